This design comes from an exercise in tuning for small area and a short achievable clock period on the open sky130 flow, not from production work. At most, simulation tests tie the RTL to the original design; equivalence was not proved. The runs stand in the order in which they began. Some may have run side by side, so a run need not build on the results above it, and the first need not be the original design. Not every run is shown, and edits may drop behaviour that the tests do not exercise. Only the layout flow was run in run 2; the RTL was not checked for function there.

## flow/design.v

```verilog
module mux8to1_8bit( input [7:0] in0,in1,in2,in3,in4,in5,in6,in7, input [2:0] Sel, output reg [7:0] outBus );
	always@(in0 or in1 or in2 or in3 or in4 or in5 or in6 or in7 or Sel)
	case (Sel)
			3'b000: outBus=in0;
			3'b001: outBus=in1;
			3'b010: outBus=in2;
			3'b011: outBus=in3;
			3'b100: outBus=in4;
			3'b101: outBus=in5;
			3'b110: outBus=in6;
			3'b111: outBus=in7;
	endcase
endmodule
module mux4to1_8bit( input [7:0] in0,in1,in2,in3, input [1:0] Sel, output reg [7:0] outBus );
	always@(in0 or in1 or in2 or in3 or Sel)
	case (Sel)
			2'b00: outBus=in0;
			2'b01: outBus=in1;
			2'b10: outBus=in2;
			2'b11: outBus=in3;
	endcase
endmodule
module mux2to1_8bit( input [7:0] in0,in1, input Sel, output reg [7:0] outBus );
	always@(in0 or in1 or Sel)
	case (Sel)
			1'b0: outBus=in0;
			1'b1: outBus=in1;
	endcase
endmodule
module mux8to1_32bit( input [31:0] in0,in1,in2,in3,in4,in5,in6,in7, input [2:0] Sel, output reg [31:0] outBus );
	always@(in0 or in1 or in2 or in3 or in4 or in5 or in6 or in7 or Sel)
	case (Sel)
			3'b000: outBus=in0;
			3'b001: outBus=in1;
			3'b010: outBus=in2;
			3'b011: outBus=in3;
			3'b100: outBus=in4;
			3'b101: outBus=in5;
			3'b110: outBus=in6;
			3'b111: outBus=in7;
	endcase
endmodule
module mux4to1_32bit( input [31:0] in0,in1,in2,in3, input [1:0] Sel, output reg [31:0] outBus );
	always@(in0 or in1 or in2 or in3 or Sel)
	case (Sel)
			2'b00: outBus=in0;
			2'b01: outBus=in1;
			2'b10: outBus=in2;
			2'b11: outBus=in3;
	endcase
endmodule
module mux2to1_32bit( input [31:0] in0,in1, input Sel, output reg [31:0] outBus );
	always@(in0 or in1 or Sel)
	case (Sel)
			1'b0: outBus=in0;
			1'b1: outBus=in1;
	endcase
endmodule
module mux2to1_1bit( input in0, in1, input Sel, output reg outBus );
	always@(in0 or in1 or Sel)
	case (Sel)
			1'b0: outBus=in0;
			1'b1: outBus=in1;
	endcase
endmodule
module signExt3to32( input [2:0] offset, output reg [31:0] signExtOffset);
  always@(offset)
  begin
    case(offset[2])
      1'b0: signExtOffset = { 29'b00000000000000000000000000000, offset};
      1'b1: signExtOffset = { 29'b11111111111111111111111111111, offset};
    endcase
  end
endmodule
module signExt5to32( input [4:0] offset, output reg [31:0] signExtOffset);
  always@(offset)
  begin
    case(offset[4])
      1'b0: signExtOffset = { 27'b000000000000000000000000000, offset};
      1'b1: signExtOffset = { 27'b111111111111111111111111111, offset};
    endcase
  end
endmodule
module signExt8to32( input [7:0] offset, output reg [31:0] signExtOffset);
  always@(offset)
  begin
    case(offset[7])
      1'b0: signExtOffset = { 24'b00000000000000000000000, offset};
      1'b1: signExtOffset = { 24'b111111111111111111111111, offset};
    endcase
  end
endmodule
module signExt11to32( input [10:0] offset, output reg [31:0] signExtOffset);
  always@(offset)
  begin
    case(offset[10])
      1'b0: signExtOffset = { 21'b000000000000000000000, offset};
      1'b1: signExtOffset = { 21'b111111111111111111111, offset};
    endcase
  end
endmodule
module zeroExt8to32( input [7:0] offset, output reg [31:0] zeroExtOffset);
  always@(offset)
  begin
    zeroExtOffset = { 24'b000000000000000000000000, offset};
  end
endmodule
module decoder3to8( input [2:0] encoded, output reg [7:0] decOut);
	always@(encoded)
	begin
		case(encoded)
			3'b000: decOut=8'b00000001; 
			3'b001: decOut=8'b00000010;
			3'b010: decOut=8'b00000100;
			3'b011: decOut=8'b00001000;
			3'b100: decOut=8'b00010000;
			3'b101: decOut=8'b00100000;
			3'b110: decOut=8'b01000000;
			3'b111: decOut=8'b10000000;
		endcase
	end
endmodule
module alu(
		input [31:0] aluIn1, input [31:0] aluIn2, input aluOp, output reg [31:0] aluOut, 
		output reg flag_z, output reg flag_n, output reg flag_c, output reg flag_v
);
 	reg [31:0] signedAluIn2;
	always@(aluIn1 or aluIn2 or aluOp)
	begin
		case(aluOp)
			1'b0: signedAluIn2 = aluIn2;
			1'b1: signedAluIn2 = -aluIn2;
		endcase
		{flag_c,aluOut} = aluIn1 + signedAluIn2;
		flag_z = (aluOut == 0)?1'b1:1'b0;
		flag_n = aluOut[31];
		flag_v = ( (aluIn1[31]==0 && signedAluIn2[31]==0 && aluOut[31]==1 ) || (aluIn1[31]==1 && signedAluIn2[31]==1 && aluOut[31]==0 ) )?1:0;
	end
endmodule
module adder32bit(input [31:0] op1, input [31:0] op2, output reg [31:0] res);
	always@(op1 or op2)
		res = op1 + op2;
endmodule
module D_ff (input clk, input reset, input regWrite, input decOut1b, input d, output reg q);
	always @ (posedge clk)
	begin
	if(reset==1'b1)
		q<=0;
	else
		if(regWrite == 1'b1 && decOut1b==1'b1) begin q<=d; end
	end
endmodule
module register3bit( input clk, input reset, input regWrite, input decOut1b, input [2:0] writeData, output  [2:0] outR );
	D_ff d0(clk, reset, regWrite, decOut1b, writeData[0], outR[0]);
	D_ff d1(clk, reset, regWrite, decOut1b, writeData[1], outR[1]);
	D_ff d2(clk, reset, regWrite, decOut1b, writeData[2], outR[2]);
endmodule
module flagRegister4bit( 
	input clk, input reset, input regWrite, 
	input p4_flag_z, p4_flag_n, p4_flag_c, p4_flag_v,
	output flag_z, flag_n, flag_c, flag_v
);
	register1bit reg_flag_z( clk, reset, regWrite, 1'b1, p4_flag_z, flag_z);
	register1bit reg_flag_n( clk, reset, regWrite, 1'b1, p4_flag_n, flag_n);
	register1bit reg_flag_c( clk, reset, regWrite, 1'b1, p4_flag_c, flag_c);
	register1bit reg_flag_v( clk, reset, regWrite, 1'b1, p4_flag_v, flag_v);
endmodule
module register1bit( input clk, input reset, input regWrite, input decOut1b, input writeData, output  outR );
	D_ff d0(clk, reset, regWrite, decOut1b, writeData, outR);
endmodule
module register8bit( input clk, input reset, input regWrite, input decOut1b, input [7:0] writeData, output  [7:0] outR );
	D_ff d0(clk, reset, regWrite, decOut1b, writeData[0], outR[0]);
	D_ff d1(clk, reset, regWrite, decOut1b, writeData[1], outR[1]);
	D_ff d2(clk, reset, regWrite, decOut1b, writeData[2], outR[2]);
	D_ff d3(clk, reset, regWrite, decOut1b, writeData[3], outR[3]);
	D_ff d4(clk, reset, regWrite, decOut1b, writeData[4], outR[4]);
	D_ff d5(clk, reset, regWrite, decOut1b, writeData[5], outR[5]);
	D_ff d6(clk, reset, regWrite, decOut1b, writeData[6], outR[6]);
	D_ff d7(clk, reset, regWrite, decOut1b, writeData[7], outR[7]);
endmodule
module register16bit( input clk, input reset, input regWrite, input decOut1b, input [15:0] writeData, output  [15:0] outR );
	D_ff d0(clk, reset, regWrite, decOut1b, writeData[0], outR[0]);
	D_ff d1(clk, reset, regWrite, decOut1b, writeData[1], outR[1]);
	D_ff d2(clk, reset, regWrite, decOut1b, writeData[2], outR[2]);
	D_ff d3(clk, reset, regWrite, decOut1b, writeData[3], outR[3]);
	D_ff d4(clk, reset, regWrite, decOut1b, writeData[4], outR[4]);
	D_ff d5(clk, reset, regWrite, decOut1b, writeData[5], outR[5]);
	D_ff d6(clk, reset, regWrite, decOut1b, writeData[6], outR[6]);
	D_ff d7(clk, reset, regWrite, decOut1b, writeData[7], outR[7]);
	D_ff d8(clk, reset, regWrite, decOut1b, writeData[8], outR[8]);
	D_ff d9(clk, reset, regWrite, decOut1b, writeData[9], outR[9]);
	D_ff d10(clk, reset, regWrite, decOut1b, writeData[10], outR[10]);
	D_ff d11(clk, reset, regWrite, decOut1b, writeData[11], outR[11]);
	D_ff d12(clk, reset, regWrite, decOut1b, writeData[12], outR[12]);
	D_ff d13(clk, reset, regWrite, decOut1b, writeData[13], outR[13]);
	D_ff d14(clk, reset, regWrite, decOut1b, writeData[14], outR[14]);
	D_ff d15(clk, reset, regWrite, decOut1b, writeData[15], outR[15]);
endmodule
module register32bit( input clk, input reset, input regWrite, input decOut1b, input [31:0] writeData, output  [31:0] outR );
	D_ff d0(clk, reset, regWrite, decOut1b, writeData[0], outR[0]);
	D_ff d1(clk, reset, regWrite, decOut1b, writeData[1], outR[1]);
	D_ff d2(clk, reset, regWrite, decOut1b, writeData[2], outR[2]);
	D_ff d3(clk, reset, regWrite, decOut1b, writeData[3], outR[3]);
	D_ff d4(clk, reset, regWrite, decOut1b, writeData[4], outR[4]);
	D_ff d5(clk, reset, regWrite, decOut1b, writeData[5], outR[5]);
	D_ff d6(clk, reset, regWrite, decOut1b, writeData[6], outR[6]);
	D_ff d7(clk, reset, regWrite, decOut1b, writeData[7], outR[7]);
	D_ff d8(clk, reset, regWrite, decOut1b, writeData[8], outR[8]);
	D_ff d9(clk, reset, regWrite, decOut1b, writeData[9], outR[9]);
	D_ff d10(clk, reset, regWrite, decOut1b, writeData[10], outR[10]);
	D_ff d11(clk, reset, regWrite, decOut1b, writeData[11], outR[11]);
	D_ff d12(clk, reset, regWrite, decOut1b, writeData[12], outR[12]);
	D_ff d13(clk, reset, regWrite, decOut1b, writeData[13], outR[13]);
	D_ff d14(clk, reset, regWrite, decOut1b, writeData[14], outR[14]);
	D_ff d15(clk, reset, regWrite, decOut1b, writeData[15], outR[15]);
	D_ff d16(clk, reset, regWrite, decOut1b, writeData[16], outR[16]);
	D_ff d17(clk, reset, regWrite, decOut1b, writeData[17], outR[17]);
	D_ff d18(clk, reset, regWrite, decOut1b, writeData[18], outR[18]);
	D_ff d19(clk, reset, regWrite, decOut1b, writeData[19], outR[19]);
	D_ff d20(clk, reset, regWrite, decOut1b, writeData[20], outR[20]);
	D_ff d21(clk, reset, regWrite, decOut1b, writeData[21], outR[21]);
	D_ff d22(clk, reset, regWrite, decOut1b, writeData[22], outR[22]);
	D_ff d23(clk, reset, regWrite, decOut1b, writeData[23], outR[23]);
	D_ff d24(clk, reset, regWrite, decOut1b, writeData[24], outR[24]);
	D_ff d25(clk, reset, regWrite, decOut1b, writeData[25], outR[25]);
	D_ff d26(clk, reset, regWrite, decOut1b, writeData[26], outR[26]);
	D_ff d27(clk, reset, regWrite, decOut1b, writeData[27], outR[27]);
	D_ff d28(clk, reset, regWrite, decOut1b, writeData[28], outR[28]);
	D_ff d29(clk, reset, regWrite, decOut1b, writeData[29], outR[29]);
	D_ff d30(clk, reset, regWrite, decOut1b, writeData[30], outR[30]);
	D_ff d31(clk, reset, regWrite, decOut1b, writeData[31], outR[31]);
endmodule
module register32bit_2WriteData( input clk, input reset, input regWrite1, input regWrite2, input decOut1b, input writeData_sel, input [31:0] writeData_1, input [31:0] writeData_2, output  [31:0] outR );
	wire [31:0] writeData;
	wire regWrite;
	mux2to1_32bit mux_writeData(writeData_1, writeData_2, writeData_sel, writeData);	 
	mux2to1_1bit mux_regWrite(regWrite1, regWrite2,writeData_sel, regWrite);
	D_ff d0(clk, reset, regWrite, decOut1b, writeData[0], outR[0]);
	D_ff d1(clk, reset, regWrite, decOut1b, writeData[1], outR[1]);
	D_ff d2(clk, reset, regWrite, decOut1b, writeData[2], outR[2]);
	D_ff d3(clk, reset, regWrite, decOut1b, writeData[3], outR[3]);
	D_ff d4(clk, reset, regWrite, decOut1b, writeData[4], outR[4]);
	D_ff d5(clk, reset, regWrite, decOut1b, writeData[5], outR[5]);
	D_ff d6(clk, reset, regWrite, decOut1b, writeData[6], outR[6]);
	D_ff d7(clk, reset, regWrite, decOut1b, writeData[7], outR[7]);
	D_ff d8(clk, reset, regWrite, decOut1b, writeData[8], outR[8]);
	D_ff d9(clk, reset, regWrite, decOut1b, writeData[9], outR[9]);
	D_ff d10(clk, reset, regWrite, decOut1b, writeData[10], outR[10]);
	D_ff d11(clk, reset, regWrite, decOut1b, writeData[11], outR[11]);
	D_ff d12(clk, reset, regWrite, decOut1b, writeData[12], outR[12]);
	D_ff d13(clk, reset, regWrite, decOut1b, writeData[13], outR[13]);
	D_ff d14(clk, reset, regWrite, decOut1b, writeData[14], outR[14]);
	D_ff d15(clk, reset, regWrite, decOut1b, writeData[15], outR[15]);
	D_ff d16(clk, reset, regWrite, decOut1b, writeData[16], outR[16]);
	D_ff d17(clk, reset, regWrite, decOut1b, writeData[17], outR[17]);
	D_ff d18(clk, reset, regWrite, decOut1b, writeData[18], outR[18]);
	D_ff d19(clk, reset, regWrite, decOut1b, writeData[19], outR[19]);
	D_ff d20(clk, reset, regWrite, decOut1b, writeData[20], outR[20]);
	D_ff d21(clk, reset, regWrite, decOut1b, writeData[21], outR[21]);
	D_ff d22(clk, reset, regWrite, decOut1b, writeData[22], outR[22]);
	D_ff d23(clk, reset, regWrite, decOut1b, writeData[23], outR[23]);
	D_ff d24(clk, reset, regWrite, decOut1b, writeData[24], outR[24]);
	D_ff d25(clk, reset, regWrite, decOut1b, writeData[25], outR[25]);
	D_ff d26(clk, reset, regWrite, decOut1b, writeData[26], outR[26]);
	D_ff d27(clk, reset, regWrite, decOut1b, writeData[27], outR[27]);
	D_ff d28(clk, reset, regWrite, decOut1b, writeData[28], outR[28]);
	D_ff d29(clk, reset, regWrite, decOut1b, writeData[29], outR[29]);
	D_ff d30(clk, reset, regWrite, decOut1b, writeData[30], outR[30]);
	D_ff d31(clk, reset, regWrite, decOut1b, writeData[31], outR[31]);
endmodule
module pipleline_IF_ID( 
		input clk, input reset, input regWrite, input IF_flush,
		input [15:0] aluInstr, memInstr, input [31:0] pc_plus4, 
		output [15:0] p1_aluInstr, output [15:0] p1_memInstr, output [31:0] p1_pc_plus4
	);
	register16bit reg_aluInstr(clk, reset | IF_flush, regWrite, 1'b1, aluInstr, p1_aluInstr);
	register16bit reg_memInstr(clk, reset | IF_flush, regWrite, 1'b1, memInstr, p1_memInstr);
	register32bit reg_pc_plus4(clk, reset | IF_flush, regWrite, 1'b1, pc_plus4 , p1_pc_plus4);
endmodule
module pipeline_ID_EX( 
		input clk, input reset, input regWrite, input ID_flush, input p2_pipeline_stall,
		input [2:0] alu_rn, alu_rm, alu_rd, mem_rn, mem_rd,
		output [2:0] p2_alu_rn, p2_alu_rm, p2_alu_rd, p2_mem_rn, p2_mem_rd,
		input [31:0] alu_reg_rm, alu_reg_rn, mem_reg_rn, mem_reg_rd, 
		output [31:0] p2_alu_reg_rm, p2_alu_reg_rn, p2_mem_reg_rn, p2_mem_reg_rd, 
		input [31:0] ex_alu_reg_rm, ex_alu_reg_rn, ex_mem_reg_rn, input [7:0] ex_mem_reg_rd,
		input [31:0] alu_sextImm3, mem_sextImm5,
		output [31:0] p2_alu_sextImm3, p2_mem_sextImm5,
		input [31:0] mem_shiftedSext8_branchOffset,	
		output [31:0] p2_mem_shiftedSext8_branchOffset,
		input memRead, memWrite, alu_regWrite, mem_regWrite, flag_regWrite,
		input aluOp, aluSrcB,
		input isBranch, isJump,
		output p2_memRead, p2_memWrite, p2_alu_regWrite, p2_mem_regWrite, p2_flag_regWrite,
		output p2_aluOp, p2_aluSrcB,
		output p2_isBranch, p2_isJump
	);
	wire signal_reset = reset | ID_flush;
	wire valWrite = regWrite | p2_pipeline_stall;
	wire [31:0] v_alu_reg_rn = p2_pipeline_stall ? ex_alu_reg_rn : alu_reg_rn;
	wire [31:0] v_alu_reg_rm = p2_pipeline_stall ? ex_alu_reg_rm : alu_reg_rm;
	wire [31:0] v_mem_reg_rn = p2_pipeline_stall ? ex_mem_reg_rn : mem_reg_rn;
	wire [31:0] v_mem_reg_rd = p2_pipeline_stall ? {24'b0, ex_mem_reg_rd} : mem_reg_rd;
	register3bit reg_alu_rn( clk, reset, regWrite, 1'b1, alu_rn, p2_alu_rn );
	register3bit reg_alu_rm( clk, reset, regWrite, 1'b1, alu_rm, p2_alu_rm );
	register3bit reg_alu_rd( clk, reset, regWrite, 1'b1, alu_rd, p2_alu_rd );
	register3bit reg_mem_rn( clk, reset, regWrite, 1'b1, mem_rn, p2_mem_rn );
	register3bit reg_mem_rd( clk, reset, regWrite, 1'b1, mem_rd, p2_mem_rd );
	register32bit reg_alu_reg_rn( clk, reset, valWrite, 1'b1, v_alu_reg_rn, p2_alu_reg_rn );
	register32bit reg_alu_reg_rm( clk, reset, valWrite, 1'b1, v_alu_reg_rm, p2_alu_reg_rm );
	register32bit reg_mem_reg_rn( clk, reset, valWrite, 1'b1, v_mem_reg_rn, p2_mem_reg_rn );
	register32bit reg_mem_reg_rd( clk, reset, valWrite, 1'b1, v_mem_reg_rd, p2_mem_reg_rd );
	register32bit reg_alu_sextImm3( clk, reset, regWrite, 1'b1, alu_sextImm3, p2_alu_sextImm3 );
	register32bit reg_mem_sextImm5( clk, reset, regWrite, 1'b1, mem_sextImm5, p2_mem_sextImm5 );
	register32bit reg_mem_sextImm8( clk, reset, regWrite, 1'b1, mem_shiftedSext8_branchOffset, p2_mem_shiftedSext8_branchOffset ); 
	register1bit  reg_memRead( clk, signal_reset, regWrite, 1'b1, memRead, p2_memRead);
	register1bit  reg_memWrite( clk, signal_reset, regWrite, 1'b1, memWrite, p2_memWrite);
	register1bit  reg_alu_regWrite( clk, signal_reset, regWrite, 1'b1, alu_regWrite, p2_alu_regWrite);
	register1bit  reg_mem_regWrite( clk, signal_reset, regWrite, 1'b1, mem_regWrite, p2_mem_regWrite);
	register1bit  reg_mem_flag_regWrite( clk, signal_reset, regWrite, 1'b1, flag_regWrite, p2_flag_regWrite);
	register1bit  reg_aluOp( clk, signal_reset, regWrite, 1'b1, aluOp, p2_aluOp);
	register1bit  reg_aluSrcB( clk, signal_reset, regWrite, 1'b1, aluSrcB, p2_aluSrcB);
	register1bit  reg_isBranch( clk, signal_reset, regWrite, 1'b1, isBranch, p2_isBranch);
	register1bit  reg_isJump( clk, signal_reset, regWrite, 1'b1, isJump, p2_isJump);
endmodule
module pipeline_EX_MEM( 
	input clk, reset, regWrite, EX_flush, bubble,
	input p2_memRead, p2_memWrite, p2_alu_regWrite, p2_mem_regWrite, p2_flag_regWrite,
	input [2:0] alu_rd, mem_rd,
	input [7:0] mem_reg_rd,
	input [31:0] alu_aluOut,  mem_address,
	input alu_flag_z, alu_flag_n, alu_flag_c, alu_flag_v,
	output p3_memRead, p3_memWrite, p3_alu_regWrite, p3_mem_regWrite,
	output [2:0] p3_alu_rd, p3_mem_rd,
	output [7:0] p3_mem_reg_rd, 
	output [31:0] p3_alu_aluOut, p3_mem_address,
	output p3_flag_z, p3_flag_n, p3_flag_c, p3_flag_v
);
	wire signal_reset = reset | EX_flush | bubble;
	register1bit  reg_memRead( clk, signal_reset, regWrite, 1'b1, p2_memRead, p3_memRead );
	register1bit  reg_memWrite( clk, signal_reset, regWrite, 1'b1, p2_memWrite, p3_memWrite);
	register1bit  reg_alu_regWrite( clk, signal_reset, regWrite, 1'b1, p2_alu_regWrite, p3_alu_regWrite);
	register1bit  reg_mem_regWrite( clk, signal_reset, regWrite, 1'b1, p2_mem_regWrite, p3_mem_regWrite);
	register3bit reg_alu_rd( clk, reset | EX_flush, regWrite, 1'b1, alu_rd, p3_alu_rd );
	register3bit reg_mem_rd( clk, reset | EX_flush, regWrite, 1'b1, mem_rd, p3_mem_rd );
	register32bit reg_alu_aluOut( clk, reset | EX_flush, regWrite, 1'b1, alu_aluOut, p3_alu_aluOut );
	register8bit reg_mem_reg_rd( clk, reset | EX_flush, regWrite, 1'b1, mem_reg_rd, p3_mem_reg_rd );
	register32bit reg_mem_address( clk, reset | EX_flush, regWrite, 1'b1, mem_address, p3_mem_address );
	register1bit reg_flag_z( clk, reset | EX_flush, regWrite & p2_flag_regWrite & ~bubble , 1'b1, alu_flag_z, p3_flag_z);  
	register1bit reg_flag_n( clk, reset | EX_flush, regWrite & p2_flag_regWrite & ~bubble , 1'b1, alu_flag_n, p3_flag_n);  
	register1bit reg_flag_c( clk, reset | EX_flush, regWrite & p2_flag_regWrite & ~bubble , 1'b1, alu_flag_c, p3_flag_c);  
	register1bit reg_flag_v( clk, reset | EX_flush, regWrite & p2_flag_regWrite & ~bubble , 1'b1, alu_flag_v, p3_flag_v);  
endmodule
module pipeline_MEM_WB(
		input clk, reset, regWrite,
		input p3_alu_regWrite, p3_mem_regWrite,
		input [2:0]  alu_rd, mem_rd,
		input [31:0] alu_aluOut, mem_memOut,
		input p3_flag_z, p3_flag_n, p3_flag_c, p3_flag_v,
		output p4_alu_regWrite, p4_mem_regWrite,
		output [2:0] p4_alu_rd, p4_mem_rd,
		output [31:0] p4_alu_aluOut, p4_mem_memOut,
		output p4_flag_z, p4_flag_n, p4_flag_c, p4_flag_v
);
	register1bit  reg_alu_regWrite( clk, reset, regWrite, 1'b1, p3_alu_regWrite, p4_alu_regWrite);
	register1bit  reg_mem_regWrite( clk, reset, regWrite, 1'b1, p3_mem_regWrite, p4_mem_regWrite);
	register3bit reg_alu_rd( clk, reset, regWrite, 1'b1, alu_rd, p4_alu_rd );
	register3bit reg_mem_rd( clk, reset, regWrite, 1'b1, mem_rd, p4_mem_rd );
	register32bit reg_alu_aluOut( clk, reset, regWrite, 1'b1, alu_aluOut, p4_alu_aluOut );
	register32bit reg_mem_memOut( clk, reset, regWrite, 1'b1, mem_memOut, p4_mem_memOut );
	register1bit reg_flag_z( clk, reset, regWrite , 1'b1, p3_flag_z, p4_flag_z);  
	register1bit reg_flag_n( clk, reset, regWrite , 1'b1, p3_flag_n, p4_flag_n);  
	register1bit reg_flag_c( clk, reset, regWrite , 1'b1, p3_flag_c, p4_flag_c);  
	register1bit reg_flag_v( clk, reset, regWrite , 1'b1, p3_flag_v, p4_flag_v);  
endmodule
module dataMem(input clk, input reset, input regWrite, input [31:0] memAddress, input [7:0] writeData, output hit, output [7:0] memOut);
	assign hit = 1'b1;
	wire [7:0] decOut;
	wire [7:0] outR0, outR1, outR2, outR3, outR4, outR5, outR6, outR7;
	decoder3to8 dm_decoder( memAddress[2:0], decOut);
	register8bit dm0( clk, reset, regWrite, decOut[0], writeData, outR0 );
	register8bit dm1( clk, reset, regWrite, decOut[1], writeData, outR1 );
	register8bit dm2( clk, reset, regWrite, decOut[2], writeData, outR2 );
	register8bit dm3( clk, reset, regWrite, decOut[3], writeData, outR3 );
	register8bit dm4( clk, reset, regWrite, decOut[4], writeData, outR4 );
	register8bit dm5( clk, reset, regWrite, decOut[5], writeData, outR5 );
	register8bit dm6( clk, reset, regWrite, decOut[6], writeData, outR6 );
	register8bit dm7( clk, reset, regWrite, decOut[7], writeData, outR7 );
	mux8to1_8bit dm_mux( outR0, outR1, outR2, outR3, outR4, outR5, outR6, outR7, memAddress[2:0], memOut);
endmodule
module controlCircuit(
		input [6:0] p1_aluOpcode, input [4:0] p1_memOpcode, 
		input p3_flag_v, input p3_flag_n, input p2_isBranch,
		output reg memRead, output reg memWrite, output reg alu_regWrite,output reg mem_regWrite, output reg flag_regWrite,
		output reg aluOp, output reg aluSrcB, 
		output reg isBranch, output reg isJump,output reg [1:0] pcSrc,
		output reg IF_flush, output reg ID_flush, output reg EX_flush
	);
	reg undefined_instruction;
	always @ (*)
	begin
		undefined_instruction = 0;
		aluOp = p1_aluOpcode[5];
		aluSrcB = p1_aluOpcode[6];
		IF_flush=0; ID_flush=0; EX_flush=0; isBranch = 0; isJump = 0;
		case(p1_aluOpcode[4:0])
			5'b00011: 
				begin
					alu_regWrite = 1;	 
					flag_regWrite = 1;
				end
			5'b01000: 
				begin
					alu_regWrite = 0;	 
					flag_regWrite = 1;
				end
			5'b00000:  
				begin
					alu_regWrite = 0;	 
					flag_regWrite = 0;
				end
			default: 
				begin
					alu_regWrite = 0;
					flag_regWrite = 0;
					undefined_instruction = 1;
				end
		endcase
		case(p1_memOpcode[4:0])
			5'b01100:   
				begin
					memRead = 0;
					memWrite = 1;
					mem_regWrite = 0;
				end
			5'b01101:  
				begin
					memRead = 1;
					memWrite = 0;
					mem_regWrite = 1;
				end
			5'b11010:  
				begin
					memRead = 0;
					memWrite = 0;
					mem_regWrite = 0;
					isBranch = 1;
				end
			5'b11110:  
				begin
					memRead = 0;
					memWrite = 0;
					mem_regWrite = 0;
					isJump = 1;
				end
			5'b00000:  
				begin
					memRead = 0;
					memWrite = 0;
					mem_regWrite = 0;
				end
			default:
				begin
					memRead = 0;
					memWrite = 0;
					mem_regWrite = 0; 
					undefined_instruction = 1;
				end
		endcase
		if(p3_flag_v )  
			begin
				pcSrc = 3;
				IF_flush=1; ID_flush=1; EX_flush=1;
			end
		else if(p2_isBranch & p3_flag_n )  
			begin	
				pcSrc = 1;
				IF_flush=1; ID_flush=1;
			end
		else if (isJump)  
			begin
				pcSrc = 2;
				IF_flush=1;
			end
		else if(undefined_instruction)
			begin
				pcSrc = 3;
				IF_flush=1;
			end
		else
			pcSrc = 0;
	end
endmodule
module registerSet( 
		input clk, input reset,
		input alu_regWrite, input mem_regWrite, input [7:0] decOut1, input [7:0] decOut2, 
		input [31:0] writeData_1, input [31:0] writeData_2,  
		output [31:0] outR0,outR1,outR2,outR3,outR4,outR5,outR6,outR7 
	);
	wire [7:0] decOut;
	assign decOut[0] = decOut1[0] | decOut2[0];
	assign decOut[1] = decOut1[1] | decOut2[1];
	assign decOut[2] = decOut1[2] | decOut2[2];
	assign decOut[3] = decOut1[3] | decOut2[3];
	assign decOut[4] = decOut1[4] | decOut2[4];
	assign decOut[5] = decOut1[5] | decOut2[5];
	assign decOut[6] = decOut1[6] | decOut2[6];
	assign decOut[7] = decOut1[7] | decOut2[7];
	register32bit_2WriteData r0 (clk, reset, alu_regWrite, mem_regWrite, decOut[0] , decOut2[0], writeData_1, writeData_2 , outR0 );
	register32bit_2WriteData r1 (clk, reset, alu_regWrite, mem_regWrite, decOut[1] , decOut2[1], writeData_1, writeData_2 , outR1 );
	register32bit_2WriteData r2 (clk, reset, alu_regWrite, mem_regWrite, decOut[2] , decOut2[2], writeData_1, writeData_2 , outR2 );
	register32bit_2WriteData r3 (clk, reset, alu_regWrite, mem_regWrite, decOut[3] , decOut2[3], writeData_1, writeData_2 , outR3 );
	register32bit_2WriteData r4 (clk, reset, alu_regWrite, mem_regWrite, decOut[4] , decOut2[4], writeData_1, writeData_2 , outR4 );
	register32bit_2WriteData r5 (clk, reset, alu_regWrite, mem_regWrite, decOut[5] , decOut2[5], writeData_1, writeData_2 , outR5 );
	register32bit_2WriteData r6 (clk, reset, alu_regWrite, mem_regWrite, decOut[6] , decOut2[6], writeData_1, writeData_2 , outR6 );
	register32bit_2WriteData r7 (clk, reset, alu_regWrite, mem_regWrite, decOut[7] , decOut2[7], writeData_1, writeData_2 , outR7 );
endmodule
module registerFile(
	input clk, input reset, 
	input p4_mem_regWrite, input [2:0] mem_rn, mem_rd, p4_mem_rd, input [31:0] mem_writeData,
	input p4_alu_regWrite, input [2:0] alu_rm, alu_rn, alu_rd, p4_alu_rd, input [31:0] alu_writeData,
	output [31:0] mem_reg_rn, mem_reg_rd, 
	output [31:0] alu_reg_rm, alu_reg_rn
	);
	wire [31:0] outR0,outR1,outR2,outR3,outR4,outR5,outR6,outR7;
	wire [7:0] alu_decOut, mem_decOut;
	decoder3to8 alu_decoder(p4_alu_rd, alu_decOut);
	decoder3to8 mem_decoder(p4_mem_rd, mem_decOut);
	wire [7:0] mem_decOut_we = mem_decOut & {8{p4_mem_regWrite}};
	registerSet rSet0( clk, reset, p4_alu_regWrite, p4_mem_regWrite, alu_decOut, mem_decOut_we, alu_writeData, mem_writeData, outR0,outR1,outR2,outR3,outR4,outR5,outR6,outR7 ); 
	wire [31:0] file_mem_reg_rn, file_mem_reg_rd, file_alu_reg_rn, file_alu_reg_rm;
	mux8to1_32bit mux_mrn( outR0,outR1,outR2,outR3,outR4,outR5,outR6,outR7, mem_rn, file_mem_reg_rn );
	mux8to1_32bit mux_mrd( outR0,outR1,outR2,outR3,outR4,outR5,outR6,outR7, mem_rd, file_mem_reg_rd );
	mux8to1_32bit mux_arn( outR0,outR1,outR2,outR3,outR4,outR5,outR6,outR7,alu_rn, file_alu_reg_rn );
	mux8to1_32bit mux_arm( outR0,outR1,outR2,outR3,outR4,outR5,outR6,outR7,alu_rm, file_alu_reg_rm );
	assign mem_reg_rn = (p4_mem_regWrite && p4_mem_rd == mem_rn) ? mem_writeData : (p4_alu_regWrite && p4_alu_rd == mem_rn) ? alu_writeData : file_mem_reg_rn;
	assign mem_reg_rd = (p4_mem_regWrite && p4_mem_rd == mem_rd) ? mem_writeData : (p4_alu_regWrite && p4_alu_rd == mem_rd) ? alu_writeData : file_mem_reg_rd;
	assign alu_reg_rn = (p4_mem_regWrite && p4_mem_rd == alu_rn) ? mem_writeData : (p4_alu_regWrite && p4_alu_rd == alu_rn) ? alu_writeData : file_alu_reg_rn;
	assign alu_reg_rm = (p4_mem_regWrite && p4_mem_rd == alu_rm) ? mem_writeData : (p4_alu_regWrite && p4_alu_rd == alu_rm) ? alu_writeData : file_alu_reg_rm;
endmodule
module forwarding_unit(
		input p3_alu_regWrite, input p4_alu_regWrite, input p4_mem_regWrite,input p2_alu_regWrite,
		input [2:0] p4_mem_rd, input [2:0] p4_alu_rd, 
		input [2:0] p3_alu_rd, input [2:0] p3_mem_rd,
		input [2:0] p2_mem_rd,input [2:0] p2_alu_rm ,
		input [2:0] p2_alu_rn,input [2:0] p2_mem_rn,
		output reg [1:0] f_alu_reg_rn_sel , output reg [1:0] f_alu_reg_rm_sel, output reg [1:0] f_mem_reg_rn_sel, output reg [1:0] f_mem_reg_rd_sel, output reg f_memStage_mem_rd_sel  
	); 
		always @ (*)
		begin
		f_alu_reg_rn_sel = 0 ; f_alu_reg_rm_sel = 0 ; f_mem_reg_rn_sel = 0 ; f_mem_reg_rd_sel = 0; f_memStage_mem_rd_sel = 0; 
		if( p3_alu_regWrite == 1 && p3_alu_rd != 0 && p3_alu_rd == p2_alu_rn )	 
			f_alu_reg_rn_sel = 1;
		else if( p4_mem_regWrite == 1 && p4_mem_rd != 0 && p4_mem_rd == p2_alu_rn )	 
			f_alu_reg_rn_sel = 3;
		else if( p4_alu_regWrite == 1 && p4_alu_rd != 0 && p4_alu_rd == p2_alu_rn )	 
			f_alu_reg_rn_sel = 2;
		if( p3_alu_regWrite == 1 &&  p3_alu_rd != 0 && p3_alu_rd == p2_alu_rm )	 
			f_alu_reg_rm_sel = 1;
		else if( p4_mem_regWrite == 1 && p4_mem_rd != 0 && p4_mem_rd == p2_alu_rm )	 
			f_alu_reg_rm_sel = 3;
		else if( p4_alu_regWrite == 1 && p4_alu_rd != 0 && p4_alu_rd == p2_alu_rm )	 
			f_alu_reg_rm_sel = 2;
		if( p3_alu_regWrite == 1 &&  p3_alu_rd != 0 && p3_alu_rd == p2_mem_rn )		 
			f_mem_reg_rn_sel = 1;
		else if( p4_mem_regWrite == 1 && p4_mem_rd != 0 && p4_mem_rd == p2_mem_rn )	 
			f_mem_reg_rn_sel = 3;
		else if( p4_alu_regWrite == 1 && p4_alu_rd != 0 && p4_alu_rd == p2_mem_rn )	 
			f_mem_reg_rn_sel = 2;
		if( p3_alu_regWrite == 1 &&  p3_alu_rd != 0 && p3_alu_rd == p2_mem_rd )		 
			f_mem_reg_rd_sel = 1;
		else if( p4_mem_regWrite == 1 && p4_mem_rd != 0 && p4_mem_rd == p2_mem_rd )	 
			f_mem_reg_rd_sel = 3;
		else if( p4_alu_regWrite == 1 && p4_alu_rd != 0 && p4_alu_rd == p2_mem_rd )	 
			f_mem_reg_rd_sel = 2;
		if( p4_mem_regWrite == 1 && p4_mem_rd != 0 && p4_mem_rd == p3_mem_rd )  
			f_memStage_mem_rd_sel = 1;
	end
endmodule
module hazard_detection(
		input p3_mem_regWrite, input [2:0] p3_mem_rd,
		input [2:0] p2_alu_rm, input [2:0] p2_alu_rn, input [2:0] p2_mem_rn,
		output reg PCWrite_HU, output reg p1_regWrite_HU, output reg p2_stall
	);
		always @ (*)	  
		begin
			PCWrite_HU = 1;  p1_regWrite_HU = 1;  p2_stall = 0; 
			if ( p3_mem_regWrite == 1 && p3_mem_rd !=0 && (p2_alu_rm == p3_mem_rd || p2_alu_rn == p3_mem_rd || p2_mem_rn == p3_mem_rd ) )
				begin 
					PCWrite_HU = 0;  
					p1_regWrite_HU = 0;  
					p2_stall = 1; 
				end	
		end
endmodule
module IFStage(
		input clk, input reset, input p1_pipeline_regWrite, input IF_flush,
		input pcWrite, 	input [31:0] pc_branchTarget, pc_jumpTarget, 
		input [1:0] pcSrc,  
		output [15:0] p1_aluInstr, p1_memInstr, 
		output [31:0] p1_pc_plus4,
		output [31:0] imem_addr, input [31:0] imem_data
	);
	wire [31:0] pc_out;
	wire [31:0] pc_writeData;
	register32bit PC( clk, reset, pcWrite, 1'b1, pc_writeData, pc_out );
	wire [31:0] pc_plus4;
	adder32bit adder_pc( pc_out, 32'd4 , pc_plus4 );
	mux4to1_32bit mux_pc_writeData( pc_plus4, pc_branchTarget,  pc_jumpTarget, 32'b00000000_11111111_00000000_11111111, pcSrc, pc_writeData );
	wire [31:0] instr2Word;
	assign imem_addr = pc_out;
	assign instr2Word = imem_data;
	pipleline_IF_ID p1(
		clk, reset, p1_pipeline_regWrite, IF_flush,
		instr2Word[31:16], instr2Word[15:0], pc_plus4, 
		p1_memInstr, p1_aluInstr, p1_pc_plus4 
	);
endmodule
module IDStage(
		input clk, input reset, input p2_pipeline_regWrite, input p2_pipeline_stall,  
		input [15:0] p1_aluInstr, p1_memInstr,
		input p3_flag_v, p3_flag_n,  
		input p4_mem_regWrite, p4_alu_regWrite, 
		input [2:0] p4_alu_rd, p4_mem_rd, 
		input [31:0] p4_alu_writeData, p4_mem_writeData,
		input p4_flag_z, p4_flag_n, p4_flag_c, p4_flag_v,
		input [31:0] ex_alu_reg_rm, ex_alu_reg_rn, ex_mem_reg_rn, input [7:0] ex_mem_reg_rd,
		output [2:0] p2_alu_rm, p2_alu_rn, p2_alu_rd, p2_mem_rn, p2_mem_rd, 
		output [31:0] p2_alu_reg_rm, p2_alu_reg_rn, p2_mem_reg_rn, p2_mem_reg_rd, 
		output [31:0] p2_alu_sext3_imm, p2_mem_sext5_memOffset, p2_mem_shiftedSext8_branchOffset, 		
		output [31:0] mem_shiftedSext11_jumpOffset,
		output flag_z, flag_n, flag_c, flag_v, 	 
		output p2_memRead, p2_memWrite, p2_alu_regWrite, p2_mem_regWrite, p2_flag_regWrite,
		output p2_aluOp, p2_aluSrcB,
		output p2_isBranch, p2_isJump, output [1:0] pcSrc,														 
		output IF_flush, output ID_flush, output EX_flush
	);
	wire [31:0] mem_sext11_jumpOffset, mem_sext8_branchOffset;
	wire [31:0] mem_shiftedSext8_branchOffset;  
	signExt11to32 mem_signExt11( p1_memInstr[15:5], mem_sext11_jumpOffset );
	signExt8to32 mem_signExt8( p1_memInstr[15:8], mem_sext8_branchOffset );
	assign mem_shiftedSext11_jumpOffset = {mem_sext11_jumpOffset[30:0],1'b0};
	assign mem_shiftedSext8_branchOffset = {mem_sext8_branchOffset[30:0],1'b0};	
	wire memRead, memWrite, alu_regWrite, mem_regWrite, flag_regWrite;
	wire aluOp, aluSrcB; 
	wire isBranch, isJump;
	wire alu_undefinedInstruction, mem_undefinedInstruction;
	wire IF_flush_raw, ID_flush_raw;
	controlCircuit ctrlCkt(
		p1_aluInstr[6:0] , p1_memInstr[4:0],
		p3_flag_v, p3_flag_n, p2_isBranch,
		memRead, memWrite, alu_regWrite, mem_regWrite, flag_regWrite,
		aluOp, aluSrcB, 
		isBranch, isJump, pcSrc,
		IF_flush_raw, ID_flush_raw, EX_flush
	);
	wire redirect_ok = p3_flag_v | ~p2_pipeline_stall;
	assign IF_flush = IF_flush_raw & redirect_ok;
	assign ID_flush = ID_flush_raw & redirect_ok;
	wire ID_flush_eff = ID_flush;
	flagRegister4bit flag_register( clk, reset, 1'b1,
		p4_flag_z, p4_flag_n, p4_flag_c, p4_flag_v,
		flag_z, flag_n, flag_c, flag_v
	);
	wire [31:0] alu_reg_rm, alu_reg_rn, mem_reg_rn, mem_reg_rd;
	registerFile rFile( clk, reset, 
		p4_mem_regWrite, p1_memInstr[10:8], p1_memInstr[7:5], p4_mem_rd, p4_mem_writeData,
		p4_alu_regWrite, p1_aluInstr[15:13], p1_aluInstr[12:10], p1_aluInstr[9:7], p4_alu_rd, p4_alu_writeData,
		mem_reg_rn, mem_reg_rd, 
		alu_reg_rm, alu_reg_rn
	);
	wire [31:0] alu_sext3_imm, mem_sext5_memOffset;
	signExt3to32 alu_signExt3( p1_aluInstr[15:13], alu_sext3_imm );
	signExt5to32 mem_signExt5( p1_memInstr[15:11], mem_sext5_memOffset );
	pipeline_ID_EX p2( 
		clk, reset, p2_pipeline_regWrite, ID_flush_eff, p2_pipeline_stall,
		p1_aluInstr[15:13], p1_aluInstr[12:10], p1_aluInstr[9:7], p1_memInstr[10:8], p1_memInstr[7:5],	 
		p2_alu_rm, p2_alu_rn, p2_alu_rd, p2_mem_rn, p2_mem_rd,											 
		alu_reg_rm, alu_reg_rn, mem_reg_rn, mem_reg_rd, 							 
		p2_alu_reg_rm, p2_alu_reg_rn, p2_mem_reg_rn, p2_mem_reg_rd, 				 
		ex_alu_reg_rm, ex_alu_reg_rn, ex_mem_reg_rn, ex_mem_reg_rd,				 
		alu_sext3_imm, mem_sext5_memOffset, 			 
		p2_alu_sext3_imm, p2_mem_sext5_memOffset, 		 
		mem_shiftedSext8_branchOffset,		 
		p2_mem_shiftedSext8_branchOffset,	 
		memRead, memWrite, alu_regWrite, mem_regWrite, flag_regWrite,
		aluOp, aluSrcB, 
		isBranch, isJump, 
		p2_memRead, p2_memWrite, p2_alu_regWrite, p2_mem_regWrite, p2_flag_regWrite,
		p2_aluOp, p2_aluSrcB,
		p2_isBranch, p2_isJump
	);
endmodule
module EXStage(input clk, input reset, input p3_pipeline_regWrite, input EX_flush,
		input p2_memRead, p2_memWrite, p2_alu_regWrite, p2_mem_regWrite, p2_flag_regWrite,
		input p2_aluOp, p2_aluSrcB, 
		input [2:0] p2_alu_rn, p2_alu_rm, p2_alu_rd, p2_mem_rn, p2_mem_rd,
		input [31:0] p2_alu_reg_rm, p2_alu_reg_rn, p2_mem_reg_rn,
		input [7:0] p2_mem_reg_rd, 
		input [31:0] p2_alu_sextImm3, p2_mem_sextImm5,
		input [1:0]	 f_mem_reg_rd_sel, 										 
		input [1:0]  f_mem_reg_rn_sel, f_alu_reg_rm_sel, f_alu_reg_rn_sel,	 
		input [31:0] f_mem_reg_rn_1, f_mem_reg_rn_2, f_mem_reg_rn_3,	 
		input [7:0] f_mem_reg_rd_1, f_mem_reg_rd_2, f_mem_reg_rd_3,		 
		input [31:0] f_alu_reg_rm_1, f_alu_reg_rm_2, f_alu_reg_rm_3,	 
		input [31:0] f_alu_reg_rn_1, f_alu_reg_rn_2, f_alu_reg_rn_3, 	 
		output p3_memRead, p3_memWrite, p3_alu_regWrite, p3_mem_regWrite,
		output [2:0] p3_alu_rd, p3_mem_rd,
		output [7:0] p3_mem_reg_rd,
		output [31:0] p3_alu_aluOut, p3_mem_address,
		output p3_flag_z, p3_flag_n, p3_flag_c, p3_flag_v,
		input stall,
		output [31:0] ex_alu_reg_rm, ex_alu_reg_rn, ex_mem_reg_rn, output [7:0] ex_mem_reg_rd
);
	wire [31:0] selected_mem_reg_rn;
	mux4to1_32bit mux_mem_reg_rn( p2_mem_reg_rn, f_mem_reg_rn_1, f_mem_reg_rn_2, f_mem_reg_rn_3, f_mem_reg_rn_sel, selected_mem_reg_rn );
	wire [7:0] selected_mem_reg_rd;
	mux4to1_8bit mux_mem_reg_rd( p2_mem_reg_rd, f_mem_reg_rd_1, f_mem_reg_rd_2, f_mem_reg_rd_3, f_mem_reg_rd_sel, selected_mem_reg_rd );
	wire [31:0] mem_address;
	adder32bit memAddressAdder(p2_mem_sextImm5, selected_mem_reg_rn, mem_address);
	wire [31:0] aluIn1;
	mux4to1_32bit mux_alu_reg_rn( p2_alu_reg_rn, f_alu_reg_rn_1, f_alu_reg_rn_2, f_alu_reg_rn_3, f_alu_reg_rn_sel, aluIn1 );
	wire [31:0] selected_alu_reg_rm;
	wire [31:0] aluIn2;
	mux4to1_32bit mux_alu_reg_rm( p2_alu_reg_rm, f_alu_reg_rm_1, f_alu_reg_rm_2, f_alu_reg_rm_3, f_alu_reg_rm_sel, selected_alu_reg_rm );
	assign ex_alu_reg_rm = selected_alu_reg_rm;
	assign ex_alu_reg_rn = aluIn1;
	assign ex_mem_reg_rn = selected_mem_reg_rn;
	assign ex_mem_reg_rd = selected_mem_reg_rd;
	mux2to1_32bit mux_alu_rm_imm( selected_alu_reg_rm, p2_alu_sextImm3, p2_aluSrcB, aluIn2 );
	wire [31:0] aluOut;
	wire alu_flag_z, alu_flag_n, alu_flag_c, alu_flag_v;
	alu theALU(
		aluIn1, aluIn2, p2_aluOp, aluOut, 
		alu_flag_z, alu_flag_n, alu_flag_c, alu_flag_v
	);
	pipeline_EX_MEM p3( 
		clk, reset, p3_pipeline_regWrite, EX_flush, stall,
		p2_memRead, p2_memWrite, p2_alu_regWrite, p2_mem_regWrite, p2_flag_regWrite,
		p2_alu_rd, p2_mem_rd,
		p2_mem_reg_rd, 
		aluOut, mem_address,
		alu_flag_z, alu_flag_n, alu_flag_c, alu_flag_v,
		p3_memRead, p3_memWrite, p3_alu_regWrite, p3_mem_regWrite,
		p3_alu_rd, p3_mem_rd,
		p3_mem_reg_rd, 
		p3_alu_aluOut, p3_mem_address,
		p3_flag_z, p3_flag_n, p3_flag_c, p3_flag_v
	);	
endmodule
module MEMStage( 
		input clk, reset, p4_pipeline_regWrite, 
		input p3_memWrite, p3_alu_regWrite, p3_mem_regWrite,
		input [2:0] p3_alu_rd, p3_mem_rd,
		input [7:0] p3_mem_reg_rd, 
		input [31:0] p3_alu_aluOut, p3_mem_address,
		input f_memStage_mem_rd_sel,
		input [7:0] f_memStage_mem_reg_rd,
		input p3_flag_z, p3_flag_n, p3_flag_c, p3_flag_v,
		output p4_alu_regWrite, p4_mem_regWrite,
		output [2:0] p4_alu_rd, p4_mem_rd,
		output [31:0] p4_alu_aluOut, 
		output [31:0] p4_mem_memOut,
		output p4_flag_z, p4_flag_n, p4_flag_c, p4_flag_v
);
	wire [7:0] selected_mem_rd;
	mux2to1_8bit mux_f_memStage_mem_rd( p3_mem_reg_rd, f_memStage_mem_reg_rd, f_memStage_mem_rd_sel, selected_mem_rd );
	wire [7:0] mem_memOut_8bit;
	wire [31:0] mem_memOut;
	wire hit;
	dataMem dataMemory( clk, reset, p3_memWrite, p3_mem_address, selected_mem_rd, hit, mem_memOut_8bit );
	zeroExt8to32 zExt_memOut( mem_memOut_8bit, mem_memOut );
	pipeline_MEM_WB p4( 
		clk, reset, p4_pipeline_regWrite, 
		p3_alu_regWrite, p3_mem_regWrite,
		p3_alu_rd, p3_mem_rd,
		p3_alu_aluOut, mem_memOut,
		p3_flag_z, p3_flag_n, p3_flag_c, p3_flag_v,
		p4_alu_regWrite, p4_mem_regWrite,
		p4_alu_rd, p4_mem_rd,
		p4_alu_aluOut, p4_mem_memOut,
		p4_flag_z, p4_flag_n, p4_flag_c, p4_flag_v
	);
endmodule
module mainModule(
		input clk, input reset,
		output [31:0] imem_addr, input [31:0] imem_data,
		output wb_alu_we, output [2:0] wb_alu_rd, output [31:0] wb_alu_data,
		output wb_mem_we, output [2:0] wb_mem_rd, output [7:0] wb_mem_data,
		output [3:0] flags
	);
	wire IF_flush, ID_flush, EX_flush; 
	wire pcWrite, p1_pipeline_regWrite;
	wire p2_pipeline_regWrite, p2_pipeline_stall;
	wire hu_pcWrite, hu_p1_regWrite, hu_stall;
	wire p3_pipeline_regWrite = 1'b1;
	wire [1:0]  f_mem_reg_rn_sel, f_alu_reg_rm_sel, f_alu_reg_rn_sel;	 
	wire [1:0] f_mem_reg_rd_sel;
	wire f_memStage_mem_rd_sel;
	wire [31:0] p2_pc_branchTarget, pc_jumpTarget; 
	wire [1:0] pcSrc;
	wire [15:0] p1_aluInstr, p1_memInstr;  
	wire [31:0] p1_pc_plus4;
	IFStage the_IFStage(
		clk, reset, p1_pipeline_regWrite, IF_flush, 
		pcWrite, 	p2_pc_branchTarget, pc_jumpTarget, 
		pcSrc,  
		p1_aluInstr, p1_memInstr, p1_pc_plus4,
		imem_addr, imem_data
	);
	wire p2_memRead, p2_memWrite, p2_alu_regWrite, p2_mem_regWrite, p2_flag_regWrite;
	wire p2_aluOp, p2_aluSrcB;
	wire p2_isBranch, p2_isJump; 
	wire p3_memRead, p3_memWrite, p3_alu_regWrite, p3_mem_regWrite;
	wire p4_alu_regWrite, p4_mem_regWrite;
	wire [2:0] p2_alu_rm, p2_alu_rn, p2_alu_rd, p2_mem_rn, p2_mem_rd;
	wire [2:0] p3_alu_rd, p3_mem_rd;
	wire [2:0] p4_alu_rd, p4_mem_rd;
	wire [31:0] p2_alu_reg_rm, p2_alu_reg_rn, p2_mem_reg_rn, p2_mem_reg_rd;  
	wire [31:0] p2_alu_imm, p2_memOffset;
	wire [7:0] p3_mem_reg_rd;
	wire [31:0] p3_alu_aluOut, p3_mem_address;
	wire [31:0] p4_alu_aluOut, p4_mem_memOut;
	wire [31:0] f_mem_reg_rn_1, f_mem_reg_rn_2, f_mem_reg_rn_3;	 
	wire [7:0] f_mem_reg_rd_1, f_mem_reg_rd_2, f_mem_reg_rd_3;		 
	wire [31:0] f_alu_reg_rm_1, f_alu_reg_rm_2, f_alu_reg_rm_3;	 
	wire [31:0] f_alu_reg_rn_1, f_alu_reg_rn_2, f_alu_reg_rn_3; 	 
	wire [7:0] f_memStage_mem_reg_rd;	
	assign f_mem_reg_rn_1 = p3_alu_aluOut; assign f_mem_reg_rn_2 = p4_alu_aluOut; assign f_mem_reg_rn_3 = p4_mem_memOut;
	assign f_alu_reg_rm_1 = p3_alu_aluOut; assign f_alu_reg_rm_2 = p4_alu_aluOut; assign f_alu_reg_rm_3 = p4_mem_memOut;
	assign f_alu_reg_rn_1 = p3_alu_aluOut; assign f_alu_reg_rn_2 = p4_alu_aluOut; assign f_alu_reg_rn_3 = p4_mem_memOut;
	assign f_mem_reg_rd_1 = p3_alu_aluOut[7:0]; assign f_mem_reg_rd_2 = p4_alu_aluOut[7:0]; assign f_mem_reg_rd_3 = p4_mem_memOut[7:0];
	assign f_memStage_mem_reg_rd = p4_mem_memOut[7:0];
	wire [31:0] ex_alu_reg_rm, ex_alu_reg_rn, ex_mem_reg_rn;
	wire [7:0] ex_mem_reg_rd;
	wire flag_z, flag_n, flag_c, flag_v;
	wire p3_flag_z, p3_flag_n, p3_flag_c, p3_flag_v;
	wire p4_flag_z, p4_flag_n, p4_flag_c, p4_flag_v;
	IDStage theIDStage(
		clk, reset, p2_pipeline_regWrite, p2_pipeline_stall,  
		p1_aluInstr, p1_memInstr,
		p3_flag_v, p3_flag_n,  
		p4_mem_regWrite, p4_alu_regWrite,
		p4_alu_rd, p4_mem_rd,  
		p4_alu_aluOut, p4_mem_memOut,
		p4_flag_z, p4_flag_n, p4_flag_c, p4_flag_v,
		ex_alu_reg_rm, ex_alu_reg_rn, ex_mem_reg_rn, ex_mem_reg_rd,
		p2_alu_rm, p2_alu_rn, p2_alu_rd, p2_mem_rn, p2_mem_rd, 
		p2_alu_reg_rm, p2_alu_reg_rn, p2_mem_reg_rn, p2_mem_reg_rd, 
		p2_alu_imm, p2_memOffset, 
		p2_pc_branchTarget, pc_jumpTarget,
		flag_z, flag_n, flag_c, flag_v, 	 
		p2_memRead, p2_memWrite, p2_alu_regWrite, p2_mem_regWrite, p2_flag_regWrite,
		p2_aluOp, p2_aluSrcB,
		p2_isBranch, p2_isJump, pcSrc,															 
		IF_flush, ID_flush, EX_flush
	);
	EXStage theEXStage(clk, reset, p3_pipeline_regWrite, EX_flush,
		p2_memRead, p2_memWrite, p2_alu_regWrite, p2_mem_regWrite, p2_flag_regWrite,
		p2_aluOp, p2_aluSrcB, 
		p2_alu_rn, p2_alu_rm, p2_alu_rd, p2_mem_rn, p2_mem_rd,
		p2_alu_reg_rm, p2_alu_reg_rn, p2_mem_reg_rn, 
		p2_mem_reg_rd[7:0],  									 
		p2_alu_imm, p2_memOffset, 
		f_mem_reg_rd_sel, 										 
		f_mem_reg_rn_sel, f_alu_reg_rm_sel, f_alu_reg_rn_sel,	 
		f_mem_reg_rn_1, f_mem_reg_rn_2, f_mem_reg_rn_3,	 
		f_mem_reg_rd_1, f_mem_reg_rd_2, f_mem_reg_rd_3,	 
		f_alu_reg_rm_1, f_alu_reg_rm_2, f_alu_reg_rm_3,	 
		f_alu_reg_rn_1, f_alu_reg_rn_2, f_alu_reg_rn_3, 	 
		p3_memRead, p3_memWrite, p3_alu_regWrite, p3_mem_regWrite,
		p3_alu_rd, p3_mem_rd,
		p3_mem_reg_rd,
		p3_alu_aluOut, p3_mem_address,
		p3_flag_z, p3_flag_n, p3_flag_c, p3_flag_v,
		p2_pipeline_stall,
		ex_alu_reg_rm, ex_alu_reg_rn, ex_mem_reg_rn, ex_mem_reg_rd
	);
	MEMStage theMEMStage( 
		clk, reset, 1'b1,
		p3_memWrite, p3_alu_regWrite, p3_mem_regWrite,
		p3_alu_rd, p3_mem_rd,
		p3_mem_reg_rd, 
		p3_alu_aluOut, p3_mem_address,
		f_memStage_mem_rd_sel,
		f_memStage_mem_reg_rd[7:0],
		p3_flag_z, p3_flag_n, p3_flag_c, p3_flag_v,
		p4_alu_regWrite, p4_mem_regWrite,
		p4_alu_rd, p4_mem_rd,
		p4_alu_aluOut,
		p4_mem_memOut,
		p4_flag_z, p4_flag_n, p4_flag_c, p4_flag_v
	);
	forwarding_unit the_forwarding_unit(
		p3_alu_regWrite, p4_alu_regWrite, p4_mem_regWrite, p2_alu_regWrite,
		p4_mem_rd, p4_alu_rd, 
		p3_alu_rd, p3_mem_rd,
		p2_mem_rd, p2_alu_rm ,
		p2_alu_rn, p2_mem_rn,
		f_alu_reg_rn_sel , f_alu_reg_rm_sel, f_mem_reg_rn_sel, f_mem_reg_rd_sel, f_memStage_mem_rd_sel  
	); 	
	 hazard_detection the_hazard_detection(
		p3_mem_regWrite, p3_mem_rd,
		p2_alu_rm, p2_alu_rn, p2_mem_rn,
		hu_pcWrite, hu_p1_regWrite, hu_stall
	);	
	assign p2_pipeline_stall = hu_stall & ~p3_flag_v;
	assign pcWrite = ~p2_pipeline_stall;
	assign p1_pipeline_regWrite = ~p2_pipeline_stall;
	assign p2_pipeline_regWrite = ~p2_pipeline_stall;
	assign wb_alu_we = p4_alu_regWrite;
	assign wb_alu_rd = p4_alu_rd;
	assign wb_alu_data = p4_alu_aluOut;
	assign wb_mem_we = p4_mem_regWrite;
	assign wb_mem_rd = p4_mem_rd;
	assign wb_mem_data = p4_mem_memOut[7:0];
	assign flags = {flag_z, flag_n, flag_c, flag_v};
endmodule
```

## flow/run.sh

```bash
#!/bin/bash
# synth_recipe.tcl (not shown) runs the flow's synth.tcl, then flattens the netlist and writes it again
# the make line also repeats each setting of config.mk as NAME=value (left out here)
make -C /OpenROAD-flow-scripts/flow DESIGN_CONFIG=/design/flow/config.mk WORK_HOME=/design/flow/orfs CLKGATE_MAP_FILE= SYNTH_SCRIPT=/design/flow/synth_recipe.tcl finish
```

## flow/config.mk

```make
export PLATFORM = sky130hd
export DESIGN_NAME = mainModule
export DESIGN_NICKNAME = mainModule
export VERILOG_FILES = /design/flow/design.v
export SDC_FILE = /design/flow/constraint.sdc
export NUM_CORES = 4
export LEC_CHECK = 0
export CAP_MARGIN = 20
export CORE_MARGIN = 2
export CORE_UTILIZATION = 40
export PLACE_DENSITY = 0.6
export SLEW_MARGIN = 20
```

## flow/constraint.sdc

```tcl
create_clock -name core_clock -period 10.0 [get_ports {clk}]
set_input_delay 2.0000 -clock core_clock [delete_from_list [all_inputs] [get_ports {clk}]]
set_output_delay 2.0000 -clock core_clock [all_outputs]
set_load 0.01 [all_outputs]
```

==> flow_summary.toml, run 1 <==
[status]
status = "no timing/DRC/antenna violations"

[floorplan]
die_h_microns = 295
fp.dieW_microns = 295
ios = 118
start_util = 0.404
std_cell_rows = 106
core_area_sq_mm = 0.0836
fp.dieArea_sq_mm = 0.0867

[synthesis]
async_flop_share = 0
yosys.area.top_type = "dfxtp_1"
syn_avg_cell_area_sq_um = 7.62
yosys_most_used_dff = "dfxtp_1"
yosysWarnings = 19
synth-edff-count = 0
syn_inst = 4433
synth_top_area_share = 0.369
synthTopCellsByArea = "dfxtp_1 37%, nand2_1 9.8%, a21oi_1 6.5%"
synth.distinct_cells = 84
ys_seq_area_frac = 0.369
synth_seq_cells = 622
syn_nets = 4505
syn-cell-area_sq_mm = 0.0338

[global_route]
grt_overflow = 0
grt_pass1_vias = 30600
grt_pass1_wl_microns = 199000
antenna_found_initial = 1
grt_use_total = 0.299
grt_max_degree = 87

[clock_network]
cts_setup_buffers = 0
ctsHoldBuffers = 0
path_clk_slew_ns = 0.06
ctsResizeCount = 0
cts.htree.levels = 3
clk_latency_ns = 0.66
cts_root_buf = "clkbuf_16"
cts_tree = "done"
clkSinkCount = 622
clk_path_buf_depth = 3
cts_made_buffers = 70

[sta]
tightest_slew_ns = 1.14
hold_viol = 0
rsz0062_at_grt = "no"
slew_viol_final = 0
fin_skew_ns = 0.0467
period_needed_ns = 8.06
fin_setup_tns_ns = 0
finalSetupViolCount = 0
fin_crit_sh = 0.806
maxClockFrequency_mhz = 124
slew_headroom = 0.240

[cells_and_area]
antenna_cells = 0
fillCellCount = 8407
layout_common_cells = "884 x nand2_1, 620 x dfxtp_1, 441 x a21oi_1"
final_nets = 4281
area_growth_pct = 10.1
drive_gt1_frac = 0.0626
final_common_cell = "nand2_1"

[run]
cap_violations = 0

[placed_design]
dp_hpwl_microns = 84000
gp_congestion = 0.935
io_buffer_count = 117

[setup_path]
r2r_start = "theMEMStage.p4.reg_alu_regWrite.d0.q"
required_ns = 10.55
worstSetupPathType = "flip-flop to flip-flop"
arrival_ns = 8.61
setup.worst_path.start = "theMEMStage.p4.reg_alu_regWrite.d0.q"
worstPathMaxFanout = 34
r2r_setup_slack_ns = 1.94
worstSetupStartpointType = "flip-flop"
endpoint_kind = "flip-flop"

[route]
drc = 0
totalWireLength_microns = 134000
drt-initial-drc-count = 3768
routedWlPerCell_microns = 25.0
firstDrtPassIters = 8
antenna_left = 0
vias = 33300
vias_per_cell = 6.24

[min_path]
hp-start = "theMEMStage.p4.reg_flag_n.d0.q"
hold_class = "flip-flop to flip-flop"
==> metrics by stage <==
step                worst slack [ns]   util  std cells  instance area [sq um]  hold slack, ns
floorplan                       3.55      -       4433                  33800           0.414
global placement                2.20  0.417       5216                  34800           0.420
detailed placement              2.09  0.417       5216                  34800           0.422
CTS                             2.01  0.445       5341                  37100           0.435
global route                    1.29  0.445       5342                  37200           0.446
finish                          1.94  0.445       5342                  37200           0.433
==> synth_stat cells (30+ instances only) <==
cell,n
a211oi_1,108
a21oi_1,441
a221oi_1,71
a22o_1,56
a22oi_1,105
a311oi_1,80
and2_1,53
buf_1,30
buf_4,86
clkbuf_1,371
dfxtp_1,622
ha_1,36
inv_1,51
mux2i_1,92
nand2_1,885
nand2b_1,31
nand3_1,55
nand4_1,63
nor2_1,338
nor2b_1,56
nor3_1,54
o2111ai_1,36
o211ai_1,47
o21ai_0,194
o22ai_1,36
xnor2_1,71
xor2_1,59
==> worst max-delay path: stages (launching register included) <==
cell	delay, ns
dfxtp_1	0.79
o31ai_2	0.28
or4_2	0.73
buf_4	0.31
nand3_1	0.32
o221ai_1	0.27
mux2i_1	0.26
ha_1	0.24
inv_1	0.11
nor3_2	0.34
a31o_1	0.23
o211ai_1	0.24
or3_1	0.45
a211oi_1	0.22
o21bai_1	0.14
ha_1	0.35
and4_1	0.29
nand3_1	0.13
nor3_1	0.07
a211oi_1	0.32
nand2_1	0.12
xor2_1	0.16
or4_1	0.51
or4_1	0.53
or4_1	0.40
o21ai_1	0.14
==> routing by layer <==
layer	share of wire	global-route usage	up-vias
met5	0	0	-
met2	0.45	0.467	1855
met3	0.095	0.0563	401
met4	0.058	0.163	0
li1	-	-	15300
met1	0.40	0.389	15800
==> area by class of cell <==
class	count	area, sq um	share of cell area
multi-input combinational	3260	19000	0.511
sequential	622	12500	0.335
clock buffer	103	2010	0.0540
timing repair buffer	201	1810	0.0488
tap	1080	1350	0.0364
clock inverter	22	327	0.00879
inverter	54	203	0.00545
==> final timing paths <==
path                                                                  to  cells after the start
worst max-delay path                       theEXStage.p3.reg_flag_z.d0.q                     25
worst min-delay path            theIDStage.flag_register.reg_flag_n.d0.q                      1
worst max register to register             theEXStage.p3.reg_flag_z.d0.q                     25
worst min register to register  theIDStage.flag_register.reg_flag_n.d0.q                      1
==> cells by family (layout without fill, tap and decap cells) <==
group / after synthesis / in the layout / share of synthesized area
compound gates: 1340 / 1340 / 0.260
xor+xnor: 130 / 130 / 0.0337
fa+ha+maj: 38 / 38 / 0.0145
buf+inv: 551 / 380 / 0.0712
flops: 622 / 622 / 0.369
mux: 121 / 121 / 0.0410
simple gates: 1631 / 1631 / 0.211
Power of run 1 is not shown: the default activity estimate is doubtful for this run.
==> inputs of run 2 (changes only) <==
==> flow/design.v (replaced) <==
module mainModule(
		input clk, input reset,
		output [31:0] imem_addr, input [31:0] imem_data,
		output wb_alu_we, output [2:0] wb_alu_rd, output [31:0] wb_alu_data,
		output wb_mem_we, output [2:0] wb_mem_rd, output [7:0] wb_mem_data,
		output [3:0] flags
	);
	reg [31:0] pc;
	reg [31:0] ir;                                   
	reg [2:0] e_rm, e_rn, e_rd, e_mrn, e_mrd;
	reg [4:0] e_off;                                 
	reg e_aop, e_asrc;
	reg e_awe, e_fwe, e_ld, e_st, e_br;
	reg rm_p3, rm_wm, rm_wa, rn_p3, rn_wm, rn_wa;
	reg pstall;                                      
	reg m_awe, m_ld, m_st;
	reg [2:0] m_ard, m_mrd;
	reg [31:0] m_alu;
	reg [7:0] m_sd;
	reg [2:0] m_addr;
	reg m_z, m_n, m_c, m_v;
	reg w_awe, w_mwe;
	reg [2:0] w_ard, w_mrd;
	reg [31:0] w_alu;
	reg [7:0] w_mem;
	reg w_z, w_n, w_c, w_v;
	reg [3:0] fl;                                    
	reg [63:0]  rlo;                                 
	reg [191:0] rhi;                                 
	reg [7:0]  hz;
	reg [31:0] r0old;
	reg hz0old;
	reg [63:0] dm;                                   
	wire [15:0] ia = ir[15:0];
	wire [15:0] im = ir[31:16];
	wire a_wr  = ia[4:0] == 5'b00011;
	wire a_cmp = ia[4:0] == 5'b01000;
	wire a_nop = ia[4:0] == 5'b00000;
	wire o_st  = im[4:0] == 5'b01100;
	wire o_ld  = im[4:0] == 5'b01101;
	wire o_br  = im[4:0] == 5'b11010;
	wire o_jp  = im[4:0] == 5'b11110;
	wire o_nop = im[4:0] == 5'b00000;
	wire undef = ~(a_wr | a_cmp | a_nop) | ~(o_st | o_ld | o_br | o_jp | o_nop);
	wire v   = m_v;
	wire brt = e_br & m_n;
	wire hz_stall = m_ld & (m_mrd != 3'd0) &
		((e_rm == m_mrd) | (e_rn == m_mrd) | (e_mrn == m_mrd));
	wire stall = hz_stall & ~v;
	wire if_flush = (v | brt | o_jp | undef) & ~stall;
	wire id_flush = (v | brt) & ~stall;
	wire [31:0] btarget = {{23{e_off[4]}}, e_off, e_mrn, 1'b0};
	wire [31:0] jtarget = {{20{im[15]}}, im[15:5], 1'b0};
	wire [31:0] pc_next = v ? 32'h00FF00FF : brt ? btarget : o_jp ? jtarget :
		undef ? 32'h00FF00FF : pc + 32'd4;
	always @(posedge clk) begin
		if (reset) pc <= 32'd0;
		else if (~stall) pc <= pc_next;
		if (reset | if_flush) ir <= 32'd0;
		else if (~stall) ir <= imem_data;
		if (~stall) begin
			e_rm <= ia[15:13]; e_rn <= ia[12:10]; e_rd <= ia[9:7];
			e_mrn <= im[10:8]; e_mrd <= im[7:5]; e_off <= im[15:11];
			e_aop <= ia[5]; e_asrc <= ia[6];
		end
		if (reset | id_flush) {e_awe, e_fwe, e_ld, e_st, e_br} <= 5'd0;
		else if (~stall) {e_awe, e_fwe, e_ld, e_st, e_br} <= {a_wr, a_wr | a_cmp, o_ld, o_st, o_br};
		pstall <= stall & ~reset;
	end
	wire [2:0] n_rm = stall ? e_rm : ia[15:13];
	wire [2:0] n_rn = stall ? e_rn : ia[12:10];
	wire n_rm_p3 = ~stall & e_awe & (e_rd == n_rm) & (n_rm != 3'd0);
	wire n_rm_wm = m_ld & (m_mrd == n_rm) & (n_rm != 3'd0);
	wire n_rm_wa = m_awe & (m_ard == n_rm) & (n_rm != 3'd0);
	wire n_rn_p3 = ~stall & e_awe & (e_rd == n_rn) & (n_rn != 3'd0);
	wire n_rn_wm = m_ld & (m_mrd == n_rn) & (n_rn != 3'd0);
	wire n_rn_wa = m_awe & (m_ard == n_rn) & (n_rn != 3'd0);
	always @(posedge clk) begin
		rm_p3 <= n_rm_p3; rm_wm <= ~n_rm_p3 & n_rm_wm; rm_wa <= ~n_rm_p3 & ~n_rm_wm & n_rm_wa;
		rn_p3 <= n_rn_p3; rn_wm <= ~n_rn_p3 & n_rn_wm; rn_wa <= ~n_rn_p3 & ~n_rn_wm & n_rn_wa;
	end
	wire [7:0] r0lo_eff = pstall ? r0old[7:0] : rlo[0+:8];
	wire [23:0] r0hi_eff = pstall ? (hz0old ? 24'd0 : r0old[31:8]) : (hz[0] ? 24'd0 : rhi[0+:24]);
	wire [255:0] rf_eff;
	assign rf_eff[31:0] = {r0hi_eff, r0lo_eff};
	genvar ri;
	generate
		for (ri = 1; ri < 8; ri = ri + 1) begin : g_rd
			assign rf_eff[32*ri +: 32] = {hz[ri] ? 24'd0 : rhi[24*ri +: 24], rlo[8*ri +: 8]};
		end
	endgenerate
	wire [31:0] w_mem32 = {24'd0, w_mem};
	wire [31:0] rm_val = rm_p3 ? m_alu : rm_wm ? w_mem32 : rm_wa ? w_alu : rf_eff[32*e_rm +: 32];
	wire [31:0] rn_val = rn_p3 ? m_alu : rn_wm ? w_mem32 : rn_wa ? w_alu : rf_eff[32*e_rn +: 32];
	wire mrn_p3 = m_awe & (m_ard == e_mrn) & (e_mrn != 3'd0);
	wire mrn_wm = w_mwe & (w_mrd == e_mrn) & (e_mrn != 3'd0);
	wire mrn_wa = w_awe & (w_ard == e_mrn) & (e_mrn != 3'd0);
	wire [31:0] mrn_rf = rf_eff[32*e_mrn +: 32];
	wire [31:0] mrd_rf = rf_eff[32*e_mrd +: 32];
	wire [2:0] mrn_val = mrn_p3 ? m_alu[2:0] : mrn_wm ? w_mem[2:0] : mrn_wa ? w_alu[2:0] : mrn_rf[2:0];
	wire mrd_pf = pstall & w_awe & (w_ard == e_mrd) & (e_mrd != 3'd0);
	wire [7:0] mrd_val = mrd_pf ? w_alu[7:0] : mrd_rf[7:0];
	wire [31:0] A = rn_val;
	wire [31:0] B = e_asrc ? {{29{e_rm[2]}}, e_rm} : rm_val;
	wire sub = e_aop;
	wire [31:0] Bx = B ^ {32{sub}};
	wire [32:0] sum = {1'b0, A} + {1'b0, Bx} + {32'd0, sub};
	wire [31:0] out = sum[31:0];
	wire b_lo_zero = ~|B[30:0];
	wire f_c = sub ? (sum[32] & ~(b_lo_zero & ~B[31])) : sum[32];
	wire s31 = sub ? (~B[31] | b_lo_zero) : B[31];
	wire f_v = (A[31] == s31) & (out[31] != A[31]);
	wire f_n = out[31];
	wire [31:0] zk = A ^ Bx;
	wire [31:0] zo = {A[30:0] | Bx[30:0], sub};
	wire f_z = (zk == zo);
	wire [2:0] addr = e_off[2:0] + mrn_val;
	always @(posedge clk) begin
		if (reset | v | stall) {m_awe, m_ld, m_st} <= 3'd0;
		else {m_awe, m_ld, m_st} <= {e_awe, e_ld, e_st};
		m_ard <= e_rd; m_mrd <= e_mrd;
		m_alu <= out; m_sd <= mrd_val; m_addr <= addr;
		if (reset | v) {m_z, m_n, m_c, m_v} <= 4'd0;
		else if (e_fwe & ~stall) {m_z, m_n, m_c, m_v} <= {f_z, f_n, f_c, f_v};
	end
	wire st_fwd = w_mwe & (w_mrd != 3'd0) & (w_mrd == m_mrd);
	wire [7:0] st_data = reset ? 8'd0 : st_fwd ? w_mem : m_sd;
	wire [7:0] mem_out = dm[m_addr*8 +: 8];
	genvar gi;
	generate
		for (gi = 0; gi < 8; gi = gi + 1) begin : g_dm
			always @(posedge clk)
				if (reset | (m_st & (m_addr == gi))) dm[gi*8 +: 8] <= st_data;
		end
	endgenerate
	always @(posedge clk) begin
		w_awe <= m_awe & ~reset;
		w_mwe <= m_ld & ~reset;
		w_ard <= m_ard; w_mrd <= m_mrd;
		w_alu <= m_alu; w_mem <= mem_out;
		{w_z, w_n, w_c, w_v} <= reset ? 4'd0 : {m_z, m_n, m_c, m_v};
		fl <= reset ? 4'd0 : {w_z, w_n, w_c, w_v};
	end
	wire [7:0] wd_m = reset ? 8'd0 : w_mem;
	wire [7:0] wd_a = reset ? 8'd0 : w_alu[7:0];
	generate
		for (gi = 0; gi < 8; gi = gi + 1) begin : g_rf
			wire mw = w_mwe & (w_mrd == gi);
			wire aw = w_awe & (w_ard == gi);
			always @(posedge clk) begin
				if (reset | mw | aw) rlo[gi*8 +: 8] <= mw ? wd_m : wd_a;
				if (aw) rhi[gi*24 +: 24] <= w_alu[31:8];
				if (reset | mw) hz[gi] <= 1'b1;
				else if (aw) hz[gi] <= 1'b0;
			end
		end
	endgenerate
	always @(posedge clk) begin
		r0old <= {rhi[0+:24], rlo[0+:8]};
		hz0old <= hz[0];
	end
	assign imem_addr = pc;
	assign wb_alu_we = w_awe;
	assign wb_alu_rd = w_ard;
	assign wb_alu_data = w_alu;
	assign wb_mem_we = w_mwe;
	assign wb_mem_rd = w_mrd;
	assign wb_mem_data = w_mem;
	assign flags = fl;
endmodule
==> run 2 against run 1 <==
Against the previous run:
- hold slack lost 0.066 ns
- clock-buffer cell count fell by 12
- critical path type unchanged
- sequential cell count decreased by 51
- register-to-register slack better by 1.4 ns
- critical path depth down 6
- largest cell class is now flip-flops and latches
==> flow_summary.toml, run 2 <==
[status]
status = "no timing/DRC/antenna violations"

[route]
totalWireLength_microns = 102000
vias = 24800
antenna_left = 0
firstDrtPassIters = 8
vias_per_cell = 6.18
routedWlPerCell_microns = 25.5
drc = 0
drt-initial-drc-count = 2881

[clock_network]
clk_path_buf_depth = 3
cts_made_buffers = 67
clkSinkCount = 571
cts_setup_buffers = 0
path_clk_slew_ns = 0.06
cts_root_buf = "clkbuf_16"
cts.htree.levels = 3
ctsResizeCount = 0
ctsHoldBuffers = 0
clk_latency_ns = 0.63
cts_tree = "done"

[floorplan]
core_area_sq_mm = 0.0747
std_cell_rows = 100
fp.dieArea_sq_mm = 0.0778
fp.dieW_microns = 279
start_util = 0.405
die_h_microns = 279
ios = 118

[sta]
layout_setup_ws_ns = 3.35
fin_skew_ns = 0.0245
fin_crit_sh = 0.665
tightest_slew_ns = 1.11
period_needed_ns = 6.65
slew_viol_final = 0
finalSetupViolCount = 0
hold_viol = 0
maxClockFrequency_mhz = 150
rsz0062_at_grt = "no"
fin_setup_tns_ns = 0
slew_headroom = 0.253

[synthesis]
yosys.area.top_type = "edfxtp_1"
syn_avg_cell_area_sq_um = 10.2
yosys_most_used_dff = "edfxtp_1"
syn_inst = 2959
async_flop_share = 0
synth.distinct_cells = 83
synthTopCellsByArea = "edfxtp_1 33%, dfxtp_1 16%, mux4_2 6.8%"
ys_seq_area_frac = 0.489
syn-cell-area_sq_mm = 0.0302
synth_top_area_share = 0.334
synth_seq_cells = 571
yosysWarnings = 1
synth-edff-count = 336
syn_nets = 3059
synth_commonest_cells = "385 x nand2_1, 336 x edfxtp_1, 267 x a21oi_1"
synth.most_common_cell = "nand2_1"

[setup_path]
worstSetupPathType = "flip-flop to flip-flop"
r2r_setup_slack_ns = 3.35
r2r_start = "e_rn[0]"
r2r_cells = 19
crit_path_cell_trace = "clkinv_1, buf_4, mux4_2, mux2i_1, nor2_1, a211oi_1, a21oi_1, mux2_2, ha_1, nor2b_1, o21ai_0, a21boi_0, o31ai_1, o31ai_1, a31oi_1, o21ai_0, a211oi_1, o311ai_0, and4b_1"
cp_slowest_cell = "dfxtp_4"
required_ns = 10.55
endpoint_kind = "flip-flop"
r2r-end = "m_c"
slowest_delay_ns = 0.93
crit_family = "compound AO/OA/AOI/OAI gates"
cp_num_buf_inv = 2
worstPathMaxFanout = 79
worstSetupStartpointType = "flip-flop"
arrival_ns = 7.20

[min_path]
whs_endpoint = "r0old[9]"
hp-start = "rhi[1]"
hold_class = "flip-flop to flip-flop"
whs_path_depth = 0

[global_route]
grt_max_degree = 94
antenna_found_initial = 1
grt_use_total = 0.260
grt_pass1_wl_microns = 154000
grt_overflow = 0
grt_pass1_vias = 24200

[cells_and_area]
regMostFlops = "rhi"
largest_reg_flops = 192
final_common_cell = "nand2_1"
fillCellCount = 6774
drive_gt1_frac = 0.108
layout_common_cells = "385 x nand2_1, 336 x edfxtp_1, 267 x a21oi_1"
final_nets = 3085
postLayoutCoreUtil = 0.464
fin_area_sq_mm = 0.0346
area_growth_pct = 14.5

[placed_design]
place_ws_ns = 3.50
place_area_sq_mm = 0.0323
gp_congestion = 0.978
io_buffer_count = 117
dp_hpwl_microns = 68600

[run]
cap_violations = 0
## run 2: changes by cell type in the layout (fill, tap and decap cells not counted), sizes merged, moves of 84 or more
| cell | delta |
|---|---|
| a21oi | -175 |
| a22oi | -84 |
| dfxtp | -387 |
| edfxtp | +336 |
| nand2 | -500 |
| nor2 | -169 |
## run 2: cell type report
type                            count  area, sq um  share of cell area
Multi-Input combinational cell   2048        14100               0.409
Clock inverter                     32          449              0.0130
Sequential cell                   571        14800               0.428
Clock buffer                       91         1910              0.0552
Inverter                          113          424              0.0122
Antenna cell                        1         2.50           0.0000723
Timing Repair Buffer              184         1670              0.0483
Tap cell                          969         1210              0.0350
## run 2: metal layers
metal / track usage / share of wire / vias to the layer above
met5: 0 / 0 / -
met4: 0.120 / 0.048 / 0
met3: 0.0395 / 0.090 / 278
met2: 0.413 / 0.46 / 1439
met1: 0.352 / 0.41 / 12100
li1: - / - / 10900
## run 2: worst max-delay path by stage
stage | to | from | cells after the start | slack [ns]
after floorplan | m_v | e_rn[0] | 23 | 4.75
after global placement | m_c | e_rn[0] | 19 | 3.68
after detailed placement | m_c | e_rn[0] | 19 | 3.50
after CTS | m_c | e_rn[0] | 19 | 3.48
after global routing | m_c | e_rn[0] | 19 | 3.04
final | m_c | e_rn[0] | 19 | 3.35
## run 2: metrics by stage
step / hold WS (ns) / instances
finish: 0.367 / 4009
global route: 0.374 / 4008
CTS: 0.369 / 4008
detailed placement: 0.356 / 3885
global placement: 0.354 / 3885
floorplan: 0.329 / 2959
## run 2: cell families after synthesis
family | share of synthesized area
AOI/OAI and AO/OA | 0.160
xor gates and xnor gates | 0.0382
adders and majority gates | 0.0278
buffers and inverters | 0.0447
DFF | 0.489
muxes | 0.0904
and+or+nand+nor | 0.150
Power of run 2 is not shown: the default activity estimate is doubtful for this run.
==> inputs of run 3 (changes only) <==
--- a/flow/design.v
+++ b/flow/design.v
@@ -13,3 +13,5 @@
 	reg e_awe, e_fwe, e_ld, e_st, e_br;
-	reg rm_p3, rm_wm, rm_wa, rn_p3, rn_wm, rn_wa;
+	reg [7:0] rm_sr, rn_sr;
+	reg rm_old, rm_p3, rm_wm, rm_wa, rm_imm;
+	reg rn_old, rn_p3, rn_wm, rn_wa;
 	reg pstall;                                      
@@ -71,2 +73,3 @@
 	wire [2:0] n_rn = stall ? e_rn : ia[12:10];
+	wire n_asrc = stall ? e_asrc : ia[6];
 	wire n_rm_p3 = ~stall & e_awe & (e_rd == n_rm) & (n_rm != 3'd0);
@@ -77,5 +80,18 @@
 	wire n_rn_wa = m_awe & (m_ard == n_rn) & (n_rn != 3'd0);
-	always @(posedge clk) begin
-		rm_p3 <= n_rm_p3; rm_wm <= ~n_rm_p3 & n_rm_wm; rm_wa <= ~n_rm_p3 & ~n_rm_wm & n_rm_wa;
-		rn_p3 <= n_rn_p3; rn_wm <= ~n_rn_p3 & n_rn_wm; rn_wa <= ~n_rn_p3 & ~n_rn_wm & n_rn_wa;
+	wire n_rm_rf = ~n_asrc & ~n_rm_p3 & ~n_rm_wm & ~n_rm_wa;
+	wire n_rn_rf = ~n_rn_p3 & ~n_rn_wm & ~n_rn_wa;
+	wire [7:0] n_rm_dec = 8'd1 << n_rm;
+	wire [7:0] n_rn_dec = 8'd1 << n_rn;
+	always @(posedge clk) begin
+		rm_imm <= n_asrc;
+		rm_p3 <= ~n_asrc & n_rm_p3;
+		rm_wm <= ~n_asrc & ~n_rm_p3 & n_rm_wm;
+		rm_wa <= ~n_asrc & ~n_rm_p3 & ~n_rm_wm & n_rm_wa;
+		rm_sr <= n_rm_dec & {8{n_rm_rf}} & {7'h7f, ~stall};
+		rm_old <= n_rm_dec[0] & n_rm_rf & stall;
+		rn_p3 <= n_rn_p3;
+		rn_wm <= ~n_rn_p3 & n_rn_wm;
+		rn_wa <= ~n_rn_p3 & ~n_rn_wm & n_rn_wa;
+		rn_sr <= n_rn_dec & {8{n_rn_rf}} & {7'h7f, ~stall};
+		rn_old <= n_rn_dec[0] & n_rn_rf & stall;
 	end
@@ -91,5 +107,26 @@
 	endgenerate
-	wire [31:0] w_mem32 = {24'd0, w_mem};
-	wire [31:0] rm_val = rm_p3 ? m_alu : rm_wm ? w_mem32 : rm_wa ? w_alu : rf_eff[32*e_rm +: 32];
-	wire [31:0] rn_val = rn_p3 ? m_alu : rn_wm ? w_mem32 : rn_wa ? w_alu : rf_eff[32*e_rn +: 32];
+	wire [7:0] rm_sh = rm_sr & ~hz;
+	wire [7:0] rn_sh = rn_sr & ~hz;
+	wire rm_oldh = rm_old & ~hz0old;
+	wire rn_oldh = rn_old & ~hz0old;
+	reg [31:0] rm_or, rn_or;
+	integer k;
+	always @(*) begin
+		rm_or[7:0]  = ({8{rm_old}} & r0old[7:0]) | ({8{rm_p3}} & m_alu[7:0]) |
+			({8{rm_wm}} & w_mem) | ({8{rm_wa}} & w_alu[7:0]) | {{5{rm_imm & e_rm[2]}}, {3{rm_imm}} & e_rm};
+		rm_or[31:8] = ({24{rm_oldh}} & r0old[31:8]) | ({24{rm_p3}} & m_alu[31:8]) |
+			({24{rm_wa}} & w_alu[31:8]) | {24{rm_imm & e_rm[2]}};
+		rn_or[7:0]  = ({8{rn_old}} & r0old[7:0]) | ({8{rn_p3}} & m_alu[7:0]) |
+			({8{rn_wm}} & w_mem) | ({8{rn_wa}} & w_alu[7:0]);
+		rn_or[31:8] = ({24{rn_oldh}} & r0old[31:8]) | ({24{rn_p3}} & m_alu[31:8]) |
+			({24{rn_wa}} & w_alu[31:8]);
+		for (k = 0; k < 8; k = k + 1) begin
+			rm_or[7:0]  = rm_or[7:0]  | ({8{rm_sr[k]}}  & rlo[8*k +: 8]);
+			rm_or[31:8] = rm_or[31:8] | ({24{rm_sh[k]}} & rhi[24*k +: 24]);
+			rn_or[7:0]  = rn_or[7:0]  | ({8{rn_sr[k]}}  & rlo[8*k +: 8]);
+			rn_or[31:8] = rn_or[31:8] | ({24{rn_sh[k]}} & rhi[24*k +: 24]);
+		end
+	end
+	wire [31:0] rm_val = rm_or;
+	wire [31:0] rn_val = rn_or;
 	wire mrn_p3 = m_awe & (m_ard == e_mrn) & (e_mrn != 3'd0);
@@ -103,3 +140,3 @@
 	wire [31:0] A = rn_val;
-	wire [31:0] B = e_asrc ? {{29{e_rm[2]}}, e_rm} : rm_val;
+	wire [31:0] B = rm_val;
 	wire sub = e_aop;
==> flow/flow/run.sh (new file) <==
#!/bin/bash
# Standard ORFS layout (standard.sh, standard synthesis unchanged) with a
# tighter timing-repair target, smaller port buffers and a denser floorplan.
# Each tool's full output stays in orfs/logs; make's own output goes to standard.log.
set -o pipefail
bash standard.sh \
  SETUP_SLACK_MARGIN=6.5 \
  "BUFFER_PORTS_ARGS=-buffer_cell sky130_fd_sc_hd__buf_2" \
  finish > standard.log 2>&1
==> flow/standard.sh (new file) <==
#!/bin/bash
# synth_recipe.tcl (not shown) runs the flow's synth.tcl, then flattens the netlist and writes it again
# the make line also repeats each setting of config.mk as NAME=value (left out here)
make -C /OpenROAD-flow-scripts/flow DESIGN_CONFIG=/design/flow/config.mk WORK_HOME=/design/flow/orfs CLKGATE_MAP_FILE= SYNTH_SCRIPT=/design/flow/synth_recipe.tcl "${@:-finish}"
--- a/flow/config.mk
+++ b/flow/config.mk
@@ -9,4 +9,4 @@
 export CORE_MARGIN = 2
-export CORE_UTILIZATION = 40
-export PLACE_DENSITY = 0.6
+export CORE_UTILIZATION = 60
+export PLACE_DENSITY = 0.7
 export SLEW_MARGIN = 20
removed: flow/run.sh
==> run 3 against run 2 <==
Against the previous run:
- sequential share of layout area up 2.5 points
- clock skew up 0.00090 ns
- setup slack better by 2.9 ns
- synthesized area down 6.7%
- first-iteration DRC count up 25%
- critical endpoint is now m_alu[30]
- register-to-register slack better by 2.9 ns
==> flow_summary.toml, run 3 <==
[clock_network]
clk_latency_ns = 0.64
cts_tree = "done"
clk_path_buf_depth = 3
cts_root_buf = "clkbuf_16"
cts_made_buffers = 59
path_clk_slew_ns = 0.06
clkSinkCount = 589
cts.htree.levels = 2

[floorplan]
std_cell_rows = 79
core_area_sq_mm = 0.0465
ios = 118
fp.dieArea_sq_mm = 0.0488
die_h_microns = 221
start_util = 0.607
fp.dieW_microns = 221

[min_path]
hp-start = "m_alu[13]"
whs_endpoint = "w_alu[13]"
hold_class = "flip-flop to flip-flop"
whs_path_depth = 0

[route]
antenna_left = 0
routedWlPerCell_microns = 28.6
drt-initial-drc-count = 3590
vias = 23800
vias_per_cell = 6.88
totalWireLength_microns = 99100
drc = 0
firstDrtPassIters = 8

[run]
cap_violations = 0

[placed_design]
gp_congestion = 0.959
io_buffer_count = 117
dp_hpwl_microns = 60200

[synthesis]
synth-edff-count = 335
synth.distinct_cells = 78
synth_top_area_share = 0.357
yosysWarnings = 1
async_flop_share = 0
ys_seq_area_frac = 0.537
syn_nets = 2753
synth_commonest_cells = "410 x nand2_1, 335 x edfxtp_1, 254 x dfxtp_1"
synthTopCellsByArea = "edfxtp_1 36%, dfxtp_1 18%, nand2_1 5.5%"
synth.most_common_cell = "nand2_1"
yosys.area.top_type = "edfxtp_1"
synth_seq_cells = 589
syn_inst = 2653
syn_avg_cell_area_sq_um = 10.6
yosys_most_used_dff = "edfxtp_1"
syn-cell-area_sq_mm = 0.0282

[setup_path]
r2r_cells = 13
worst-path-stages = 13
worstSetupPathType = "flip-flop to flip-flop"
slowest_delay_ns = 0.46
endpoint_kind = "flip-flop"
r2r_setup_slack_ns = 6.23
worstSetupStartpointType = "flip-flop"
r2r_start = "rlo[4]"
crit_family = "compound AO/OA/AOI/OAI gates"
arrival_ns = 4.34
crit_path_cell_trace = "a222oi_1, nand3_1, a2111oi_4, xnor2_1, ha_2, and3_4, a221oi_4, a311oi_4, o2111ai_2, nand2_2, a211o_1, a21oi_2, xnor2_1"
r2r-end = "m_alu[30]"
required_ns = 10.57
cp_num_buf_inv = 0
worstPathMaxFanout = 5
cp_slowest_cell = "edfxtp_1"
critPathMostFrequentCell = "xnor2_1"

[global_route]
grt_pass1_wl_microns = 144000
grt_use_total = 0.390
antenna_found_initial = 2
grt_max_degree = 73
grt_pass1_vias = 23100
grt_overflow = 0

[sta]
slew_headroom = 0.316
finalSetupViolCount = 0
rsz0062_at_grt = "yes"
slew_viol_final = 0
tightest_slew_ns = 1.02
fin_setup_tns_ns = 0
fin_skew_ns = 0.0254
maxClockFrequency_mhz = 265
hold_viol = 0
fin_crit_sh = 0.377
period_needed_ns = 3.77

[cells_and_area]
largest_reg_flops = 192
final_common_cell = "nand2_1"
layout_common_cells = "406 x nand2_1, 335 x edfxtp_1, 203 x dfxtp_1"
area_growth_pct = 19.4
fillCellCount = 3242
regMostFlops = "rhi"
final_nets = 2906
drive_gt1_frac = 0.231

[status]
status = "no timing/DRC/antenna violations"
[run 3: cell count changes in the layout (fill, tap and decap cells not counted), moves of 56 or more]
cell | before | now
nor3b_1 | 71 | 4
a22oi_1 | 21 | 189
a21oi_1 | 267 | 147
a31oi_1 | 62 | 6
clkdlybuf4s50_1 | 116 | 0
o21ai_0 | 134 | 63
buf_2 | 0 | 117
[run 3: logic make-up (layout without fill, tap and decap cells)]
group,after synthesis,in the layout,share of synthesized area
AND/OR/NAND/NOR,818,824,0.135
AO/OA/AOI/OAI,684,684,0.172
flip-flops,589,589,0.537
buffers and inverters,284,479,0.0388
XOR/XNOR,134,134,0.0416
multiplexers,78,78,0.0459
adder cells (fa/ha/maj),66,66,0.0298
other,0,2,0
[run 3: worst max path at each step]
stage / start / end
6_report: rlo[4] / m_alu[30]
3_5_place_dp: rm_old / m_c
2_1_floorplan: rn_sr[1] / m_c
5_1_grt: rlo[4] / m_alu[20]
3_3_place_gp: rm_sr[0] / m_c
4_1_cts: rn_sr[0] / m_c
[run 3: metrics by stage]
stage          utilization  cell area (sq um)  std cells  hold WS (ns)  setup slack (ns)
6_report             0.725              33700       3463         0.370              6.23
5_1_grt              0.725              33700       3461         0.374              6.08
4_1_cts              0.709              32900       3430         0.368              6.35
3_5_place_dp         0.632              29300       3232         0.358              5.38
3_3_place_gp         0.632              29300       3232         0.358              5.50
2_1_floorplan            -              28500       2653         0.326              6.44
[run 3: final cells by class]
type	count	area, sq um	area share
Antenna cell	2	5.00	0.000149
Clock inverter	31	260	0.00773
Tap cell	607	759	0.0225
Inverter	101	379	0.0113
Sequential cell	589	15200	0.453
Clock buffer	78	1550	0.0459
Multi-Input combinational cell	1786	13300	0.394
Timing Repair Buffer	269	2200	0.0653
[run 3: repair_timing]
action                                  in CTS  in global routing
hold buffers                                 0                  0
buffers inserted                            81                 29
resized for setup                          218                 89
pin swaps                                   59                 49
gates cloned                                 8                  2
endpoints found under the setup margin      80                 86
[run 3: metal layers]
layer	GRT usage	share of wire
met3	0.0803	0.10
met1	0.489	0.36
met5	0	0
met4	0.222	0.069
met2	0.631	0.47
Power of run 3 is not shown: the default activity estimate is doubtful for this run.
==> inputs of run 4 (changes only) <==
--- a/flow/design.v
+++ b/flow/design.v
@@ -13,5 +13,6 @@
 	reg e_awe, e_fwe, e_ld, e_st, e_br;
-	reg [7:0] rm_sr, rn_sr;
-	reg rm_old, rm_p3, rm_wm, rm_wa, rm_imm;
-	reg rn_old, rn_p3, rn_wm, rn_wa;
+	reg [7:0] rm_sr, rn_sr;                          
+	reg [7:0] rm_sh, rn_sh;                          
+	reg rm_old, rm_oldh, rm_p3, rm_wm, rm_wa, rm_imm;
+	reg rn_old, rn_oldh, rn_p3, rn_wm, rn_wa;
 	reg pstall;                                      
@@ -22,3 +23,9 @@
 	reg [2:0] m_addr;
-	reg m_z, m_n, m_c, m_v;
+	reg m_fnew;                                      
+	reg [3:0] m_fold;                                
+	reg m_znew, m_vraw, m_vsp, m_a31, m_craw, m_cmask;
+	wire m_z = m_fnew ? m_znew : m_fold[3];
+	wire m_n = m_fnew ? m_alu[31] : m_fold[2];
+	wire m_c = m_fnew ? (m_craw & ~m_cmask) : m_fold[1];
+	wire m_v = m_fnew ? (m_vsp ? m_a31 : m_vraw) : m_fold[0];
 	reg w_awe, w_mwe;
@@ -32,4 +39,4 @@
 	reg [7:0]  hz;
+	wire [7:0] hz_nx;                                
 	reg [31:0] r0old;
-	reg hz0old;
 	reg [63:0] dm;                                   
@@ -90,3 +97,5 @@
 		rm_sr <= n_rm_dec & {8{n_rm_rf}} & {7'h7f, ~stall};
+		rm_sh <= n_rm_dec & {8{n_rm_rf}} & {7'h7f, ~stall} & ~hz_nx;
 		rm_old <= n_rm_dec[0] & n_rm_rf & stall;
+		rm_oldh <= n_rm_dec[0] & n_rm_rf & stall & ~hz[0];
 		rn_p3 <= n_rn_p3;
@@ -95,6 +104,8 @@
 		rn_sr <= n_rn_dec & {8{n_rn_rf}} & {7'h7f, ~stall};
+		rn_sh <= n_rn_dec & {8{n_rn_rf}} & {7'h7f, ~stall} & ~hz_nx;
 		rn_old <= n_rn_dec[0] & n_rn_rf & stall;
+		rn_oldh <= n_rn_dec[0] & n_rn_rf & stall & ~hz[0];
 	end
 	wire [7:0] r0lo_eff = pstall ? r0old[7:0] : rlo[0+:8];
-	wire [23:0] r0hi_eff = pstall ? (hz0old ? 24'd0 : r0old[31:8]) : (hz[0] ? 24'd0 : rhi[0+:24]);
+	wire [23:0] r0hi_eff = pstall ? r0old[31:8] : (hz[0] ? 24'd0 : rhi[0+:24]);    
 	wire [255:0] rf_eff;
@@ -107,6 +118,2 @@
 	endgenerate
-	wire [7:0] rm_sh = rm_sr & ~hz;
-	wire [7:0] rn_sh = rn_sr & ~hz;
-	wire rm_oldh = rm_old & ~hz0old;
-	wire rn_oldh = rn_old & ~hz0old;
 	reg [31:0] rm_or, rn_or;
@@ -143,9 +150,28 @@
 	wire [31:0] Bx = B ^ {32{sub}};
-	wire [32:0] sum = {1'b0, A} + {1'b0, Bx} + {32'd0, sub};
-	wire [31:0] out = sum[31:0];
-	wire b_lo_zero = ~|B[30:0];
-	wire f_c = sub ? (sum[32] & ~(b_lo_zero & ~B[31])) : sum[32];
-	wire s31 = sub ? (~B[31] | b_lo_zero) : B[31];
-	wire f_v = (A[31] == s31) & (out[31] != A[31]);
-	wire f_n = out[31];
+	wire [31:0] pp = A ^ Bx;
+	wire [31:0] gg = A & Bx;
+	reg [191:0] pg, pq;                                         
+	integer l, i, j;
+	always @(*) begin
+		pg[31:0] = {gg[31:1], gg[0] | (pp[0] & sub)};
+		pq[31:0] = pp;
+		for (l = 0; l < 5; l = l + 1) begin
+			for (i = 0; i < 32; i = i + 1) begin
+				if ((i >> l) & 1) begin
+					j = ((i >> l) << l) - 1;
+					pg[32*(l+1)+i] = pg[32*l+i] | (pq[32*l+i] & pg[32*l+j]);
+					pq[32*(l+1)+i] = pq[32*l+i] & pq[32*l+j];
+				end else begin
+					pg[32*(l+1)+i] = pg[32*l+i];
+					pq[32*(l+1)+i] = pq[32*l+i];
+				end
+			end
+		end
+	end
+	wire [31:0] cy = pg[160 +: 32];                                   
+	wire [31:0] out = pp ^ {cy[30:0], sub};
+	wire cout = cy[31];
+	wire bx_lo_ones = &Bx[30:0];
+	wire f_cmask = sub & bx_lo_ones & Bx[31];
+	wire f_vsp = sub & bx_lo_ones & ~Bx[31];
 	wire [31:0] zk = A ^ Bx;
@@ -159,4 +185,6 @@
 		m_alu <= out; m_sd <= mrd_val; m_addr <= addr;
-		if (reset | v) {m_z, m_n, m_c, m_v} <= 4'd0;
-		else if (e_fwe & ~stall) {m_z, m_n, m_c, m_v} <= {f_z, f_n, f_c, f_v};
+		m_fnew <= e_fwe & ~stall & ~reset & ~v;
+		m_fold <= (reset | v) ? 4'd0 : {m_z, m_n, m_c, m_v};
+		m_znew <= f_z; m_vraw <= cy[30] ^ cy[31]; m_vsp <= f_vsp; m_a31 <= A[31];
+		m_craw <= cout; m_cmask <= f_cmask;
 	end
@@ -186,2 +214,3 @@
 			wire aw = w_awe & (w_ard == gi);
+			assign hz_nx[gi] = reset | mw | (hz[gi] & ~aw);
 			always @(posedge clk) begin
@@ -189,4 +218,3 @@
 				if (aw) rhi[gi*24 +: 24] <= w_alu[31:8];
-				if (reset | mw) hz[gi] <= 1'b1;
-				else if (aw) hz[gi] <= 1'b0;
+				hz[gi] <= hz_nx[gi];
 			end
@@ -196,3 +224,2 @@
 		r0old <= {rhi[0+:24], rlo[0+:8]};
-		hz0old <= hz[0];
 	end
==> run 4 against run 3 <==
Against the previous run:
- via count is 1.8% lower
- sequential cell count is 24 higher
- clock skew down 0.0090 ns
- cell area decreased by 2.8%
- clock-buffer cell count grew 7
- fmax is 5.0% higher
- core utilization is 3.7 points lower
- final cell count fell by 2.4%
- global-route usage decreased by 2.0 points
- sequential share of layout area rose by 2.6 points
- die area up 2.1%
- synthesized area rose by 2.1%
==> flow_summary.toml, run 4 <==
[min_path]
whs_path_depth = 0
hold_class = "flip-flop to flip-flop"
whs_endpoint = "w_alu[6]"
hp-start = "m_alu[6]"

[sta]
slew_headroom = 0.241
slew_viol_final = 0
rsz0062_at_grt = "yes"
tightest_slew_ns = 1.13
fin_crit_sh = 0.359
finalSetupViolCount = 0
fin_setup_tns_ns = 0
maxClockFrequency_mhz = 278
fin_skew_ns = 0.0164
period_needed_ns = 3.59
hold_viol = 0

[placed_design]
dp_hpwl_microns = 59900
place_area_sq_mm = 0.0299
io_buffer_count = 117
gp_congestion = 0.969

[clock_network]
clk_path_buf_depth = 3
cts_tree = "done"
clkSinkCount = 613
clk_latency_ns = 0.64
cts.htree.levels = 2
ctsHoldBuffers = 0
path_clk_slew_ns = 0.07
cts_root_buf = "clkbuf_16"
cts_made_buffers = 61

[cells_and_area]
final_common_cell = "nand2_1"
regMostFlops = "rhi"
largest_reg_flops = 192
fin_area_sq_mm = 0.0327
postLayoutCoreUtil = 0.688
fillCellCount = 3488
area_growth_pct = 13.6
final_nets = 2817
antenna_cells = 0
layout_common_cells = "365 x nand2_1, 335 x edfxtp_1, 252 x dfxtp_1"
drive_gt1_frac = 0.172

[status]
status = "no timing/DRC/antenna violations"

[synthesis]
syn-cell-area_sq_mm = 0.0288
yosysWarnings = 1
synth.distinct_cells = 88
synth_commonest_cells = "366 x nand2_1, 335 x edfxtp_1, 278 x dfxtp_1"
syn_avg_cell_area_sq_um = 11.0
synth_top_area_share = 0.349
syn_inst = 2624
yosys.area.top_type = "edfxtp_1"
synth_seq_cells = 613
synthTopCellsByArea = "edfxtp_1 35%, dfxtp_1 19%, nand2_1 4.8%"
syn_nets = 2728
async_flop_share = 0
synth.most_common_cell = "nand2_1"
yosys_most_used_dff = "edfxtp_1"
ys_seq_area_frac = 0.542
synth-edff-count = 335

[setup_path]
critPathMostFrequentCell = "a21o_1"
arrival_ns = 4.12
r2r_cells = 15
endpoint_kind = "flip-flop"
slowest_delay_ns = 0.42
cp_slowest_cell = "and3_1"
required_ns = 10.53
r2r_setup_slack_ns = 6.41
r2r-end = "m_vraw"
cp_num_buf_inv = 2
r2r_start = "rm_wa"
worstPathMaxFanout = 7
crit_family = "compound AO/OA/AOI/OAI gates"
crit_path_cell_trace = "buf_12, buf_4, a22o_1, a221oi_1, and3_1, xnor2_1, ha_1, a21o_1, a21o_1, a21oi_1, o21ai_0, a21oi_2, o211ai_1, nand2_1, mux2_2"
worstSetupPathType = "flip-flop to flip-flop"
worstSetupStartpointType = "flip-flop"

[global_route]
grt_overflow = 0
grt_pass1_vias = 22700
grt_use_total = 0.370
grt_pass1_wl_microns = 139000
antenna_found_initial = 0
grt_max_degree = 73

[route]
firstDrtPassIters = 8
vias_per_cell = 6.92
drc = 0
vias = 23400
totalWireLength_microns = 94200
routedWlPerCell_microns = 27.9
antenna_left = 0
drt-initial-drc-count = 3334

[floorplan]
die_h_microns = 223
core_area_sq_mm = 0.0475
start_util = 0.606
fp.dieW_microns = 223
ios = 118
fp.dieArea_sq_mm = 0.0498
std_cell_rows = 80

[run]
cap_violations = 0
-- run 4: final cells by class --
class,count,area [sq um],share of cell area
Clock inverter,30,383,0.0117
Sequential cell,613,15700,0.479
Multi-Input combinational cell,1749,12500,0.382
Inverter,102,383,0.0117
Tap cell,615,769,0.0235
Clock buffer,85,1800,0.0549
Timing Repair Buffer,186,1220,0.0372
-- run 4: how the worst max path moves through the flow --
stage | depth (start not counted) | from | to | slack, ns
floorplan | 15 | rm_p3 | m_vraw | 6.52
global placement | 14 | rm_wa | m_vraw | 5.38
detailed placement | 14 | rm_wa | m_vraw | 5.27
CTS | 14 | rm_wa | m_vraw | 6.47
global route | 14 | rm_wa | m_vraw | 6.19
finish | 15 | rm_wa | m_vraw | 6.41
-- run 4: through the flow --
step	hold slack, ns	setup slack, ns	std cells
floorplan	0.329	6.52	2624
global placement	0.358	5.38	3237
detailed placement	0.361	5.27	3237
CTS	0.369	6.47	3368
global route	0.370	6.19	3380
finish	0.370	6.41	3380
-- run 4: cells by family (layout without fill, tap and decap cells) --
family          count (synthesis)  after routing  synth area share
simple gates                  788            790             0.127
compound gates                663            663             0.171
flops                         613            613             0.542
buf+inv                       264            403            0.0360
xor+xnor                      136            136            0.0413
mux                            89             89            0.0506
fa+ha+maj                      70             70            0.0320
other cells                     1              1          0.000130
-- run 4: timing repair --
item	in CTS	in global routing
gates cloned	2	2
pin swaps	20	25
setup endpoints to repair	72	50
setup buffers	14	10
endpoints found under the hold margin	0	0
gates resized for setup	85	21
-- run 4: layer usage --
metal | GRT usage | wire length (microns) | vias to the layer above
li1 | - | - | 10000
met1 | 0.480 | 35300 | 11400
met2 | 0.597 | 43800 | 1637
met3 | 0.0678 | 9730 | 377
met4 | 0.192 | 5380 | 0
met5 | 0 | 0 | -
Power of run 4 is not shown: the default activity estimate is doubtful for this run.
==> inputs of run 5 (changes only) <==
--- a/flow/design.v
+++ b/flow/design.v
@@ -9,2 +9,3 @@
 	reg [31:0] ir;                                   
+	reg iv;                                          
 	reg [2:0] e_rm, e_rn, e_rd, e_mrn, e_mrd;
@@ -44,11 +45,13 @@
 	wire [15:0] im = ir[31:16];
-	wire a_wr  = ia[4:0] == 5'b00011;
-	wire a_cmp = ia[4:0] == 5'b01000;
-	wire a_nop = ia[4:0] == 5'b00000;
-	wire o_st  = im[4:0] == 5'b01100;
-	wire o_ld  = im[4:0] == 5'b01101;
-	wire o_br  = im[4:0] == 5'b11010;
-	wire o_jp  = im[4:0] == 5'b11110;
-	wire o_nop = im[4:0] == 5'b00000;
-	wire undef = ~(a_wr | a_cmp | a_nop) | ~(o_st | o_ld | o_br | o_jp | o_nop);
+	wire a_wr0  = ia[4:0] == 5'b00011;
+	wire a_cmp0 = ia[4:0] == 5'b01000;
+	wire a_nop0 = ia[4:0] == 5'b00000;
+	wire o_st0  = im[4:0] == 5'b01100;
+	wire o_ld0  = im[4:0] == 5'b01101;
+	wire o_br0  = im[4:0] == 5'b11010;
+	wire o_jp0  = im[4:0] == 5'b11110;
+	wire o_nop0 = im[4:0] == 5'b00000;
+	wire a_wr = iv & a_wr0, a_cmp = iv & a_cmp0;
+	wire o_st = iv & o_st0, o_ld = iv & o_ld0, o_br = iv & o_br0, o_jp = iv & o_jp0;
+	wire undef = iv & (~(a_wr0 | a_cmp0 | a_nop0) | ~(o_st0 | o_ld0 | o_br0 | o_jp0 | o_nop0));
 	wire v   = m_v;
@@ -67,7 +70,8 @@
 		else if (~stall) pc <= pc_next;
-		if (reset | if_flush) ir <= 32'd0;
-		else if (~stall) ir <= imem_data;
+		if (~stall) ir <= imem_data;
+		if (reset | if_flush) iv <= 1'b0;
+		else if (~stall) iv <= 1'b1;
 		if (~stall) begin
-			e_rm <= ia[15:13]; e_rn <= ia[12:10]; e_rd <= ia[9:7];
-			e_mrn <= im[10:8]; e_mrd <= im[7:5]; e_off <= im[15:11];
+			e_rm <= ia[15:13] & {3{iv}}; e_rn <= ia[12:10] & {3{iv}}; e_rd <= ia[9:7];
+			e_mrn <= im[10:8] & {3{iv}}; e_mrd <= im[7:5]; e_off <= im[15:11];
 			e_aop <= ia[5]; e_asrc <= ia[6];
@@ -76,3 +80,3 @@
 		else if (~stall) {e_awe, e_fwe, e_ld, e_st, e_br} <= {a_wr, a_wr | a_cmp, o_ld, o_st, o_br};
-		pstall <= stall & ~reset;
+		pstall <= stall;
 	end
--- a/flow/config.mk
+++ b/flow/config.mk
@@ -10,2 +10,4 @@
 export CORE_UTILIZATION = 60
+export CTS_CLUSTER_DIAMETER = 80
+export CTS_CLUSTER_SIZE = 20
 export PLACE_DENSITY = 0.7
==> run 5 against run 4 <==
Against the previous run:
- clock-buffer cell count shrank 22
- cell area fell by 2.5%
- still clean
- synthesized area is 0.43% lower
- via count shrank 4.4%
- critical path depth is 1 higher
- synthesized cell count is 3.5% lower
- sequential cell count is 1 higher
- register-to-register slack got worse by 0.09 ns
- critical path type unchanged
- first-iteration DRC count shrank 2.6%
- wire length fell by 7.3%
==> flow_summary.toml, run 5 <==
[status]
status = "no timing/DRC/antenna violations"

[route]
vias_per_cell = 6.85
routedWlPerCell_microns = 26.7
totalWireLength_microns = 87300
vias = 22400
firstDrtPassIters = 7
drt-initial-drc-count = 3248
drc = 0
antenna_left = 0

[setup_path]
arrival_ns = 4.18
worstSetupStartpointType = "flip-flop"
r2r-end = "m_vraw"
r2r_start = "e_rm[2]"
r2r_setup_slack_ns = 6.32
required_ns = 10.50
worstPathMaxFanout = 10
r2r_cells = 16
worstSetupPathType = "flip-flop to flip-flop"
endpoint_kind = "flip-flop"

[clock_network]
ctsHoldBuffers = 0
cts_root_buf = "clkbuf_16"
cts_tree = "done"
clk_path_buf_depth = 3
clkSinkCount = 614
path_clk_slew_ns = 0.09
cts.htree.levels = 2
cts_made_buffers = 39
clk_latency_ns = 0.60

[sta]
tightest_slew_ns = 1.06
fin_skew_ns = 0.0279
rsz0062_at_grt = "yes"
layout_setup_ws_ns = 6.32
fin_setup_tns_ns = 0
period_needed_ns = 3.68
fin_crit_sh = 0.368
hold_viol = 0
slew_viol_final = 0
slew_headroom = 0.297
maxClockFrequency_mhz = 272
holdWs_ns = 0.362
finalSetupViolCount = 0

[synthesis]
yosys_most_used_dff = "edfxtp_1"
synthTopCellsByArea = "edfxtp_1 39%, dfxtp_1 17%, a22oi_1 4.8%"
yosysWarnings = 1
synth.most_common_cell = "edfxtp_1"
synth_top_area_share = 0.390
syn-cell-area_sq_mm = 0.0287
syn_inst = 2532
synth_commonest_cells = "373 x edfxtp_1, 309 x nand2_1, 241 x dfxtp_1"
syn_avg_cell_area_sq_um = 11.3
async_flop_share = 0
syn_nets = 2636
synth.distinct_cells = 76
synth_seq_cells = 614
synth-edff-count = 373
ys_seq_area_frac = 0.558
yosys.area.top_type = "edfxtp_1"

[global_route]
grt_use_total = 0.347
grt_pass1_wl_microns = 131000
grt_max_degree = 78
grt_pass1_vias = 21700
antenna_found_initial = 1
grt_overflow = 0

[min_path]
hp-start = "m_alu[18]"
whs_path_depth = 0
whs_endpoint = "w_alu[18]"
hold_class = "flip-flop to flip-flop"

[placed_design]
io_buffer_count = 117
dpl.cell_count = 3139
place_ws_ns = 5.09
dp_hpwl_microns = 55900
gp_congestion = 0.968

[cells_and_area]
area_growth_pct = 11.3
finalNonFillerCells = 3268
regMostFlops = "rhi"
final_common_cell = "edfxtp_1"
final_nets = 2725
layout_common_cells = "373 x edfxtp_1, 308 x nand2_1, 212 x dfxtp_1"
drive_gt1_frac = 0.169
largest_reg_flops = 192

[floorplan]
core_area_sq_mm = 0.0474
die_h_microns = 223
fp.dieArea_sq_mm = 0.0496
ios = 118
fp.dieW_microns = 223
std_cell_rows = 80
start_util = 0.605

[run]
cap_violations = 0
run 5: timing repair:
item / CTS / global route
setup buffers: 39 / 13
gates cloned: 2 / 2
endpoints found under the hold margin: 0 / 0
gates resized for setup: 93 / 43
pin swaps: 48 / 24
endpoints found under the setup margin: 168 / 90
run 5: layout make-up:
class | instances | area (sq um)
clock buffers | 63 | 1130
diodes | 2 | 5.00
repair buffers | 206 | 1340
flip-flops and latches | 614 | 16100
well taps | 615 | 769
clock inverters | 8 | 100
multi-input cells | 1675 | 12200
fillers | 3604 | 15500
inverters | 85 | 333
run 5: critical path, stage by stage, from the launching register on:
cell	delay [ns]
edfxtp_1	0.43
and2_4	0.20
buf_12	0.16
buf_4	0.15
a211oi_1	0.19
and3_1	0.27
xnor2_1	0.16
ha_1	0.28
a21o_1	0.17
a21o_1	0.18
a21oi_2	0.27
o21ai_0	0.16
a21oi_2	0.18
o21ai_2	0.10
a21o_1	0.20
a21oi_4	0.17
mux2_4	0.31
run 5: worst max-delay path by stage:
stage | from | endpoint | cells past startpoint
2_1_floorplan | e_rm[2] | m_vraw | 16
3_3_place_gp | e_rm[2] | m_vraw | 16
3_5_place_dp | e_rm[2] | m_vraw | 16
4_1_cts | e_rm[2] | m_vraw | 16
5_1_grt | rlo[5] | m_vraw | 14
6_report | e_rm[2] | m_vraw | 16
run 5: kinds of logic (layout without fill, tap and decap cells):
kind of cell	Yosys count	after routing	share of synthesized area
flip-flops	614	614	0.558
AO/OA/AOI/OAI	606	607	0.153
AND/OR/NAND/NOR	760	763	0.127
buffers and inverters	247	362	0.0347
other	1	3	0.000131
adder cells (fa/ha/maj)	70	70	0.0321
XOR/XNOR	134	134	0.0409
multiplexers	100	100	0.0538
run 5: through the flow:
stage                     area, sq um   util
after floorplan                 28800      -
after global placement          29700  0.626
after detailed placement        29700  0.626
after CTS                       31600  0.667
after global routing            31900  0.673
final                           31900  0.673
run 5: metal layers:
metal | vias up | part of all wire | track usage
met1 | 10800 | 0.38 | 0.458
met5 | - | 0 | 0
li1 | 9702 | - | -
met4 | 0 | 0.045 | 0.144
met2 | 1540 | 0.47 | 0.567
met3 | 306 | 0.10 | 0.0639
Power of run 5 is not shown: the default activity estimate is doubtful for this run.
==> inputs of run 6 (changes only) <==
--- a/flow/config.mk
+++ b/flow/config.mk
@@ -10,4 +10,4 @@
 export CORE_UTILIZATION = 60
-export CTS_CLUSTER_DIAMETER = 80
-export CTS_CLUSTER_SIZE = 20
+export CTS_CLUSTER_DIAMETER = 90
+export CTS_CLUSTER_SIZE = 25
 export PLACE_DENSITY = 0.7
==> run 6 against run 5 <==
Against the previous run:
- setup slack got worse by 0.059 ns
- non-clock buffer count decreased by 1
- synthesized cell count stayed put
- register-to-register slack worse by 0.06 ns
- cell area down 0.88%
- core utilization down 0.59 points
- via count decreased by 0.22%
- critical path depth decreased by 2
- final cell count down 0.52%
- clock skew up 0.0045 ns
- synthesized area unchanged
- global-route usage decreased by 0.47 points
==> flow_summary.toml, run 6 <==
[status]
status = "no timing/DRC/antenna violations"

[min_path]
hold_class = "flip-flop to flip-flop"
whs_path_depth = 0

[placed_design]
gp_congestion = 0.968
dp_hpwl_microns = 55900
io_buffer_count = 117
place_area_sq_mm = 0.0297

[synthesis]
synth.distinct_cells = 76
yosys_most_used_dff = "edfxtp_1"
async_flop_share = 0
synthTopCellsByArea = "edfxtp_1 39%, dfxtp_1 17%, a22oi_1 4.8%"
synth-edff-count = 373
synth_commonest_cells = "373 x edfxtp_1, 309 x nand2_1, 241 x dfxtp_1"
synth_seq_cells = 614
yosys.area.top_type = "edfxtp_1"
synth_top_area_share = 0.390
yosysWarnings = 1
synth.most_common_cell = "edfxtp_1"
syn_avg_cell_area_sq_um = 11.3
ys_seq_area_frac = 0.558
syn_nets = 2636
syn_inst = 2532
syn-cell-area_sq_mm = 0.0287

[floorplan]
ios = 118
fp.dieW_microns = 223
start_util = 0.605
std_cell_rows = 80
fp.dieArea_sq_mm = 0.0496
die_h_microns = 223
core_area_sq_mm = 0.0474

[clock_network]
cts_tree = "done"
cts_root_buf = "clkbuf_16"
path_clk_slew_ns = 0.11
clk_path_buf_depth = 3
cts_made_buffers = 30
cts.htree.levels = 1
clkSinkCount = 614
clk_latency_ns = 0.64

[setup_path]
required_ns = 10.53
r2r_cells = 14
worstSetupStartpointType = "flip-flop"
worstSetupPathType = "flip-flop to flip-flop"
endpoint_kind = "flip-flop"
arrival_ns = 4.27
worstPathMaxFanout = 4

[global_route]
grt_overflow = 0
grt_pass1_wl_microns = 130000
grt_use_total = 0.342
antenna_found_initial = 1
grt_pass1_vias = 21700
grt_max_degree = 78

[sta]
finalSetupViolCount = 0
period_needed_ns = 3.74
tightest_slew_ns = 1.09
holdWs_ns = 0.374
rsz0062_at_grt = "yes"
slew_headroom = 0.276
fin_skew_ns = 0.0324
slew_viol_final = 0
maxClockFrequency_mhz = 267
fin_setup_tns_ns = 0
fin_crit_sh = 0.374
hold_viol = 0

[route]
drc = 0
wl_met3_microns = 8740
routedWlPerCell_microns = 26.7
vias_per_cell = 6.87
wl_met2_microns = 41300
firstDrtPassIters = 9
vias = 22300
totalWireLength_microns = 86700
antenna_left = 0
top_layer = "met4"
wl_met1_microns = 32500
drt-initial-drc-count = 3227

[cells_and_area]
fin_area_sq_mm = 0.0316
final_nets = 2715
largest_reg_flops = 192
final_common_cell = "edfxtp_1"
regMostFlops = "rhi"
layout_common_cells = "373 x edfxtp_1, 307 x nand2_1, 210 x dfxtp_1"
area_growth_pct = 10.3
drive_gt1_frac = 0.168

[run]
cap_violations = 0
[run 6: cell type report]
cell class                 instances  area, sq um
tap                              615          769
clock inverter                    10         78.8
sequential                       614        16100
inverter                          85          330
timing repair buffer             205         1320
multi-input combinational       1675        12200
antenna                            1         2.50
clock buffer                      46          832
fill                            3626        15800
[run 6: metal layers]
layer,up-vias,global-route usage
met5,-,0
met4,0,0.147
met1,10800,0.449
met2,1523,0.564
li1,9686,-
met3,310,0.0585
[run 6: cell families (layout without fill, tap and decap cells)]
family,after synthesis,in the layout,synth area share
buffers and inverters,247,346,0.0347
xor gates and xnor gates,134,134,0.0409
AOI/OAI and AO/OA,606,607,0.153
and+or+nand+nor,760,763,0.127
muxes,100,100,0.0538
other,1,2,0.000131
DFF,614,614,0.558
adders and majority gates,70,70,0.0321
[run 6: worst paths after layout]
check,start,to,slack (ns)
worst max-delay path,rlo[5],m_vraw,6.26
worst min-delay path,m_alu[22],w_alu[22],0.37
worst max register to register,rlo[5],m_vraw,6.26
worst min register to register,m_alu[22],w_alu[22],0.37
[run 6: critical path: stages, from the launching register on]
cell       delay [ns]
edfxtp_1         0.44
a222oi_1         0.44
nand3_1          0.19
a2111oi_4        0.42
xnor2_2          0.19
ha_4             0.26
a21oi_4          0.12
o211ai_1         0.15
o221ai_2         0.31
o21ai_4          0.13
a21oi_2          0.20
o21ai_2          0.09
a21o_1           0.20
a21oi_4          0.17
mux2_4           0.31
[run 6: what timing repair did]
action                                  in CTS  in global routing
endpoints found under the setup margin     176                 82
cloned                                       2                  2
setup buffers                               39                 12
gates resized for setup                     95                 52
hold buffers                                 0                  0
pin swaps                                   46                 30
[run 6: through the flow]
stage,util,cells,setup slack [ns]
6_report,0.667,3251,6.26
5_1_grt,0.667,3251,6.04
4_1_cts,0.659,3236,6.32
3_5_place_dp,0.626,3139,5.09
3_3_place_gp,0.626,3139,5.26
2_1_floorplan,-,2532,6.24
Power of run 6 is not shown: the default activity estimate is doubtful for this run.
==> inputs of run 7 (changes only) <==
--- a/flow/design.v
+++ b/flow/design.v
@@ -40,3 +40,3 @@
 	reg [7:0]  hz;
-	wire [7:0] hz_nx;                                
+	wire [7:0] hz_sel;                               
 	reg [31:0] r0old;
@@ -101,3 +101,3 @@
 		rm_sr <= n_rm_dec & {8{n_rm_rf}} & {7'h7f, ~stall};
-		rm_sh <= n_rm_dec & {8{n_rm_rf}} & {7'h7f, ~stall} & ~hz_nx;
+		rm_sh <= n_rm_dec & {8{n_rm_rf}} & {7'h7f, ~stall} & ~hz_sel;
 		rm_old <= n_rm_dec[0] & n_rm_rf & stall;
@@ -108,3 +108,3 @@
 		rn_sr <= n_rn_dec & {8{n_rn_rf}} & {7'h7f, ~stall};
-		rn_sh <= n_rn_dec & {8{n_rn_rf}} & {7'h7f, ~stall} & ~hz_nx;
+		rn_sh <= n_rn_dec & {8{n_rn_rf}} & {7'h7f, ~stall} & ~hz_sel;
 		rn_old <= n_rn_dec[0] & n_rn_rf & stall;
@@ -218,3 +218,3 @@
 			wire aw = w_awe & (w_ard == gi);
-			assign hz_nx[gi] = reset | mw | (hz[gi] & ~aw);
+			assign hz_sel[gi] = mw | (hz[gi] & ~aw);
 			always @(posedge clk) begin
@@ -222,3 +222,3 @@
 				if (aw) rhi[gi*24 +: 24] <= w_alu[31:8];
-				hz[gi] <= hz_nx[gi];
+				hz[gi] <= reset | hz_sel[gi];
 			end
--- a/flow/config.mk
+++ b/flow/config.mk
@@ -7,2 +7,3 @@
 export LEC_CHECK = 0
+export ABC_AREA = 1
 export CAP_MARGIN = 20
@@ -10,4 +11,4 @@
 export CORE_UTILIZATION = 60
-export CTS_CLUSTER_DIAMETER = 90
-export CTS_CLUSTER_SIZE = 25
+export CTS_CLUSTER_DIAMETER = 80
+export CTS_CLUSTER_SIZE = 20
 export PLACE_DENSITY = 0.7
==> run 7 against run 6 <==
Against the previous run:
- setup slack gained 0.29 ns
- critical path depth shrank 13
- synthesized cell count grew 25%
- hold slack lost 0.0079 ns
- fmax grew 8.4%
- clock skew shrank 0.011 ns
- core utilization grew 0.28 points
- wire length grew 9.6%
- global-route usage grew 3.0 points
- register-to-register slack gained 0.33 ns
- die area grew 1.5%
- cell area grew 1.3%
- critical path type is now flip-flop to output pin
==> flow_summary.toml, run 7 <==
[clock_network]
ctsHoldBuffers = 0
clk_path_buf_depth = 3
cts_root_buf = "clkbuf_16"
clk_latency_ns = 0.60
clkSinkCount = 614
cts_tree = "done"
path_clk_slew_ns = 0.09
cts.htree.levels = 2
cts_made_buffers = 38

[synthesis]
ys_seq_area_frac = 0.550
synth_commonest_cells = "839 x nand2_1, 373 x edfxtp_1, 299 x inv_1"
syn_inst = 3177
synth_top_area_share = 0.384
synth_seq_cells = 614
synthTopCellsByArea = "edfxtp_1 38%, dfxtp_1 17%, nand2_1 11%"
yosys_most_used_dff = "edfxtp_1"
synth.most_common_cell = "nand2_1"
syn_nets = 3281
syn_avg_cell_area_sq_um = 9.17
synth.distinct_cells = 54
async_flop_share = 0
syn-cell-area_sq_mm = 0.0291
synth-edff-count = 373
yosys.area.top_type = "edfxtp_1"
yosysWarnings = 1

[floorplan]
start_util = 0.609
fp.dieArea_sq_mm = 0.0503
ios = 118
fp.dieW_microns = 224
core_area_sq_mm = 0.0478
die_h_microns = 224
std_cell_rows = 80

[setup_path]
worstSetupPathType = "flip-flop to output pin"
cp_num_buf_inv = 1
cp_slowest_cell = "dfxtp_1"
required_ns = 8.00
crit_path_cell_trace = "buf_2"
crit_family = "flip-flops"
endpoint_kind = "output pin"
slowest_delay_ns = 0.64
arrival_ns = 1.45
worstSetupStartpointType = "flip-flop"
worstPathMaxFanout = 6

[placed_design]
io_buffer_count = 117
gp_congestion = 0.993
dpl.cell_count = 3815
dp_hpwl_microns = 63300

[cells_and_area]
fillCellCount = 3814
final_common_cell = "nand2_1"
largest_reg_flops = 192
seq_area_sq_mm = 0.0160
regMostFlops = "rhi"
area_growth_pct = 9.96
drive_gt1_frac = 0.0984
layout_common_cells = "836 x nand2_1, 373 x edfxtp_1, 296 x inv_1"
multi_input_area_sq_mm = 0.0118
finalNonFillerCells = 3908
final_nets = 3366

[sta]
hold_viol = 0
slew_headroom = 0.203
fin_setup_tns_ns = 0
period_needed_ns = 3.45
tightest_slew_ns = 1.19
fin_skew_ns = 0.0210
slew_viol_final = 0
rsz0062_at_grt = "yes"
maxClockFrequency_mhz = 290
finalSetupViolCount = 0
fin_crit_sh = 0.345

[route]
totalWireLength_microns = 95000
routedWlPerCell_microns = 24.3
firstDrtPassIters = 6
vias = 24700
vias_per_cell = 6.33
drt-initial-drc-count = 2845
drc = 0
antenna_left = 0

[global_route]
grt_max_degree = 73
grt_use_total = 0.372
grt_pass1_vias = 23400
grt_overflow = 0
grt_pass1_wl_microns = 141000
antenna_found_initial = 2

[status]
status = "no timing/DRC/antenna violations"

[min_path]
hold_class = "flip-flop to flip-flop"

[run]
cap_violations = 0
run 7: kinds of logic after synthesis:
group | count (synthesis) | share of synthesized area
simple gates | 1352 | 0.196
flops | 614 | 0.550
compound gates | 598 | 0.133
buf+inv | 437 | 0.0576
xor+xnor | 105 | 0.0316
fa+ha+maj | 70 | 0.0316
other cells | 1 | 0.000129
run 7: timing repair:
action,CTS,global route
pin swaps,3,8
resized for setup,36,39
buffers inserted,7,13
endpoints found under the setup margin,193,101
gates cloned,1,1
run 7: area by class of cell:
class	count	share of cell area
flip-flops and latches	614	0.501
multi-input cells	2126	0.367
inverters	309	0.0363
clock buffers	65	0.0351
repair buffers	173	0.0349
well taps	615	0.0240
clock inverters	5	0.00168
diodes	1	0.0000781
run 7: through the flow:
step | setup slack [ns] | hold slack, ns | util | area [sq um]
5_1_grt | 6.41 | 0.368 | 0.670 | 32000
6_report | 6.55 | 0.366 | 0.670 | 32000
3_5_place_dp | 5.71 | 0.344 | 0.633 | 30300
2_1_floorplan | 6.57 | 0.331 | - | 29200
3_3_place_gp | 5.80 | 0.348 | 0.633 | 30300
4_1_cts | 6.51 | 0.366 | 0.664 | 31700
run 7: worst paths after layout:
check                                from              to  slack, ns  cells after the start
worst max-delay path             w_mem[2]  wb_mem_data[2]       6.55                      1
worst min-delay path            m_alu[30]       w_alu[30]       0.37                      0
worst max register to register      rn_wa       m_alu[17]       6.59                     18
worst min register to register  m_alu[30]       w_alu[30]       0.37                      0
run 7: per-layer routing:
metal	part of all wire	GRT usage
met5	0.00012	0
met4	0.058	0.190
met2	0.46	0.601
met1	0.38	0.480
met3	0.099	0.0715
Power of run 7 is not shown: the default activity estimate is doubtful for this run.
==> inputs of run 8 (changes only) <==
--- a/flow/design.v
+++ b/flow/design.v
@@ -26,4 +26,4 @@
 	reg [3:0] m_fold;                                
-	reg m_znew, m_vraw, m_vsp, m_a31, m_craw, m_cmask;
-	wire m_z = m_fnew ? m_znew : m_fold[3];
+	reg m_vraw, m_vsp, m_a31, m_craw, m_cmask;
+	wire m_z = m_fnew ? (m_alu == 32'd0) : m_fold[3];
 	wire m_n = m_fnew ? m_alu[31] : m_fold[2];
@@ -180,5 +180,2 @@
 	wire f_vsp = sub & bx_lo_ones & ~Bx[31];
-	wire [31:0] zk = A ^ Bx;
-	wire [31:0] zo = {A[30:0] | Bx[30:0], sub};
-	wire f_z = (zk == zo);
 	wire [2:0] addr = e_off[2:0] + mrn_val;
@@ -191,3 +188,3 @@
 		m_fold <= (reset | v) ? 4'd0 : {m_z, m_n, m_c, m_v};
-		m_znew <= f_z; m_vraw <= cy[30] ^ cy[31]; m_vsp <= f_vsp; m_a31 <= A[31];
+		m_vraw <= cy[30] ^ cy[31]; m_vsp <= f_vsp; m_a31 <= A[31];
 		m_craw <= cout; m_cmask <= f_cmask;
==> run 8 against run 7 <==
Against the previous run:
- hold slack gained 0.026 ns
- wire length is 4.4% lower
- final cell count shrank 2.8%
- highest routed layer is now met4
==> flow_summary.toml, run 8 <==
[route]
vias_per_cell = 6.36
firstDrtPassIters = 8
antenna_left = 0
vias = 24200
routedWlPerCell_microns = 23.9
drt-initial-drc-count = 2987
drc = 0
totalWireLength_microns = 90800

[clock_network]
cts.htree.levels = 2
clk_path_buf_depth = 3
cts_made_buffers = 38
path_clk_slew_ns = 0.08
clkSinkCount = 613
cts_tree = "done"
cts_root_buf = "clkbuf_16"
ctsHoldBuffers = 0
clk_latency_ns = 0.59

[setup_path]
cp_num_buf_inv = 19
r2r_start = "rn_p3"
critPathMostFrequentCell = "buf_6"
r2r_cells = 27
crit_family = "buffers and inverters"
crit_end = "m_alu[0]"
worstSetupStartpointType = "flip-flop"
cp_slowest_cell = "dfxtp_4"
arrival_ns = 4.00
worst-path-stages = 27
worstPathMaxFanout = 5
required_ns = 10.47
r2r-end = "m_alu[0]"
slowest_delay_ns = 0.36
r2r_setup_slack_ns = 6.46
worstSetupPathType = "flip-flop to flip-flop"
endpoint_kind = "flip-flop"
setup.worst_path.start = "rn_p3"

[synthesis]
yosys.area.top_type = "edfxtp_1"
synth_commonest_cells = "876 x nand2_1, 373 x edfxtp_1, 240 x dfxtp_1"
synth_seq_cells = 613
syn_inst = 3054
syn-cell-area_sq_mm = 0.0282
synth_fa_ha_area_frac = 0.0185
synth_top_area_share = 0.397
muxShareOfSynthArea = 0.000710
synth-simple-area-share = 0.207
yosys_most_used_dff = "edfxtp_1"
syn_nets = 3126
ys_seq_area_frac = 0.568
synth-edff-count = 373
synth.most_common_cell = "nand2_1"
synth_compound_area_frac = 0.131
synth_top_family_by_area = "simple AND/OR/NAND/NOR gates"
yosysWarnings = 1
syn_avg_cell_area_sq_um = 9.23
synth_xor_area_frac = 0.0224
synthTopCellsByArea = "edfxtp_1 40%, dfxtp_1 17%, nand2_1 12%"
async_flop_share = 0
synth.distinct_cells = 53

[floorplan]
core_area_sq_mm = 0.0465
start_util = 0.607
fp.dieW_microns = 221
ios = 118
std_cell_rows = 79
die_h_microns = 221
fp.dieArea_sq_mm = 0.0487

[sta]
hold_viol = 0
slew_headroom = 0.304
period_needed_ns = 3.54
layout_setup_ws_ns = 6.46
fin_setup_tns_ns = 0
fin_crit_sh = 0.354
rsz0062_at_grt = "yes"
fin_skew_ns = 0.0197
tightest_slew_ns = 1.03
finalSetupViolCount = 0
slew_viol_final = 0
maxClockFrequency_mhz = 283

[placed_design]
io_buffer_count = 117
gp_congestion = 0.950
dp_hpwl_microns = 60100
place_ws_ns = 5.61

[cells_and_area]
regMostFlops = "rhi"
antenna_cells = 0
final_nets = 3233
fillCellCount = 3748
area_growth_pct = 10.5
final_common_cell = "nand2_1"
postLayoutCoreUtil = 0.671
largest_reg_flops = 192
layout_common_cells = "872 x nand2_1, 373 x edfxtp_1, 236 x dfxtp_1"
drive_gt1_frac = 0.111

[status]
status = "no timing/DRC/antenna violations"

[min_path]
hold_class = "flip-flop to flip-flop"
hp-start = "m_ard[2]"

[run]
cap_violations = 0

[global_route]
grt_max_degree = 75
grt_pass1_vias = 23000
antenna_found_initial = 0
grt_use_total = 0.367
grt_overflow = 0
grt_pass1_wl_microns = 134000
[run 8: area by class of cell]
type / count / area [sq um] / share of cell area
clock buffer: 61 / 1060 / 0.0340
clock inverter: 8 / 71.3 / 0.00229
inverter: 245 / 942 / 0.0302
multi-input combinational: 2059 / 10900 / 0.351
sequential: 613 / 16000 / 0.514
tap: 607 / 759 / 0.0244
timing repair buffer: 203 / 1360 / 0.0437
timing repair inverter: 1 / 5.00 / 0.000161
[run 8: per-stage QoR]
step / hold WS, ns / std cells / area [sq um]
global route: 0.401 / 3797 / 31200
floorplan: 0.332 / 3054 / 28200
detailed placement: 0.366 / 3682 / 29300
CTS: 0.390 / 3781 / 30900
global placement: 0.363 / 3681 / 29300
finish: 0.393 / 3797 / 31200
[run 8: worst min path at each step]
stage	endpoint	slack, ns	cells after the start
CTS	w_alu[2]	0.39	0
floorplan	w_mrd[0]	0.33	0
global placement	w_alu[2]	0.36	0
global route	w_alu[7]	0.40	0
detailed placement	w_alu[2]	0.37	0
finish	w_ard[2]	0.39	0
[run 8: cell families (layout without fill, tap and decap cells)]
| kind of cell | count (synthesis) | in the layout |
|---|---|---|
| simple gates | 1375 | 1375 |
| flops | 613 | 613 |
| compound gates | 571 | 571 |
| buf+inv | 382 | 518 |
| xor+xnor | 72 | 72 |
| fa+ha+maj | 38 | 38 |
| mux | 2 | 2 |
| other cells | 1 | 1 |
[run 8: repair_timing]
action / CTS / global route
setup buffers: 28 / 15
gates cloned: 2 / 0
pin swaps: 7 / 13
endpoints found under the hold margin: 0 / 0
resized for setup: 44 / 45
setup endpoints to repair: 259 / 48
[run 8: metal layers]
metal / vias to the layer above / global-route usage / part of all wire
li1: 10900 / - / -
met1: 11400 / 0.465 / 0.37
met2: 1585 / 0.596 / 0.47
met3: 343 / 0.0757 / 0.11
met4: 0 / 0.190 / 0.054
met5: - / 0 / 0
Power of run 8 is not shown: the default activity estimate is doubtful for this run.
==> inputs of run 9 (changes only) <==
--- a/flow/flow/run.sh
+++ b/flow/flow/run.sh
@@ -6,3 +6,3 @@
 bash standard.sh \
-  SETUP_SLACK_MARGIN=6.5 \
+  SETUP_SLACK_MARGIN=6.7 \
   "BUFFER_PORTS_ARGS=-buffer_cell sky130_fd_sc_hd__buf_2" \
==> run 9 against run 8 <==
Against the previous run:
- synthesized cell count unchanged
- critical path type unchanged
- via count fell by 0.25%
- wire length rose by 0.63%
- first-iteration DRC count increased by 7.7%
- global-route usage about the same
- cell area rose by 2.1%
- setup slack better by 0.046 ns
- still clean on timing, DRC and antenna
- sequential share of layout area fell by 0.81 points
==> flow_summary.toml, run 9 <==
[status]
status = "no timing/DRC/antenna violations"

[sta]
fin_crit_sh = 0.349
slew_headroom = 0.199
fin_skew_ns = 0.0268
tightest_slew_ns = 1.20
fin_setup_tns_ns = 0
rsz0062_at_grt = "yes"
finalSetupViolCount = 0
maxClockFrequency_mhz = 287
slew_viol_final = 0
hold_viol = 0
period_needed_ns = 3.49

[clock_network]
cts_root_buf = "clkbuf_16"
cts_made_buffers = 38
cts_tree = "done"
clk_latency_ns = 0.61
clkSinkCount = 613
path_clk_slew_ns = 0.08
clk_path_buf_depth = 3
cts.htree.levels = 2
ctsHoldBuffers = 0

[route]
drt-initial-drc-count = 3218
routedWlPerCell_microns = 24.0
antenna_left = 0
vias = 24100
drc = 0
vias_per_cell = 6.33
firstDrtPassIters = 7
totalWireLength_microns = 91400

[setup_path]
r2r_setup_slack_ns = 6.51
r2r_start = "rn_p3"
required_ns = 10.50
endpoint_kind = "flip-flop"
arrival_ns = 3.99
worstPathMaxFanout = 5
worstSetupStartpointType = "flip-flop"
r2r-end = "m_alu[17]"
setup.worst_path.start = "rn_p3"
worstSetupPathType = "flip-flop to flip-flop"
r2r_cells = 20
crit_end = "m_alu[17]"

[floorplan]
core_area_sq_mm = 0.0465
ios = 118
fp.dieW_microns = 221
std_cell_rows = 79
fp.dieArea_sq_mm = 0.0487
start_util = 0.607
die_h_microns = 221

[placed_design]
place_area_sq_mm = 0.0293
gp_congestion = 0.960
io_buffer_count = 117
dp_hpwl_microns = 59400

[cells_and_area]
drive_gt1_frac = 0.150
fillCellCount = 3615
regMostFlops = "rhi"
largest_reg_flops = 192
final_common_cell = "nand2_1"
antenna_cells = 0
seq_area_sq_mm = 0.0161
layout_common_cells = "862 x nand2_1, 373 x edfxtp_1, 226 x inv_1"
fin_area_sq_mm = 0.0318
multi_input_area_sq_mm = 0.0113
final_nets = 3244
area_growth_pct = 12.8

[synthesis]
yosys.area.top_type = "edfxtp_1"
synth.distinct_cells = 53
yosysWarnings = 1
synth-edff-count = 373
syn_avg_cell_area_sq_um = 9.23
yosys_most_used_dff = "edfxtp_1"
syn_inst = 3054
synth_seq_cells = 613
async_flop_share = 0
synth.most_common_cell = "nand2_1"
syn-cell-area_sq_mm = 0.0282
synthTopCellsByArea = "edfxtp_1 40%, dfxtp_1 17%, nand2_1 12%"
ys_seq_area_frac = 0.568
synth_top_area_share = 0.397
syn_nets = 3126
synth_commonest_cells = "876 x nand2_1, 373 x edfxtp_1, 240 x dfxtp_1"

[global_route]
grt_pass1_wl_microns = 134000
grt_overflow = 0
antenna_found_initial = 0
grt_pass1_vias = 22800
grt_max_degree = 65
grt_use_total = 0.367

[min_path]
hold_class = "flip-flop to flip-flop"

[run]
cap_violations = 0
## run 9: cell counts after synthesis
Identical to the previous run, type by type.
## run 9: worst max-delay path, stage by stage, from the launching register on
cell and delay (ns):
dfxtp_4 0.36, buf_12 0.15, buf_4 0.15, nand2_1 0.06
o211ai_1 0.10, a221oi_1 0.21, nand3_1 0.10, a221oi_1 0.28
nand4_1 0.21, fa_2 0.40, nand3_2 0.08, nand2_2 0.05
nand2_1 0.07, nand2_2 0.06, nand3_2 0.09, nand2_4 0.08
a21oi_4 0.19, o21ai_4 0.09, buf_12 0.15, fa_2 0.35
xor2_1 0.15
## run 9: worst min-delay path by stage
| stage | start | endpoint | slack (ns) | depth (start not counted) |
|---|---|---|---|---|
| 6_report | m_alu[2] | w_alu[2] | 0.36 | 0 |
| 5_1_grt | m_alu[2] | w_alu[2] | 0.37 | 0 |
| 4_1_cts | m_alu[2] | w_alu[2] | 0.36 | 0 |
| 3_5_place_dp | m_alu[2] | w_alu[2] | 0.37 | 0 |
| 3_3_place_gp | m_alu[2] | w_alu[2] | 0.36 | 0 |
| 2_1_floorplan | m_mrd[0] | w_mrd[0] | 0.33 | 0 |
## run 9: metrics by stage
step / hold slack, ns / util / instances / setup WS (ns)
3_5_place_dp: 0.365 / 0.631 / 3675 / 5.80
3_3_place_gp: 0.362 / 0.631 / 3675 / 5.88
6_report: 0.358 / 0.685 / 3808 / 6.51
5_1_grt: 0.367 / 0.685 / 3808 / 6.43
2_1_floorplan: 0.332 / - / 3054 / 6.61
4_1_cts: 0.363 / 0.669 / 3783 / 6.54
## run 9: layer usage
layer / wire [microns] / share of wire / vias to the layer above / GRT usage
met2: 42500 / 0.47 / 1478 / 0.603
met4: 5100 / 0.056 / 0 / 0.162
li1: - / - / 10900 / -
met5: 0 / 0 / - / 0
met1: 34500 / 0.38 / 11400 / 0.470
met3: 9330 / 0.10 / 387 / 0.0771
## run 9: cells by family after synthesis
logic type / Yosys count / share of synthesized area
muxes: 2 / 0.000710
DFF: 613 / 0.568
adders and majority gates: 38 / 0.0185
AOI/OAI and AO/OA: 571 / 0.131
xor gates and xnor gates: 72 / 0.0224
buffers and inverters: 382 / 0.0522
other: 1 / 0.000133
and+or+nand+nor: 1375 / 0.207
## run 9: what timing repair did
item,4_1_cts,5_1_grt
pin swaps,14,36
setup endpoints to repair,271,241
resized for setup,101,107
gates cloned,2,2
buffers inserted,37,23
## run 9: layout make-up
type	count	area share
Timing Repair Buffer	214	0.0478
Clock inverter	8	0.00299
Tap cell	607	0.0239
Multi-Input combinational cell	2060	0.357
Clock buffer	61	0.0329
Inverter	245	0.0297
Sequential cell	613	0.506
Power of run 9 is not shown: the default activity estimate is doubtful for this run.
==> inputs of run 10 (changes only) <==
--- a/flow/flow/run.sh
+++ b/flow/flow/run.sh
@@ -6,3 +6,3 @@
 bash standard.sh \
-  SETUP_SLACK_MARGIN=6.7 \
+  SETUP_SLACK_MARGIN=6.5 \
   "BUFFER_PORTS_ARGS=-buffer_cell sky130_fd_sc_hd__buf_2" \
--- a/flow/config.mk
+++ b/flow/config.mk
@@ -11,4 +11,4 @@
 export CORE_UTILIZATION = 60
-export CTS_CLUSTER_DIAMETER = 80
-export CTS_CLUSTER_SIZE = 20
+export CTS_CLUSTER_DIAMETER = 90
+export CTS_CLUSTER_SIZE = 25
 export PLACE_DENSITY = 0.7
==> run 10 against run 9 <==
Against the previous run:
- first-iteration DRC count up 3.1%
- global-route usage down 0.42 points
- critical path depth up 6
- synthesized cell count unchanged
- final cell count down 0.45%
- clock-buffer cell count down 14
- via count up 0.36%
- still clean
- synthesized area unchanged
- core utilization down 1.3 points
==> flow_summary.toml, run 10 <==
[status]
status = "no timing/DRC/antenna violations"

[cells_and_area]
final_nets = 3232
largest_reg_flops = 192
seq_area_sq_mm = 0.0160
regMostFlops = "rhi"
final_common_cell = "nand2_1"
area_growth_pct = 10.6
drive_gt1_frac = 0.114
layout_common_cells = "871 x nand2_1, 373 x edfxtp_1, 235 x dfxtp_1"
antenna_cells = 0
fillCellCount = 3741
multi_input_area_sq_mm = 0.0110

[setup_path]
worstPathMaxFanout = 8
endpoint_kind = "flip-flop"
required_ns = 10.52
r2r_cells = 26
r2r-end = "m_alu[0]"
critPathMostFrequentCell = "buf_4"
worstSetupStartpointType = "flip-flop"
worstSetupPathType = "flip-flop to flip-flop"
r2r_start = "rn_old"
r2r_setup_slack_ns = 6.50
arrival_ns = 4.02
cp_slowest_cell = "dfxtp_2"
slowest_delay_ns = 0.40

[floorplan]
fp.dieW_microns = 221
fp.dieArea_sq_mm = 0.0487
core_area_sq_mm = 0.0465
die_h_microns = 221
start_util = 0.607
std_cell_rows = 79
ios = 118

[synthesis]
synth_commonest_cells = "876 x nand2_1, 373 x edfxtp_1, 240 x dfxtp_1"
syn_avg_cell_area_sq_um = 9.23
synth-edff-count = 373
async_flop_share = 0
synthTopCellsByArea = "edfxtp_1 40%, dfxtp_1 17%, nand2_1 12%"
ys_seq_area_frac = 0.568
yosys_most_used_dff = "edfxtp_1"
synth.distinct_cells = 53
synth_top_area_share = 0.397
synth.most_common_cell = "nand2_1"
yosysWarnings = 1
syn_nets = 3126
yosys.area.top_type = "edfxtp_1"
syn_inst = 3054
syn-cell-area_sq_mm = 0.0282
synth_seq_cells = 613

[sta]
period_needed_ns = 3.50
fin_skew_ns = 0.0227
fin_crit_sh = 0.350
tightest_slew_ns = 1.08
fin_setup_tns_ns = 0
maxClockFrequency_mhz = 286
slew_viol_final = 0
finalSetupViolCount = 0
rsz0062_at_grt = "yes"
slew_headroom = 0.275
hold_viol = 0

[clock_network]
ctsHoldBuffers = 0
clkSinkCount = 613
path_clk_slew_ns = 0.09
clk_latency_ns = 0.63
cts_tree = "done"
cts_made_buffers = 30
cts_root_buf = "clkbuf_16"
clk_path_buf_depth = 3
cts.htree.levels = 1

[global_route]
grt_pass1_vias = 22800
grt_max_degree = 75
grt_overflow = 0
grt_use_total = 0.362
grt_pass1_wl_microns = 133000
antenna_found_initial = 0

[route]
top_layer = "met4"
antenna_left = 0
wl_met2_microns = 42700
vias_per_cell = 6.38
drc = 0
drt-initial-drc-count = 3317
totalWireLength_microns = 91200
firstDrtPassIters = 8
routedWlPerCell_microns = 24.1
vias = 24200
wl_met1_microns = 34800
wl_met3_microns = 9030

[placed_design]
gp_congestion = 0.950
io_buffer_count = 117
dp_hpwl_microns = 60100

[min_path]
hp-start = "m_ard[2]"
hold_class = "flip-flop to flip-flop"
whs_path_depth = 0
whs_endpoint = "w_ard[2]"

[run]
cap_violations = 0
[run 10: cell counts after synthesis]
No cell type changed its count.
[run 10: layout make-up]
| type | instances | share of cell area |
|---|---|---|
| flip-flops and latches | 613 | 0.514 |
| multi-input cells | 2060 | 0.354 |
| repair buffers | 209 | 0.0475 |
| inverters | 245 | 0.0302 |
| clock buffers | 47 | 0.0268 |
| well taps | 607 | 0.0244 |
| clock inverters | 9 | 0.00317 |
| repair inverters | 1 | 0.000161 |
[run 10: kinds of logic (layout without fill, tap and decap cells)]
kind of cell	after synthesis	after routing	share of synthesized area
AOI/OAI and AO/OA	571	572	0.131
buffers and inverters	382	511	0.0522
xor gates and xnor gates	72	72	0.0224
DFF	613	613	0.568
other	1	1	0.000133
adders and majority gates	38	38	0.0185
and+or+nand+nor	1375	1375	0.207
muxes	2	2	0.000710
[run 10: metal layers]
layer	vias up	GRT usage
met4	0	0.168
met1	11400	0.471
li1	10800	-
met3	329	0.0616
met5	-	0
met2	1601	0.595
[run 10: how the worst max path moves through the flow]
stage	from	endpoint	slack, ns	cells past startpoint
after floorplan	reset	dm[0]	6.48	5
after global placement	reset	dm[12]	5.66	5
after detailed placement	reset	dm[29]	5.61	6
after CTS	rn_p3	m_alu[0]	6.41	27
after global routing	rn_p3	m_alu[0]	6.35	27
final	rn_old	m_alu[0]	6.50	26
[run 10: worst max-delay path: cells and delay by family, from the launching register on]
kind | cells | cell delay (ns)
buffers and inverters | 17 | 1.95
AO/OA/AOI/OAI | 5 | 0.55
flip-flops | 1 | 0.40
AND/OR/NAND/NOR | 3 | 0.36
XOR/XNOR | 1 | 0.14
[run 10: what timing repair did]
action | in CTS | in global routing
pin swaps | 5 | 23
setup endpoints to repair | 237 | 143
cloned | 2 | 3
buffers inserted | 25 | 22
gates resized for setup | 40 | 66
[run 10: per-stage QoR]
stage	instance area (sq um)	util	cells	hold slack, ns	setup slack [ns]
CTS	30600	0.659	3765	0.384	6.41
global placement	29300	0.631	3681	0.363	5.66
detailed placement	29300	0.631	3682	0.366	5.61
floorplan	28200	-	3054	0.332	6.48
global route	31200	0.671	3791	0.400	6.35
finish	31200	0.671	3791	0.396	6.50
Power of run 10 is not shown: the default activity estimate is doubtful for this run.
==> inputs of run 11 (changes only) <==
--- a/flow/design.v
+++ b/flow/design.v
@@ -17,2 +17,3 @@
 	reg rm_old, rm_oldh, rm_p3, rm_wm, rm_wa, rm_imm;
+	reg rm_ineg;                                     
 	reg rn_old, rn_oldh, rn_p3, rn_wm, rn_wa;
@@ -97,2 +98,3 @@
 		rm_imm <= n_asrc;
+		rm_ineg <= n_asrc & n_rm[2];
 		rm_p3 <= ~n_asrc & n_rm_p3;
@@ -126,5 +128,5 @@
 		rm_or[7:0]  = ({8{rm_old}} & r0old[7:0]) | ({8{rm_p3}} & m_alu[7:0]) |
-			({8{rm_wm}} & w_mem) | ({8{rm_wa}} & w_alu[7:0]) | {{5{rm_imm & e_rm[2]}}, {3{rm_imm}} & e_rm};
+			({8{rm_wm}} & w_mem) | ({8{rm_wa}} & w_alu[7:0]) | {{5{rm_ineg}}, {3{rm_imm}} & e_rm};
 		rm_or[31:8] = ({24{rm_oldh}} & r0old[31:8]) | ({24{rm_p3}} & m_alu[31:8]) |
-			({24{rm_wa}} & w_alu[31:8]) | {24{rm_imm & e_rm[2]}};
+			({24{rm_wa}} & w_alu[31:8]) | {24{rm_ineg}};
 		rn_or[7:0]  = ({8{rn_old}} & r0old[7:0]) | ({8{rn_p3}} & m_alu[7:0]) |
--- a/flow/config.mk
+++ b/flow/config.mk
@@ -11,4 +11,4 @@
 export CORE_UTILIZATION = 60
-export CTS_CLUSTER_DIAMETER = 90
-export CTS_CLUSTER_SIZE = 25
+export CTS_CLUSTER_DIAMETER = 80
+export CTS_CLUSTER_SIZE = 20
 export PLACE_DENSITY = 0.7
==> run 11 against run 10 <==
Against the previous run:
- still clean
- synthesized cell count barely moved
- synthesized area increased by 0.35%
- critical path depth down 25
- fmax increased by 1.7%
- setup slack gained 0.058 ns
- core utilization is 0.43 points lower
- sequential cell count is 1 higher
- non-clock buffer count is 43 lower
- global-route usage increased by 0.16 points
- largest cell class unchanged
==> flow_summary.toml, run 11 <==
[global_route]
grt_overflow = 0
grt_max_degree = 45
top_usage_layer = "met2"
grt_pass1_wl_microns = 136000
grt_pass1_vias = 23100
met3_usage = 0.0712
use_met1 = 0.478
grt_use_total = 0.364
use_met2 = 0.574
antenna_found_initial = 0

[setup_path]
arrival_ns = 1.44
r2r-end = "m_alu[17]"
endpoint_kind = "output pin"
r2r_cells = 18
worstPathMaxFanout = 6
r2r_setup_slack_ns = 6.58
crit_path_cell_trace = "buf_2"
crit_family = "flip-flops"
r2r_start = "rm_p3"
slowest_delay_ns = 0.64
worstSetupPathType = "flip-flop to output pin"
required_ns = 8.00
worstSetupStartpointType = "flip-flop"
cp_slowest_cell = "dfxtp_1"
cp_num_buf_inv = 1

[sta]
hold_viol = 0
rsz0062_at_grt = "yes"
fin_crit_sh = 0.344
slew_headroom = 0.228
layout_setup_ws_ns = 6.56
period_needed_ns = 3.44
fin_skew_ns = 0.0282
tightest_slew_ns = 1.15
slew_viol_final = 0
fin_setup_tns_ns = 0
maxClockFrequency_mhz = 290
finalSetupViolCount = 0

[synthesis]
async_flop_share = 0
syn-cell-area_sq_mm = 0.0283
ys_seq_area_frac = 0.567
yosysWarnings = 1
syn_nets = 3124
synth_top_area_share = 0.396
synth_commonest_cells = "859 x nand2_1, 373 x edfxtp_1, 241 x dfxtp_1"
synthTopCellsByArea = "edfxtp_1 40%, dfxtp_1 17%, nand2_1 11%"
synth.distinct_cells = 59
yosys_most_used_dff = "edfxtp_1"
syn_inst = 3052
synth-edff-count = 373
yosys.area.top_type = "edfxtp_1"
synth_seq_cells = 614
synth.most_common_cell = "nand2_1"
syn_avg_cell_area_sq_um = 9.27

[cells_and_area]
seq_area_sq_mm = 0.0160
final_common_cell = "nand2_1"
regMostFlops = "rhi"
multi_input_area_sq_mm = 0.0110
final_nets = 3199
antenna_cells = 0
area_growth_pct = 9.77
drive_gt1_frac = 0.104
fillCellCount = 3734
layout_common_cells = "856 x nand2_1, 373 x edfxtp_1, 231 x inv_1, 231 x dfxtp_1, 185 x nor2_1"
largest_reg_flops = 192

[floorplan]
ios = 118
start_util = 0.608
core_area_sq_mm = 0.0466
fp.dieArea_sq_mm = 0.0489
std_cell_rows = 79
die_h_microns = 221
fp.dieW_microns = 221

[clock_network]
cts.htree.levels = 2
clk_path_buf_depth = 3
clkSinkCount = 614
ctsHoldBuffers = 0
cts_tree = "done"
path_clk_slew_ns = 0.09
cts_root_buf = "clkbuf_16"
clk_latency_ns = 0.60
cts_made_buffers = 39

[route]
drc = 0
antenna_left = 0
vias = 24000
drt-initial-drc-count = 3233
vias_per_cell = 6.39
firstDrtPassIters = 8
routedWlPerCell_microns = 24.2
totalWireLength_microns = 90900

[placed_design]
dp_hpwl_microns = 60000
io_buffer_count = 117
gp_congestion = 0.954
place_ws_ns = 5.44

[min_path]
whs_path_depth = 0
hp-start = "m_alu[9]"
whs_endpoint = "w_alu[9]"
hold_class = "flip-flop to flip-flop"

[run]
cap_violations = 0

[status]
status = "no timing/DRC/antenna violations"
==> run 11: changes by cell type after synthesis, sizes merged, moves of 3 or more <==
cell / delta
xor2: +4
nand2: -16
o211ai: -6
a21oi: +4
nand4: -5
o21ai: +3
nand3: +3
==> run 11: what timing repair did <==
item / 4_1_cts / 5_1_grt
pin swaps: 4 / 5
gates cloned: 4 / 1
setup endpoints to repair: 307 / 254
setup buffers: 7 / 4
gates resized for setup: 48 / 31
==> run 11: logic make-up (layout without fill, tap and decap cells) <==
kind of cell | count (synthesis) | count (layout) | synth area share
compound gates | 577 | 578 | 0.131
other cells | 1 | 1 | 0.000133
buf+inv | 384 | 486 | 0.0530
flops | 614 | 614 | 0.567
simple gates | 1364 | 1365 | 0.208
xor+xnor | 74 | 74 | 0.0229
fa+ha+maj | 38 | 38 | 0.0184
==> run 11: layout make-up <==
| class | instances | area share |
|---|---|---|
| flip-flops and latches | 614 | 0.517 |
| multi-input cells | 2056 | 0.354 |
| repair buffers | 166 | 0.0347 |
| clock buffers | 60 | 0.0343 |
| inverters | 248 | 0.0314 |
| well taps | 607 | 0.0245 |
| clock inverters | 10 | 0.00371 |
| repair inverters | 2 | 0.000443 |
==> run 11: how the worst max path moves through the flow <==
stage,from,end,slack (ns),depth (start not counted)
after floorplan,reset,dm[0],6.48,5
after global placement,reset,dm[3],5.52,4
after detailed placement,reset,dm[35],5.44,4
after CTS,reset,dm[25],6.44,4
after global routing,rm_p3,m_alu[17],6.43,18
final,w_mem[2],wb_mem_data[2],6.56,1
==> run 11: per-layer routing <==
layer	share of wire	vias to the layer above	wire length, microns
met5	0	-	0
met4	0.062	0	5680
met2	0.45	1542	40800
li1	-	10800	-
met3	0.10	355	9170
met1	0.39	11400	35200
==> run 11: metrics by stage <==
| stage | std cells | area [sq um] | util | hold slack, ns |
|---|---|---|---|---|
| 3_5_place_dp | 3677 | 29400 | 0.632 | 0.363 |
| 4_1_cts | 3758 | 30900 | 0.664 | 0.371 |
| 3_3_place_gp | 3675 | 29400 | 0.631 | 0.359 |
| 2_1_floorplan | 3052 | 28300 | - | 0.332 |
| 6_report | 3763 | 31000 | 0.667 | 0.365 |
| 5_1_grt | 3763 | 31000 | 0.667 | 0.375 |
Power of run 11 is not shown: the default activity estimate is doubtful for this run.
==> inputs of run 12 (changes only) <==
--- a/flow/design.v
+++ b/flow/design.v
@@ -165,3 +165,9 @@
 			for (i = 0; i < 32; i = i + 1) begin
-				if ((i >> l) & 1) begin
+				if (i == 1) begin
+					pg[32*(l+1)+i] = gg[1] | (pp[1] & gg[0]) | (pp[1] & pp[0] & sub);
+					pq[32*(l+1)+i] = pq[32*l+i] & pq[32*l+0];
+				end else if (i == (1 << l)) begin
+					pg[32*(l+1)+i] = gg[i] | (pp[i] & gg[i-1]) | (pp[i] & pp[i-1] & pg[32*l+i-2]);
+					pq[32*(l+1)+i] = pq[32*l+i] & pq[32*l+i-1];
+				end else if ((i >> l) & 1) begin
 					j = ((i >> l) << l) - 1;
==> run 12 against run 11 <==
Against the previous run:
- sequential share of layout area fell by 0.35 points
- cell area grew 0.63%
- setup slack worse by 0.044 ns
- clock skew decreased by 0.0056 ns
- die area grew 0.96%
- clock-buffer cell count increased by 3
- fmax down 1.3%
- hold slack improved by 0.011 ns
- highest routed layer unchanged
==> flow_summary.toml, run 12 <==
[global_route]
grt_pass1_wl_microns = 137000
top_usage_layer = "met2"
met3_usage = 0.0661
use_met2 = 0.585
antenna_found_initial = 1
grt_overflow = 0
grt_use_total = 0.362
grt_max_degree = 55
grt_pass1_vias = 23200
use_met1 = 0.479

[cells_and_area]
regMostFlops = "rhi"
layout_common_cells = "908 x nand2_1, 373 x edfxtp_1, 283 x inv_1"
fillCellCount = 3717
antenna_cells = 0
largest_reg_flops = 192
drive_gt1_frac = 0.0963
area_growth_pct = 9.40
final_nets = 3321
final_common_cell = "nand2_1"

[clock_network]
clkSinkCount = 614
cts_made_buffers = 38
cts_root_buf = "clkbuf_16"
clk_path_buf_depth = 3
cts.htree.levels = 2
clk_latency_ns = 0.60
path_clk_slew_ns = 0.08
cts_tree = "done"
ctsHoldBuffers = 0

[synthesis]
yosys_most_used_dff = "edfxtp_1"
async_flop_share = 0
yosys.area.top_type = "edfxtp_1"
ys_seq_area_frac = 0.561
synth_commonest_cells = "908 x nand2_1, 373 x edfxtp_1, 287 x inv_1"
syn_avg_cell_area_sq_um = 9.02
syn_nets = 3234
synth.distinct_cells = 59
synth-edff-count = 373
syn_inst = 3165
synth_seq_cells = 614
synth_top_area_share = 0.392
yosysWarnings = 1
synthTopCellsByArea = "edfxtp_1 39%, dfxtp_1 17%, nand2_1 12%"
synth.most_common_cell = "nand2_1"
syn-cell-area_sq_mm = 0.0286

[floorplan]
fp.dieArea_sq_mm = 0.0494
die_h_microns = 222
fp.dieW_microns = 222
core_area_sq_mm = 0.0468
start_util = 0.611
std_cell_rows = 79
ios = 118

[placed_design]
dp_hpwl_microns = 59900
io_buffer_count = 117
gp_congestion = 0.974

[setup_path]
arrival_ns = 3.70
slowest_delay_ns = 0.53
worstPathMaxFanout = 54
r2r_setup_slack_ns = 6.61
required_ns = 10.21
endpoint_kind = "flip-flop"
crit_path_cell_trace = "buf_2, buf_4, clkinv_1, buf_6, o21ai_1"
setup.worst_path.start = "reset"
crit_end = "dm[23]"
r2r-end = "m_alu[27]"
worstSetupStartpointType = "input pin"
r2r_cells = 19
r2r_start = "rn_wa"
cp_slowest_cell = "o21ai_1"
worstSetupPathType = "input pin to flip-flop"

[sta]
tightest_slew_ns = 0.953
slew_viol_final = 0
hold_viol = 0
slew_headroom = 0.365
fin_crit_sh = 0.349
period_needed_ns = 3.49
maxClockFrequency_mhz = 287
finalSetupViolCount = 0
rsz0062_at_grt = "yes"
fin_skew_ns = 0.0226
fin_setup_tns_ns = 0

[route]
totalWireLength_microns = 91200
vias = 24500
vias_per_cell = 6.29
drt-initial-drc-count = 3409
antenna_left = 0
routedWlPerCell_microns = 23.5
drc = 0
firstDrtPassIters = 10

[run]
cap_violations = 0

[status]
status = "no timing/DRC/antenna violations"

[min_path]
hold_class = "flip-flop to flip-flop"
hp-start = "m_alu[17]"
-- run 12: changes by cell type in the layout (fill, tap and decap cells not counted), moves of 10 or more --
cell / before / now
nand2_1: 856 / 908
xor2_1: 56 / 43
inv_1: 231 / 283
nand3_1: 138 / 148
a221oi_1: 128 / 111
a211oi_1: 10 / 37
buf_4: 37 / 53
o21ai_0: 181 / 198
-- run 12: cell type report --
type,instances,area [sq um],area share
flip-flops and latches,614,16000,0.513
inverters,297,1120,0.0360
repair buffers,177,1090,0.0350
clock buffers,63,1120,0.0359
well taps,607,759,0.0243
clock inverters,6,55.1,0.00176
multi-input cells,2124,11100,0.354
-- run 12: routing by layer --
| layer | vias up | part of all wire |
|---|---|---|
| li1 | 11100 | - |
| met1 | 11400 | 0.39 |
| met2 | 1597 | 0.46 |
| met3 | 339 | 0.11 |
| met4 | 0 | 0.052 |
| met5 | - | 0 |
-- run 12: worst min path at each step --
stage,to,cells past startpoint,slack (ns)
2_1_floorplan,w_mrd[0],0,0.33
3_3_place_gp,w_alu[17],0,0.36
3_5_place_dp,w_alu[17],0,0.36
4_1_cts,w_alu[17],0,0.38
5_1_grt,w_alu[17],0,0.39
6_report,w_alu[17],0,0.38
-- run 12: cells by family (layout without fill, tap and decap cells) --
family / Yosys count / in the layout / synth area share
buffers and inverters: 428 / 543 / 0.0580
flip-flops: 614 / 614 / 0.561
adder cells (fa/ha/maj): 35 / 35 / 0.0156
AND/OR/NAND/NOR: 1412 / 1413 / 0.211
other: 1 / 1 / 0.000131
XOR/XNOR: 57 / 57 / 0.0175
AO/OA/AOI/OAI: 618 / 618 / 0.137
-- run 12: repair_timing --
item	in CTS	in global routing
pin swaps	2	5
buffers inserted	11	11
cloned	1	0
setup endpoints to repair	120	171
resized for setup	11	32
-- run 12: worst max-delay path: cells and delay by family --
kind                   cells  cell delay [ns]
buffers and inverters      4             1.09
AO/OA/AOI/OAI              1             0.53
-- run 12: through the flow --
step	hold WS, ns	util	instances	setup slack (ns)	area, sq um
6_report	0.376	0.668	3888	6.51	31200
5_1_grt	0.387	0.668	3888	6.43	31200
3_3_place_gp	0.362	0.635	3795	5.90	29700
3_5_place_dp	0.364	0.635	3795	5.84	29700
4_1_cts	0.376	0.663	3876	6.48	31000
2_1_floorplan	0.332	-	3165	6.48	28600
Power of run 12 is not shown: the default activity estimate is doubtful for this run.
==> inputs of run 13 (changes only) <==
--- a/flow/flow/run.sh
+++ b/flow/flow/run.sh
@@ -6,3 +6,3 @@
 bash standard.sh \
-  SETUP_SLACK_MARGIN=6.5 \
+  SETUP_SLACK_MARGIN=6.7 \
   "BUFFER_PORTS_ARGS=-buffer_cell sky130_fd_sc_hd__buf_2" \
==> run 13 against run 12 <==
Against the previous run:
- non-clock buffer count grew 29
- clock-buffer cell count did not move
- setup slack improved by 0.21 ns
- die area unchanged
- wire length up 1.3%
- hold slack got worse by 0.0018 ns
- synthesized cell count is the same
- via count is 1.6% higher
- largest cell class unchanged
- sequential cell count is the same
- synthesized area stayed put
==> flow_summary.toml, run 13 <==
[status]
status = "no timing/DRC/antenna violations"

[route]
drc = 0
firstDrtPassIters = 8
vias_per_cell = 6.34
vias = 24900
totalWireLength_microns = 92400
routedWlPerCell_microns = 23.6
antenna_left = 0
drt-initial-drc-count = 3584

[synthesis]
synthTopCellsByArea = "edfxtp_1 39%, dfxtp_1 17%, nand2_1 12%"
async_flop_share = 0
ys_seq_area_frac = 0.561
yosys.area.top_type = "edfxtp_1"
synth_seq_cells = 614
syn_nets = 3234
syn_inst = 3165
syn_avg_cell_area_sq_um = 9.02
synth-edff-count = 373
yosys_most_used_dff = "edfxtp_1"
synth.most_common_cell = "nand2_1"
synth_commonest_cells = "908 x nand2_1, 373 x edfxtp_1, 287 x inv_1"
syn-cell-area_sq_mm = 0.0286
synth_top_area_share = 0.392
yosysWarnings = 1
synth.distinct_cells = 59

[setup_path]
r2r_cells = 22
worstPathMaxFanout = 8
r2r_setup_slack_ns = 6.74
worstSetupStartpointType = "flip-flop"
crit_path_cell_trace = "buf_2"
slowest_delay_ns = 0.49
cp_num_buf_inv = 1
arrival_ns = 1.28
endpoint_kind = "output pin"
cp_slowest_cell = "dfxtp_1"
r2r-end = "m_vraw"
crit_family = "flip-flops"
worstSetupPathType = "flip-flop to output pin"
r2r_start = "rn_p3"
required_ns = 8.00
setup.worst_path.start = "pc[20]"

[sta]
fin_setup_tns_ns = 0
fin_skew_ns = 0.0301
maxClockFrequency_mhz = 305
rsz0062_at_grt = "yes"
tightest_slew_ns = 0.927
finalSetupViolCount = 0
layout_setup_ws_ns = 6.72
period_needed_ns = 3.28
hold_viol = 0
slew_headroom = 0.382
slew_viol_final = 0
holdWs_ns = 0.374
fin_crit_sh = 0.328

[global_route]
grt_max_degree = 49
grt_pass1_vias = 23400
grt_use_total = 0.362
grt_pass1_wl_microns = 136000
grt_overflow = 0
antenna_found_initial = 1

[placed_design]
gp_congestion = 0.989
dp_hpwl_microns = 59700
place_ws_ns = 5.31
io_buffer_count = 117

[cells_and_area]
fillCellCount = 3660
area_growth_pct = 12.7
final_common_cell = "nand2_1"
regMostFlops = "rhi"
layout_common_cells = "900 x nand2_1, 373 x edfxtp_1, 281 x inv_1"
largest_reg_flops = 192
antenna_cells = 0
drive_gt1_frac = 0.138
final_nets = 3352
postLayoutCoreUtil = 0.688

[clock_network]
cts_root_buf = "clkbuf_16"
path_clk_slew_ns = 0.08
cts.htree.levels = 2
cts_made_buffers = 38
cts_tree = "done"
clk_latency_ns = 0.59
clkSinkCount = 614
clk_path_buf_depth = 3

[floorplan]
start_util = 0.611
std_cell_rows = 79
fp.dieW_microns = 222
core_area_sq_mm = 0.0468
fp.dieArea_sq_mm = 0.0494
ios = 118
die_h_microns = 222

[run]
cap_violations = 0

[min_path]
whs_path_depth = 0
hp-start = "m_alu[18]"
whs_endpoint = "w_alu[18]"
hold_class = "flip-flop to flip-flop"
==> run 13: cell counts after synthesis <==
Identical to the previous run, type by type.
==> run 13: per-layer routing <==
layer | up-vias | part of all wire | GRT usage | wire [microns]
li1 | 11200 | - | - | -
met1 | 11700 | 0.38 | 0.468 | 34800
met2 | 1625 | 0.47 | 0.584 | 43000
met3 | 333 | 0.11 | 0.0705 | 9740
met4 | 0 | 0.052 | 0.180 | 4790
met5 | - | 0 | 0 | 0
==> run 13: cell type report <==
| cell class | instances | area (sq um) | area share |
|---|---|---|---|
| multi-input combinational | 2126 | 11600 | 0.360 |
| clock inverter | 6 | 66.3 | 0.00206 |
| tap | 607 | 759 | 0.0236 |
| sequential | 614 | 16100 | 0.500 |
| timing repair buffer | 206 | 1470 | 0.0456 |
| clock buffer | 63 | 1080 | 0.0334 |
| inverter | 297 | 1130 | 0.0353 |
==> run 13: worst max-delay path by stage <==
stage,cells after the start,slack [ns],to
after floorplan,5,6.62,dm[10]
after global placement,5,5.41,dm[37]
after detailed placement,5,5.31,dm[60]
after CTS,5,6.61,dm[38]
after global routing,22,6.55,m_vraw
final,1,6.72,imem_addr[20]
==> run 13: through the flow <==
stage / std cells / instance area (sq um)
after floorplan: 3165 / 28600
after global placement: 3796 / 29700
after detailed placement: 3797 / 29700
after CTS: 3881 / 31300
after global routing: 3919 / 32200
final: 3919 / 32200
==> run 13: kinds of logic (layout without fill, tap and decap cells) <==
logic type	count (synthesis)	count (layout)	synth area share
and+or+nand+nor	1412	1415	0.211
AOI/OAI and AO/OA	618	618	0.137
DFF	614	614	0.561
buffers and inverters	428	572	0.0580
xor gates and xnor gates	57	57	0.0175
adders and majority gates	35	35	0.0156
other	1	1	0.000131
==> run 13: timing repair <==
action,in CTS,in global routing
resized for setup,89,120
cloned,3,2
hold buffers,0,0
endpoints found under the setup margin,402,148
setup buffers,12,34
pin swaps,7,37
Power of run 13 is not shown: the default activity estimate is doubtful for this run.
==> inputs of run 14 (changes only) <==
--- a/flow/flow/run.sh
+++ b/flow/flow/run.sh
@@ -6,3 +6,3 @@
 bash standard.sh \
-  SETUP_SLACK_MARGIN=6.7 \
+  SETUP_SLACK_MARGIN=6.9 \
   "BUFFER_PORTS_ARGS=-buffer_cell sky130_fd_sc_hd__buf_2" \
==> run 14 against run 13 <==
Against the previous run:
- core utilization up 2.4 points
- cell area is 3.5% higher
- still clean on timing, DRC and antenna
- hold slack improved by 0.0020 ns
- fmax fell by 0.37%
- clock skew is 0.0042 ns lower
- sequential share of layout area fell by 1.0 points
==> flow_summary.toml, run 14 <==
[status]
status = "no timing/DRC/antenna violations"

[synthesis]
synth.distinct_cells = 59
syn_nets = 3234
synthTopCellsByArea = "edfxtp_1 39%, dfxtp_1 17%, nand2_1 12%"
ys_seq_area_frac = 0.561
synth_top_area_share = 0.392
synth_seq_cells = 614
syn_avg_cell_area_sq_um = 9.02
yosys.area.top_type = "edfxtp_1"
synth.most_common_cell = "nand2_1"
syn_inst = 3165
async_flop_share = 0
yosys_most_used_dff = "edfxtp_1"
yosysWarnings = 1
syn-cell-area_sq_mm = 0.0286
synth-edff-count = 373
synth_commonest_cells = "908 x nand2_1, 373 x edfxtp_1, 287 x inv_1"

[sta]
slew_headroom = 0.296
fin_skew_ns = 0.0259
period_needed_ns = 3.29
slew_viol_final = 0
holdWs_ns = 0.376
fin_setup_tns_ns = 0
tightest_slew_ns = 1.06
maxClockFrequency_mhz = 304
hold_viol = 0
finalSetupViolCount = 0
fin_crit_sh = 0.329
rsz0062_at_grt = "yes"

[route]
routedWlPerCell_microns = 24.7
drt-initial-drc-count = 3705
drc = 0
vias_per_cell = 6.46
firstDrtPassIters = 9
totalWireLength_microns = 98600
antenna_left = 0
vias = 25800

[clock_network]
path_clk_slew_ns = 0.08
clk_latency_ns = 0.60
clk_path_buf_depth = 3
cts.htree.levels = 2
cts_made_buffers = 38
cts_tree = "done"
clkSinkCount = 614
cts_root_buf = "clkbuf_16"

[cells_and_area]
layout_common_cells = "897 x nand2_1, 373 x edfxtp_1, 277 x inv_1"
largest_reg_flops = 192
final_common_cell = "nand2_1"
fillCellCount = 3504
antenna_cells = 0
final_nets = 3425
regMostFlops = "rhi"
drive_gt1_frac = 0.174
area_growth_pct = 16.7
fin_area_sq_mm = 0.0333

[setup_path]
setup.worst_path.start = "rn_sh[0]"
critPathMostFrequentCell = "nand2_1"
crit_family = "simple AND/OR/NAND/NOR gates"
worstPathMaxFanout = 24
r2r_start = "rn_sh[0]"
worstSetupStartpointType = "flip-flop"
worstSetupPathType = "flip-flop to flip-flop"
cp_num_buf_inv = 4
arrival_ns = 3.78
slowest_delay_ns = 0.40
endpoint_kind = "flip-flop"
cp_slowest_cell = "ha_1"
required_ns = 10.49
crit_path_cell_trace = "buf_4, a221oi_1, nand4_1, a221oi_1, nand3_1, ha_1, nand2_1, inv_1, nand3_2, inv_2, nand3_1, nor3_1, nand2_2, nand3_4, inv_2, nand2_1, nand2_1"
r2r_cells = 17
r2r-end = "m_vraw"
r2r_setup_slack_ns = 6.71

[run]
cap_violations = 0

[floorplan]
std_cell_rows = 79
start_util = 0.611
ios = 118
core_area_sq_mm = 0.0468
fp.dieW_microns = 222
fp.dieArea_sq_mm = 0.0494
die_h_microns = 222

[placed_design]
gp_congestion = 0.976
io_buffer_count = 117
dp_hpwl_microns = 60800
place_area_sq_mm = 0.0298

[min_path]
whs_path_depth = 0
whs_endpoint = "w_alu[17]"
hp-start = "m_alu[17]"
hold_class = "flip-flop to flip-flop"

[global_route]
grt_pass1_vias = 24700
grt_use_total = 0.387
grt_overflow = 0
grt_pass1_wl_microns = 145000
antenna_found_initial = 0
grt_max_degree = 49
[run 14: layer usage]
| metal | up-vias | GRT usage | routed length (microns) |
|---|---|---|---|
| met5 | - | 0 | 0 |
| met4 | 0 | 0.213 | 6570 |
| met2 | 1790 | 0.620 | 45000 |
| met3 | 447 | 0.0823 | 11000 |
| met1 | 12200 | 0.492 | 36000 |
| li1 | 11300 | - | - |
[run 14: logic make-up after synthesis]
family                     after synthesis  share of synthesized area
other                                    1                   0.000131
buffers and inverters                  428                     0.0580
DFF                                    614                      0.561
xor gates and xnor gates                57                     0.0175
and+or+nand+nor                       1412                      0.211
AOI/OAI and AO/OA                      618                      0.137
adders and majority gates               35                     0.0156
[run 14: stage by stage]
stage                     cells  utilization  setup slack, ns
after floorplan            3165            -             6.85
after global placement     3798        0.638             5.91
after detailed placement   3799        0.638             5.79
after CTS                  3970        0.697             6.89
after global routing       3990        0.713             6.63
final                      3990        0.713             6.71
[run 14: area by class of cell]
type | count | area (sq um) | area share
Timing Repair Buffer | 277 | 2250 | 0.0675
Sequential cell | 614 | 16300 | 0.490
Timing Repair inverter | 1 | 5.00 | 0.000150
Clock inverter | 6 | 62.6 | 0.00188
Tap cell | 607 | 759 | 0.0228
Multi-Input combinational cell | 2127 | 11700 | 0.351
Clock buffer | 61 | 1090 | 0.0327
Inverter | 297 | 1130 | 0.0339
[run 14: worst register-to-register path: stages (launching register included)]
cell	delay (ns)
dfxtp_1	0.30
buf_4	0.29
a221oi_1	0.32
nand4_1	0.14
a221oi_1	0.29
nand3_1	0.17
ha_1	0.40
nand2_1	0.08
inv_1	0.16
nand3_2	0.14
inv_2	0.16
nand3_1	0.16
nor3_1	0.25
nand2_2	0.11
nand3_4	0.09
inv_2	0.03
nand2_1	0.06
nand2_1	0.05
[run 14: timing repair]
action                     in CTS  in global routing
resized for setup             255                118
gates cloned                    6                  2
hold buffers                    0                  0
buffers inserted               98                 17
setup endpoints to repair     372                118
pin swaps                      16                 38
[run 14: worst max-delay path by stage]
| stage | end | slack (ns) | depth (start not counted) |
|---|---|---|---|
| 6_report | m_vraw | 6.71 | 17 |
| 5_1_grt | m_alu[28] | 6.63 | 16 |
| 4_1_cts | imem_addr[29] | 6.89 | 1 |
| 3_5_place_dp | rlo[46] | 5.79 | 5 |
| 3_3_place_gp | rlo[62] | 5.91 | 5 |
| 2_1_floorplan | dm[32] | 6.85 | 4 |
Power of run 14 is not shown: the default activity estimate is doubtful for this run.
==> inputs of run 15 (changes only) <==
--- a/flow/flow/run.sh
+++ b/flow/flow/run.sh
@@ -6,3 +6,3 @@
 bash standard.sh \
-  SETUP_SLACK_MARGIN=6.9 \
+  SETUP_SLACK_MARGIN=7.1 \
   "BUFFER_PORTS_ARGS=-buffer_cell sky130_fd_sc_hd__buf_2" \
==> run 15 against run 14 <==
Against the previous run:
- cell area up 2.7%
- critical path depth rose by 2
- synthesized area is the same
- non-clock buffer count grew 23
- via count shrank 0.39%
- critical path type unchanged
- highest routed layer unchanged
==> flow_summary.toml, run 15 <==
[status]
status = "no timing/DRC/antenna violations"

[sta]
finalSetupViolCount = 0
fin_skew_ns = 0.0348
fin_setup_tns_ns = 0
maxClockFrequency_mhz = 309
hold_viol = 0
period_needed_ns = 3.24
tightest_slew_ns = 0.935
fin_crit_sh = 0.324
slew_viol_final = 0
rsz0062_at_grt = "yes"
slew_headroom = 0.377

[synthesis]
syn-cell-area_sq_mm = 0.0286
syn_avg_cell_area_sq_um = 9.02
yosys.area.top_type = "edfxtp_1"
ys_seq_area_frac = 0.561
synth_top_area_share = 0.392
yosys_most_used_dff = "edfxtp_1"
synth.distinct_cells = 59
synth-edff-count = 373
synth.most_common_cell = "nand2_1"
yosysWarnings = 1
syn_inst = 3165
synthTopCellsByArea = "edfxtp_1 39%, dfxtp_1 17%, nand2_1 12%"
async_flop_share = 0
synth_seq_cells = 614
synth_commonest_cells = "908 x nand2_1, 373 x edfxtp_1, 287 x inv_1"
syn_nets = 3234

[setup_path]
crit_family = "compound AO/OA/AOI/OAI gates"
endpoint_kind = "flip-flop"
critPathMostFrequentCell = "o21bai_4"
arrival_ns = 3.73
crit_path_cell_trace = "buf_12, clkinvlp_4, buf_6, o21ai_1, a211oi_2, nand4_1, xor2_2, ha_4, inv_2, o21bai_4, a21oi_4, o21bai_4, a21boi_4, o21bai_4, nand2_2, nand2_2, a21oi_4, nand2_1, nand2_1"
slowest_delay_ns = 0.36
r2r_cells = 19
worstSetupStartpointType = "flip-flop"
required_ns = 10.49
r2r_setup_slack_ns = 6.76
r2r_start = "rm_p3"
r2r-end = "m_alu[31]"
cp_num_buf_inv = 4
worstSetupPathType = "flip-flop to flip-flop"
worstPathMaxFanout = 5
cp_slowest_cell = "dfxtp_4"

[cells_and_area]
final_nets = 3449
largest_reg_flops = 192
drive_gt1_frac = 0.197
layout_common_cells = "894 x nand2_1, 373 x edfxtp_1, 270 x inv_1"
area_growth_pct = 19.8
antenna_cells = 0
postLayoutCoreUtil = 0.732
regMostFlops = "rhi"
finalNonFillerCells = 4017
final_common_cell = "nand2_1"
fin_area_sq_mm = 0.0342

[global_route]
grt_max_degree = 60
grt_pass1_wl_microns = 144000
grt_use_total = 0.382
antenna_found_initial = 0
grt_overflow = 0
grt_pass1_vias = 24300

[clock_network]
cts_made_buffers = 38
cts_root_buf = "clkbuf_16"
cts_tree = "done"
path_clk_slew_ns = 0.09
clkSinkCount = 614
cts.htree.levels = 2
clk_path_buf_depth = 3
clk_latency_ns = 0.60
ctsHoldBuffers = 0

[placed_design]
dpl.cell_count = 3796
gp_congestion = 0.975
place_area_sq_mm = 0.0299
dp_hpwl_microns = 59100
io_buffer_count = 117

[route]
totalWireLength_microns = 97500
antenna_left = 0
drc = 0
firstDrtPassIters = 6
routedWlPerCell_microns = 24.3
vias_per_cell = 6.39
drt-initial-drc-count = 3406
vias = 25700

[floorplan]
ios = 118
std_cell_rows = 79
core_area_sq_mm = 0.0468
fp.dieW_microns = 222
fp.dieArea_sq_mm = 0.0494
die_h_microns = 222
start_util = 0.611

[run]
cap_violations = 0

[min_path]
whs_endpoint = "w_alu[19]"
hold_class = "flip-flop to flip-flop"
whs_path_depth = 0
hp-start = "m_alu[19]"
## run 15: cell counts after synthesis
Identical to the previous run, type by type.
## run 15: cell type report
class | count | area (sq um)
sequential | 614 | 16300
timing repair inverter | 1 | 5.00
fill | 3358 | 12500
clock buffer | 63 | 1130
multi-input combinational | 2128 | 12000
inverter | 297 | 1160
tap | 607 | 759
clock inverter | 7 | 81.3
timing repair buffer | 300 | 2740
## run 15: layer usage
metal	share of wire	GRT usage	up-vias	wire length [microns]
li1	-	-	11400	-
met1	0.36	0.488	12000	35400
met2	0.46	0.613	1798	44500
met3	0.11	0.0823	486	11100
met4	0.067	0.203	0	6540
met5	0	0	-	0
## run 15: worst max path at each step
stage | slack (ns) | from | cells past startpoint | end
6_report | 6.76 | rm_p3 | 19 | m_alu[31]
5_1_grt | 6.54 | rm_p3 | 19 | m_alu[26]
4_1_cts | 6.88 | pc[11] | 1 | imem_addr[11]
3_5_place_dp | 5.92 | reset | 3 | dm[62]
3_3_place_gp | 6.02 | reset | 3 | dm[61]
2_1_floorplan | 7.01 | reset | 4 | dm[32]
## run 15: kinds of logic after synthesis
logic type	after synthesis	share of synthesized area
adder cells (fa/ha/maj)	35	0.0156
flip-flops	614	0.561
XOR/XNOR	57	0.0175
other	1	0.000131
AND/OR/NAND/NOR	1412	0.211
buffers and inverters	428	0.0580
AO/OA/AOI/OAI	618	0.137
## run 15: worst reg2reg max path: stages (launching register included)
cell	delay (ns)
dfxtp_4	0.36
buf_12	0.13
clkinvlp_4	0.09
buf_6	0.14
o21ai_1	0.09
a211oi_2	0.27
nand4_1	0.22
xor2_2	0.24
ha_4	0.29
inv_2	0.05
o21bai_4	0.18
a21oi_4	0.09
o21bai_4	0.22
a21boi_4	0.12
o21bai_4	0.27
nand2_2	0.11
nand2_2	0.11
a21oi_4	0.04
nand2_1	0.07
nand2_1	0.06
## run 15: timing repair
item / 4_1_cts / 5_1_grt
endpoints found under the setup margin: 460 / 172
cloned: 8 / 3
resized for setup: 375 / 109
setup buffers: 126 / 13
pin swaps: 38 / 63
## run 15: metrics by stage
step	hold slack, ns	worst slack, ns
after floorplan	0.332	7.01
after global placement	0.368	6.02
after detailed placement	0.367	5.92
after CTS	0.374	6.88
after global routing	0.383	6.54
final	0.367	6.76
Power of run 15 is not shown: the default activity estimate is doubtful for this run.
==> inputs of run 16 (changes only) <==
--- a/flow/flow/run.sh
+++ b/flow/flow/run.sh
@@ -6,3 +6,3 @@
 bash standard.sh \
-  SETUP_SLACK_MARGIN=7.1 \
+  SETUP_SLACK_MARGIN=6.7 \
   "BUFFER_PORTS_ARGS=-buffer_cell sky130_fd_sc_hd__buf_2" \
--- a/flow/config.mk
+++ b/flow/config.mk
@@ -11,4 +11,2 @@
 export CORE_UTILIZATION = 60
-export CTS_CLUSTER_DIAMETER = 80
-export CTS_CLUSTER_SIZE = 20
 export PLACE_DENSITY = 0.7
==> run 16 against run 15 <==
Against the previous run:
- critical path depth shrank 18
- sequential share of layout area grew 1.0 points
- global-route usage shrank 1.7 points
- wire length shrank 4.3%
- critical endpoint is now wb_alu_data[23]
==> flow_summary.toml, run 16 <==
[status]
status = "no timing/DRC/antenna violations"

[cells_and_area]
largest_reg_flops = 192
antenna_cells = 0
multi_input_area_sq_mm = 0.0116
final_nets = 3370
layout_common_cells = "904 x nand2_1, 373 x edfxtp_1, 280 x inv_1"
regMostFlops = "rhi"
seq_area_sq_mm = 0.0161
fin_area_sq_mm = 0.0331
fillCellCount = 3526
final_common_cell = "nand2_1"
area_growth_pct = 15.8
finalNonFillerCells = 3961
drive_gt1_frac = 0.153

[route]
routedWlPerCell_microns = 23.6
totalWireLength_microns = 93300
drc = 0
vias = 24900
drt-initial-drc-count = 3440
firstDrtPassIters = 6
vias_per_cell = 6.29
antenna_left = 0

[placed_design]
gp_congestion = 0.989
dpl.cell_count = 3797
place_ws_ns = 5.31
io_buffer_count = 117
place_area_sq_mm = 0.0297
dp_hpwl_microns = 59700

[setup_path]
worstPathMaxFanout = 11
worstSetupPathType = "flip-flop to output pin"
r2r_start = "rn_p3"
required_ns = 8.00
r2r_cells = 18
cp_slowest_cell = "dfxtp_2"
r2r-end = "m_vraw"
arrival_ns = 1.30
crit_family = "flip-flops"
cp_num_buf_inv = 1
crit_path_cell_trace = "buf_2"
slowest_delay_ns = 0.44
worstSetupStartpointType = "flip-flop"
r2r_setup_slack_ns = 6.71
endpoint_kind = "output pin"

[clock_network]
clk_latency_ns = 0.65
cts_root_buf = "clkbuf_16"
clkSinkCount = 614
clk_path_buf_depth = 3
path_clk_slew_ns = 0.06
cts_tree = "done"
cts.htree.levels = 2
cts_made_buffers = 61
ctsHoldBuffers = 0

[synthesis]
synth_commonest_cells = "908 x nand2_1, 373 x edfxtp_1, 287 x inv_1"
synth.most_common_cell = "nand2_1"
yosys_most_used_dff = "edfxtp_1"
syn_inst = 3165
synth_seq_cells = 614
synthTopCellsByArea = "edfxtp_1 39%, dfxtp_1 17%, nand2_1 12%"
yosys.area.top_type = "edfxtp_1"
synth_top_area_share = 0.392
yosysWarnings = 1
synth-edff-count = 373
async_flop_share = 0
syn_avg_cell_area_sq_um = 9.02
syn-cell-area_sq_mm = 0.0286
synth.distinct_cells = 59
ys_seq_area_frac = 0.561
syn_nets = 3234

[min_path]
whs_path_depth = 0
hp-start = "m_alu[18]"
hold_class = "flip-flop to flip-flop"
whs_endpoint = "w_alu[18]"

[sta]
finalSetupViolCount = 0
hold_viol = 0
tightest_slew_ns = 1.21
fin_setup_tns_ns = 0
fin_skew_ns = 0.0212
fin_crit_sh = 0.330
maxClockFrequency_mhz = 303
slew_viol_final = 0
slew_headroom = 0.189
period_needed_ns = 3.30
rsz0062_at_grt = "yes"
layout_setup_ws_ns = 6.70

[floorplan]
fp.dieW_microns = 222
std_cell_rows = 79
die_h_microns = 222
ios = 118
start_util = 0.611
core_area_sq_mm = 0.0468
fp.dieArea_sq_mm = 0.0494

[run]
cap_violations = 0

[global_route]
grt_pass1_vias = 23800
grt_max_degree = 49
grt_use_total = 0.366
grt_pass1_wl_microns = 138000
grt_overflow = 0
antenna_found_initial = 0
## run 16: cell counts after synthesis
Identical to the previous run, type by type.
## run 16: cells by family after synthesis
logic type	Yosys count	share of synthesized area
AOI/OAI and AO/OA	618	0.137
other	1	0.000131
adders and majority gates	35	0.0156
xor gates and xnor gates	57	0.0175
and+or+nand+nor	1412	0.211
buffers and inverters	428	0.0580
DFF	614	0.561
## run 16: metal layers
metal	routed length [microns]	vias up	GRT usage
met2	43300	1616	0.589
met3	10000	365	0.0678
li1	-	11300	-
met1	34900	11700	0.474
met5	0	-	0
met4	5110	0	0.190
## run 16: stage by stage
stage | util | hold slack [ns]
finish | 0.707 | 0.368
global route | 0.707 | 0.383
CTS | 0.691 | 0.368
detailed placement | 0.636 | 0.366
global placement | 0.635 | 0.363
floorplan | - | 0.332
## run 16: how the worst max path moves through the flow
stage | from | endpoint | cells past startpoint
2_1_floorplan | reset | dm[10] | 5
5_1_grt | rn_p3 | m_vraw | 18
4_1_cts | rn_p3 | m_vraw | 20
3_3_place_gp | reset | dm[37] | 5
3_5_place_dp | reset | dm[60] | 5
6_report | w_alu[23] | wb_alu_data[23] | 1
## run 16: area by class of cell
class | instances | share of cell area
clock inverter | 28 | 0.00938
multi-input combinational | 2126 | 0.350
clock buffer | 88 | 0.0548
inverter | 297 | 0.0344
sequential | 614 | 0.488
tap | 607 | 0.0230
timing repair buffer | 201 | 0.0414
## run 16: what timing repair did
item,4_1_cts,5_1_grt
endpoints found under the setup margin,410,125
gates resized for setup,101,115
gates cloned,3,1
pin swaps,7,22
buffers inserted,16,27
Power of run 16 is not shown: the default activity estimate is doubtful for this run.
==> inputs of run 17 (changes only) <==
--- a/flow/flow/run.sh
+++ b/flow/flow/run.sh
@@ -6,3 +6,3 @@
 bash standard.sh \
-  SETUP_SLACK_MARGIN=6.7 \
+  SETUP_SLACK_MARGIN=6.8 \
   "BUFFER_PORTS_ARGS=-buffer_cell sky130_fd_sc_hd__buf_2" \
--- a/flow/config.mk
+++ b/flow/config.mk
@@ -11,2 +11,4 @@
 export CORE_UTILIZATION = 60
+export CTS_CLUSTER_DIAMETER = 80
+export CTS_CLUSTER_SIZE = 20
 export PLACE_DENSITY = 0.7
==> run 17 against run 16 <==
Against the previous run:
- hold slack got worse by 0.0025 ns
- global-route usage increased by 0.67 points
- die area stayed put
- non-clock buffer count rose by 7
- critical endpoint is now m_alu[18]
- largest cell class unchanged
- highest routed layer unchanged
==> flow_summary.toml, run 17 <==
[min_path]
hp-start = "m_alu[18]"
whs_path_depth = 0
hold_class = "flip-flop to flip-flop"
whs_endpoint = "w_alu[18]"

[sta]
fin_setup_tns_ns = 0
finalSetupViolCount = 0
tightest_slew_ns = 1.02
maxClockFrequency_mhz = 299
hold_viol = 0
fin_crit_sh = 0.335
rsz0062_at_grt = "yes"
slew_viol_final = 0
slew_headroom = 0.321
fin_skew_ns = 0.0255
holdWs_ns = 0.365
period_needed_ns = 3.35

[synthesis]
synth-edff-count = 373
syn_nets = 3234
synth_commonest_cells = "908 x nand2_1, 373 x edfxtp_1, 287 x inv_1"
synth_seq_cells = 614
async_flop_share = 0
syn-cell-area_sq_mm = 0.0286
yosys_most_used_dff = "edfxtp_1"
syn_inst = 3165
yosys.area.top_type = "edfxtp_1"
ys_seq_area_frac = 0.561
synth.distinct_cells = 59
yosysWarnings = 1
synth.most_common_cell = "nand2_1"
syn_avg_cell_area_sq_um = 9.02
synth_top_area_share = 0.392
synthTopCellsByArea = "edfxtp_1 39%, dfxtp_1 17%, nand2_1 12%"

[floorplan]
fp.dieArea_sq_mm = 0.0494
std_cell_rows = 79
core_area_sq_mm = 0.0468
fp.dieW_microns = 222
die_h_microns = 222
start_util = 0.611
ios = 118

[route]
vias = 25000
vias_per_cell = 6.37
antenna_left = 0
drc = 0
firstDrtPassIters = 7
drt-initial-drc-count = 3544
routedWlPerCell_microns = 24.0
totalWireLength_microns = 94200

[global_route]
antenna_found_initial = 0
grt_use_total = 0.372
grt_pass1_wl_microns = 141000
met3_usage = 0.0715
use_met2 = 0.598
use_met1 = 0.493
grt_overflow = 0
grt_max_degree = 49
top_usage_layer = "met2"
grt_pass1_vias = 23700

[setup_path]
r2r_cells = 17
worstPathMaxFanout = 12
cp_num_buf_inv = 4
r2r-end = "m_alu[18]"
crit_family = "compound AO/OA/AOI/OAI gates"
worstSetupStartpointType = "flip-flop"
cp_slowest_cell = "dfxtp_4"
r2r_start = "rn_oldh"
worstSetupPathType = "flip-flop to flip-flop"
endpoint_kind = "flip-flop"
required_ns = 10.48
slowest_delay_ns = 0.36
arrival_ns = 3.83
r2r_setup_slack_ns = 6.65
crit_path_cell_trace = "buf_12, a22o_1, a221oi_2, nand3_1, a221oi_2, nand4_1, ha_4, a21oi_2, inv_1, a21oi_2, inv_2, a221oi_4, buf_6, nand2_8, nand2_2, nand2_1, xor2_1"

[cells_and_area]
regMostFlops = "rhi"
drive_gt1_frac = 0.145
fillCellCount = 3573
antenna_cells = 0
fin_area_sq_mm = 0.0322
largest_reg_flops = 192
area_growth_pct = 12.7
final_nets = 3357
postLayoutCoreUtil = 0.688
final_common_cell = "nand2_1"
layout_common_cells = "904 x nand2_1, 373 x edfxtp_1, 279 x inv_1"

[clock_network]
cts_made_buffers = 39
cts.htree.levels = 2
cts_root_buf = "clkbuf_16"
cts_tree = "done"
clk_latency_ns = 0.60
path_clk_slew_ns = 0.09
clkSinkCount = 614
clk_path_buf_depth = 3

[placed_design]
io_buffer_count = 117
gp_congestion = 0.993
place_area_sq_mm = 0.0298
dp_hpwl_microns = 60300

[status]
status = "no timing/DRC/antenna violations"

[run]
cap_violations = 0
[run 17: logic make-up after synthesis]
kind of cell / after synthesis / share of synthesized area
flops: 614 / 0.561
other cells: 1 / 0.000131
buf+inv: 428 / 0.0580
simple gates: 1412 / 0.211
fa+ha+maj: 35 / 0.0156
compound gates: 618 / 0.137
xor+xnor: 57 / 0.0175
[run 17: how the worst max path moves through the flow]
stage	startpoint	end	slack, ns	cells past startpoint
after floorplan	rn_p3	m_vraw	6.84	20
after global placement	reset	dm[13]	6.00	5
after detailed placement	reset	dm[27]	5.86	5
after CTS	rm_sr[1]	m_vraw	6.77	18
after global routing	rn_oldh	m_alu[18]	6.61	17
final	rn_oldh	m_alu[18]	6.65	17
[run 17: final cells by class]
type	count	area, sq um	area share
clock inverter	8	70.1	0.00218
clock buffer	61	1130	0.0352
multi-input combinational	2127	11400	0.355
tap	607	759	0.0236
timing repair buffer	208	1430	0.0443
timing repair inverter	1	5.00	0.000156
sequential	614	16200	0.504
inverter	297	1140	0.0353
[run 17: per-stage QoR]
| step | setup WS, ns | std cells |
|---|---|---|
| after floorplan | 6.84 | 3165 |
| after CTS | 6.77 | 3889 |
| after detailed placement | 5.86 | 3801 |
| after global routing | 6.61 | 3923 |
| after global placement | 6.00 | 3801 |
| final | 6.65 | 3923 |
[run 17: per-layer routing]
layer	wire length (microns)	up-vias	part of all wire
li1	-	11200	-
met3	10400	340	0.11
met1	35600	11700	0.38
met4	4720	0	0.050
met5	0	-	0
met2	43400	1712	0.46
[run 17: repair_timing]
item,CTS,global route
setup buffers,16,30
setup endpoints to repair,318,110
gates cloned,3,4
resized for setup,154,73
hold buffers,0,0
pin swaps,7,22
Power of run 17 is not shown: the default activity estimate is doubtful for this run.

[re-timing with driven ports]
In the flow no input, the clock included, has a driving cell. The finished layouts below were timed again as built, in two steps. Step 1 (the two cells are an assumption about what drives the block):
set clk [get_ports {clk}]
set_driving_cell -lib_cell sky130_fd_sc_hd__clkbuf_16 $clk
set_driving_cell -lib_cell sky130_fd_sc_hd__buf_2 [delete_from_list [all_inputs] $clk]
Step 2 also shifts input and output timing later by t, the mid clock arrival at the registers, as if the neighbouring blocks saw the same clock. Three values: ideal ports, drivers, drivers and shift; two values: the first two.
| run | t (ns) | setup slack, ns | pins driven straight from the clock port |
|---|---|---|---|
| run 1 | 0.705 | 1.938 / 1.938 / 1.938 | 1 |
| run 2 | 0.688 | 3.349 / 3.349 / 3.349 | 1 |
| run 3 | 0.689 | 6.227 / 6.227 / 6.040 | 1 |
| run 4 | 0.698 | 6.408 / 6.408 / 5.936 | 1 |
| run 5 | 0.644 | 6.318 / 6.318 / 6.063 | 1 |
| run 6 | 0.680 | 6.259 / 6.259 / 6.074 | 1 |
| run 7 | 0.644 | 6.548 / 6.490 / 5.994 | 1 |
| run 8 | 0.647 | 6.464 / 6.464 / 5.987 | 1 |
| run 9 | 0.655 | 6.510 / 6.510 / 6.143 | 1 |
| run 10 | 0.679 | 6.498 / 6.490 / 5.988 | 1 |
| run 11 | 0.644 | 6.556 / 6.495 / 6.049 | 1 |
| run 12 | 0.649 | 6.513 / 6.513 / 5.906 | 1 |
| run 13 | 0.638 | 6.724 / 6.664 / 6.243 | 1 |
| run 14 | 0.645 | 6.712 / 6.712 / 6.366 | 1 |
| run 15 | 0.645 | 6.759 / 6.759 / 6.563 | 1 |
| run 16 | 0.697 | 6.704 / 6.642 / 6.248 | 1 |
| run 17 | 0.643 | 6.650 / 6.650 / 6.340 | 1 |
After both steps every run listed still meets setup and hold. The setup slack of run 12, which loses most, moves by 0.000 ns with the drivers and by -0.607 ns with both steps.
